Source: an optimization exercise on an open RTL-to-GDS flow (aim: small area). Production flows keep margins and buffers that such runs may drop.
RTL that was checked went through simulation tests only; none was proved equivalent to the original.
Runs are listed by start time; runs that overlapped did not see each other's results, and the first one shown may already differ from the original design.
The series may have gaps, and a smaller design here may also do less where the tests do not look.
For runs 1 to 3, only the layout was checked, not whether the RTL still works.
Power and IR drop assume default switching activity. The clock port is modelled as an ideal driver; clocking choices that lean on that would not hold on a real chip.

==> flow/design.v <==
module Memory #(parameter Depth = 4,
			  parameter Data_width = 32)
			 ( input  wire clk,
			   input  wire rst,
			   input  wire EN,
			   input  wire wr_en,
			   input  wire rd_en,
			   input  wire [  Depth    - 1 : 0] add,
			   input  wire [Data_width - 1 : 0] Data_in,
			   output reg  valid_out,
			   output reg  [Data_width - 1 : 0] Data_out
			 );
reg [Data_width-1:0] mem [0:15];
reg [15:0] arr_add [0:15];
integer i;													
integer counter;
always @(posedge clk or negedge rst) begin
	if (~rst) begin
		for (i = 0; i < 16; i = i + 1)
	      begin
	        arr_add[i] <= 16'hFFFF;
	      end
	      counter <= 0; 
	end else if (EN)begin
		if (~wr_en && rd_en)begin
			mem[add]     <= Data_in;
			arr_add[add] <= add;
			if (counter == 15) begin 
				counter <= 1;
			end else begin
			counter <= counter + 1;
			end
		end else if (~rd_en && wr_en)begin
			if (counter == 0 || arr_add[add] != add) begin
			valid_out <= 0;
			Data_out <= 32'hXXXXXXXX;	
			end else begin
			Data_out  <= mem[add];
			valid_out <= 1;	
			end 
			end else begin 
			valid_out <= 0;
			Data_out <= 32'hXXXXXXXX;
			end
	end else begin 
		Data_out <= 32'hXXXXXXXX;
		valid_out <= 0;
	end
end
endmodule
==> flow/run.sh <==
#!/bin/bash
# synth_recipe.tcl (not shown) runs the flow's synth.tcl, then flattens the netlist and writes it again
# the make line also repeats each setting of config.mk as NAME=value (left out here)
make -C /OpenROAD-flow-scripts/flow DESIGN_CONFIG=/design/flow/config.mk WORK_HOME=/design/flow/orfs CLKGATE_MAP_FILE= SYNTH_SCRIPT=/design/flow/synth_recipe.tcl finish
==> flow/config.mk <==
export PLATFORM = sky130hd
export DESIGN_NAME = Memory
export DESIGN_NICKNAME = Memory
export VERILOG_FILES = /design/flow/design.v
export SDC_FILE = /design/flow/constraint.sdc
export NUM_CORES = 4
export LEC_CHECK = 0
export CAP_MARGIN = 20
export CORE_MARGIN = 2
export CORE_UTILIZATION = 40
export SLEW_MARGIN = 20
==> flow/constraint.sdc <==
create_clock -name core_clock -period 5.0 [get_ports {clk}]
set_input_delay 1.0000 -clock core_clock [delete_from_list [all_inputs] [get_ports {clk}]]
set_output_delay 1.0000 -clock core_clock [all_outputs]
set_load 0.01 [all_outputs]
==> summary.txt, run 1 <==
Status
The flow ran to the end and the layout has no timing, DRC or antenna violations.

Power
Power comes to 11.7 mW. For this design the ratio of total power to cell area is about 400 nW/µm². The analysis attributes to cell leakage a power of 9.74 nW. VDD sags by at most just over 0.2 mV.

Yosys
Synthesis instantiated 65 different standard cells from the library. The instance count of the mapped netlist is 1442. Sequential cells were found to cover 78.3% of the synthesized design area.

Of all flip-flops after synthesis, the portion carrying an async set or reset was between 10% and 20%. For this run, the number of Yosys warnings is 3. The mapped cell area is 24600 µm².

Counting every net in the synthesized netlist gives ~1500. The number of flops mapped to enable cells by yosys is 545. The synthesized design contains 657 register bits. Each instance of the synthesized netlist takes up on average roughly 17 µm². The most used flip-flop cell after synthesis is sky130_fd_sc_hd__edfxtp_1.

Timing
The final critical path takes up 72.0% of the cycle. The final count of pins violating max slew is 0. The worst-margin pin slew is approximately 1 ns. The worst path needs 3.60 ns of the cycle, external delays included. Hold is met by 0.447 ns. In this run the tightest slew margin relative to its limit is approximately a third. The number of endpoints with negative hold slack in the final report is 0. The clock arrives with 0.0191 ns of skew.

For this run, the top clock speed supported by timing is 278 MHz. Setup violations remaining at the end of the flow were counted as 0. Summed over all failing endpoints, the final setup total negative slack is 0 ns. Setup repair after global routing left no endpoint under its margin.

Critical path
Together, buffers and inverters on the worst path number 2. On the worst path, the slowest cell contributes a delay of 1.11 ns. Walking the worst path, the cells encountered are clkdlybuf4s50_1 -> or4_2 -> buf_4 -> nand3_1 -> nor3_2 -> mux2i_1 -> nor4_2. The worst setup path is launched from an input pin.

The capture instance of the worst register-to-register path is counter[28]. At the worst endpoint, the required time is 5.34 ns. The cell family contributing the most delay on the critical path is buffers and inverters. The startpoint identified for the worst register-to-register timing path is counter[0]. The setup check on the worst reg-to-reg path leaves a slack of between 2 and 3 ns. The maximum fanout along the worst path is 68.

The sort of element at the end of the critical path is a flop. Tracing the worst setup path back leads to its startpoint at add[2]. The setup path with the least slack is of type input pin to flop. The logic depth of the worst path, buffers included is 7. For the worst flop-to-flop path, the logic depth is 7. The arrival time of data at the critical path endpoint is between 3 and 4 ns. For this design, the slowest cell found on the critical path is sky130_fd_sc_hd__clkdlybuf4s50_1.

In this run the worst setup path terminates at valid_out.

Floorplan
The horizontal die dimension is about 250 µm. The core footprint is 60600 µm². The floorplan step set the die height to 252 µm. The starting density of the core is 40.6%. The floorplan step defined a die boundary enclosing 63500 µm².

During I/O placement, the number of pins put on the boundary was 74. Row generation in the floorplan step produced 90 rows.

Clock tree
The number of buffers created by CTS is 69. The clock passes through at most 3 buffers. The root cell of the clock tree is sky130_fd_sc_hd__clkbuf_16.

The post-CTS clock slew at the launch and capture registers of the worst setup and hold paths is 0.06 ns. The CTS tree is built. The clock net in this run drives a total of 657 sinks. The post-CTS setup buffer count is 0. The total number of H-tree levels is 3. In this run, post-CTS repair resized a total of 0 instances.

Clock latency on the worst-skew pair, taken at its later pin, is 0.61 ns. Hold repair after CTS inserted 0 buffers.

Route
In this run the remaining antenna-violating nets after routing total 0. The total number of vias is ~14000. The post-route DRC violation count is 0. The via count normalized by instance count is 5.94.

The final routed wirelength across all metal layers is 65700 µm. The first TritonRoute pass finished after 7 iterations. In the final routed layout, each cell accounts on average for 27.3 µm. The first routing iteration left 1688 violations.

GRT
The first global-routing pass estimated roughly 95000 µm of wire. Summed over all layers, the global routing overflow is 0. The global-route total usage across every layer is 20.7%. The via count of the first global-routing pass is around 14000. The initial antenna violation count came to 2. The pin count of the biggest net entering global routing is 69.

Layout
The area added between synthesis and finish is 17.7%. 0 antenna diodes ended up in the layout. The post-layout instance count excluding filler cells is 2408.

The number of nets at the end of the flow is around 1600. Of the cells placed in the final design, the portion with a size suffix greater than 1 is 19.6%.

Place
Once placement completed, the tool counted placed cells totaling 2282. The global placement routability congestion is around 0.86. Buffers placed on the I/O ports in this run total 73. The HPWL reported at the end of detailed placement is 35800 µm.

Run
The max-cap check violation count is 0.

Worst hold path
The type of the tightest min-delay check is input pin to async pin.
==> per-stage QoR <==
stage | utilization [%] | cell area (µm²) | worst slack (ns)
floorplan | - | 24600 | 1.51
global placement | 44.1 | 26700 | 0.879
detailed placement | 44.2 | 26700 | 0.846
CTS | 47.8 | 29000 | 1.47
global route | 47.8 | 29000 | 1.26
finish | 47.8 | 29000 | 1.40
==> worst min-delay path by stage <==
stage | slack (ns) | cells past startpoint | from | to
after floorplan | 0.45 | 1 | counter[31] | counter[31]
after global placement | 0.46 | 1 | counter[31] | counter[31]
after detailed placement | 0.47 | 1 | arr_add[12][1] | arr_add[12][1]
after CTS | 0.44 | 1 | rst | counter[7]
after global routing | 0.47 | 1 | rst | counter[7]
final | 0.45 | 1 | rst | counter[17]
==> registers in the layout, indices dropped and copies added (netlist names) <==
signal,cells
mem,512
arr_add,80
Data_out,32
counter,32
valid_out,1
==> worst register-to-register path, delay by kind of cell (launching register included) <==
| kind | cells | cell delay, ns |
|---|---|---|
| fa+ha+maj | 1 | 0.20 |
| simple gates | 5 | 1.29 |
| flops | 1 | 0.42 |
| xor+xnor | 1 | 0.14 |
==> Yosys cell counts, drive strengths merged (6+ instances only) <==
cell type / n / area, µm²
inv: 8 / 30.0
nor2: 19 / 71.3
o21ai: 8 / 40.0
or2: 30 / 188
nand3: 45 / 225
nor3: 11 / 81.3
buf: 50 / 267
nand2: 62 / 233
and3: 18 / 113
nor4: 19 / 140
dfstp: 80 / 2100
nor2b: 47 / 294
xnor2: 22 / 193
clkbuf: 33 / 124
a221oi: 64 / 561
edfxtp: 545 / 16400
a22oi: 106 / 796
o22a: 31 / 272
and2: 18 / 113
nand4: 45 / 282
nand3b: 6 / 45.0
mux2i: 7 / 70.1
a22o: 65 / 569
dfrtp: 32 / 801
==> area by class of cell <==
type                    instances  area, µm²
clock buffers                  91       1890
clock inverters                35        320
fillers                      5103      31600
inverters                       8       30.0
multi-input cells             694       5040
flip-flops and latches        657      19300
well taps                     782        978
repair buffers                141       1430
==> layout by cell type, fill, tap and decap left out, types with 8 or more instances in the layout <==
cell                              synthesis  layout
sky130_fd_sc_hd__clkdlybuf4s50_1          0      71
sky130_fd_sc_hd__nand3_1                 45      45
sky130_fd_sc_hd__inv_1                    8       8
sky130_fd_sc_hd__dfstp_2                 80      80
sky130_fd_sc_hd__nor4_1                  17      16
sky130_fd_sc_hd__nand2_1                 62      62
sky130_fd_sc_hd__nand4_1                 45      45
sky130_fd_sc_hd__clkbuf_16                0      71
sky130_fd_sc_hd__or2_2                   30      30
sky130_fd_sc_hd__clkinv_1                 0      15
sky130_fd_sc_hd__o21ai_0                  8       8
sky130_fd_sc_hd__nor2b_1                 47      47
sky130_fd_sc_hd__clkinv_2                 0       9
sky130_fd_sc_hd__a22o_1                  65      65
sky130_fd_sc_hd__xnor2_1                 22      22
sky130_fd_sc_hd__edfxtp_1               545     545
sky130_fd_sc_hd__buf_12                   0      16
sky130_fd_sc_hd__and3_2                   0      12
sky130_fd_sc_hd__and2_1                  18      12
sky130_fd_sc_hd__buf_4                    4      53
sky130_fd_sc_hd__a221oi_1                64      64
sky130_fd_sc_hd__dfrtp_1                 32      32
sky130_fd_sc_hd__a22oi_1                106     106
sky130_fd_sc_hd__nor2_1                  19      18
sky130_fd_sc_hd__clkbuf_1                33      16
sky130_fd_sc_hd__o22a_1                  31      31
==> routing by layer <==
metal	track usage, %	part of all wire, %	routed length [µm]
met1	29.3	42	27800
met4	5.17	2.0	1320
met2	32.9	47	31200
met3	4.18	8.2	5380
met5	0	0.050	33
==> power breakdown <==
group | leakage, nW | internal [mW] | switching, mW
clock | 1.07 | 2.85 | 2.12
sequential | 6.19 | 6.09 | 0.0665
combinational | 2.48 | 0.233 | 0.332
==> cell families after synthesis <==
group / after synthesis / share of synthesized area [%]
flip-flops: 657 / 78.3
AND/OR/NAND/NOR: 343 / 8.20
AO/OA/AOI/OAI: 312 / 10.3
buffers and inverters: 91 / 1.71
XOR/XNOR: 26 / 0.925
multiplexers: 11 / 0.468
adder cells (fa/ha/maj): 2 / 0.102
==> run 2: changes to the inputs <==
==> flow/design.v (replaced) <==
module Memory #(parameter Depth = 4,
                parameter Data_width = 32)
               ( input  wire clk,
                 input  wire rst,
                 input  wire EN,
                 input  wire wr_en,
                 input  wire rd_en,
                 input  wire [  Depth    - 1 : 0] add,
                 input  wire [Data_width - 1 : 0] Data_in,
                 output reg  valid_out,
                 output reg  [Data_width - 1 : 0] Data_out
               );
wire do_wr = EN & rd_en & ~wr_en;
wire do_rd = EN & wr_en & ~rd_en;
reg                   phase;
reg  [Data_width-1:0] st [0:15];
reg  [15:0]           written;
wire [Data_width-1:0] col = Data_in ^ {Data_width{phase}};
always @(posedge clk or negedge rst)
    if (~rst) phase <= 1'b0;
    else      phase <= ~phase;
wire [15:0] nsel;
wire [Data_width-1:0] pair [0:7];
genvar r;
generate
    for (r = 0; r < 16; r = r + 1) begin : row
        wire we  = do_wr & (add == r);
        wire nwe = ~(we & rst);
        assign nsel[r] = ~(add == r);
        always @(posedge clk)
            st[r] <= ~((st[r] | {Data_width{we}}) & (col | {Data_width{nwe}}));
        always @(posedge clk or negedge rst)
            if (~rst)    written[r] <= 1'b0;
            else if (we) written[r] <= 1'b1;
    end
    for (r = 0; r < 8; r = r + 1) begin : rp
        assign pair[r] = ~((st[2*r]   | {Data_width{nsel[2*r]}}) &
                           (st[2*r+1] | {Data_width{nsel[2*r+1]}}));
    end
endgenerate
wire [Data_width-1:0] nst = pair[0] | pair[1] | pair[2] | pair[3] |
                              pair[4] | pair[5] | pair[6] | pair[7];
always @(posedge clk) begin
    if (~do_wr) begin
        valid_out <= do_rd & written[add];
        Data_out  <= ~nst ^ {Data_width{phase}};
    end
end
endmodule
--- a/flow/config.mk
+++ b/flow/config.mk
@@ -7,5 +7,7 @@
 export LEC_CHECK = 0
 export CAP_MARGIN = 20
 export CORE_MARGIN = 2
-export CORE_UTILIZATION = 40
+export CORE_UTILIZATION = 70
+export CTS_BUF_LIST = sky130_fd_sc_hd__clkbuf_4 sky130_fd_sc_hd__clkbuf_8
+export CTS_CLUSTER_SIZE = 30
 export SLEW_MARGIN = 20
==> summary.txt, run 2 <==
Timing
The worst-margin pin slew is 1.18 ns (was 1.02 ns). The final count of pins violating max slew was 0 (unchanged). The setup violation total in the final timing report was 0 (unchanged). The setup slack after layout is 1.72 ns (was 1.40 ns). The worst clock skew on the final layout came to 0.0271 ns (was 0.0191 ns).

The accumulated negative setup slack is 0 ns (unchanged). The final critical delay including setup and external delays was 3.28 ns (was 3.60 ns). The highest clock rate is 305 MHz (was 278 MHz). The remaining max-slew budget at the tightest pin came to 21.3% (was 31.4%). The share of the clock period used by the worst path after layout was 65.5% (was 72.0%).

Unrepaired setup endpoints after global routing: no (unchanged). The number of endpoints with negative hold slack in the final report is 0 (unchanged).

Critical path
The critical path class is input pin to flop (unchanged). The depth of the most critical reg-to-reg path was 3 (was 7). The worst setup path startpoint was rd_en (was add[2]). The capture instance of the worst register-to-register path is st[11][17] (was counter[28]).

The origin of the critical flop-to-flop path is phase (was counter[0]). The category of the worst setup path launch point is an input pin (unchanged). The worst reg-to-reg setup slack is 2.31 ns (was 2.84 ns).

The required time of the critical path is 5.53 ns (was 5.34 ns). The sort of element at the end of the critical path is a flop (unchanged). The maximum fanout along the worst path is 21 (was 68). The endpoint of the most critical setup path is st[13][26] (was valid_out).

The arrival time of data at the critical path endpoint was 3.80 ns (was 3.94 ns).

GRT
The wire length of the first global-routing pass is 100000 µm (was 95500 µm). The aggregate global routing overflow came to 0 (unchanged). The via count of the first global-routing pass is 17058 (was 14023). The initial antenna violation count was 0 (was 2). The global-route total usage across every layer is 43.2% (was 20.7%).

The pin count of the biggest net entering global routing is 48 (was 69).

Place
The minimum setup slack after placement came to 1.25 ns (was 0.846 ns). The port buffer count is 73 (unchanged). The HPWL reported at the end of detailed placement was 37500 µm (was 35800 µm). The global placement routability congestion is 0.888 (was 0.865).

Run
The max-cap check violation count is 0 (unchanged).

Layout
The number of nets at the end of the flow is 1904 (was 1614). The area added between synthesis and finish is 14.8% (was 17.7%). The final antenna diode count is 0 (unchanged). The most common cell after layout, fill and taps aside is sky130_fd_sc_hd__o22ai_1 (was sky130_fd_sc_hd__edfxtp_1).

The register bank with the most flops is st (was mem). The flip-flop count of the largest register, all copies and words added is 512 (unchanged). Registers with the highest flip-flop counts: st (512), Data_out (32), written (16) (was mem (512), arr_add (80)). The count of filler cells inserted in the layout is 1785 (was 5103). The fraction of final layout cells sized beyond drive strength 1 is 18.7% (was 19.6%).

Top library cells by usage in the layout, fill and taps aside: sky130_fd_sc_hd__o22ai_1, sky130_fd_sc_hd__dfxtp_1, sky130_fd_sc_hd__clkbuf_8, sky130_fd_sc_hd__clkdlybuf4s50_1, sky130_fd_sc_hd__buf_4 (was sky130_fd_sc_hd__edfxtp_1, sky130_fd_sc_hd__a22oi_1, sky130_fd_sc_hd__dfstp_2, sky130_fd_sc_hd__clkbuf_16, sky130_fd_sc_hd__clkdlybuf4s50_1).

Route
The number of design-rule violations left by the first detailed-router iteration is 2783 (was 1688). The residual antenna-violating net count after detailed routing was 0 (unchanged). The post-route DRC violation count is 0 (unchanged). The total number of vias is 17519 (was 14314).

The final routed wirelength across all metal layers is 67300 µm (was 65700 µm). The number of detailed-routing iterations run before antenna repair is 7 (unchanged). The average wire per standard cell came to 29.1 µm (was 27.3 µm). The via count normalized by instance count is 7.57 (was 5.94).

Yosys
The flip-flop cell with the highest count after synthesis was sky130_fd_sc_hd__dfxtp_1 (was sky130_fd_sc_hd__edfxtp_1). The mean area per synthesized cell is 11.0 µm² (was 17.1 µm²). Leading cell types by total area after synthesis: sky130_fd_sc_hd__dfxtp_1, sky130_fd_sc_hd__o22ai_1, sky130_fd_sc_hd__edfxtp_1, sky130_fd_sc_hd__mux2_2, sky130_fd_sc_hd__buf_2 (was sky130_fd_sc_hd__edfxtp_1, sky130_fd_sc_hd__dfstp_2, sky130_fd_sc_hd__dfrtp_1, sky130_fd_sc_hd__a22oi_1, sky130_fd_sc_hd__a22o_1). The instance count of the mapped netlist is 1840 (was 1442).

The proportion of register bits with asynchronous set or reset after synthesis is 3.02% (was 17.0%). The number of flip-flops and latches in the synthesized netlist was 562 (was 657). The net count after synthesis is 1881 (was 1485). The sequential area share after synthesis is 57.9% (was 78.3%).

The most frequent cell after synthesis was sky130_fd_sc_hd__o22ai_1 (was sky130_fd_sc_hd__edfxtp_1). The cell type with the highest aggregate area in the netlist is sky130_fd_sc_hd__dfxtp_1 (was sky130_fd_sc_hd__edfxtp_1). The count of synthesis-stage warnings from yosys is 2 (was 3). The distinct cell type count after synthesis was 45 (was 65).

Synth cell count leaders: sky130_fd_sc_hd__o22ai_1, sky130_fd_sc_hd__dfxtp_1, sky130_fd_sc_hd__clkbuf_1 (was sky130_fd_sc_hd__edfxtp_1, sky130_fd_sc_hd__a22oi_1, sky130_fd_sc_hd__dfstp_2). The mapped cell area was 20200 µm² (was 24600 µm²). The top-area cell type share of the netlist area is 50.8% (was 66.5%).

The number of flops mapped to enable cells by yosys came to 33 (was 545).

Floorplan
The total die area came to 30200 µm² (was 63500 µm²). The horizontal die dimension is 174 µm (was 252 µm). The starting density of the core is 70.6% (was 40.6%). The count of standard-cell rows was 62 (was 90). The die outline height is 174 µm (was 252 µm). The core footprint was 28500 µm² (was 60600 µm²). The number of I/O pins is 74 (unchanged).

Clock tree
The number of buffers created by CTS is 86 (was 69). The post-CTS clock slew at the launch and capture registers of the worst setup and hold paths is 0.06 ns (about the same). The CTS tree is built (unchanged). The root cell of the clock tree is sky130_fd_sc_hd__clkbuf_8 (was sky130_fd_sc_hd__clkbuf_16). The number of clock sinks is 562 (was 657). The number of gates given a new drive strength after cts is 0 (unchanged). The maximum buffer depth of the clock tree was 3 (unchanged). The clock network latency to the later pin of the worst-skew pair is 0.62 ns (was 0.61 ns). The total number of H-tree levels is 3 (unchanged). The number of buffers added to fix hold violations after cts was 0 (unchanged).

The post-CTS setup buffer count is 0 (unchanged).

Status
Outcome: no timing/DRC/antenna violations (unchanged).

Power
The highest ir drop seen on vdd is 0.355 mV (was 0.202 mV). The power density over the cells is 474 nW/µm² (was 404 nW/µm²). The leakage power of the design was 8.63 nW (was 9.74 nW).

Worst hold path
The type of the tightest min-delay check is flop to flop (was input pin to async pin).
run 2: where the power goes:
group / total [mW] / internal, mW / switching (mW) / leakage (nW)
clock: 4.00 / 2.23 / 1.77 / 0.975
sequential: 5.63 / 5.25 / 0.378 / 5.04
combinational: 1.35 / 0.748 / 0.603 / 2.61
total: 11.0 / 8.23 / 2.75 / 8.63
run 2: critical path, stage by stage:
cell	delay, ns
sky130_fd_sc_hd__clkdlybuf4s50_1	0.46
sky130_fd_sc_hd__and3b_1	0.40
sky130_fd_sc_hd__nand2_1	0.19
sky130_fd_sc_hd__nor3_1	0.42
sky130_fd_sc_hd__nand2_1	0.63
sky130_fd_sc_hd__buf_4	0.49
sky130_fd_sc_hd__o22ai_1	0.19
run 2: cell families after synthesis:
family	synth area share (%)
DFF	57.9
and+or+nand+nor	2.38
buffers and inverters	4.79
AOI/OAI and AO/OA	26.7
xor gates and xnor gates	2.78
muxes	5.50
run 2: routing by layer:
layer | vias up | track usage [%] | wire length, µm
met5 | - | 0 | 0
met4 | 0 | 23.6 | 3720
met3 | 325 | 13.8 | 9080
met2 | 1443 | 65.3 | 29700
met1 | 8450 | 55.5 | 24800
li1 | 7301 | - | -
run 2: worst min-delay path by stage:
stage | end | start | depth (start not counted) | slack [ns]
2_1_floorplan | st[9][30] | st[9][30] | 1 | 0.43
3_3_place_gp | st[9][30] | st[9][30] | 1 | 0.43
3_5_place_dp | st[5][29] | st[5][29] | 1 | 0.44
4_1_cts | st[5][29] | st[5][29] | 1 | 0.45
5_1_grt | st[12][23] | st[12][23] | 1 | 0.46
6_report | st[5][29] | st[5][29] | 1 | 0.45
run 2: final cells by class:
type,instances,area (µm²),share of cell area [%]
Inverter,6,22.5,0.0973
Tap cell,384,480,2.08
Timing Repair Buffer,147,1380,5.94
Sequential cell,562,11700,50.4
Clock inverter,16,116,0.503
Clock buffer,139,1720,7.43
Multi-Input combinational cell,1060,7770,33.6
run 2: per-stage QoR:
| stage | cell area (µm²) | std cells | hold WS, ns | utilization (%) | power (mW) |
|---|---|---|---|---|---|
| global placement | 21100 | 2157 | 0.433 | 74.0 | 6.92 |
| detailed placement | 21200 | 2157 | 0.443 | 74.2 | 7.01 |
| floorplan | 20200 | 1840 | 0.425 | - | 6.56 |
| finish | 23200 | 2314 | 0.451 | 81.1 | 11.0 |
| CTS | 23000 | 2312 | 0.451 | 80.6 | 10.9 |
| global route | 23200 | 2314 | 0.465 | 81.1 | 11.3 |
==> run 3: changes to the inputs <==
--- a/flow/config.mk
+++ b/flow/config.mk
@@ -7,7 +7,5 @@
 export LEC_CHECK = 0
 export CAP_MARGIN = 20
 export CORE_MARGIN = 2
-export CORE_UTILIZATION = 70
-export CTS_BUF_LIST = sky130_fd_sc_hd__clkbuf_4 sky130_fd_sc_hd__clkbuf_8
-export CTS_CLUSTER_SIZE = 30
+export CORE_UTILIZATION = 40
 export SLEW_MARGIN = 20
==> summary.txt, run 3 <==
GRT
The met3 track demand over resource in global routing is 6.37% (was 13.8%). The pin count of the biggest net entering global routing is 44 (was 48). The layer carrying the most global-route usage is met2 (unchanged). The initial antenna violation count came to 1 (was 0). The global-route total usage across every layer is 26.1% (was 43.2%). The wire length of the first global-routing pass is 105000 µm (was 100000 µm). The aggregate global routing overflow is 0 (unchanged). The via count of the first global-routing pass is 16636 (was 17058).

The met2 track demand over resource was 40.7% (was 65.3%). The met1 track utilization from global routing is 34.6% (was 55.5%).

Floorplan
The horizontal die dimension is 229 µm (was 174 µm). The number of I/O pins came to 74 (unchanged). The die outline height is 229 µm (was 174 µm). The starting density of the core is 40.4% (was 70.6%). The total die area is 52200 µm² (was 30200 µm²).

The core footprint is 50000 µm² (was 28500 µm²). The count of standard-cell rows is 82 (was 62).

Clock tree
The post-CTS clock slew at the launch and capture registers of the worst setup and hold paths is 0.06 ns (about the same). The maximum buffer depth of the clock tree was 3 (unchanged). The number of clock sinks is 562 (unchanged). The clock network latency to the later pin of the worst-skew pair is 0.61 ns (was 0.62 ns). The total number of H-tree levels was 2 (was 3).

The post-CTS setup buffer count is 0 (unchanged). The root cell of the clock tree is sky130_fd_sc_hd__clkbuf_16 (was sky130_fd_sc_hd__clkbuf_8). The number of buffers added to fix hold violations after cts is 0 (unchanged). The CTS tree is built (unchanged). The number of buffers created by CTS is 54 (was 86). The number of gates given a new drive strength after cts came to 0 (unchanged).

Yosys
The top-area cell type share of the netlist area was 50.8% (unchanged). The share of synthesized area spent on multiplexers was 5.50% (unchanged). The cell type with the highest aggregate area in the netlist is sky130_fd_sc_hd__dfxtp_1 (unchanged). The count of synthesis-stage warnings from yosys came to 2 (unchanged). Leading cell types by total area after synthesis: sky130_fd_sc_hd__dfxtp_1, sky130_fd_sc_hd__o22ai_1, sky130_fd_sc_hd__edfxtp_1, sky130_fd_sc_hd__mux2_2, sky130_fd_sc_hd__buf_2 (unchanged). The flip-flop cell with the highest count after synthesis was sky130_fd_sc_hd__dfxtp_1 (unchanged).

The net count after synthesis is 1881 (unchanged). The largest family of logic cells by synthesized area was compound AO/OA/AOI/OAI gates (unchanged). The post-synthesis compound-gate area fraction is 26.7% (unchanged).

The sequential area share after synthesis is 57.9% (unchanged). The most frequent cell after synthesis is sky130_fd_sc_hd__o22ai_1 (unchanged). The instance count of the mapped netlist is 1840 (unchanged). The post-synthesis simple-gate area fraction came to 2.38% (unchanged).

The distinct cell type count after synthesis is 45 (unchanged). The number of flops mapped to enable cells by yosys is 33 (unchanged). The xor and xnor fraction of the mapped netlist area is 2.78% (unchanged). The number of flip-flops and latches in the synthesized netlist is 562 (unchanged).

The proportion of register bits with asynchronous set or reset after synthesis came to 3.02% (unchanged). The mean area per synthesized cell is 11.0 µm² (unchanged). The mapped cell area is 20200 µm² (unchanged). Synth cell count leaders: sky130_fd_sc_hd__o22ai_1, sky130_fd_sc_hd__dfxtp_1, sky130_fd_sc_hd__clkbuf_1 (unchanged). The area share of fa/ha/maj cells after synthesis came to 0% (unchanged).

Route
The via count normalized by instance count came to 6.59 (was 7.57). The number of detailed-routing iterations run before antenna repair is 6 (was 7). The total number of vias is 16796 (was 17519). The post-route DRC violation count is 0 (unchanged). The number of design-rule violations left by the first detailed-router iteration is 1939 (was 2783). The final routed wirelength across all metal layers is 70200 µm (was 67300 µm).

The residual antenna-violating net count after detailed routing is 0 (unchanged). The average wire per standard cell is 27.5 µm (was 29.1 µm).

Layout
The area added between synthesis and finish is 16.5% (was 14.8%). The combined area of the multi-input logic cells was 7790 µm² (was 7770 µm²). The final antenna diode count is 0 (unchanged).

The register area is 11700 µm² (about the same). The most common cell after layout, fill and taps aside is sky130_fd_sc_hd__o22ai_1 (unchanged). The fraction of final layout cells sized beyond drive strength 1 was 15.7% (was 18.7%). Top library cells by usage in the layout, fill and taps aside: sky130_fd_sc_hd__o22ai_1, sky130_fd_sc_hd__dfxtp_1, sky130_fd_sc_hd__buf_4, sky130_fd_sc_hd__clkdlybuf4s50_1, sky130_fd_sc_hd__mux2_2 (was sky130_fd_sc_hd__o22ai_1, sky130_fd_sc_hd__dfxtp_1, sky130_fd_sc_hd__clkbuf_8, sky130_fd_sc_hd__clkdlybuf4s50_1, sky130_fd_sc_hd__buf_4). The flip-flop count of the largest register, all copies and words added is 512 (unchanged). The number of nets at the end of the flow is 1875 (was 1904). The summed area of non-filler cells in the final layout is 23500 µm² (was 23200 µm²). The count of filler cells inserted in the layout is 4512 (was 1785). The register bank with the most flops is st (unchanged).

Registers with the highest flip-flop counts: st (512), Data_out (32), written (16) (unchanged).

Place
The port buffer count is 73 (unchanged). The HPWL reported at the end of detailed placement is 40000 µm (was 37500 µm). The area of placed instances is 21600 µm² (was 21200 µm²). The global placement routability congestion is 0.852 (was 0.888).

Run
The max-cap check violation count is 0 (unchanged).

Critical path
The maximum fanout along the worst path is 38 (was 21). The critical path class is input pin to flop (unchanged). The depth of the most critical reg-to-reg path is 3 (unchanged). The critical path's largest stage delay is 0.90 ns (was 0.63 ns). The arrival time of data at the critical path endpoint is 3.65 ns (was 3.80 ns). Cells traversed along the worst timing path: clkdlybuf4s50_1 -> or3b_2 -> buf_4 -> o22ai_1 -> o22ai_1 -> o2111a_1 -> xnor2_1 (was clkdlybuf4s50_1 -> and3b_1 -> nand2_1 -> nor3_1 -> nand2_1 -> buf_4 -> o22ai_1). The cell repeated most along the worst path is sky130_fd_sc_hd__o22ai_1 (was sky130_fd_sc_hd__nand2_1).

The required time of the critical path was 5.34 ns (was 5.53 ns). The sort of element at the end of the critical path is a flop (unchanged). The category of the worst setup path launch point is an input pin (unchanged). The slowest library cell on the worst path is sky130_fd_sc_hd__or3b_2 (was sky130_fd_sc_hd__nand2_1).

Timing
The highest clock rate is 303 MHz (was 305 MHz). The remaining max-slew budget at the tightest pin was 22.1% (was 21.3%). Unrepaired setup endpoints after global routing: no (unchanged). The number of endpoints with negative hold slack in the final report is 0 (unchanged). The setup violation total in the final timing report came to 0 (unchanged). The worst-margin pin slew is 1.17 ns (was 1.18 ns). The accumulated negative setup slack is 0 ns (unchanged). The worst clock skew on the final layout is 0.0118 ns (was 0.0271 ns). The share of the clock period used by the worst path after layout is 66.1% (was 65.5%).

The final critical delay including setup and external delays is 3.31 ns (was 3.28 ns). The final count of pins violating max slew is 0 (unchanged).

Status
Outcome: no timing/DRC/antenna violations (unchanged).

Worst hold path
The type of the tightest min-delay check is flop to flop (unchanged). The number of cells traversed by the worst hold path is 1 (unchanged).

Power
The power density over the cells is 472 nW/µm² (was 474 nW/µm²). The leakage power of the design was 8.53 nW (was 8.63 nW). The highest ir drop seen on vdd came to 0.258 mV (was 0.355 mV).
-- run 3: routing by layer --
| layer | part of all wire, % | routed length (µm) | up-vias |
|---|---|---|---|
| met5 | 0 | 0 | - |
| met4 | 4.0 | 2810 | 0 |
| met3 | 9.3 | 6510 | 191 |
| met2 | 45 | 31300 | 898 |
| met1 | 42 | 29500 | 8438 |
| li1 | - | - | 7269 |
-- run 3: power breakdown --
group | total (mW) | switching (mW) | internal (mW)
sequential | 5.62 | 0.365 | 5.25
clock | 4.12 | 1.77 | 2.35
combinational | 1.35 | 0.599 | 0.749
-- run 3: cell type report --
cell class	count	area share, %
well taps	672	3.58
repair buffers	150	5.84
flip-flops and latches	562	49.7
multi-input cells	1060	33.2
clock inverters	11	0.448
clock buffers	89	7.17
inverters	6	0.0959
-- run 3: logic make-up after synthesis --
group,count (synthesis)
muxes,97
buffers and inverters,218
AOI/OAI and AO/OA,804
xor gates and xnor gates,64
and+or+nand+nor,95
DFF,562
-- run 3: critical path: cells and delay by family --
kind | cells | cell delay (ns)
compound gates | 3 | 0.57
buf+inv | 2 | 1.07
simple gates | 1 | 0.90
xor+xnor | 1 | 0.06
-- run 3: worst paths after layout --
check                                from      endpoint  slack, ns
max in group asynchronous             rst         phase       4.04
worst min register to register  st[14][6]     st[14][6]       0.45
worst min-delay path            st[14][6]     st[14][6]       0.45
worst max register to register      phase    st[13][14]       2.55
min in group asynchronous             rst    written[8]       0.74
worst max-delay path               add[1]  Data_out[24]       1.69
-- run 3: through the flow --
| step | std cells | power (mW) | utilization (%) | setup WS (ns) | hold slack (ns) |
|---|---|---|---|---|---|
| 2_1_floorplan | 1840 | 6.56 | - | 2.40 | 0.425 |
| 3_3_place_gp | 2449 | 6.95 | 43.1 | 1.06 | 0.436 |
| 3_5_place_dp | 2449 | 7.02 | 43.2 | 1.18 | 0.443 |
| 4_1_cts | 2549 | 11.1 | 46.8 | 1.82 | 0.452 |
| 5_1_grt | 2550 | 11.5 | 47.0 | 1.66 | 0.465 |
| 6_report | 2550 | 11.1 | 47.0 | 1.69 | 0.450 |
==> run 4: changes to the inputs <==
==> flow/design.v (replaced) <==
module Memory #(parameter Depth = 4,
                parameter Data_width = 32)
               ( input  wire clk,
                 input  wire rst,
                 input  wire EN,
                 input  wire wr_en,
                 input  wire rd_en,
                 input  wire [  Depth    - 1 : 0] add,
                 input  wire [Data_width - 1 : 0] Data_in,
                 output reg  valid_out,
                 output wire [Data_width - 1 : 0] Data_out
               );
localparam W = Data_width;
wire do_wr = EN & rd_en & ~wr_en;
wire do_rd = EN & wr_en & ~rd_en;
reg          phase;
reg  [W-1:0] st [0:15];
reg  [15:0]  written;
reg  [W-1:0] dq;
always @(posedge clk or negedge rst)
    if (~rst) phase <= 1'b0;
    else      phase <= ~phase;
wire [W-1:0] col = Data_in ^ {W{phase}};
wire [15:0] nsel;
wire [W-1:0] pr [0:7];
genvar r;
generate
    for (r = 0; r < 16; r = r + 1) begin : row
        wire         we  = do_wr & (add == r);
        wire         nwe = ~we;
        wire [W-1:0] nx;
        assign nsel[r] = ~(~do_wr & (add == r));
        oai22 #(W) u_nx (.a1(st[r]), .a2({W{we}}), .b1(col), .b2({W{nwe}}), .y(nx));
        always @(posedge clk)
            st[r] <= nx;
        always @(posedge clk or negedge rst)
            if (~rst)    written[r] <= 1'b0;
            else if (we) written[r] <= 1'b1;
    end
    for (r = 0; r < 8; r = r + 1) begin : rp
        oai22 #(W) u_rd (.a1(st[2*r]),   .a2({W{nsel[2*r]}}),
                         .b1(st[2*r+1]), .b2({W{nsel[2*r+1]}}), .y(pr[r]));
    end
endgenerate
wire [W-1:0] q0, q1, nq, dnx;
or4v   #(W) u_q0 (.a(pr[0]), .b(pr[1]), .c(pr[2]), .d(pr[3]), .y(q0));
or4v   #(W) u_q1 (.a(pr[4]), .b(pr[5]), .c(pr[6]), .d(pr[7]), .y(q1));
nor2v  #(W) u_nq (.a(q0), .b(q1), .y(nq));
oai21v #(W) u_dq (.a1(dq), .a2({W{~do_wr}}), .b(nq), .y(dnx));
always @(posedge clk)
    dq <= dnx;
assign Data_out = dq ^ {W{phase}};
always @(posedge clk)
    if (~do_wr)
        valid_out <= do_rd & written[add];
endmodule
module oai22 #(parameter W = 1)
             (input wire [W-1:0] a1, a2, b1, b2, output wire [W-1:0] y);
assign y = ~((a1 | a2) & (b1 | b2));
endmodule
module or4v #(parameter W = 1)
            (input wire [W-1:0] a, b, c, d, output wire [W-1:0] y);
assign y = a | b | c | d;
endmodule
module nor2v #(parameter W = 1)
             (input wire [W-1:0] a, b, output wire [W-1:0] y);
assign y = ~(a | b);
endmodule
module oai21v #(parameter W = 1)
              (input wire [W-1:0] a1, a2, b, output wire [W-1:0] y);
assign y = ~((a1 | a2) & b);
endmodule
--- a/flow/config.mk
+++ b/flow/config.mk
@@ -9,3 +9,5 @@
 export CORE_MARGIN = 2
 export CORE_UTILIZATION = 40
 export SLEW_MARGIN = 20
+export SYNTH_HIERARCHICAL = 1
+export SYNTH_MINIMUM_KEEP_SIZE = 0
==> summary.txt, run 4 <==
Yosys
The distinct cell type count after synthesis came to 29 (was 45). The sequential area share after synthesis came to 62.7% (was 57.9%). The mean area per synthesized cell is 11.1 µm² (was 11.0 µm²). Leading cell types by total area after synthesis: sky130_fd_sc_hd__dfxtp_1, sky130_fd_sc_hd__o22ai_1, sky130_fd_sc_hd__xor2_1, sky130_fd_sc_hd__or4_1, sky130_fd_sc_hd__dfrtp_1 (was sky130_fd_sc_hd__dfxtp_1, sky130_fd_sc_hd__o22ai_1, sky130_fd_sc_hd__edfxtp_1, sky130_fd_sc_hd__mux2_2, sky130_fd_sc_hd__buf_2). The mapped cell area is 18100 µm² (was 20200 µm²). The flip-flop cell with the highest count after synthesis was sky130_fd_sc_hd__dfxtp_1 (unchanged). The cell type with the highest aggregate area in the netlist is sky130_fd_sc_hd__dfxtp_1 (unchanged). The count of synthesis-stage warnings from yosys is 9 (was 2). The instance count of the mapped netlist is 1636 (was 1840). The number of flip-flops and latches in the synthesized netlist came to 562 (unchanged). The most frequent cell after synthesis is sky130_fd_sc_hd__o22ai_1 (unchanged). Synth cell count leaders: sky130_fd_sc_hd__o22ai_1, sky130_fd_sc_hd__dfxtp_1, sky130_fd_sc_hd__or4_1, sky130_fd_sc_hd__xor2_1, sky130_fd_sc_hd__nor2_1 (was sky130_fd_sc_hd__o22ai_1, sky130_fd_sc_hd__dfxtp_1, sky130_fd_sc_hd__clkbuf_1).

The proportion of register bits with asynchronous set or reset after synthesis came to 3.02% (unchanged). The top-area cell type share of the netlist area was 60.2% (was 50.8%). The net count after synthesis is 1677 (was 1881).

The number of flops mapped to enable cells by yosys came to 1 (was 33).

Critical path
The family with the most delay on the worst path was simple AND/OR/NAND/NOR gates (was buffers and inverters). The arrival time of data at the critical path endpoint is 4.00 ns (was 3.65 ns). The sort of element at the end of the critical path was a flop (unchanged). The maximum fanout along the worst path came to 12 (was 38).

Cells traversed along the worst timing path: clkdlybuf4s50_1 -> inv_1 -> nand2_1 -> nor2_1 -> nand2_1 -> buf_4 -> o22ai_1 -> or4_1 -> nor2_1 -> o21ai_1 (was clkdlybuf4s50_1 -> or3b_2 -> buf_4 -> o22ai_1 -> o22ai_1 -> o2111a_1 -> xnor2_1). The critical path's largest stage delay is 0.69 ns (was 0.90 ns). The critical path class is input pin to flop (unchanged). The slowest library cell on the worst path is sky130_fd_sc_hd__clkdlybuf4s50_1 (was sky130_fd_sc_hd__or3b_2).

The number of buffers and inverters on the critical path is 3 (was 2). The worst reg-to-reg setup slack was 2.96 ns (was 2.55 ns). The required time of the critical path is 5.47 ns (was 5.34 ns). The category of the worst setup path launch point is an input pin (unchanged).

Power
The leakage power of the design was 8.65 nW (was 8.53 nW). The highest ir drop seen on vdd came to 0.271 mV (was 0.258 mV). The power density over the cells is 510 nW/µm² (was 472 nW/µm²).

Layout
The flip-flop count of the largest register, all copies and words added is 512 (unchanged). The number of nets at the end of the flow is 1876 (was 1875). The core occupancy in the finished layout was 50.6% (was 47.0%).

The most common cell after layout, fill and taps aside is sky130_fd_sc_hd__o22ai_1 (unchanged). The combined area of the multi-input logic cells was 6810 µm² (was 7790 µm²). The count of filler cells inserted in the layout is 4007 (was 4512). Top library cells by usage in the layout, fill and taps aside: sky130_fd_sc_hd__o22ai_1, sky130_fd_sc_hd__dfxtp_1, sky130_fd_sc_hd__clkdlybuf4s50_1, sky130_fd_sc_hd__buf_4, sky130_fd_sc_hd__or4_1 (was sky130_fd_sc_hd__o22ai_1, sky130_fd_sc_hd__dfxtp_1, sky130_fd_sc_hd__buf_4, sky130_fd_sc_hd__clkdlybuf4s50_1, sky130_fd_sc_hd__mux2_2). The register area is 11300 µm² (was 11700 µm²).

The area added between synthesis and finish is 24.1% (was 16.5%). The fraction of final layout cells sized beyond drive strength 1 was 11.7% (was 15.7%). The register bank with the most flops is st (unchanged). Registers with the highest flip-flop counts: st (512), dq (32), written (16) (was st (512), Data_out (32), written (16)).

Place
The HPWL reported at the end of detailed placement is 38300 µm (was 40000 µm). The port buffer count is 73 (unchanged). The global placement routability congestion is 0.848 (was 0.852).

GRT
The wire length of the first global-routing pass is 95400 µm (was 105000 µm). The via count of the first global-routing pass is 15611 (was 16636). The pin count of the biggest net entering global routing was 56 (was 44). The initial antenna violation count is 1 (unchanged). The aggregate global routing overflow is 0 (unchanged). The global-route total usage across every layer was 26.4% (was 26.1%).

Floorplan
The die outline height was 217 µm (was 229 µm). The core footprint is 44400 µm² (was 50000 µm²). The number of I/O pins is 74 (unchanged). The starting density of the core is 40.7% (was 40.4%). The horizontal die dimension came to 217 µm (was 229 µm). The count of standard-cell rows is 77 (was 82).

The total die area is 46900 µm² (was 52200 µm²).

Timing
The final critical delay including setup and external delays is 3.52 ns (was 3.31 ns). The worst clock skew on the final layout is 0.0191 ns (was 0.0118 ns). The accumulated negative setup slack is 0 ns (unchanged). The highest clock rate is 284 MHz (was 303 MHz). The worst-margin pin slew is 0.873 ns (was 1.17 ns). Unrepaired setup endpoints after global routing: no (unchanged). The setup violation total in the final timing report is 0 (unchanged).

The number of endpoints with negative hold slack in the final report is 0 (unchanged). The final count of pins violating max slew is 0 (unchanged). The share of the clock period used by the worst path after layout was 70.5% (was 66.1%). The remaining max-slew budget at the tightest pin is 41.8% (was 22.1%).

Route
The post-route DRC violation count came to 0 (unchanged). The via count normalized by instance count came to 6.57 (was 6.59). The total number of vias was 16262 (was 16796).

The number of detailed-routing iterations run before antenna repair was 7 (was 6). The final routed wirelength across all metal layers is 64200 µm (was 70200 µm). The total length of routed met3 wires came to 5050 µm (was 6510 µm).

The detailed route wirelength on metal2 is 29800 µm (was 31300 µm). The uppermost signal routing layer after detailed routing is met4 (unchanged). The total routed wire length on the met1 layer is 27100 µm (was 29500 µm). The average wire per standard cell was 26.0 µm (was 27.5 µm). The number of design-rule violations left by the first detailed-router iteration is 1782 (was 1939). The residual antenna-violating net count after detailed routing is 0 (unchanged).

Clock tree
The maximum buffer depth of the clock tree was 3 (unchanged). The number of clock sinks is 562 (unchanged). The CTS tree is built (unchanged).

The root cell of the clock tree is sky130_fd_sc_hd__clkbuf_16 (unchanged). The total number of H-tree levels came to 2 (unchanged). The clock network latency to the later pin of the worst-skew pair is 0.62 ns (was 0.61 ns). The number of buffers added to fix hold violations after cts was 0 (unchanged). The number of buffers created by CTS is 56 (was 54). The post-CTS clock slew at the launch and capture registers of the worst setup and hold paths is 0.06 ns (about the same). The post-CTS setup buffer count came to 0 (unchanged).

The number of gates given a new drive strength after cts is 0 (unchanged).

Status
Outcome: no timing/DRC/antenna violations (unchanged).

Run
The max-cap check violation count is 0 (unchanged).

Worst hold path
The type of the tightest min-delay check is flop to flop (unchanged).
-- run 4: logic make-up after synthesis --
group | count (synthesis) | synth area share [%]
AO/OA/AOI/OAI | 804 | 27.7
flip-flops | 562 | 62.7
AND/OR/NAND/NOR | 168 | 5.24
XOR/XNOR | 64 | 3.10
buffers and inverters | 32 | 0.796
multiplexers | 6 | 0.484
-- run 4: stage by stage --
stage	cell area [µm²]	std cells	total power, mW	hold WS [ns]	worst slack (ns)
after floorplan	18100	1636	6.49	0.422	1.32
after global placement	20300	2368	6.91	0.430	0.985
after detailed placement	20300	2368	6.99	0.438	0.948
after CTS	22300	2472	11.5	0.446	1.14
after global routing	22500	2473	11.8	0.451	1.40
final	22500	2474	11.4	0.442	1.48
-- run 4: routing by layer --
layer  GRT usage (%)  vias up
li1                -     7138
met1            35.0     8138
met2            42.5      831
met3            4.80      155
met4            10.7        0
met5               0        -
-- run 4: final timing paths --
kind                               endpoint  cells past startpoint  startpoint
min in group asynchronous       written[13]                      1         rst
worst min-delay path               st[7][9]                      1    st[7][9]
max in group asynchronous             phase                      1         rst
worst max-delay path                 dq[15]                     10      add[2]
worst max register to register   st[12][13]                      3       phase
worst min register to register     st[7][9]                      1    st[7][9]
-- run 4: layout make-up --
cell class / instances / share of cell area [%]
well taps: 592 / 3.30
diodes: 1 / 0.0111
flip-flops and latches: 562 / 50.5
clock buffers: 82 / 7.48
inverters: 19 / 0.318
clock inverters: 22 / 1.44
repair buffers: 154 / 6.55
multi-input cells: 1042 / 30.3
-- run 4: power breakdown --
group / switching (mW) / total [mW] / internal, mW
sequential: 0.466 / 5.77 / 5.31
combinational: 0.518 / 1.17 / 0.647
clock: 1.77 / 4.51 / 2.74
total: 2.76 / 11.4 / 8.69
==> run 5: changes to the inputs <==
==> flow/config.mk (replaced) <==
export PLATFORM = sky130hd
export DESIGN_NAME = Memory
export DESIGN_NICKNAME = Memory
export VERILOG_FILES = /design/flow/design.v
export SDC_FILE = /design/flow/constraint.sdc
export NUM_CORES = 4
export LEC_CHECK = 0
export CAP_MARGIN = 0
export CORE_MARGIN = 2
export CORE_UTILIZATION = 70
export CTS_CLUSTER_DIAMETER = 100
export CTS_CLUSTER_SIZE = 30
export SLEW_MARGIN = 0
export SYNTH_HIERARCHICAL = 1
export SYNTH_MINIMUM_KEEP_SIZE = 0
==> summary.txt, run 5 <==
Floorplan
The count of standard-cell rows is 58 (was 77). The number of I/O pins came to 74 (unchanged). The core footprint is 25300 µm² (was 44400 µm²).

The die outline height is 165 µm (was 217 µm). The total die area came to 27100 µm² (was 46900 µm²). The horizontal die dimension came to 165 µm (was 217 µm). The starting density of the core is 71.6% (was 40.7%).

Route
The number of design-rule violations left by the first detailed-router iteration is 2798 (was 1782). The number of detailed-routing iterations run before antenna repair is 7 (unchanged). The residual antenna-violating net count after detailed routing is 0 (unchanged). The average wire per standard cell is 28.8 µm (was 26.0 µm). The post-route DRC violation count is 0 (unchanged). The total number of vias is 16704 (was 16262).

The final routed wirelength across all metal layers is 61000 µm (was 64200 µm). The via count normalized by instance count is 7.88 (was 6.57).

Clock tree
The post-CTS clock slew at the launch and capture registers of the worst setup and hold paths is 0.11 ns (was 0.06 ns). The number of buffers added to fix hold violations after cts is 0 (unchanged). The clock network latency to the later pin of the worst-skew pair is 0.57 ns (was 0.62 ns).

The number of clock sinks was 562 (unchanged). The number of gates given a new drive strength after cts was 0 (unchanged). The maximum buffer depth of the clock tree is 3 (unchanged).

The post-CTS setup buffer count is 0 (unchanged). The CTS tree is built (unchanged). The number of buffers created by CTS is 22 (was 56). The total number of H-tree levels is 1 (was 2). The root cell of the clock tree is sky130_fd_sc_hd__clkbuf_16 (unchanged).

Worst hold path
The number of cells traversed by the worst hold path is 1 (unchanged). The startpoint of the lowest-slack hold path was st[6][25] (was st[7][9]). The type of the tightest min-delay check is flop to flop (unchanged). The worst hold path endpoint is st[6][25] (was st[7][9]).

Yosys
The mapped cell area was 18100 µm² (unchanged). The number of flip-flops and latches in the synthesized netlist came to 562 (unchanged). The most frequent cell after synthesis is sky130_fd_sc_hd__o22ai_1 (unchanged).

The number of flops mapped to enable cells by yosys is 1 (unchanged). The instance count of the mapped netlist came to 1636 (unchanged). The top-area cell type share of the netlist area was 60.2% (unchanged). The count of synthesis-stage warnings from yosys came to 9 (unchanged). The flip-flop cell with the highest count after synthesis was sky130_fd_sc_hd__dfxtp_1 (unchanged). Leading cell types by total area after synthesis: sky130_fd_sc_hd__dfxtp_1, sky130_fd_sc_hd__o22ai_1, sky130_fd_sc_hd__xor2_1, sky130_fd_sc_hd__or4_1, sky130_fd_sc_hd__dfrtp_1 (unchanged). The proportion of register bits with asynchronous set or reset after synthesis is 3.02% (unchanged).

The mean area per synthesized cell is 11.1 µm² (unchanged). Synth cell count leaders: sky130_fd_sc_hd__o22ai_1, sky130_fd_sc_hd__dfxtp_1, sky130_fd_sc_hd__or4_1, sky130_fd_sc_hd__xor2_1, sky130_fd_sc_hd__nor2_1 (unchanged). The net count after synthesis was 1677 (unchanged).

The distinct cell type count after synthesis is 29 (unchanged). The cell type with the highest aggregate area in the netlist is sky130_fd_sc_hd__dfxtp_1 (unchanged). The sequential area share after synthesis is 62.7% (unchanged).

Critical path
The depth of the most critical reg-to-reg path is 3 (unchanged). The maximum fanout along the worst path is 51 (was 12). The worst setup path startpoint was phase (was add[2]). The worst reg-to-reg setup slack was 2.25 ns (was 2.96 ns). The required time of the critical path is 4.00 ns (was 5.47 ns). The capture instance of the worst register-to-register path is st[15][3] (was st[12][13]).

The arrival time of data at the critical path endpoint is 2.73 ns (was 4.00 ns). The critical path class is flop to primary output (was input pin to flop). The sort of element at the end of the critical path is a primary output (was flop).

The origin of the critical flop-to-flop path is phase (unchanged). The category of the worst setup path launch point is a flop (was input pin).

GRT
The global-route total usage across every layer was 44.0% (was 26.4%). The initial antenna violation count is 1 (unchanged). The aggregate global routing overflow is 0 (unchanged). The wire length of the first global-routing pass is 90800 µm (was 95400 µm). The pin count of the biggest net entering global routing is 52 (was 56). The via count of the first global-routing pass came to 15987 (was 15611).

Timing
The worst-margin pin slew is 1.37 ns (was 0.873 ns). The share of the clock period used by the worst path after layout is 74.7% (was 70.5%). The accumulated negative setup slack came to 0 ns (unchanged). The final count of pins violating max slew is 0 (unchanged). The highest clock rate is 268 MHz (was 284 MHz).

The setup violation total in the final timing report is 0 (unchanged). The final critical delay including setup and external delays came to 3.73 ns (was 3.52 ns). The number of endpoints with negative hold slack in the final report came to 0 (unchanged). The remaining max-slew budget at the tightest pin is 8.29% (was 41.8%). The worst clock skew on the final layout is 0.0171 ns (was 0.0191 ns). Unrepaired setup endpoints after global routing: no (unchanged).

Layout
The most common cell after layout, fill and taps aside is sky130_fd_sc_hd__o22ai_1 (unchanged). The core occupancy in the finished layout came to 80.7% (was 50.6%). The fraction of final layout cells sized beyond drive strength 1 is 6.26% (was 11.7%).

Registers with the highest flip-flop counts: st (512), dq (32), written (16) (unchanged). The area added between synthesis and finish was 12.7% (was 24.1%). The flip-flop count of the largest register, all copies and words added is 512 (unchanged). The register bank with the most flops is st (unchanged). The number of nets at the end of the flow is 1827 (was 1876).

Top library cells by usage in the layout, fill and taps aside: sky130_fd_sc_hd__o22ai_1, sky130_fd_sc_hd__dfxtp_1, sky130_fd_sc_hd__clkdlybuf4s50_1, sky130_fd_sc_hd__xor2_1, sky130_fd_sc_hd__or4_1 (was sky130_fd_sc_hd__o22ai_1, sky130_fd_sc_hd__dfxtp_1, sky130_fd_sc_hd__clkdlybuf4s50_1, sky130_fd_sc_hd__buf_4, sky130_fd_sc_hd__or4_1).

Place
The global placement routability congestion is 0.860 (was 0.848). The port buffer count was 73 (unchanged). The HPWL reported at the end of detailed placement is 33100 µm (was 38300 µm).

Power
The power density over the cells came to 446 nW/µm² (was 510 nW/µm²). The leakage power of the design is 7.83 nW (was 8.65 nW). The highest ir drop seen on vdd is 0.432 mV (was 0.271 mV).

Status
Outcome: no timing/DRC/antenna violations (unchanged).

Run
The max-cap check violation count was 0 (unchanged).
-- run 5: cell counts after synthesis --
No cell type changed its count.
-- run 5: critical path, cell delays in order, from the launching register on --
cell and delay [ns]:
sky130_fd_sc_hd__dfrtp_4 1.03, sky130_fd_sc_hd__buf_4 0.33, sky130_fd_sc_hd__xor2_1 0.18, sky130_fd_sc_hd__clkdlybuf4s50_1 0.56
-- run 5: kinds of logic (layout without fill, tap and decap cells) --
kind of cell / count (synthesis) / in the layout / synth area share, %
AO/OA/AOI/OAI: 804 / 804 / 27.7
flip-flops: 562 / 562 / 62.7
AND/OR/NAND/NOR: 168 / 168 / 5.24
XOR/XNOR: 64 / 64 / 3.10
buffers and inverters: 32 / 184 / 0.796
multiplexers: 6 / 6 / 0.484
other: 0 / 1 / 0
-- run 5: worst max path at each step --
| stage | to | slack [ns] |
|---|---|---|
| 2_1_floorplan | st[13][0] | 1.32 |
| 3_3_place_gp | st[6][28] | 1.02 |
| 3_5_place_dp | st[6][13] | 1.0 |
| 4_1_cts | Data_out[24] | 1.29 |
| 5_1_grt | Data_out[24] | 1.18 |
| 6_report | Data_out[24] | 1.27 |
-- run 5: power breakdown --
group          internal, mW  total, mW  switching (mW)  leakage [nW]
Combinational         0.643       1.18           0.533          2.57
Clock                 0.814       2.13            1.31         0.285
Sequential             5.30       5.78           0.477          4.98
-- run 5: cell type report --
class	count	area [µm²]
Clock inverter	2	25.0
Timing Repair Buffer	139	1310
Clock buffer	24	558
Tap cell	330	413
Sequential cell	562	11300
Multi-Input combinational cell	1042	6650
Inverter	19	71.3
Fill cell	1589	4880
Antenna cell	1	2.50
-- run 5: stage by stage --
stage	cell area [µm²]	instances	hold slack, ns	power (mW)	setup WS [ns]
floorplan	18100	1636	0.422	6.49	1.32
global placement	19800	2092	0.430	6.87	1.02
detailed placement	19800	2092	0.438	6.97	0.998
CTS	20400	2118	0.451	9.00	1.29
global route	20400	2118	0.462	9.35	1.18
finish	20400	2119	0.449	9.08	1.27
-- run 5: per-layer routing --
metal  vias to the layer above  share of wire [%]  GRT usage, %  routed length, µm
met5                         -                  0             0                  0
met2                      1403                 45          70.1              27700
met4                         0                6.7          28.2               4060
met1                      7949                 35          54.1              21500
li1                       6991                  -             -                  -
met3                       361                 13          10.1               7700
==> run 6: changes to the inputs <==
--- a/flow/config.mk
+++ b/flow/config.mk
@@ -7,7 +7,7 @@
 export LEC_CHECK = 0
 export CAP_MARGIN = 0
 export CORE_MARGIN = 2
-export CORE_UTILIZATION = 70
+export CORE_UTILIZATION = 50
 export CTS_CLUSTER_DIAMETER = 100
 export CTS_CLUSTER_SIZE = 30
 export SLEW_MARGIN = 0
==> summary.txt, run 6 <==
Yosys
The mean area per synthesized cell came to 11.1 µm² (unchanged). The most frequent cell after synthesis is sky130_fd_sc_hd__o22ai_1 (unchanged). The top-area cell type share of the netlist area is 60.2% (unchanged). The number of flops mapped to enable cells by yosys is 1 (unchanged).

The instance count of the mapped netlist is 1636 (unchanged). The cell type with the highest aggregate area in the netlist is sky130_fd_sc_hd__dfxtp_1 (unchanged). Synth cell count leaders: sky130_fd_sc_hd__o22ai_1, sky130_fd_sc_hd__dfxtp_1, sky130_fd_sc_hd__or4_1, sky130_fd_sc_hd__xor2_1, sky130_fd_sc_hd__nor2_1 (unchanged). The sequential area share after synthesis came to 62.7% (unchanged). The distinct cell type count after synthesis was 29 (unchanged). The number of flip-flops and latches in the synthesized netlist is 562 (unchanged). The proportion of register bits with asynchronous set or reset after synthesis is 3.02% (unchanged). The flip-flop cell with the highest count after synthesis is sky130_fd_sc_hd__dfxtp_1 (unchanged).

Leading cell types by total area after synthesis: sky130_fd_sc_hd__dfxtp_1, sky130_fd_sc_hd__o22ai_1, sky130_fd_sc_hd__xor2_1, sky130_fd_sc_hd__or4_1, sky130_fd_sc_hd__dfrtp_1 (unchanged). The net count after synthesis was 1677 (unchanged). The mapped cell area is 18100 µm² (unchanged). The count of synthesis-stage warnings from yosys is 9 (unchanged).

Power
The power density over the cells was 440 nW/µm² (was 446 nW/µm²). The net switching power is 2.33 mW (was 2.32 mW). The combinational share of power was 12.7% (was 13.0%). The leakage power of the design is 7.87 nW (was 7.83 nW). The switching share of total power is 25.7% (was 25.6%). The internal power of the cells is 6.76 mW (about the same). The total power after layout is 9.09 mW (was 9.08 mW).

The share of power burned in registers is 63.3% (was 63.6%). The share of power burned in the clock network is 24.0% (was 23.4%). The highest ir drop seen on vdd came to 0.428 mV (was 0.432 mV).

Layout
Top library cells by usage in the layout, fill and taps aside: sky130_fd_sc_hd__o22ai_1, sky130_fd_sc_hd__dfxtp_1, sky130_fd_sc_hd__clkdlybuf4s50_1, sky130_fd_sc_hd__xor2_1, sky130_fd_sc_hd__or4_1 (unchanged). Registers with the highest flip-flop counts: st (512), dq (32), written (16) (unchanged). The number of nets at the end of the flow is 1832 (was 1827).

The flip-flop count of the largest register, all copies and words added is 512 (unchanged). The most common cell after layout, fill and taps aside is sky130_fd_sc_hd__o22ai_1 (unchanged). The final antenna diode count is 0 (was 1). The core occupancy in the finished layout was 58.2% (was 80.7%).

The register bank with the most flops was st (unchanged). The fraction of final layout cells sized beyond drive strength 1 was 6.74% (was 6.26%). The area added between synthesis and finish came to 14.4% (was 12.7%).

Worst hold path
The type of the tightest min-delay check is flop to flop (unchanged). The worst hold path endpoint is st[1][16] (was st[6][25]). The startpoint of the lowest-slack hold path is st[1][16] (was st[6][25]). The number of cells traversed by the worst hold path was 1 (unchanged).

Route
The residual antenna-violating net count after detailed routing came to 0 (unchanged). The number of design-rule violations left by the first detailed-router iteration is 1790 (was 2798). The average wire per standard cell came to 29.0 µm (was 28.8 µm). The via count normalized by instance count is 7.17 (was 7.88).

The final routed wirelength across all metal layers came to 65300 µm (was 61000 µm). The post-route DRC violation count is 0 (unchanged). The total number of vias came to 16171 (was 16704).

The number of detailed-routing iterations run before antenna repair is 5 (was 7).

Timing
The number of endpoints with negative hold slack in the final report is 0 (unchanged). The setup violation total in the final timing report is 0 (unchanged). The highest clock rate is 264 MHz (was 268 MHz). The remaining max-slew budget at the tightest pin is 10.2% (was 8.29%). Unrepaired setup endpoints after global routing: no (unchanged).

The final count of pins violating max slew is 0 (unchanged). The worst clock skew on the final layout is 0.0131 ns (was 0.0171 ns). The accumulated negative setup slack is 0 ns (unchanged).

The worst-margin pin slew was 1.34 ns (was 1.37 ns). The share of the clock period used by the worst path after layout is 75.8% (was 74.7%). The final critical delay including setup and external delays is 3.79 ns (was 3.73 ns).

Critical path
The capture instance of the worst register-to-register path is st[12][27] (was st[15][3]). The origin of the critical flop-to-flop path is phase (unchanged). The sort of element at the end of the critical path is a primary output (unchanged). The worst reg-to-reg setup slack came to 1.93 ns (was 2.25 ns). The category of the worst setup path launch point is a flop (unchanged). The critical path class is flop to primary output (unchanged).

The depth of the most critical reg-to-reg path is 4 (was 3). The arrival time of data at the critical path endpoint came to 2.79 ns (was 2.73 ns). The required time of the critical path is 4.00 ns (about the same).

The maximum fanout along the worst path is 44 (was 51). The worst setup path startpoint is phase (unchanged).

Floorplan
The starting density of the core is 50.9% (was 71.6%). The total die area came to 37700 µm² (was 27100 µm²). The die outline height is 194 µm (was 165 µm).

The horizontal die dimension is 194 µm (was 165 µm). The count of standard-cell rows is 69 (was 58). The core footprint was 35600 µm² (was 25300 µm²).

The number of I/O pins was 74 (unchanged).

Clock tree
The number of buffers created by CTS is 22 (unchanged). The post-CTS setup buffer count came to 0 (unchanged). The CTS tree is built (unchanged). The number of gates given a new drive strength after cts came to 0 (unchanged). The maximum buffer depth of the clock tree was 3 (unchanged). The clock network latency to the later pin of the worst-skew pair was 0.58 ns (was 0.57 ns).

The root cell of the clock tree is sky130_fd_sc_hd__clkbuf_16 (unchanged). The total number of H-tree levels is 1 (unchanged). The post-CTS clock slew at the launch and capture registers of the worst setup and hold paths came to 0.12 ns (was 0.11 ns). The number of buffers added to fix hold violations after cts is 0 (unchanged). The number of clock sinks is 562 (unchanged).

Place
The global placement routability congestion is 0.846 (was 0.860). The HPWL reported at the end of detailed placement is 36800 µm (was 33100 µm). The port buffer count is 73 (unchanged).

GRT
The wire length of the first global-routing pass is 97500 µm (was 90800 µm). The via count of the first global-routing pass was 15654 (was 15987). The pin count of the biggest net entering global routing is 45 (was 52). The initial antenna violation count is 0 (was 1). The global-route total usage across every layer is 33.2% (was 44.0%).

The aggregate global routing overflow is 0 (unchanged).

Run
The max-cap check violation count is 0 (unchanged).

Status
Outcome: no timing/DRC/antenna violations (unchanged).
-- run 6: cell counts after synthesis --
Identical to the previous run, type by type.
-- run 6: worst max-delay path by stage --
stage                         to  slack, ns  depth (start not counted)
floorplan              st[13][0]       1.32                          7
global placement          dq[21]       1.06                          9
detailed placement        dq[22]       0.97                          9
CTS                 Data_out[21]       1.18                          3
global route        Data_out[19]       1.07                          3
finish              Data_out[19]       1.21                          3
-- run 6: metrics by stage --
stage	worst slack (ns)	hold WS, ns	cell area [µm²]	std cells
finish	1.21	0.451	20700	2255
CTS	1.18	0.452	20700	2255
global placement	1.06	0.430	20100	2228
floorplan	1.32	0.422	18100	1636
global route	1.07	0.462	20700	2255
detailed placement	0.969	0.438	20100	2228
-- run 6: logic make-up after synthesis --
logic type             synth area share [%]
buffers and inverters                 0.796
flip-flops                             62.7
XOR/XNOR                               3.10
AND/OR/NAND/NOR                        5.24
multiplexers                          0.484
AO/OA/AOI/OAI                          27.7
-- run 6: worst max-delay path, stage by stage (launching register included) --
cell,delay [ns]
sky130_fd_sc_hd__dfrtp_4,0.97
sky130_fd_sc_hd__buf_4,0.44
sky130_fd_sc_hd__xor2_1,0.21
sky130_fd_sc_hd__clkdlybuf4s50_1,0.56
-- run 6: metal layers --
layer  share of wire, %  track usage, %  vias to the layer above
met1                 41            44.2                     8071
met4                3.9            13.1                        0
met3                8.7            5.84                      185
met5                  0               0                        -
li1                   -               -                     7003
met2                 46            53.7                      912
-- run 6: area by class of cell --
| cell class | count | area, µm² |
|---|---|---|
| Sequential cell | 562 | 11300 |
| Clock inverter | 2 | 25.0 |
| Clock buffer | 25 | 562 |
| Tap cell | 461 | 577 |
| Inverter | 19 | 71.3 |
| Multi-Input combinational cell | 1042 | 6680 |
| Timing Repair Buffer | 144 | 1430 |
| Fill cell | 3105 | 14900 |
-- run 6: power groups by stage --
| stage | registers [mW] | logic (mW) | clock network, mW |
|---|---|---|---|
| 2_1_floorplan | 5.71 | 0.783 | 0 |
| 3_3_place_gp | 5.81 | 1.10 | 0 |
| 3_5_place_dp | 5.83 | 1.14 | 0 |
| 4_1_cts | 5.73 | 1.14 | 2.20 |
| 5_1_grt | 5.83 | 1.26 | 2.34 |
| 6_report | 5.76 | 1.16 | 2.18 |
==> run 7: changes to the inputs <==
==> flow/flow/run.sh (new file) <==
#!/bin/bash
# The standard ORFS layout, with two changes passed to its make through the
# environment: ports are buffered with the smallest buffer, and clock tree
# synthesis adds no dummy loads. Each step's full log stays under orfs/logs/.
set -euo pipefail
cd "$(dirname "$0")/.."
export BUFFER_PORTS_ARGS="-buffer_cell sky130_fd_sc_hd__buf_1"
export CTS_ARGS="-sink_clustering_enable -repair_clock_nets -dont_use_dummy_load -sink_clustering_size 25 -sink_clustering_max_diameter 100"
bash standard.sh > standard.log 2>&1
==> flow/standard.sh (new file) <==
#!/bin/bash
# synth_recipe.tcl (not shown) runs the flow's synth.tcl, then flattens the netlist and writes it again
# the make line also repeats each setting of config.mk as NAME=value (left out here)
make -C /OpenROAD-flow-scripts/flow DESIGN_CONFIG=/design/flow/config.mk WORK_HOME=/design/flow/orfs CLKGATE_MAP_FILE= SYNTH_SCRIPT=/design/flow/synth_recipe.tcl "${@:-finish}"
--- a/flow/config.mk
+++ b/flow/config.mk
@@ -9,7 +9,7 @@
 export CORE_MARGIN = 2
 export CORE_UTILIZATION = 50
 export CTS_CLUSTER_DIAMETER = 100
-export CTS_CLUSTER_SIZE = 30
+export CTS_CLUSTER_SIZE = 25
 export SLEW_MARGIN = 0
 export SYNTH_HIERARCHICAL = 1
 export SYNTH_MINIMUM_KEEP_SIZE = 0
removed: flow/run.sh
==> summary.txt, run 7 <==
Clock tree
The number of buffers added to fix hold violations after cts is 0 (unchanged). The post-CTS setup buffer count is 0 (unchanged). The number of gates given a new drive strength after cts was 0 (unchanged). The clock network latency to the later pin of the worst-skew pair is 0.57 ns (was 0.58 ns). The total number of H-tree levels was 1 (unchanged). The number of clock sinks was 562 (unchanged). The CTS tree is built (unchanged).

The maximum buffer depth of the clock tree came to 3 (unchanged). The post-CTS clock slew at the launch and capture registers of the worst setup and hold paths came to 0.10 ns (was 0.12 ns). The root cell of the clock tree is sky130_fd_sc_hd__clkbuf_16 (unchanged). The number of buffers created by CTS is 26 (was 22).

Layout
The register bank with the most flops was st (unchanged). The flip-flop count of the largest register, all copies and words added is 512 (unchanged). The area added between synthesis and finish is 11.5% (was 14.4%). The post-layout instance count excluding filler cells was 2255 (unchanged). The fraction of final layout cells sized beyond drive strength 1 is 7.02% (was 6.74%). The register area is 11300 µm² (unchanged). The final antenna diode count was 0 (unchanged).

The number of nets at the end of the flow is 1837 (was 1832). Registers with the highest flip-flop counts: st (512), dq (32), written (16) (unchanged). The count of filler cells inserted in the layout is 3130 (was 3105).

The most common cell after layout, fill and taps aside is sky130_fd_sc_hd__o22ai_1 (unchanged). Top library cells by usage in the layout, fill and taps aside: sky130_fd_sc_hd__o22ai_1, sky130_fd_sc_hd__dfxtp_1, sky130_fd_sc_hd__buf_1, sky130_fd_sc_hd__buf_4 (was sky130_fd_sc_hd__o22ai_1, sky130_fd_sc_hd__dfxtp_1, sky130_fd_sc_hd__clkdlybuf4s50_1, sky130_fd_sc_hd__xor2_1, sky130_fd_sc_hd__or4_1). The combined area of the multi-input logic cells was 6690 µm² (was 6680 µm²).

Yosys
The instance count of the mapped netlist is 1636 (unchanged). The distinct cell type count after synthesis is 29 (unchanged). The cell type with the highest aggregate area in the netlist was sky130_fd_sc_hd__dfxtp_1 (unchanged). The most frequent cell after synthesis is sky130_fd_sc_hd__o22ai_1 (unchanged). The flip-flop cell with the highest count after synthesis is sky130_fd_sc_hd__dfxtp_1 (unchanged). The mapped cell area is 18100 µm² (unchanged). The number of flip-flops and latches in the synthesized netlist is 562 (unchanged). The proportion of register bits with asynchronous set or reset after synthesis is 3.02% (unchanged). The count of synthesis-stage warnings from yosys is 9 (unchanged). The number of flops mapped to enable cells by yosys was 1 (unchanged). Leading cell types by total area after synthesis: sky130_fd_sc_hd__dfxtp_1, sky130_fd_sc_hd__o22ai_1, sky130_fd_sc_hd__xor2_1, sky130_fd_sc_hd__or4_1, sky130_fd_sc_hd__dfrtp_1 (unchanged).

The net count after synthesis came to 1677 (unchanged). The top-area cell type share of the netlist area was 60.2% (unchanged). The sequential area share after synthesis came to 62.7% (unchanged).

The mean area per synthesized cell is 11.1 µm² (unchanged). Synth cell count leaders: sky130_fd_sc_hd__o22ai_1, sky130_fd_sc_hd__dfxtp_1, sky130_fd_sc_hd__or4_1, sky130_fd_sc_hd__xor2_1, sky130_fd_sc_hd__nor2_1 (unchanged).

GRT
The wire length of the first global-routing pass came to 96300 µm (was 97500 µm). The met3 track demand over resource in global routing is 4.30% (was 5.84%). The via count of the first global-routing pass was 15329 (was 15654). The initial antenna violation count came to 0 (unchanged). The layer carrying the most global-route usage is met2 (unchanged). The met2 track demand over resource is 54.0% (was 53.7%).

The pin count of the biggest net entering global routing was 48 (was 45). The aggregate global routing overflow is 0 (unchanged). The global-route total usage across every layer is 32.9% (was 33.2%). The met1 track utilization from global routing is 44.9% (was 44.2%).

Route
The final routed wirelength across all metal layers came to 64100 µm (was 65300 µm). The via count normalized by instance count came to 7.10 (was 7.17). The number of design-rule violations left by the first detailed-router iteration is 1812 (was 1790). The residual antenna-violating net count after detailed routing was 0 (unchanged). The post-route DRC violation count was 0 (unchanged). The total number of vias is 16004 (was 16171). The number of detailed-routing iterations run before antenna repair is 5 (unchanged). The average wire per standard cell is 28.4 µm (was 29.0 µm).

Timing
The highest clock rate is 294 MHz (was 264 MHz). The setup violation total in the final timing report is 0 (unchanged). The worst clock skew on the final layout is 0.0296 ns (was 0.0131 ns). The setup slack after layout is 1.60 ns (was 1.21 ns). The share of the clock period used by the worst path after layout was 68.1% (was 75.8%). The final critical delay including setup and external delays is 3.40 ns (was 3.79 ns). The final count of pins violating max slew was 0 (unchanged). The accumulated negative setup slack is 0 ns (unchanged). Unrepaired setup endpoints after global routing: no (unchanged). The worst-margin pin slew is 1.32 ns (was 1.34 ns). The remaining max-slew budget at the tightest pin is 12.0% (was 10.2%).

The number of endpoints with negative hold slack in the final report is 0 (unchanged).

Critical path
The category of the worst setup path launch point is a flop (unchanged). The critical path class is flop to primary output (unchanged). The sort of element at the end of the critical path was a primary output (unchanged). The required time of the critical path came to 4.00 ns (about the same). The maximum fanout along the worst path was 47 (was 44). The arrival time of data at the critical path endpoint is 2.40 ns (was 2.79 ns).

Power
The leakage power of the design is 7.67 nW (was 7.87 nW). The power density over the cells came to 451 nW/µm² (was 440 nW/µm²). The total power after layout is 9.09 mW (about the same).

The highest ir drop seen on vdd was 0.321 mV (was 0.428 mV).

Floorplan
The die outline height is 194 µm (unchanged). The horizontal die dimension is 194 µm (unchanged). The count of standard-cell rows is 69 (unchanged). The core footprint is 35600 µm² (unchanged). The number of I/O pins is 74 (unchanged). The total die area is 37700 µm² (unchanged). The starting density of the core came to 50.9% (unchanged).

Place
The count of placed standard cells including taps is 2229 (was 2228). The HPWL reported at the end of detailed placement is 36200 µm (was 36800 µm). The global placement routability congestion is 0.836 (was 0.846). The port buffer count came to 73 (unchanged). The minimum setup slack after placement was 1.08 ns (was 0.969 ns).

Worst hold path
The type of the tightest min-delay check is flop to flop (unchanged).

Run
The max-cap check violation count is 0 (unchanged).

Status
Outcome: no timing/DRC/antenna violations (unchanged).
-- run 7: path summary, 6_finish.rpt --
kind	startpoint	to	slack, ns	cells after the start
setup / recovery	phase	Data_out[21]	1.60	3
hold / removal	st[7][21]	st[7][21]	0.45	1
setup reg to reg	phase	st[0][26]	2.18	3
hold reg to reg	st[7][21]	st[7][21]	0.45	1
max in group asynchronous	rst	phase	3.73	1
min in group asynchronous	rst	written[6]	0.56	1
-- run 7: area by class of cell --
| class | instances | area share, % |
|---|---|---|
| flip-flops and latches | 562 | 56.3 |
| multi-input cells | 1042 | 33.1 |
| repair buffers | 145 | 4.16 |
| clock buffers | 26 | 3.23 |
| well taps | 461 | 2.86 |
| inverters | 19 | 0.354 |
-- run 7: cell families (layout without fill, tap and decap cells) --
group | after synthesis | in the layout | synth area share (%)
DFF | 562 | 562 | 62.7
and+or+nand+nor | 168 | 168 | 5.24
AOI/OAI and AO/OA | 804 | 804 | 27.7
buffers and inverters | 32 | 190 | 0.796
xor gates and xnor gates | 64 | 64 | 3.10
muxes | 6 | 6 | 0.484
-- run 7: power breakdown --
part	total (mW)	switching [mW]	internal [mW]	leakage [nW]
Combinational	1.07	0.516	0.551	2.37
Clock	2.27	1.34	0.931	0.320
Sequential	5.76	0.457	5.30	4.98
Total	9.09	2.31	6.78	7.67
-- run 7: through the flow --
| step | hold slack (ns) | util [%] | area (µm²) |
|---|---|---|---|
| 5_1_grt | 0.460 | 56.7 | 20200 |
| 3_5_place_dp | 0.438 | 54.9 | 19500 |
| 4_1_cts | 0.446 | 56.7 | 20200 |
| 6_report | 0.446 | 56.7 | 20200 |
| 2_1_floorplan | 0.422 | - | 18100 |
| 3_3_place_gp | 0.430 | 54.9 | 19500 |
-- run 7: metal layers --
| layer | up-vias | share of wire [%] |
|---|---|---|
| met1 | 8025 | 42 |
| met2 | 805 | 47 |
| li1 | 7022 | - |
| met3 | 152 | 7.5 |
| met4 | 0 | 3.2 |
| met5 | - | 0 |
-- run 7: worst max-delay path: stages, from the launching register on --
cell	delay [ns]
sky130_fd_sc_hd__dfrtp_4	0.99
sky130_fd_sc_hd__buf_4	0.46
sky130_fd_sc_hd__xor2_1	0.21
sky130_fd_sc_hd__buf_1	0.17
==> run 8: changes to the inputs <==
--- a/flow/flow/run.sh
+++ b/flow/flow/run.sh
@@ -5,5 +5,5 @@
 set -euo pipefail
 cd "$(dirname "$0")/.."
 export BUFFER_PORTS_ARGS="-buffer_cell sky130_fd_sc_hd__buf_1"
-export CTS_ARGS="-sink_clustering_enable -repair_clock_nets -dont_use_dummy_load -sink_clustering_size 25 -sink_clustering_max_diameter 100"
+export CTS_ARGS="-sink_clustering_enable -repair_clock_nets -dont_use_dummy_load -sink_clustering_size 30 -sink_clustering_max_diameter 100 -buf_list {sky130_fd_sc_hd__clkbuf_8 sky130_fd_sc_hd__clkbuf_16}"
 bash standard.sh > standard.log 2>&1
--- a/flow/config.mk
+++ b/flow/config.mk
@@ -7,9 +7,8 @@
 export LEC_CHECK = 0
 export CAP_MARGIN = 0
 export CORE_MARGIN = 2
-export CORE_UTILIZATION = 50
-export CTS_CLUSTER_DIAMETER = 100
-export CTS_CLUSTER_SIZE = 25
+export CORE_UTILIZATION = 65
+export GPL_TIMING_DRIVEN = 0
 export SLEW_MARGIN = 0
 export SYNTH_HIERARCHICAL = 1
 export SYNTH_MINIMUM_KEEP_SIZE = 0
==> summary.txt, run 8 <==
Yosys
The net count after synthesis was 1677 (unchanged). The top-area cell type share of the netlist area came to 60.2% (unchanged). Leading cell types by total area after synthesis: sky130_fd_sc_hd__dfxtp_1, sky130_fd_sc_hd__o22ai_1, sky130_fd_sc_hd__xor2_1, sky130_fd_sc_hd__or4_1, sky130_fd_sc_hd__dfrtp_1 (unchanged). The number of flip-flops and latches in the synthesized netlist came to 562 (unchanged). The cell type with the highest aggregate area in the netlist is sky130_fd_sc_hd__dfxtp_1 (unchanged). The instance count of the mapped netlist came to 1636 (unchanged). Synth cell count leaders: sky130_fd_sc_hd__o22ai_1, sky130_fd_sc_hd__dfxtp_1, sky130_fd_sc_hd__or4_1, sky130_fd_sc_hd__xor2_1, sky130_fd_sc_hd__nor2_1 (unchanged). The mean area per synthesized cell is 11.1 µm² (unchanged). The number of flops mapped to enable cells by yosys is 1 (unchanged). The count of synthesis-stage warnings from yosys came to 9 (unchanged).

The most frequent cell after synthesis is sky130_fd_sc_hd__o22ai_1 (unchanged). The distinct cell type count after synthesis came to 29 (unchanged). The sequential area share after synthesis is 62.7% (unchanged). The mapped cell area is 18100 µm² (unchanged). The proportion of register bits with asynchronous set or reset after synthesis was 3.02% (unchanged).

The flip-flop cell with the highest count after synthesis is sky130_fd_sc_hd__dfxtp_1 (unchanged).

Place
The port buffer count is 70 (was 73). The HPWL reported at the end of detailed placement was 33700 µm (was 36200 µm). The global placement routability congestion is 0.856 (was 0.836). The count of placed standard cells including taps is 2102 (was 2229).

Layout
The flip-flop count of the largest register, all copies and words added is 512 (unchanged). Registers with the highest flip-flop counts: st (512), dq (32), written (16) (unchanged). The area added between synthesis and finish is 11.4% (was 11.5%). The number of nets at the end of the flow is 1795 (was 1837). The fraction of final layout cells sized beyond drive strength 1 is 6.74% (was 7.02%).

The register bank with the most flops is st (unchanged). Top library cells by usage in the layout, fill and taps aside: sky130_fd_sc_hd__o22ai_1, sky130_fd_sc_hd__dfxtp_1, sky130_fd_sc_hd__buf_1, sky130_fd_sc_hd__or4_1, sky130_fd_sc_hd__xor2_1 (was sky130_fd_sc_hd__o22ai_1, sky130_fd_sc_hd__dfxtp_1, sky130_fd_sc_hd__buf_1, sky130_fd_sc_hd__buf_4). The count of filler cells inserted in the layout is 1975 (was 3130). The final antenna diode count is 0 (unchanged).

The post-layout instance count excluding filler cells is 2130 (was 2255). The most common cell after layout, fill and taps aside is sky130_fd_sc_hd__o22ai_1 (unchanged).

Clock tree
The CTS tree is built (unchanged). The maximum buffer depth of the clock tree is 3 (unchanged). The number of clock sinks is 562 (unchanged). The number of buffers added to fix hold violations after cts is 0 (unchanged). The post-CTS setup buffer count is 0 (unchanged). The root cell of the clock tree is sky130_fd_sc_hd__clkbuf_16 (unchanged).

The post-CTS clock slew at the launch and capture registers of the worst setup and hold paths is 0.10 ns (about the same). The total number of H-tree levels came to 1 (unchanged). The number of buffers created by CTS is 22 (was 26). The clock network latency to the later pin of the worst-skew pair is 0.56 ns (was 0.57 ns).

The number of gates given a new drive strength after cts is 0 (unchanged).

Critical path
The category of the worst setup path launch point is an input pin (was flop). The critical path class is input pin to flop (was flop to primary output). The sort of element at the end of the critical path is a flop (was primary output). The required time of the critical path is 5.45 ns (was 4.00 ns).

The maximum fanout along the worst path was 34 (was 47). The arrival time of data at the critical path endpoint is 4.98 ns (was 2.40 ns).

Power
The highest ir drop seen on vdd was 0.359 mV (was 0.321 mV). The power density over the cells is 443 nW/µm² (was 451 nW/µm²). The share of power burned in the clock network is 23.4% (was 25.0%). The share of power burned in registers is 64.4% (was 63.3%). The switching share of total power is 25.5% (was 25.4%). The net switching power was 2.28 mW (was 2.31 mW). The leakage power of the design is 7.58 nW (was 7.67 nW).

The internal power of the cells is 6.65 mW (was 6.78 mW). The combinational share of power is 12.2% (was 11.7%).

Floorplan
The count of standard-cell rows came to 61 (was 69). The core footprint is 27600 µm² (was 35600 µm²). The number of I/O pins is 74 (unchanged). The starting density of the core is 65.6% (was 50.9%).

The total die area is 29200 µm² (was 37700 µm²). The die outline height is 171 µm (was 194 µm). The horizontal die dimension came to 171 µm (was 194 µm).

Timing
The number of endpoints with negative hold slack in the final report came to 0 (unchanged). The worst clock skew on the final layout came to 0.0272 ns (was 0.0296 ns). The share of the clock period used by the worst path after layout is 90.6% (was 68.1%). The highest clock rate is 221 MHz (was 294 MHz). Unrepaired setup endpoints after global routing: no (unchanged). The final critical delay including setup and external delays is 4.53 ns (was 3.40 ns). The remaining max-slew budget at the tightest pin is -5.01% (was 12.0%). The accumulated negative setup slack came to 0 ns (unchanged). The final count of pins violating max slew is 66 (was 0). The setup violation total in the final timing report was 0 (unchanged).

The worst-margin pin slew came to 1.57 ns (was 1.32 ns).

GRT
The via count of the first global-routing pass is 15592 (was 15329). The met2 track demand over resource is 67.8% (was 54.0%). The global-route total usage across every layer is 40.5% (was 32.9%).

The met3 track demand over resource in global routing is 6.87% (was 4.30%). The wire length of the first global-routing pass is 89700 µm (was 96300 µm). The layer carrying the most global-route usage is met2 (unchanged).

The initial antenna violation count is 0 (unchanged). The aggregate global routing overflow was 0 (unchanged). The pin count of the biggest net entering global routing was 35 (was 48).

The met1 track utilization from global routing came to 49.7% (was 44.9%).

Route
The final routed wirelength across all metal layers is 60800 µm (was 64100 µm). The number of design-rule violations left by the first detailed-router iteration is 2059 (was 1812). The post-route DRC violation count is 0 (unchanged). The via count normalized by instance count was 7.63 (was 7.10). The total number of vias is 16248 (was 16004). The number of detailed-routing iterations run before antenna repair is 6 (was 5).

The residual antenna-violating net count after detailed routing is 0 (unchanged). The average wire per standard cell is 28.5 µm (was 28.4 µm).

Worst hold path
The type of the tightest min-delay check was flop to flop (unchanged).

Run
The max-cap check violation count is 2 (was 0).

Status
Outcome: finished with violations (was no timing/DRC/antenna violations). The violated checks flagged are capacitance limit, slew limit.
-- run 8: cell counts after synthesis --
No cell type changed its count.
-- run 8: critical path: stages --
cell and delay [ns]:
sky130_fd_sc_hd__buf_1 0.09, sky130_fd_sc_hd__and3b_1 0.21, sky130_fd_sc_hd__buf_2 0.20, sky130_fd_sc_hd__inv_1 0.48
sky130_fd_sc_hd__buf_16 0.25, sky130_fd_sc_hd__nor3_1 0.12, sky130_fd_sc_hd__nand2_2 0.81, sky130_fd_sc_hd__clkinv_1 1.11
sky130_fd_sc_hd__buf_16 0.47, sky130_fd_sc_hd__o22ai_1 0.20
-- run 8: logic make-up (layout without fill, tap and decap cells) --
logic type | count (synthesis) | count (layout) | synth area share (%)
muxes | 6 | 6 | 0.484
xor gates and xnor gates | 64 | 64 | 3.10
and+or+nand+nor | 168 | 168 | 5.24
buffers and inverters | 32 | 148 | 0.796
AOI/OAI and AO/OA | 804 | 804 | 27.7
DFF | 562 | 562 | 62.7
-- run 8: area by class of cell --
type	count	area [µm²]	area share [%]
Tap cell	378	473	2.35
Buffer	13	72.6	0.360
Inverter	19	71.3	0.354
Timing Repair Buffer	94	866	4.30
Clock buffer	22	551	2.73
Multi-Input combinational cell	1042	6780	33.6
Sequential cell	562	11300	56.3
-- run 8: per-stage QoR --
step	cell area, µm²	hold WS [ns]	setup slack, ns	total power [mW]	util (%)
2_1_floorplan	18100	0.422	1.32	6.49	-
3_3_place_gp	18800	0.430	-1.67	6.77	68.3
6_report	20200	0.448	0.472	8.93	73.1
5_1_grt	20200	0.459	0.548	9.24	73.1
3_5_place_dp	19400	0.438	-0.394	6.88	70.5
4_1_cts	20000	0.450	0.191	8.86	72.5
-- run 8: final timing paths --
| path | start | end | slack [ns] | cells after the start |
|---|---|---|---|---|
| max | wr_en | st[0][23] | 0.47 | 10 |
| min | st[6][20] | st[6][20] | 0.45 | 1 |
| max reg2reg | phase | st[13][12] | 2.34 | 4 |
| min reg2reg | st[6][20] | st[6][20] | 0.45 | 1 |
| max in group asynchronous | rst | written[6] | 3.89 | 1 |
| min in group asynchronous | rst | phase | 0.53 | 1 |
-- run 8: routing by layer --
layer  wire (µm)  up-vias
met5           0        -
met4        3160        0
met3        6310      271
met2       29000     1116
met1       22300     7934
li1            -     6927
-- run 8: power by group through the flow --
stage               Sequential, mW  Clock [mW]  Combinational (mW)
floorplan                     5.71           0               0.783
global placement              5.78           0               0.989
detailed placement            5.82           0                1.06
CTS                           5.72        2.08                1.06
global route                  5.82        2.24                1.18
finish                        5.75        2.09                1.09
==> run 9: changes to the inputs <==
--- a/flow/config.mk
+++ b/flow/config.mk
@@ -8,7 +8,7 @@
 export CAP_MARGIN = 0
 export CORE_MARGIN = 2
 export CORE_UTILIZATION = 65
-export GPL_TIMING_DRIVEN = 0
+export GPL_TIMING_DRIVEN = 1
 export SLEW_MARGIN = 0
 export SYNTH_HIERARCHICAL = 1
 export SYNTH_MINIMUM_KEEP_SIZE = 0
==> summary.txt, run 9 <==
Layout
Top library cells by usage in the layout, fill and taps aside: sky130_fd_sc_hd__o22ai_1, sky130_fd_sc_hd__dfxtp_1, sky130_fd_sc_hd__buf_1, sky130_fd_sc_hd__buf_4 (was sky130_fd_sc_hd__o22ai_1, sky130_fd_sc_hd__dfxtp_1, sky130_fd_sc_hd__buf_1, sky130_fd_sc_hd__or4_1, sky130_fd_sc_hd__xor2_1). The most common cell after layout, fill and taps aside was sky130_fd_sc_hd__o22ai_1 (unchanged). The fraction of final layout cells sized beyond drive strength 1 was 6.70% (was 6.74%).

The summed area of non-filler cells in the final layout is 20000 µm² (was 20200 µm²). The register bank with the most flops was st (unchanged). The number of nets at the end of the flow is 1835 (was 1795). The area added between synthesis and finish came to 10.5% (was 11.4%). The core occupancy in the finished layout is 72.5% (was 73.1%). The flip-flop count of the largest register, all copies and words added is 512 (unchanged). The post-layout instance count excluding filler cells is 2170 (was 2130). The count of filler cells inserted in the layout is 2085 (was 1975).

The final antenna diode count was 0 (unchanged). Registers with the highest flip-flop counts: st (512), dq (32), written (16) (unchanged).

Floorplan
The core footprint is 27600 µm² (unchanged). The count of standard-cell rows came to 61 (unchanged). The number of I/O pins was 74 (unchanged). The starting density of the core is 65.6% (unchanged).

The total die area is 29200 µm² (unchanged). The horizontal die dimension is 171 µm (unchanged). The die outline height came to 171 µm (unchanged).

Yosys
The sequential area share after synthesis is 62.7% (unchanged). The instance count of the mapped netlist is 1636 (unchanged). Leading cell types by total area after synthesis: sky130_fd_sc_hd__dfxtp_1, sky130_fd_sc_hd__o22ai_1, sky130_fd_sc_hd__xor2_1, sky130_fd_sc_hd__or4_1, sky130_fd_sc_hd__dfrtp_1 (unchanged). The most frequent cell after synthesis is sky130_fd_sc_hd__o22ai_1 (unchanged). The count of synthesis-stage warnings from yosys came to 9 (unchanged). Synth cell count leaders: sky130_fd_sc_hd__o22ai_1, sky130_fd_sc_hd__dfxtp_1, sky130_fd_sc_hd__or4_1, sky130_fd_sc_hd__xor2_1, sky130_fd_sc_hd__nor2_1 (unchanged). The cell type with the highest aggregate area in the netlist is sky130_fd_sc_hd__dfxtp_1 (unchanged). The distinct cell type count after synthesis is 29 (unchanged). The top-area cell type share of the netlist area is 60.2% (unchanged). The number of flops mapped to enable cells by yosys is 1 (unchanged).

The net count after synthesis is 1677 (unchanged). The mapped cell area came to 18100 µm² (unchanged). The flip-flop cell with the highest count after synthesis is sky130_fd_sc_hd__dfxtp_1 (unchanged). The proportion of register bits with asynchronous set or reset after synthesis is 3.02% (unchanged). The mean area per synthesized cell was 11.1 µm² (unchanged). The number of flip-flops and latches in the synthesized netlist is 562 (unchanged).

Power
The total power after layout came to 8.95 mW (was 8.93 mW). The power density over the cells is 448 nW/µm² (was 443 nW/µm²). The highest ir drop seen on vdd is 0.338 mV (was 0.359 mV). The leakage power of the design is 7.63 nW (was 7.58 nW).

Clock tree
The number of buffers added to fix hold violations after cts is 0 (unchanged). The post-CTS setup buffer count came to 0 (unchanged). The number of buffers created by CTS is 22 (unchanged). The CTS tree is built (unchanged). The clock network latency to the later pin of the worst-skew pair is 0.55 ns (was 0.56 ns). The maximum buffer depth of the clock tree is 3 (unchanged). The root cell of the clock tree is sky130_fd_sc_hd__clkbuf_16 (unchanged). The number of clock sinks is 562 (unchanged). The total number of H-tree levels is 1 (unchanged). The post-CTS clock slew at the launch and capture registers of the worst setup and hold paths is 0.11 ns (was 0.10 ns).

The number of gates given a new drive strength after cts is 0 (unchanged).

Timing
The highest clock rate is 302 MHz (was 221 MHz). The accumulated negative setup slack was 0 ns (unchanged). Unrepaired setup endpoints after global routing: no (unchanged). The remaining max-slew budget at the tightest pin is 7.13% (was -5.01%).

The worst clock skew on the final layout is 0.0272 ns (about the same). The setup violation total in the final timing report is 0 (unchanged). The share of the clock period used by the worst path after layout is 66.2% (was 90.6%). The number of endpoints with negative hold slack in the final report is 0 (unchanged). The worst-margin pin slew is 1.39 ns (was 1.57 ns). The final count of pins violating max slew is 0 (was 66). The final critical delay including setup and external delays came to 3.31 ns (was 4.53 ns).

Critical path
The worst setup path startpoint was add[2] (was wr_en). The sort of element at the end of the critical path was a flop (unchanged). The maximum fanout along the worst path is 20 (was 34). The critical path class is input pin to flop (unchanged).

The critical path's largest stage delay is 0.62 ns (was 1.11 ns). The slowest library cell on the worst path is sky130_fd_sc_hd__nand2_1 (was sky130_fd_sc_hd__clkinv_1). The capture instance of the worst register-to-register path was st[8][14] (was st[13][12]). The depth of the most critical reg-to-reg path is 3 (was 4). The origin of the critical flop-to-flop path was phase (unchanged).

The endpoint of the most critical setup path is dq[7] (was st[0][23]). The required time of the critical path was 5.44 ns (was 5.45 ns). Cells traversed along the worst timing path: buf_1 -> inv_1 -> nand2_1 -> nor2_1 -> nand2_1 -> buf_12 -> o22ai_1 -> or4_1 -> nor2_1 -> o21ai_1 (was buf_1 -> and3b_1 -> buf_2 -> inv_1 -> buf_16 -> nor3_1 -> nand2_2 -> clkinv_1 -> buf_16 -> o22ai_1). The worst reg-to-reg setup slack is 2.24 ns (was 2.34 ns). The category of the worst setup path launch point is an input pin (unchanged).

The arrival time of data at the critical path endpoint came to 3.75 ns (was 4.98 ns).

GRT
The global-route total usage across every layer is 41.7% (was 40.5%). The initial antenna violation count came to 0 (unchanged). The pin count of the biggest net entering global routing is 41 (was 35).

The via count of the first global-routing pass came to 15011 (was 15592). The aggregate global routing overflow was 0 (unchanged). The wire length of the first global-routing pass was 92000 µm (was 89700 µm).

Route
The residual antenna-violating net count after detailed routing is 0 (unchanged). The final routed wirelength across all metal layers was 62600 µm (was 60800 µm). The number of detailed-routing iterations run before antenna repair was 6 (unchanged).

The average wire per standard cell is 28.8 µm (was 28.5 µm). The number of design-rule violations left by the first detailed-router iteration was 2433 (was 2059). The total number of vias is 16623 (was 16248). The post-route DRC violation count is 0 (unchanged).

The via count normalized by instance count is 7.66 (was 7.63).

Place
The HPWL reported at the end of detailed placement came to 35700 µm (was 33700 µm). The count of placed standard cells including taps is 2148 (was 2102). The port buffer count is 73 (was 70). The global placement routability congestion is 0.928 (was 0.856). The area of placed instances is 19400 µm² (about the same).

Run
The max-cap check violation count came to 0 (was 2).

Worst hold path
The type of the tightest min-delay check was flop to flop (unchanged).

Status
Outcome: no timing/DRC/antenna violations (was finished with violations).
[run 9: changes by cell type in the layout (fill, tap and decap cells not counted), moves of 6 or more]
cell                      change
sky130_fd_sc_hd__xor2_2       -6
sky130_fd_sc_hd__buf_4       +69
sky130_fd_sc_hd__inv_1       +13
sky130_fd_sc_hd__buf_2       -10
sky130_fd_sc_hd__nand2_2     -18
sky130_fd_sc_hd__xor2_1       +6
sky130_fd_sc_hd__inv_2        -9
sky130_fd_sc_hd__buf_16      -18
sky130_fd_sc_hd__nand2_1     +18
[run 9: per-layer routing]
metal,GRT usage (%),vias up,share of wire (%),wire length (µm)
met5,0,-,0,0
met4,19.5,0,4.8,3010
met3,9.62,250,13,8350
met2,60.8,1312,43,27100
met1,59.1,8052,39,24200
li1,-,7009,-,-
[run 9: report_power, final]
| group | switching (mW) | internal, mW |
|---|---|---|
| clock | 1.31 | 0.798 |
| sequential | 0.465 | 5.30 |
| combinational | 0.534 | 0.551 |
| total | 2.30 | 6.65 |
[run 9: layout make-up]
cell class	instances	area (µm²)	area share, %
flip-flops and latches	562	11300	56.8
repair buffers	147	880	4.40
multi-input cells	1042	6670	33.3
clock buffers	22	551	2.75
well taps	378	473	2.37
inverters	19	71.3	0.357
[run 9: worst max-delay path: cells and delay by family]
family                 cells  cell delay (ns)
AND/OR/NAND/NOR            5             1.69
buffers and inverters      3             0.85
AO/OA/AOI/OAI              2             0.20
[run 9: kinds of logic after synthesis]
logic type             after synthesis  share of synthesized area (%)
XOR/XNOR                            64                           3.10
multiplexers                         6                          0.484
AO/OA/AOI/OAI                      804                           27.7
AND/OR/NAND/NOR                    168                           5.24
flip-flops                         562                           62.7
buffers and inverters               32                          0.796
[run 9: worst min path at each step]
stage | start | slack, ns | cells past startpoint | to
CTS | st[3][31] | 0.45 | 1 | st[3][31]
global route | st[10][20] | 0.46 | 1 | st[10][20]
global placement | st[5][20] | 0.43 | 1 | st[5][20]
floorplan | st[11][0] | 0.42 | 1 | st[11][0]
finish | st[14][31] | 0.45 | 1 | st[14][31]
detailed placement | st[3][28] | 0.44 | 1 | st[3][28]
[run 9: stage by stage]
step                      hold slack, ns  worst slack, ns
after detailed placement           0.438             1.24
after global routing               0.456             1.61
after floorplan                    0.422             1.32
final                              0.448             1.69
after CTS                          0.449             1.72
after global placement             0.430             1.32
==> run 10: changes to the inputs <==
--- a/flow/design.v
+++ b/flow/design.v
@@ -23,6 +23,7 @@
 wire [W-1:0] col = Data_in ^ {W{phase}};
 wire [15:0] nsel;
 wire [W-1:0] pr [0:7];
+wire [7:0]   pw;
 genvar r;
 generate
     for (r = 0; r < 16; r = r + 1) begin : row
@@ -40,33 +41,30 @@
     for (r = 0; r < 8; r = r + 1) begin : rp
         oai22 #(W) u_rd (.a1(st[2*r]),   .a2({W{nsel[2*r]}}),
                          .b1(st[2*r+1]), .b2({W{nsel[2*r+1]}}), .y(pr[r]));
+        oai22 #(1) u_wr (.a1(written[2*r]),   .a2(nsel[2*r]),
+                         .b1(written[2*r+1]), .b2(nsel[2*r+1]), .y(pw[r]));
     end
 endgenerate
-wire [W-1:0] q0, q1, nq, dnx;
-or4v   #(W) u_q0 (.a(pr[0]), .b(pr[1]), .c(pr[2]), .d(pr[3]), .y(q0));
-or4v   #(W) u_q1 (.a(pr[4]), .b(pr[5]), .c(pr[6]), .d(pr[7]), .y(q1));
-nor2v  #(W) u_nq (.a(q0), .b(q1), .y(nq));
-oai21v #(W) u_dq (.a1(dq), .a2({W{~do_wr}}), .b(nq), .y(dnx));
+wire [W-1:0] n0, n1, dnx;
+nor4v   #(W) u_n0 (.a(pr[0]), .b(pr[1]), .c(pr[2]), .d(pr[3]), .y(n0));
+nor4v   #(W) u_n1 (.a(pr[4]), .b(pr[5]), .c(pr[6]), .d(pr[7]), .y(n1));
+oai211v #(W) u_dq (.a1(dq), .a2({W{~do_wr}}), .b(n0), .c(n1), .y(dnx));
 always @(posedge clk)
     dq <= dnx;
 assign Data_out = dq ^ {W{phase}};
 always @(posedge clk)
     if (~do_wr)
-        valid_out <= do_rd & written[add];
+        valid_out <= do_rd & ~|pw;
 endmodule
 module oai22 #(parameter W = 1)
              (input wire [W-1:0] a1, a2, b1, b2, output wire [W-1:0] y);
 assign y = ~((a1 | a2) & (b1 | b2));
 endmodule
-module or4v #(parameter W = 1)
-            (input wire [W-1:0] a, b, c, d, output wire [W-1:0] y);
-assign y = a | b | c | d;
+module nor4v #(parameter W = 1)
+             (input wire [W-1:0] a, b, c, d, output wire [W-1:0] y);
+assign y = ~(a | b | c | d);
 endmodule
-module nor2v #(parameter W = 1)
-             (input wire [W-1:0] a, b, output wire [W-1:0] y);
-assign y = ~(a | b);
+module oai211v #(parameter W = 1)
+               (input wire [W-1:0] a1, a2, b, c, output wire [W-1:0] y);
+assign y = ~((a1 | a2) & b & c);
 endmodule
-module oai21v #(parameter W = 1)
-              (input wire [W-1:0] a1, a2, b, output wire [W-1:0] y);
-assign y = ~((a1 | a2) & b);
-endmodule
==> flow/flow/run.sh (replaced) <==
#!/bin/bash
# The standard ORFS layout with these changes:
#  - after the standard synthesis, the read-path NOR4 and OAI211 gates that
#    ABC mapped at drive strength 2 are set back to strength 1 (same
#    function; each drives a single gate input),
#  - ports are buffered with the smallest buffer,
#  - clock tree synthesis uses clkbuf_8 leaves and adds no dummy loads.
# The log of each standard.sh call is kept here; each ORFS step's full log
# stays under orfs/logs/.
set -euo pipefail
cd "$(dirname "$0")/.."
export BUFFER_PORTS_ARGS="-buffer_cell sky130_fd_sc_hd__buf_1"
export CTS_ARGS="-sink_clustering_enable -repair_clock_nets -dont_use_dummy_load -sink_clustering_size 18 -sink_clustering_max_diameter 100 -buf_list sky130_fd_sc_hd__clkbuf_8"
bash standard.sh synth > synth.log 2>&1
NET=orfs/results/sky130hd/Memory/base/1_2_yosys.v
cp "$NET" 1_2_yosys.standard.v
sed -i -e 's/sky130_fd_sc_hd__nor4_2 /sky130_fd_sc_hd__nor4_1 /' \
       -e 's/sky130_fd_sc_hd__o211ai_2 /sky130_fd_sc_hd__o211ai_1 /' "$NET"
rm -f orfs/results/sky130hd/Memory/base/1_synth.odb orfs/results/sky130hd/Memory/base/1_synth.sdc
bash standard.sh > layout.log 2>&1
--- a/flow/config.mk
+++ b/flow/config.mk
@@ -7,8 +7,7 @@
 export LEC_CHECK = 0
 export CAP_MARGIN = 0
 export CORE_MARGIN = 2
-export CORE_UTILIZATION = 65
-export GPL_TIMING_DRIVEN = 1
+export CORE_UTILIZATION = 50
 export SLEW_MARGIN = 0
 export SYNTH_HIERARCHICAL = 1
 export SYNTH_MINIMUM_KEEP_SIZE = 0
==> summary.txt, run 10 <==
Worst hold path
The type of the tightest min-delay check is flop to flop (unchanged).

Yosys
The instance count of the mapped netlist is 1605 (was 1636). The count of synthesis-stage warnings from yosys is 9 (unchanged). The mapped cell area is 18100 µm² (about the same).

The net count after synthesis was 1646 (was 1677). The mean area per synthesized cell is 11.3 µm² (was 11.1 µm²).

Layout
The fraction of final layout cells sized beyond drive strength 1 is 8.74% (was 6.70%). The combined area of the multi-input logic cells came to 6610 µm² (was 6670 µm²). Registers with the highest flip-flop counts: st (512), dq (32), written (16) (unchanged). The number of nets at the end of the flow is 1816 (was 1835). Top library cells by usage in the layout, fill and taps aside: sky130_fd_sc_hd__o22ai_1, sky130_fd_sc_hd__dfxtp_1, sky130_fd_sc_hd__buf_4, sky130_fd_sc_hd__buf_1, sky130_fd_sc_hd__nor4_1 (was sky130_fd_sc_hd__o22ai_1, sky130_fd_sc_hd__dfxtp_1, sky130_fd_sc_hd__buf_1, sky130_fd_sc_hd__buf_4). The register bank with the most flops is st (unchanged). The count of filler cells inserted in the layout is 3217 (was 2085). The summed area of non-filler cells in the final layout is 20000 µm² (about the same). The core occupancy in the finished layout is 56.2% (was 72.5%).

The area added between synthesis and finish is 10.4% (was 10.5%). The most common cell after layout, fill and taps aside is sky130_fd_sc_hd__o22ai_1 (unchanged). The register area is 11300 µm² (unchanged). The flip-flop count of the largest register, all copies and words added is 512 (unchanged). The final antenna diode count was 0 (unchanged).

Route
The total number of vias is 16049 (was 16623). The number of detailed-routing iterations run before antenna repair is 5 (was 6). The total routed wire length on the met1 layer is 26700 µm (was 24200 µm). The detailed route wirelength on metal2 is 30600 µm (was 27100 µm). The post-route DRC violation count is 0 (unchanged). The uppermost signal routing layer after detailed routing is met5 (was met4). The total length of routed met3 wires is 5320 µm (was 8350 µm).

The residual antenna-violating net count after detailed routing was 0 (unchanged). The final routed wirelength across all metal layers was 65100 µm (was 62600 µm). The average wire per standard cell came to 29.1 µm (was 28.8 µm).

The number of design-rule violations left by the first detailed-router iteration is 1643 (was 2433). The via count normalized by instance count is 7.18 (was 7.66).

Timing
The worst clock skew on the final layout is 0.0558 ns (was 0.0272 ns). The worst-margin pin slew is 1.37 ns (was 1.39 ns). The number of endpoints with negative hold slack in the final report was 0 (unchanged). The share of the clock period used by the worst path after layout is 69.6% (was 66.2%). The accumulated negative setup slack came to 0 ns (unchanged). The highest clock rate was 287 MHz (was 302 MHz). The final count of pins violating max slew is 0 (unchanged). The setup violation total in the final timing report is 0 (unchanged). The remaining max-slew budget at the tightest pin is 8.59% (was 7.13%).

The setup slack after layout is 1.52 ns (was 1.69 ns). The final critical delay including setup and external delays is 3.48 ns (was 3.31 ns). Unrepaired setup endpoints after global routing: no (unchanged).

Run
The max-cap check violation count is 0 (unchanged).

Power
The total power after layout came to 8.87 mW (was 8.95 mW). The combinational share of power was 12.1% (about the same). The highest ir drop seen on vdd came to 0.296 mV (was 0.338 mV). The net switching power is 2.36 mW (was 2.30 mW). The switching share of total power is 26.6% (was 25.7%). The leakage power of the design is 7.29 nW (was 7.63 nW). The share of power burned in the clock network was 22.9% (was 23.5%). The internal power of the cells was 6.51 mW (was 6.65 mW). The share of power burned in registers came to 65.1% (was 64.4%).

The power density over the cells is 444 nW/µm² (was 448 nW/µm²).

Clock tree
The post-CTS clock slew at the launch and capture registers of the worst setup and hold paths is 0.10 ns (was 0.11 ns). The post-CTS setup buffer count is 0 (unchanged). The number of gates given a new drive strength after cts is 0 (unchanged). The root cell of the clock tree is sky130_fd_sc_hd__clkbuf_8 (was sky130_fd_sc_hd__clkbuf_16).

The number of clock sinks is 562 (unchanged). The clock network latency to the later pin of the worst-skew pair is 0.56 ns (was 0.55 ns). The maximum buffer depth of the clock tree is 3 (unchanged). The CTS tree is built (unchanged). The total number of H-tree levels is 2 (was 1). The number of buffers created by CTS is 37 (was 22). The number of buffers added to fix hold violations after cts is 0 (unchanged).

Place
The global placement routability congestion is 0.792 (was 0.928). The area of placed instances was 19500 µm² (was 19400 µm²). The minimum setup slack after placement is 1.30 ns (was 1.24 ns). The port buffer count is 73 (unchanged). The HPWL reported at the end of detailed placement came to 37000 µm (was 35700 µm).

GRT
The aggregate global routing overflow is 0 (unchanged). The initial antenna violation count came to 0 (unchanged). The via count of the first global-routing pass is 15559 (was 15011). The pin count of the biggest net entering global routing is 53 (was 41). The global-route total usage across every layer is 33.1% (was 41.7%).

The wire length of the first global-routing pass was 96200 µm (was 92000 µm).

Critical path
The category of the worst setup path launch point was a flop (was input pin). The worst reg-to-reg setup slack is 2.19 ns (was 2.24 ns). The worst setup path startpoint is phase (was add[2]). The capture instance of the worst register-to-register path is st[4][0] (was st[8][14]).

The endpoint of the most critical setup path is Data_out[9] (was dq[7]). The critical path class is flop to primary output (was input pin to flop). The arrival time of data at the critical path endpoint was 2.48 ns (was 3.75 ns).

The required time of the critical path came to 4.00 ns (was 5.44 ns). The depth of the most critical reg-to-reg path is 3 (unchanged). The sort of element at the end of the critical path is a primary output (was flop).

The maximum fanout along the worst path is 52 (was 20). The origin of the critical flop-to-flop path is phase (unchanged).

Floorplan
The die outline height is 194 µm (was 171 µm). The count of standard-cell rows is 69 (was 61). The number of I/O pins is 74 (unchanged). The core footprint is 35600 µm² (was 27600 µm²). The starting density of the core is 50.9% (was 65.6%). The total die area was 37700 µm² (was 29200 µm²). The horizontal die dimension came to 194 µm (was 171 µm).

Status
Outcome: no timing/DRC/antenna violations (unchanged).
==> run 10: routing by layer <==
layer | up-vias | track usage [%]
met5 | - | 1.15
met4 | 2 | 13.2
met3 | 151 | 5.71
met2 | 837 | 54.8
met1 | 8016 | 43.1
li1 | 7043 | -
==> run 10: area by class of cell <==
type                            instances  share of cell area [%]
Clock buffer                           37                    2.55
Tap cell                              461                    2.89
Timing Repair Buffer                  159                    4.67
Multi-Input combinational cell       1013                    33.1
Inverter                                2                  0.0376
Sequential cell                       562                    56.8
==> run 10: stage by stage <==
| step | instances | hold slack, ns |
|---|---|---|
| floorplan | 1605 | 0.422 |
| global placement | 2197 | 0.430 |
| detailed placement | 2197 | 0.438 |
| CTS | 2234 | 0.450 |
| global route | 2234 | 0.463 |
| finish | 2234 | 0.448 |
==> run 10: critical path: stages, from the launching register on <==
cell and delay, ns:
sky130_fd_sc_hd__dfrtp_4 1.04, sky130_fd_sc_hd__buf_4 0.38, sky130_fd_sc_hd__xor2_1 0.23, sky130_fd_sc_hd__buf_1 0.20
==> run 10: power groups by stage <==
stage	logic, mW	clock network [mW]	registers [mW]
CTS	1.05	2.04	5.75
detailed placement	1.05	0	5.85
global placement	1.01	0	5.83
finish	1.07	2.03	5.77
global route	1.17	2.19	5.85
floorplan	0.775	0	5.71
==> run 10: worst min path at each step <==
stage / cells past startpoint / from / end / slack, ns
2_1_floorplan: 1 / st[11][0] / st[11][0] / 0.42
3_3_place_gp: 1 / st[7][26] / st[7][26] / 0.43
3_5_place_dp: 1 / st[13][8] / st[13][8] / 0.44
4_1_cts: 1 / st[6][26] / st[6][26] / 0.45
5_1_grt: 1 / st[0][14] / st[0][14] / 0.46
6_report: 1 / st[3][21] / st[3][21] / 0.45
==> run 11: changes to the inputs <==
--- a/flow/config.mk
+++ b/flow/config.mk
@@ -7,7 +7,7 @@
 export LEC_CHECK = 0
 export CAP_MARGIN = 0
 export CORE_MARGIN = 2
-export CORE_UTILIZATION = 50
+export CORE_UTILIZATION = 62
 export SLEW_MARGIN = 0
 export SYNTH_HIERARCHICAL = 1
 export SYNTH_MINIMUM_KEEP_SIZE = 0
==> summary.txt, run 11 <==
Yosys
The count of synthesis-stage warnings from yosys is 9 (unchanged). The mapped cell area is 18100 µm² (unchanged). The mean area per synthesized cell is 11.3 µm² (unchanged). The net count after synthesis is 1646 (unchanged). The instance count of the mapped netlist is 1605 (unchanged).

Clock tree
The post-CTS clock slew at the launch and capture registers of the worst setup and hold paths is 0.10 ns (about the same). The number of gates given a new drive strength after cts was 0 (unchanged). The clock network latency to the later pin of the worst-skew pair was 0.59 ns (was 0.56 ns).

The post-CTS setup buffer count is 0 (unchanged). The total number of H-tree levels is 2 (unchanged). The number of buffers added to fix hold violations after cts is 0 (unchanged). The number of clock sinks is 562 (unchanged). The CTS tree is built (unchanged). The maximum buffer depth of the clock tree came to 3 (unchanged).

The root cell of the clock tree is sky130_fd_sc_hd__clkbuf_8 (unchanged). The number of buffers created by CTS is 37 (unchanged).

Power
The leakage power of the design is 7.27 nW (was 7.29 nW). The share of power burned in registers is 65.2% (was 65.1%). The net switching power came to 2.33 mW (was 2.36 mW).

The total power after layout is 8.84 mW (was 8.87 mW). The combinational share of power is 12.1% (about the same). The power density over the cells is 444 nW/µm² (about the same). The share of power burned in the clock network came to 22.7% (was 22.9%). The switching share of total power came to 26.4% (was 26.6%). The highest ir drop seen on vdd is 0.308 mV (was 0.296 mV).

The internal power of the cells was 6.51 mW (about the same).

Layout
The count of filler cells inserted in the layout is 2278 (was 3217). The post-layout instance count excluding filler cells is 2144 (was 2234). The final antenna diode count is 0 (unchanged). The register bank with the most flops was st (unchanged). The most common cell after layout, fill and taps aside is sky130_fd_sc_hd__o22ai_1 (unchanged). The flip-flop count of the largest register, all copies and words added is 512 (unchanged). The number of nets at the end of the flow is 1803 (was 1816). Top library cells by usage in the layout, fill and taps aside: sky130_fd_sc_hd__o22ai_1, sky130_fd_sc_hd__dfxtp_1, sky130_fd_sc_hd__buf_1, sky130_fd_sc_hd__buf_4, sky130_fd_sc_hd__nor4_1 (was sky130_fd_sc_hd__o22ai_1, sky130_fd_sc_hd__dfxtp_1, sky130_fd_sc_hd__buf_4, sky130_fd_sc_hd__buf_1, sky130_fd_sc_hd__nor4_1). Registers with the highest flip-flop counts: st (512), dq (32), written (16) (unchanged). The area added between synthesis and finish was 10.0% (was 10.4%). The summed area of non-filler cells in the final layout is 19900 µm² (was 20000 µm²). The fraction of final layout cells sized beyond drive strength 1 is 8.64% (was 8.74%).

Place
The count of placed standard cells including taps came to 2107 (was 2197). The global placement routability congestion is 0.859 (was 0.792). The port buffer count is 73 (unchanged). The HPWL reported at the end of detailed placement is 35500 µm (was 37000 µm).

The area of placed instances was 19400 µm² (was 19500 µm²).

Route
The total number of vias came to 16394 (was 16049). The average wire per standard cell is 28.9 µm (was 29.1 µm). The number of design-rule violations left by the first detailed-router iteration came to 2199 (was 1643).

The post-route DRC violation count is 0 (unchanged). The number of detailed-routing iterations run before antenna repair is 5 (unchanged). The final routed wirelength across all metal layers is 62000 µm (was 65100 µm). The residual antenna-violating net count after detailed routing was 0 (unchanged).

The via count normalized by instance count is 7.65 (was 7.18).

Timing
The number of endpoints with negative hold slack in the final report came to 0 (unchanged). The final critical delay including setup and external delays is 3.44 ns (was 3.48 ns). The worst clock skew on the final layout is 0.0636 ns (was 0.0558 ns). The remaining max-slew budget at the tightest pin is 6.67% (was 8.59%). The highest clock rate is 291 MHz (was 287 MHz). The share of the clock period used by the worst path after layout is 68.8% (was 69.6%). The final count of pins violating max slew is 0 (unchanged). Unrepaired setup endpoints after global routing: no (unchanged). The accumulated negative setup slack was 0 ns (unchanged). The worst-margin pin slew is 1.40 ns (was 1.37 ns). The setup violation total in the final timing report is 0 (unchanged).

Run
The max-cap check violation count is 0 (unchanged).

Critical path
The arrival time of data at the critical path endpoint is 2.44 ns (was 2.48 ns). The category of the worst setup path launch point is a flop (unchanged). The sort of element at the end of the critical path is a primary output (unchanged). The critical path class is flop to primary output (unchanged).

The maximum fanout along the worst path is 45 (was 52). The required time of the critical path came to 4.00 ns (about the same).

Floorplan
The count of standard-cell rows is 62 (was 69). The die outline height is 175 µm (was 194 µm). The total die area is 30600 µm² (was 37700 µm²). The starting density of the core was 63.1% (was 50.9%). The number of I/O pins was 74 (unchanged). The core footprint came to 28700 µm² (was 35600 µm²). The horizontal die dimension is 175 µm (was 194 µm).

GRT
The global-route total usage across every layer is 39.4% (was 33.1%). The via count of the first global-routing pass is 15581 (was 15559). The pin count of the biggest net entering global routing was 49 (was 53).

The wire length of the first global-routing pass is 93000 µm (was 96200 µm). The aggregate global routing overflow is 0 (unchanged). The initial antenna violation count is 0 (unchanged).

Status
Outcome: no timing/DRC/antenna violations (unchanged).

Worst hold path
The type of the tightest min-delay check is flop to flop (unchanged).
-- run 11: path summary, 6_finish.rpt --
| kind | startpoint | end | slack [ns] | depth (start not counted) |
|---|---|---|---|---|
| max in group asynchronous | rst | phase | 3.60 | 1 |
| worst min register to register | st[1][16] | st[1][16] | 0.45 | 1 |
| worst max-delay path | phase | Data_out[0] | 1.56 | 3 |
| worst min-delay path | st[1][16] | st[1][16] | 0.45 | 1 |
| worst max register to register | phase | st[1][17] | 2.05 | 3 |
| min in group asynchronous | rst | written[0] | 0.55 | 1 |
-- run 11: routing by layer --
metal | track usage, % | routed length [µm]
met1 | 54.8 | 25400
met2 | 59.7 | 27200
met3 | 8.14 | 6520
met4 | 17.9 | 2840
met5 | 0 | 0
-- run 11: cell type report --
class / count / area, µm² / share of cell area, %
sequential: 562 / 11300 / 57.0
clock buffer: 37 / 509 / 2.56
multi-input combinational: 1013 / 6660 / 33.4
timing repair buffer: 146 / 910 / 4.57
tap: 384 / 480 / 2.41
inverter: 2 / 7.51 / 0.0377
-- run 11: stage by stage --
stage                     setup WS (ns)  util (%)  hold slack (ns)
after floorplan                    1.85         -            0.422
after global placement             1.36      67.6            0.430
after detailed placement           1.27      67.6            0.438
after CTS                          1.58      69.3            0.452
after global routing               1.47      69.4            0.458
final                              1.56      69.4            0.451
-- run 11: critical path, cell delays in order, from the launching register on --
cell	delay [ns]
sky130_fd_sc_hd__dfrtp_4	0.98
sky130_fd_sc_hd__buf_4	0.46
sky130_fd_sc_hd__xor2_1	0.21
sky130_fd_sc_hd__buf_1	0.19
-- run 11: power groups by stage --
| stage | clock, mW | sequential [mW] | combinational [mW] |
|---|---|---|---|
| 6_report | 2.00 | 5.76 | 1.07 |
| 4_1_cts | 2.01 | 5.74 | 1.05 |
| 3_3_place_gp | 0 | 5.80 | 1.00 |
| 5_1_grt | 2.16 | 5.83 | 1.16 |
| 3_5_place_dp | 0 | 5.84 | 1.05 |
| 2_1_floorplan | 0 | 5.71 | 0.775 |
==> run 12: changes to the inputs <==
--- a/flow/config.mk
+++ b/flow/config.mk
@@ -7,7 +7,8 @@
 export LEC_CHECK = 0
 export CAP_MARGIN = 0
 export CORE_MARGIN = 2
-export CORE_UTILIZATION = 62
+export CORE_UTILIZATION = 50
+export PLACE_DENSITY = 0.8
 export SLEW_MARGIN = 0
 export SYNTH_HIERARCHICAL = 1
 export SYNTH_MINIMUM_KEEP_SIZE = 0
==> summary.txt, run 12 <==
Clock tree
The root cell of the clock tree is sky130_fd_sc_hd__clkbuf_8 (unchanged). The number of buffers added to fix hold violations after cts is 0 (unchanged). The maximum buffer depth of the clock tree is 3 (unchanged). The number of gates given a new drive strength after cts came to 0 (unchanged).

The number of clock sinks came to 562 (unchanged). The CTS tree is built (unchanged). The clock network latency to the later pin of the worst-skew pair is 0.58 ns (was 0.59 ns).

The total number of H-tree levels is 2 (unchanged). The post-CTS clock slew at the launch and capture registers of the worst setup and hold paths was 0.11 ns (was 0.10 ns). The post-CTS setup buffer count came to 0 (unchanged). The number of buffers created by CTS was 37 (unchanged).

Critical path
The sort of element at the end of the critical path is a primary output (unchanged). The number of buffers and inverters on the critical path came to 2 (unchanged). The worst setup path startpoint is phase (unchanged). The worst reg-to-reg setup slack came to 2.08 ns (was 2.05 ns).

The critical path class was flop to primary output (unchanged). The origin of the critical flop-to-flop path was phase (unchanged). The capture instance of the worst register-to-register path is st[1][17] (unchanged). The depth of the most critical reg-to-reg path is 3 (unchanged).

The required time of the critical path is 4.00 ns (about the same). The category of the worst setup path launch point is a flop (unchanged). The slowest library cell on the worst path is sky130_fd_sc_hd__dfrtp_4 (unchanged).

The maximum fanout along the worst path was 44 (was 45). The family with the most delay on the worst path is flip-flops (unchanged). The arrival time of data at the critical path endpoint is 2.44 ns (about the same). Cells traversed along the worst timing path: buf_4 -> xor2_1 -> buf_1 (unchanged). The logic depth of the worst path, buffers included is 3 (unchanged). The critical path's largest stage delay came to 1.00 ns (was 0.98 ns).

Route
The average wire per standard cell is 27.4 µm (was 28.9 µm). The total number of vias is 16745 (was 16394). The post-route DRC violation count is 0 (unchanged). The number of design-rule violations left by the first detailed-router iteration is 2172 (was 2199). The residual antenna-violating net count after detailed routing was 0 (unchanged).

The via count normalized by instance count came to 7.51 (was 7.65). The final routed wirelength across all metal layers came to 61100 µm (was 62000 µm). The number of detailed-routing iterations run before antenna repair is 6 (was 5).

Floorplan
The number of I/O pins is 74 (unchanged). The core footprint came to 35600 µm² (was 28700 µm²). The total die area came to 37700 µm² (was 30600 µm²).

The starting density of the core is 50.9% (was 63.1%). The count of standard-cell rows is 69 (was 62). The die outline height is 194 µm (was 175 µm). The horizontal die dimension is 194 µm (was 175 µm).

Timing
The accumulated negative setup slack was 0 ns (unchanged). The final critical delay including setup and external delays is 3.44 ns (about the same). The remaining max-slew budget at the tightest pin was 7.17% (was 6.67%).

The final-layout worst hold slack is 0.447 ns (was 0.451 ns). The share of the clock period used by the worst path after layout is 68.8% (about the same). The worst clock skew on the final layout is 0.0707 ns (was 0.0636 ns). The highest clock rate is 291 MHz (about the same).

Unrepaired setup endpoints after global routing: no (unchanged). The number of endpoints with negative hold slack in the final report is 0 (unchanged). The worst-margin pin slew is 1.39 ns (was 1.40 ns). The setup violation total in the final timing report was 0 (unchanged). The final count of pins violating max slew was 0 (unchanged).

Worst hold path
The startpoint of the lowest-slack hold path is st[5][31] (was st[1][16]). The number of cells traversed by the worst hold path was 1 (unchanged). The worst hold path endpoint is st[5][31] (was st[1][16]). The type of the tightest min-delay check is flop to flop (unchanged).

Status
Outcome: no timing/DRC/antenna violations (unchanged).

Layout
The flip-flop count of the largest register, all copies and words added came to 512 (unchanged). Registers with the highest flip-flop counts: st (512), dq (32), written (16) (unchanged). The post-layout instance count excluding filler cells came to 2231 (was 2144). The register bank with the most flops is st (unchanged).

The number of nets at the end of the flow came to 1813 (was 1803). The area added between synthesis and finish is 10.0% (about the same). The final antenna diode count was 0 (unchanged).

The fraction of final layout cells sized beyond drive strength 1 is 8.02% (was 8.64%). Top library cells by usage in the layout, fill and taps aside: sky130_fd_sc_hd__o22ai_1, sky130_fd_sc_hd__dfxtp_1, sky130_fd_sc_hd__buf_4, sky130_fd_sc_hd__buf_1, sky130_fd_sc_hd__nor4_1 (was sky130_fd_sc_hd__o22ai_1, sky130_fd_sc_hd__dfxtp_1, sky130_fd_sc_hd__buf_1, sky130_fd_sc_hd__buf_4, sky130_fd_sc_hd__nor4_1). The most common cell after layout, fill and taps aside was sky130_fd_sc_hd__o22ai_1 (unchanged). The count of filler cells inserted in the layout was 2981 (was 2278). The register area is 11300 µm² (unchanged).

The combined area of the multi-input logic cells is 6560 µm² (was 6660 µm²). The summed area of non-filler cells in the final layout was 19900 µm² (about the same).

Place
The HPWL reported at the end of detailed placement is 36500 µm (was 35500 µm). The count of placed standard cells including taps is 2192 (was 2107). The port buffer count came to 73 (unchanged).

The global placement routability congestion came to 0.868 (was 0.859). The area of placed instances was 19400 µm² (about the same).

Yosys
The net count after synthesis is 1646 (unchanged). The mean area per synthesized cell is 11.3 µm² (unchanged). The mapped cell area is 18100 µm² (unchanged).

The instance count of the mapped netlist is 1605 (unchanged). The count of synthesis-stage warnings from yosys is 9 (unchanged).

GRT
The global-route total usage across every layer was 30.8% (was 39.4%). The initial antenna violation count is 0 (unchanged). The via count of the first global-routing pass is 16206 (was 15581).

The wire length of the first global-routing pass is 92800 µm (was 93000 µm). The pin count of the biggest net entering global routing is 49 (unchanged). The aggregate global routing overflow came to 0 (unchanged).

Power
The highest ir drop seen on vdd is 0.203 mV (was 0.308 mV). The total power after layout was 8.87 mW (was 8.84 mW). The power density over the cells was 446 nW/µm² (was 444 nW/µm²).

The leakage power of the design is 7.27 nW (about the same).

Run
The max-cap check violation count is 0 (unchanged).
run 12: cell types whose count changed in the layout (fill, tap and decap cells not counted):
cell	before	now
sky130_fd_sc_hd__buf_12	7	1
sky130_fd_sc_hd__buf_4	66	82
sky130_fd_sc_hd__nand3_1	11	32
sky130_fd_sc_hd__nand3_2	21	0
sky130_fd_sc_hd__xor2_1	63	62
sky130_fd_sc_hd__xor2_2	1	2
run 12: metal layers:
| layer | share of wire (%) | global-route usage, % | wire length (µm) |
|---|---|---|---|
| met4 | 6.6 | 19.3 | 4010 |
| met2 | 46 | 49.5 | 28100 |
| met1 | 37 | 38.7 | 22900 |
| met5 | 0 | 0 | 0 |
| met3 | 9.9 | 5.34 | 6040 |
run 12: layout make-up:
cell class                 instances  area share, %
sequential                       562           57.0
multi-input combinational       1013           32.9
timing repair buffer             156           4.57
tap                              461           2.90
clock buffer                      37           2.56
inverter                           2         0.0377
run 12: per-stage QoR:
stage,setup slack [ns],utilization (%)
finish,1.56,56.0
global route,1.44,56.0
CTS,1.61,55.9
detailed placement,1.44,54.5
global placement,1.43,54.5
floorplan,1.85,-
run 12: power by group:
group          internal, mW  switching [mW]  leakage [nW]  total [mW]
clock                 0.672            1.33         0.266        2.00
combinational         0.536           0.542          2.03        1.08
sequential             5.30           0.497          4.98        5.80
total                  6.51            2.37          7.27        8.87
run 12: worst max-delay path by stage:
stage | endpoint
finish | Data_out[15]
global route | Data_out[23]
CTS | Data_out[15]
detailed placement | dq[29]
global placement | dq[29]
floorplan | valid_out
run 12: worst register-to-register path: stages, from the launching register on:
cell and delay (ns):
sky130_fd_sc_hd__dfrtp_4 1.00, sky130_fd_sc_hd__buf_4 0.50, sky130_fd_sc_hd__xor2_1 1.08, sky130_fd_sc_hd__o22ai_1 0.18
==> run 13: changes to the inputs <==
--- a/flow/config.mk
+++ b/flow/config.mk
@@ -8,7 +8,8 @@
 export CAP_MARGIN = 0
 export CORE_MARGIN = 2
 export CORE_UTILIZATION = 50
-export PLACE_DENSITY = 0.8
+export GPL_ROUTABILITY_DRIVEN = 0
+export PLACE_DENSITY = 0.7
 export SLEW_MARGIN = 0
 export SYNTH_HIERARCHICAL = 1
 export SYNTH_MINIMUM_KEEP_SIZE = 0
==> summary.txt, run 13 <==
Status
Outcome: no timing/DRC/antenna violations (unchanged).

GRT
The met1 track utilization from global routing was 42.4% (was 38.7%). The global-route total usage across every layer is 31.1% (was 30.8%). The met2 track demand over resource is 48.5% (was 49.5%).

The aggregate global routing overflow is 0 (unchanged). The met3 track demand over resource in global routing is 5.04% (was 5.34%). The layer carrying the most global-route usage is met2 (unchanged). The pin count of the biggest net entering global routing is 49 (unchanged). The initial antenna violation count is 0 (unchanged). The wire length of the first global-routing pass is 92500 µm (was 92800 µm). The via count of the first global-routing pass is 15546 (was 16206).

Route
The post-route DRC violation count came to 0 (unchanged). The total number of vias is 16325 (was 16745). The residual antenna-violating net count after detailed routing is 0 (unchanged). The average wire per standard cell is 27.6 µm (was 27.4 µm). The number of design-rule violations left by the first detailed-router iteration is 2076 (was 2172). The final routed wirelength across all metal layers is 61500 µm (was 61100 µm).

The number of detailed-routing iterations run before antenna repair is 5 (was 6). The via count normalized by instance count came to 7.34 (was 7.51).

Layout
The flip-flop count of the largest register, all copies and words added is 512 (unchanged). The final antenna diode count is 0 (unchanged). The count of filler cells inserted in the layout is 3073 (was 2981). The fraction of final layout cells sized beyond drive strength 1 is 7.99% (was 8.02%). The area added between synthesis and finish came to 10.0% (unchanged). The most common cell after layout, fill and taps aside was sky130_fd_sc_hd__o22ai_1 (unchanged).

Registers with the highest flip-flop counts: st (512), dq (32), written (16) (unchanged). The register bank with the most flops is st (unchanged). The core occupancy in the finished layout came to 56.0% (unchanged).

The number of nets at the end of the flow was 1807 (was 1813). Top library cells by usage in the layout, fill and taps aside: sky130_fd_sc_hd__o22ai_1, sky130_fd_sc_hd__dfxtp_1, sky130_fd_sc_hd__buf_4, sky130_fd_sc_hd__buf_1, sky130_fd_sc_hd__nor4_1 (unchanged).

Clock tree
The number of gates given a new drive strength after cts is 0 (unchanged). The number of clock sinks came to 562 (unchanged). The maximum buffer depth of the clock tree came to 3 (unchanged). The total number of H-tree levels is 2 (unchanged). The post-CTS clock slew at the launch and capture registers of the worst setup and hold paths was 0.11 ns (about the same). The root cell of the clock tree is sky130_fd_sc_hd__clkbuf_8 (unchanged). The post-CTS setup buffer count came to 0 (unchanged). The CTS tree is built (unchanged).

The clock network latency to the later pin of the worst-skew pair is 0.60 ns (was 0.58 ns). The number of buffers created by CTS is 37 (unchanged). The number of buffers added to fix hold violations after cts is 0 (unchanged).

Floorplan
The core footprint is 35600 µm² (unchanged). The number of I/O pins is 74 (unchanged). The starting density of the core is 50.9% (unchanged). The total die area is 37700 µm² (unchanged). The horizontal die dimension is 194 µm (unchanged). The count of standard-cell rows is 69 (unchanged).

The die outline height is 194 µm (unchanged).

Timing
The worst clock skew on the final layout was 0.0908 ns (was 0.0707 ns). The final critical delay including setup and external delays is 3.33 ns (was 3.44 ns). The share of the clock period used by the worst path after layout is 66.6% (was 68.8%). The worst-margin pin slew is 1.37 ns (was 1.39 ns). The final count of pins violating max slew came to 0 (unchanged). The highest clock rate was 300 MHz (was 291 MHz). Unrepaired setup endpoints after global routing: no (unchanged).

The number of endpoints with negative hold slack in the final report came to 0 (unchanged). The setup slack after layout is 1.67 ns (was 1.56 ns). The accumulated negative setup slack is 0 ns (unchanged). The remaining max-slew budget at the tightest pin came to 8.58% (was 7.17%). The setup violation total in the final timing report was 0 (unchanged).

Place
The minimum setup slack after placement is 1.56 ns (was 1.44 ns). The HPWL reported at the end of detailed placement is 34900 µm (was 36500 µm). The port buffer count is 73 (unchanged).

Yosys
The mapped cell area came to 18100 µm² (unchanged). The net count after synthesis is 1646 (unchanged). The mean area per synthesized cell is 11.3 µm² (unchanged). The count of synthesis-stage warnings from yosys was 9 (unchanged). The instance count of the mapped netlist came to 1605 (unchanged).

Run
The max-cap check violation count is 0 (unchanged).

Critical path
The number of buffers and inverters on the critical path is 2 (unchanged). The category of the worst setup path launch point was a flop (unchanged). The critical path class is flop to primary output (unchanged). The required time of the critical path is 4.00 ns (about the same). Cells traversed along the worst timing path: buf_4 -> xor2_1 -> buf_1 (unchanged).

The sort of element at the end of the critical path is a primary output (unchanged). The family with the most delay on the worst path is flip-flops (unchanged). The maximum fanout along the worst path is 27 (was 44). The critical path's largest stage delay is 0.80 ns (was 1.00 ns). The arrival time of data at the critical path endpoint is 2.33 ns (was 2.44 ns). The slowest library cell on the worst path is sky130_fd_sc_hd__dfrtp_4 (unchanged).

Power
The power density over the cells is 444 nW/µm² (was 446 nW/µm²). The highest ir drop seen on vdd is 0.303 mV (was 0.203 mV). The leakage power of the design is 7.25 nW (was 7.27 nW).

Worst hold path
The type of the tightest min-delay check is flop to flop (unchanged).
run 13: stage by stage:
stage	area (µm²)	total power, mW	hold WS [ns]	cells
6_report	19900	8.85	0.443	2225
5_1_grt	19900	9.16	0.453	2225
4_1_cts	19900	8.81	0.444	2224
3_5_place_dp	19400	6.89	0.438	2187
3_3_place_gp	19400	6.81	0.430	2187
2_1_floorplan	18100	6.49	0.422	1605
run 13: layer usage:
layer | wire, µm | share of wire (%) | vias to the layer above
met2 | 27900 | 45 | 1044
met1 | 24700 | 40 | 8085
met5 | 0 | 0 | -
met4 | 2610 | 4.3 | 0
met3 | 6200 | 10 | 172
li1 | - | - | 7024
run 13: power breakdown:
part / switching [mW] / internal [mW] / total [mW]
Combinational: 0.534 / 0.535 / 1.07
Sequential: 0.474 / 5.30 / 5.77
Clock: 1.33 / 0.672 / 2.01
Total: 2.34 / 6.51 / 8.85
run 13: final cells by class:
| type | instances | area (µm²) | share of cell area [%] |
|---|---|---|---|
| tap | 461 | 577 | 2.90 |
| sequential | 562 | 11300 | 57.0 |
| clock buffer | 37 | 509 | 2.56 |
| timing repair buffer | 150 | 890 | 4.47 |
| multi-input combinational | 1013 | 6580 | 33.0 |
| inverter | 2 | 7.51 | 0.0377 |
run 13: worst paths after layout:
path | cells past startpoint | startpoint | slack (ns) | end
min in group asynchronous | 1 | rst | 0.55 | phase
min | 1 | st[6][28] | 0.44 | st[6][28]
max | 3 | phase | 1.67 | Data_out[19]
max reg2reg | 3 | phase | 2.35 | st[14][14]
min reg2reg | 1 | st[6][28] | 0.44 | st[6][28]
max in group asynchronous | 1 | rst | 3.76 | phase
==> run 14: changes to the inputs <==
--- a/flow/design.v
+++ b/flow/design.v
@@ -34,9 +34,11 @@
         oai22 #(W) u_nx (.a1(st[r]), .a2({W{we}}), .b1(col), .b2({W{nwe}}), .y(nx));
         always @(posedge clk)
             st[r] <= nx;
+        wire         wnx;
+        or2v #(1) u_wn (.a(written[r]), .b(we), .y(wnx));
         always @(posedge clk or negedge rst)
-            if (~rst)    written[r] <= 1'b0;
-            else if (we) written[r] <= 1'b1;
+            if (~rst) written[r] <= 1'b0;
+            else      written[r] <= wnx;
     end
     for (r = 0; r < 8; r = r + 1) begin : rp
         oai22 #(W) u_rd (.a1(st[2*r]),   .a2({W{nsel[2*r]}}),
@@ -60,6 +62,10 @@
              (input wire [W-1:0] a1, a2, b1, b2, output wire [W-1:0] y);
 assign y = ~((a1 | a2) & (b1 | b2));
 endmodule
+module or2v #(parameter W = 1)
+            (input wire [W-1:0] a, b, output wire [W-1:0] y);
+assign y = a | b;
+endmodule
 module nor4v #(parameter W = 1)
              (input wire [W-1:0] a, b, c, d, output wire [W-1:0] y);
 assign y = ~(a | b | c | d);
--- a/flow/config.mk
+++ b/flow/config.mk
@@ -8,8 +8,7 @@
 export CAP_MARGIN = 0
 export CORE_MARGIN = 2
 export CORE_UTILIZATION = 50
-export GPL_ROUTABILITY_DRIVEN = 0
-export PLACE_DENSITY = 0.7
+export PLACE_DENSITY = 0.8
 export SLEW_MARGIN = 0
 export SYNTH_HIERARCHICAL = 1
 export SYNTH_MINIMUM_KEEP_SIZE = 0
==> summary.txt, run 14 <==
Place
The minimum setup slack after placement is 1.03 ns (was 1.56 ns). The count of placed standard cells including taps is 2179 (was 2187). The port buffer count came to 73 (unchanged). At the end of routability-driven placement, the weighted congestion stood at 0.881. The HPWL reported at the end of detailed placement came to 35300 µm (was 34900 µm).

The area of placed instances is 19300 µm² (was 19400 µm²).

Timing
The setup slack after layout was 1.47 ns (was 1.67 ns). The final-layout worst hold slack was 0.449 ns (was 0.443 ns). The worst clock skew on the final layout is 0.0398 ns (was 0.0908 ns). The remaining max-slew budget at the tightest pin came to 9.79% (was 8.58%). The accumulated negative setup slack is 0 ns (unchanged). The highest clock rate was 283 MHz (was 300 MHz). The final critical delay including setup and external delays is 3.53 ns (was 3.33 ns).

The worst-margin pin slew is 1.35 ns (was 1.37 ns). The share of the clock period used by the worst path after layout was 70.6% (was 66.6%). Unrepaired setup endpoints after global routing: no (unchanged). The final count of pins violating max slew is 0 (unchanged). The number of endpoints with negative hold slack in the final report was 0 (unchanged).

The setup violation total in the final timing report is 0 (unchanged).

Route
The residual antenna-violating net count after detailed routing is 0 (unchanged). The average wire per standard cell was 26.3 µm (was 27.6 µm). The number of detailed-routing iterations run before antenna repair came to 6 (was 5). The number of design-rule violations left by the first detailed-router iteration is 2344 (was 2076). The final routed wirelength across all metal layers is 58400 µm (was 61500 µm). The via count normalized by instance count is 7.34 (about the same). The total number of vias is 16289 (was 16325). The post-route DRC violation count came to 0 (unchanged).

Power
The internal power of the cells came to 6.50 mW (was 6.51 mW). The share of power burned in the clock network is 22.7% (about the same). The highest ir drop seen on vdd is 0.360 mV (was 0.303 mV). The power density over the cells is 444 nW/µm² (about the same).

The net switching power is 2.31 mW (was 2.34 mW). The combinational share of power is 11.8% (was 12.1%). The share of power burned in registers is 65.5% (was 65.2%). The switching share of total power is 26.3% (was 26.5%).

The total power after layout is 8.81 mW (was 8.85 mW). The leakage power of the design is 7.23 nW (was 7.25 nW).

GRT
The aggregate global routing overflow is 0 (unchanged). The pin count of the biggest net entering global routing was 56 (was 49). The wire length of the first global-routing pass is 89100 µm (was 92500 µm).

The global-route total usage across every layer was 29.5% (was 31.1%). The initial antenna violation count is 0 (unchanged). The via count of the first global-routing pass is 15584 (was 15546).

Layout
The core occupancy in the finished layout is 55.7% (was 56.0%). Top library cells by usage in the layout, fill and taps aside: sky130_fd_sc_hd__o22ai_1, sky130_fd_sc_hd__dfxtp_1, sky130_fd_sc_hd__buf_1, sky130_fd_sc_hd__buf_4, sky130_fd_sc_hd__nor4_1 (was sky130_fd_sc_hd__o22ai_1, sky130_fd_sc_hd__dfxtp_1, sky130_fd_sc_hd__buf_4, sky130_fd_sc_hd__buf_1, sky130_fd_sc_hd__nor4_1). The final antenna diode count is 0 (unchanged). The register bank with the most flops is st (unchanged).

Registers with the highest flip-flop counts: st (512), dq (32), written (16) (unchanged). The summed area of non-filler cells in the final layout is 19800 µm² (was 19900 µm²). The flip-flop count of the largest register, all copies and words added is 512 (unchanged). The number of nets at the end of the flow was 1800 (was 1807). The post-layout instance count excluding filler cells was 2218 (was 2225). The area added between synthesis and finish is 10.0% (about the same).

The most common cell after layout, fill and taps aside is sky130_fd_sc_hd__o22ai_1 (unchanged). The fraction of final layout cells sized beyond drive strength 1 was 6.89% (was 7.99%).

Clock tree
The post-CTS setup buffer count is 0 (unchanged). The post-CTS clock slew at the launch and capture registers of the worst setup and hold paths is 0.10 ns (was 0.11 ns). The CTS tree is built (unchanged). The number of buffers added to fix hold violations after cts came to 0 (unchanged). The number of buffers created by CTS is 37 (unchanged). The clock network latency to the later pin of the worst-skew pair is 0.59 ns (was 0.60 ns). The root cell of the clock tree was sky130_fd_sc_hd__clkbuf_8 (unchanged). The number of gates given a new drive strength after cts came to 0 (unchanged). The maximum buffer depth of the clock tree is 3 (unchanged). The total number of H-tree levels is 2 (unchanged). The number of clock sinks is 562 (unchanged).

Critical path
The critical path class is input pin to flop (was flop to primary output). The maximum fanout along the worst path came to 49 (was 27). The arrival time of data at the critical path endpoint is 3.95 ns (was 2.33 ns). The required time of the critical path is 5.41 ns (was 4.00 ns).

The sort of element at the end of the critical path is a flop (was primary output). The category of the worst setup path launch point is an input pin (was flop).

Worst hold path
The type of the tightest min-delay check is flop to flop (unchanged).

Yosys
The mean area per synthesized cell came to 11.3 µm² (about the same). The instance count of the mapped netlist is 1597 (was 1605). The net count after synthesis is 1638 (was 1646).

The mapped cell area is 18000 µm² (was 18100 µm²). The count of synthesis-stage warnings from yosys is 9 (unchanged).

Floorplan
The horizontal die dimension is 194 µm (about the same). The count of standard-cell rows is 69 (unchanged). The number of I/O pins is 74 (unchanged). The total die area is 37600 µm² (was 37700 µm²).

The core footprint is 35600 µm² (unchanged). The starting density of the core was 50.7% (was 50.9%). The die outline height came to 194 µm (about the same).

Status
Outcome: no timing/DRC/antenna violations (unchanged).

Run
The max-cap check violation count came to 0 (unchanged).
## run 14: layer usage
metal	routed length (µm)	vias up	global-route usage [%]	part of all wire (%)
li1	-	6970	-	-
met1	23200	7929	40.2	40
met2	26400	1199	45.9	45
met3	6680	189	5.71	11
met4	2080	2	12.9	3.6
met5	54	-	0.894	0.092
## run 14: cell type report
cell class,count,area (µm²)
Inverter,2,10.0
Sequential cell,562,11300
Timing Repair Buffer,143,816
Fill cell,3033,15800
Tap cell,461,577
Clock buffer,37,509
Multi-Input combinational cell,1013,6560
## run 14: power groups by stage
stage	combinational (mW)	clock [mW]	sequential, mW
after global routing	1.13	2.15	5.84
after floorplan	0.758	0	5.71
after CTS	1.02	1.99	5.74
after global placement	0.962	0	5.80
final	1.04	2.00	5.77
after detailed placement	1.02	0	5.84
## run 14: path summary, 6_finish.rpt
path | from | to | slack [ns] | cells after the start
setup / recovery | wr_en | dq[20] | 1.47 | 9
hold / removal | st[0][27] | st[0][27] | 0.45 | 1
setup reg to reg | phase | st[11][14] | 2.14 | 3
hold reg to reg | st[0][27] | st[0][27] | 0.45 | 1
max in group asynchronous | rst | phase | 3.76 | 1
min in group asynchronous | rst | written[8] | 0.54 | 1
## run 14: critical path, stage by stage
cell and delay [ns]:
sky130_fd_sc_hd__buf_1 0.08, sky130_fd_sc_hd__and3b_1 0.27, sky130_fd_sc_hd__buf_4 0.30, sky130_fd_sc_hd__inv_4 0.33
sky130_fd_sc_hd__nand3_2 0.61, sky130_fd_sc_hd__buf_4 0.33, sky130_fd_sc_hd__o22ai_1 0.11, sky130_fd_sc_hd__nor4_1 0.72
sky130_fd_sc_hd__o211ai_1 0.18
==> run 15: changes to the inputs <==
--- a/flow/config.mk
+++ b/flow/config.mk
@@ -8,7 +8,7 @@
 export CAP_MARGIN = 0
 export CORE_MARGIN = 2
 export CORE_UTILIZATION = 50
-export PLACE_DENSITY = 0.8
+export PLACE_DENSITY = 0.9
 export SLEW_MARGIN = 0
 export SYNTH_HIERARCHICAL = 1
 export SYNTH_MINIMUM_KEEP_SIZE = 0
==> summary.txt, run 15 <==
GRT
The initial antenna violation count is 0 (unchanged). The aggregate global routing overflow is 0 (unchanged). The wire length of the first global-routing pass is 91000 µm (was 89100 µm). The global-route total usage across every layer is 30.2% (was 29.5%). The pin count of the biggest net entering global routing was 56 (unchanged). The via count of the first global-routing pass was 16405 (was 15584).

Yosys
The mean area per synthesized cell is 11.3 µm² (unchanged). The instance count of the mapped netlist is 1597 (unchanged). The mapped cell area is 18000 µm² (unchanged). The net count after synthesis is 1638 (unchanged). The count of synthesis-stage warnings from yosys came to 9 (unchanged).

Critical path
The worst reg-to-reg setup slack came to 2.02 ns (was 2.14 ns). The maximum fanout along the worst path came to 55 (was 49). The category of the worst setup path launch point is a flop (was input pin).

The arrival time of data at the critical path endpoint is 2.36 ns (was 3.95 ns). The depth of the most critical reg-to-reg path was 3 (unchanged). The required time of the critical path is 4.00 ns (was 5.41 ns). The sort of element at the end of the critical path is a primary output (was flop). The critical path class is flop to primary output (was input pin to flop).

Route
The via count normalized by instance count is 7.57 (was 7.34). The final routed wirelength across all metal layers was 59500 µm (was 58400 µm). The average wire per standard cell came to 26.9 µm (was 26.3 µm). The number of detailed-routing iterations run before antenna repair is 6 (unchanged). The total number of vias came to 16751 (was 16289). The post-route DRC violation count is 0 (unchanged). The residual antenna-violating net count after detailed routing is 0 (unchanged). The number of design-rule violations left by the first detailed-router iteration is 2825 (was 2344).

Timing
The setup violation total in the final timing report came to 0 (unchanged). The worst clock skew on the final layout is 0.0592 ns (was 0.0398 ns). The highest clock rate is 298 MHz (was 283 MHz). The worst-margin pin slew is 1.36 ns (was 1.35 ns). The share of the clock period used by the worst path after layout came to 67.2% (was 70.6%). The setup slack after layout was 1.64 ns (was 1.47 ns). The accumulated negative setup slack was 0 ns (unchanged). The remaining max-slew budget at the tightest pin is 9.32% (was 9.79%). The final critical delay including setup and external delays is 3.36 ns (was 3.53 ns). The final count of pins violating max slew is 0 (unchanged). Unrepaired setup endpoints after global routing: no (unchanged).

The number of endpoints with negative hold slack in the final report came to 0 (unchanged).

Power
The highest ir drop seen on vdd is 0.244 mV (was 0.360 mV). The power density over the cells is 448 nW/µm² (was 444 nW/µm²). The leakage power of the design is 7.19 nW (was 7.23 nW).

Floorplan
The total die area was 37600 µm² (unchanged). The horizontal die dimension came to 194 µm (unchanged). The core footprint came to 35600 µm² (unchanged).

The count of standard-cell rows is 69 (unchanged). The starting density of the core is 50.7% (unchanged). The number of I/O pins is 74 (unchanged).

The die outline height came to 194 µm (unchanged).

Clock tree
The number of buffers created by CTS was 37 (unchanged). The total number of H-tree levels is 2 (unchanged). The number of clock sinks was 562 (unchanged).

The number of gates given a new drive strength after cts is 0 (unchanged). The clock network latency to the later pin of the worst-skew pair came to 0.57 ns (was 0.59 ns). The root cell of the clock tree is sky130_fd_sc_hd__clkbuf_8 (unchanged). The post-CTS setup buffer count came to 0 (unchanged). The maximum buffer depth of the clock tree is 3 (unchanged). The number of buffers added to fix hold violations after cts was 0 (unchanged). The CTS tree was built (unchanged). The post-CTS clock slew at the launch and capture registers of the worst setup and hold paths is 0.10 ns (about the same).

Layout
The area added between synthesis and finish is 9.38% (was 10.0%). The flip-flop count of the largest register, all copies and words added was 512 (unchanged). The fraction of final layout cells sized beyond drive strength 1 was 6.00% (was 6.89%). The core occupancy in the finished layout is 55.4% (was 55.7%). The most common cell after layout, fill and taps aside was sky130_fd_sc_hd__o22ai_1 (unchanged).

The final antenna diode count is 0 (unchanged). The register bank with the most flops is st (unchanged). The number of nets at the end of the flow came to 1794 (was 1800). Top library cells by usage in the layout, fill and taps aside: sky130_fd_sc_hd__o22ai_1, sky130_fd_sc_hd__dfxtp_1, sky130_fd_sc_hd__buf_1, sky130_fd_sc_hd__nor4_1 (was sky130_fd_sc_hd__o22ai_1, sky130_fd_sc_hd__dfxtp_1, sky130_fd_sc_hd__buf_1, sky130_fd_sc_hd__buf_4, sky130_fd_sc_hd__nor4_1). The summed area of non-filler cells in the final layout is 19700 µm² (was 19800 µm²).

Registers with the highest flip-flop counts: st (512), dq (32), written (16) (unchanged).

Place
The global placement routability congestion is 0.894 (was 0.881). The port buffer count came to 73 (unchanged). The minimum setup slack after placement is 1.27 ns (was 1.03 ns). The HPWL reported at the end of detailed placement is 33900 µm (was 35300 µm). The area of placed instances is 19200 µm² (was 19300 µm²).

Run
The max-cap check violation count is 0 (unchanged).

Worst hold path
The number of cells traversed by the worst hold path is 1 (unchanged). The type of the tightest min-delay check is flop to flop (unchanged).

Status
Outcome: no timing/DRC/antenna violations (unchanged).
-- run 15: final cells by class --
type	count	area, µm²
clock buffers	37	509
fillers	2943	15900
inverters	2	10.0
multi-input cells	1013	6510
flip-flops and latches	562	11300
well taps	461	577
repair buffers	137	754
-- run 15: worst paths after layout --
path	endpoint	from
setup reg to reg	st[10][30]	phase
setup / recovery	Data_out[30]	phase
max in group asynchronous	phase	rst
hold / removal	st[6][26]	st[6][26]
hold reg to reg	st[6][26]	st[6][26]
min in group asynchronous	written[0]	rst
-- run 15: metal layers --
metal,part of all wire (%),track usage [%]
met2,44,46.8
met3,13,7.18
met5,0,0
met1,36,38.2
met4,6.2,18.5
-- run 15: metrics by stage --
step                      hold WS (ns)  power (mW)  cells
after floorplan                  0.422        6.47   1597
after detailed placement         0.438        6.87   2174
after global routing             0.460        9.13   2212
final                            0.444        8.83   2212
after global placement           0.429        6.75   2174
after CTS                        0.443        8.75   2211
-- run 15: worst max-delay path, stage by stage, from the launching register on --
cell	delay, ns
sky130_fd_sc_hd__dfrtp_4	1.09
sky130_fd_sc_hd__buf_4	0.35
sky130_fd_sc_hd__xor2_1	0.16
sky130_fd_sc_hd__buf_1	0.16
-- run 15: where the power goes --
part | internal [mW] | switching [mW] | leakage (nW)
sequential | 5.30 | 0.496 | 4.98
combinational | 0.521 | 0.528 | 1.95
clock | 0.671 | 1.31 | 0.266
total | 6.49 | 2.34 | 7.19
==> run 16: changes to the inputs <==
--- a/flow/flow/run.sh
+++ b/flow/flow/run.sh
@@ -10,7 +10,7 @@
 set -euo pipefail
 cd "$(dirname "$0")/.."
 export BUFFER_PORTS_ARGS="-buffer_cell sky130_fd_sc_hd__buf_1"
-export CTS_ARGS="-sink_clustering_enable -repair_clock_nets -dont_use_dummy_load -sink_clustering_size 18 -sink_clustering_max_diameter 100 -buf_list sky130_fd_sc_hd__clkbuf_8"
+export CTS_ARGS="-sink_clustering_enable -repair_clock_nets -dont_use_dummy_load -sink_clustering_size 20 -sink_clustering_max_diameter 60 -buf_list sky130_fd_sc_hd__clkbuf_8"
 bash standard.sh synth > synth.log 2>&1
 NET=orfs/results/sky130hd/Memory/base/1_2_yosys.v
 cp "$NET" 1_2_yosys.standard.v
--- a/flow/config.mk
+++ b/flow/config.mk
@@ -8,7 +8,7 @@
 export CAP_MARGIN = 0
 export CORE_MARGIN = 2
 export CORE_UTILIZATION = 50
-export PLACE_DENSITY = 0.9
+export PLACE_DENSITY = 0.95
 export SLEW_MARGIN = 0
 export SYNTH_HIERARCHICAL = 1
 export SYNTH_MINIMUM_KEEP_SIZE = 0
==> summary.txt, run 16 <==
Status
Outcome: finished with violations (was no timing/DRC/antenna violations). In this run the layout check failures are capacitance limit, slew limit.

Timing
The highest clock rate is 278 MHz (was 298 MHz). The final-layout worst hold slack was 0.448 ns (was 0.444 ns). The number of endpoints with negative hold slack in the final report is 0 (unchanged). The setup violation total in the final timing report is 0 (unchanged). The accumulated negative setup slack is 0 ns (unchanged).

The final count of pins violating max slew is 17 (was 0). The share of the clock period used by the worst path after layout came to 71.9% (was 67.2%). The remaining max-slew budget at the tightest pin came to -0.596% (was 9.32%). The worst-margin pin slew is 1.50 ns (was 1.36 ns). Unrepaired setup endpoints after global routing: no (unchanged).

The final critical delay including setup and external delays was 3.59 ns (was 3.36 ns). The worst clock skew on the final layout came to 0.0634 ns (was 0.0592 ns).

Place
The port buffer count is 73 (unchanged). The HPWL reported at the end of detailed placement came to 36400 µm (was 33900 µm). The global placement routability congestion is 0.894 (about the same).

GRT
The global-route total usage across every layer is 31.2% (was 30.2%). The met3 track demand over resource in global routing is 8.80% (was 7.18%). The wire length of the first global-routing pass is 93800 µm (was 91000 µm). The met1 track utilization from global routing is 38.2% (about the same). The met2 track demand over resource was 47.6% (was 46.8%). The via count of the first global-routing pass came to 16976 (was 16405). The pin count of the biggest net entering global routing is 57 (was 56). The initial antenna violation count came to 0 (unchanged).

The aggregate global routing overflow is 0 (unchanged). The layer carrying the most global-route usage is met2 (unchanged).

Yosys
The mapped cell area is 18000 µm² (unchanged). The mean area per synthesized cell is 11.3 µm² (unchanged). The net count after synthesis was 1638 (unchanged). The instance count of the mapped netlist was 1597 (unchanged).

The count of synthesis-stage warnings from yosys is 9 (unchanged).

Clock tree
The clock network latency to the later pin of the worst-skew pair is 0.61 ns (was 0.57 ns). The number of clock sinks came to 562 (unchanged). The number of buffers created by CTS is 35 (was 37).

The maximum buffer depth of the clock tree is 3 (unchanged). The root cell of the clock tree is sky130_fd_sc_hd__clkbuf_8 (unchanged). The post-CTS setup buffer count came to 0 (unchanged). The number of buffers added to fix hold violations after cts is 0 (unchanged). The total number of H-tree levels is 2 (unchanged).

The CTS tree is built (unchanged). The post-CTS clock slew at the launch and capture registers of the worst setup and hold paths is 0.12 ns (was 0.10 ns). The number of gates given a new drive strength after cts is 0 (unchanged).

Layout
The count of filler cells inserted in the layout is 2893 (was 2943). The area added between synthesis and finish is 9.92% (was 9.38%). The register bank with the most flops is st (unchanged).

Top library cells by usage in the layout, fill and taps aside: sky130_fd_sc_hd__o22ai_1, sky130_fd_sc_hd__dfxtp_1, sky130_fd_sc_hd__buf_4, sky130_fd_sc_hd__buf_1, sky130_fd_sc_hd__nor4_1 (was sky130_fd_sc_hd__o22ai_1, sky130_fd_sc_hd__dfxtp_1, sky130_fd_sc_hd__buf_1, sky130_fd_sc_hd__nor4_1). The flip-flop count of the largest register, all copies and words added is 512 (unchanged). The fraction of final layout cells sized beyond drive strength 1 is 6.74% (was 6.00%). The number of nets at the end of the flow is 1809 (was 1794). Registers with the highest flip-flop counts: st (512), dq (32), written (16) (unchanged). The final antenna diode count is 0 (unchanged). The most common cell after layout, fill and taps aside is sky130_fd_sc_hd__o22ai_1 (unchanged).

Floorplan
The number of I/O pins is 74 (unchanged). The horizontal die dimension was 194 µm (unchanged). The starting density of the core is 50.7% (unchanged). The count of standard-cell rows was 69 (unchanged). The die outline height is 194 µm (unchanged). The total die area came to 37600 µm² (unchanged). The core footprint is 35600 µm² (unchanged).

Worst hold path
The startpoint of the lowest-slack hold path is st[7][25] (was st[6][26]). The type of the tightest min-delay check is flop to flop (unchanged).

Power
The highest ir drop seen on vdd was 0.191 mV (was 0.244 mV). The leakage power of the design is 7.26 nW (was 7.19 nW). The power density over the cells is 447 nW/µm² (was 448 nW/µm²).

Critical path
The required time of the critical path came to 5.46 ns (was 4.00 ns). The origin of the critical flop-to-flop path is phase (unchanged). The critical path class is input pin to flop (was flop to primary output). The sort of element at the end of the critical path is a flop (was primary output).

The category of the worst setup path launch point is an input pin (was flop). The arrival time of data at the critical path endpoint came to 4.06 ns (was 2.36 ns). The maximum fanout along the worst path is 49 (was 55). The worst setup path startpoint is wr_en (was phase).

Route
The final routed wirelength across all metal layers is 61500 µm (was 59500 µm). The number of detailed-routing iterations run before antenna repair is 6 (unchanged). The average wire per standard cell is 27.6 µm (was 26.9 µm). The via count normalized by instance count was 7.74 (was 7.57). The residual antenna-violating net count after detailed routing is 0 (unchanged). The total number of vias came to 17231 (was 16751). The number of design-rule violations left by the first detailed-router iteration is 3251 (was 2825). The post-route DRC violation count came to 0 (unchanged).

Run
The max-cap check violation count is 1 (was 0).
[run 16: worst paths after layout]
kind / cells after the start / slack (ns) / end
hold / removal: 1 / 0.45 / st[7][25]
max in group asynchronous: 1 / 3.76 / phase
setup / recovery: 9 / 1.41 / dq[23]
hold reg to reg: 1 / 0.45 / st[7][25]
setup reg to reg: 3 / 2.10 / st[12][14]
min in group asynchronous: 1 / 0.54 / written[11]
[run 16: critical path, cell delays in order]
cell and delay [ns]:
sky130_fd_sc_hd__buf_1 0.08, sky130_fd_sc_hd__and3b_1 0.24, sky130_fd_sc_hd__buf_4 0.31, sky130_fd_sc_hd__inv_4 0.31, sky130_fd_sc_hd__nand3_1 0.52, sky130_fd_sc_hd__buf_4 0.44
sky130_fd_sc_hd__o22ai_1 0.15, sky130_fd_sc_hd__nor4_1 0.78, sky130_fd_sc_hd__o211ai_1 0.20
[run 16: report_power, final]
part           internal (mW)  switching, mW
sequential              5.30          0.523
clock                  0.637           1.32
combinational          0.526          0.546
total                   6.46           2.38
[run 16: final cells by class]
type	instances	area, µm²	share of cell area (%)
Sequential cell	562	11300	57.3
Multi-Input combinational cell	1013	6500	32.8
Timing Repair Buffer	154	882	4.45
Tap cell	461	577	2.91
Clock buffer	35	482	2.43
Inverter	2	10.0	0.0505
[run 16: through the flow]
stage	total power, mW	cells	instance area, µm²	util, %	setup WS (ns)
2_1_floorplan	6.47	1597	18000	-	1.95
5_1_grt	9.12	2227	19800	55.7	1.35
3_5_place_dp	6.90	2192	19300	54.3	1.09
4_1_cts	8.74	2227	19800	55.7	1.56
3_3_place_gp	6.77	2192	19300	54.3	1.17
6_report	8.85	2227	19800	55.7	1.41
[run 16: routing by layer]
| layer | vias to the layer above | wire length, µm |
|---|---|---|
| li1 | 6975 | - |
| met3 | 454 | 8960 |
| met5 | - | 0 |
| met2 | 1775 | 26700 |
| met4 | 0 | 4750 |
| met1 | 8027 | 21100 |
==> run 17: changes to the inputs <==
--- a/flow/flow/run.sh
+++ b/flow/flow/run.sh
@@ -10,7 +10,7 @@
 set -euo pipefail
 cd "$(dirname "$0")/.."
 export BUFFER_PORTS_ARGS="-buffer_cell sky130_fd_sc_hd__buf_1"
-export CTS_ARGS="-sink_clustering_enable -repair_clock_nets -dont_use_dummy_load -sink_clustering_size 20 -sink_clustering_max_diameter 60 -buf_list sky130_fd_sc_hd__clkbuf_8"
+export CTS_ARGS="-sink_clustering_enable -repair_clock_nets -dont_use_dummy_load -sink_clustering_size 18 -sink_clustering_max_diameter 100 -buf_list sky130_fd_sc_hd__clkbuf_8"
 bash standard.sh synth > synth.log 2>&1
 NET=orfs/results/sky130hd/Memory/base/1_2_yosys.v
 cp "$NET" 1_2_yosys.standard.v
--- a/flow/config.mk
+++ b/flow/config.mk
@@ -7,8 +7,8 @@
 export LEC_CHECK = 0
 export CAP_MARGIN = 0
 export CORE_MARGIN = 2
-export CORE_UTILIZATION = 50
-export PLACE_DENSITY = 0.95
+export CORE_UTILIZATION = 56
+export PLACE_DENSITY = 0.9
 export SLEW_MARGIN = 0
 export SYNTH_HIERARCHICAL = 1
 export SYNTH_MINIMUM_KEEP_SIZE = 0
==> summary.txt, run 17 <==
Critical path
The critical path class is flop to primary output (was input pin to flop). The family with the most delay on the worst path is flip-flops (was simple AND/OR/NAND/NOR gates). The worst setup path startpoint is phase (was wr_en).

The endpoint of the most critical setup path is Data_out[16] (was dq[23]). The logic depth of the worst path, buffers included is 3 (was 9). The critical path's largest stage delay is 1.11 ns (was 0.78 ns). Cells traversed along the worst timing path: buf_4 -> xor2_1 -> buf_1 (was buf_1 -> and3b_1 -> buf_4 -> inv_4 -> nand3_1 -> buf_4 -> o22ai_1 -> nor4_1 -> o211ai_1). The category of the worst setup path launch point is a flop (was input pin).

The slowest library cell on the worst path is sky130_fd_sc_hd__dfrtp_4 (was sky130_fd_sc_hd__nor4_1). The capture instance of the worst register-to-register path is st[13][13] (was st[12][14]). The required time of the critical path is 4.00 ns (was 5.46 ns). The worst reg-to-reg setup slack is 2.06 ns (was 2.10 ns). The sort of element at the end of the critical path is a primary output (was flop). The maximum fanout along the worst path came to 56 (was 49).

The depth of the most critical reg-to-reg path is 3 (unchanged). The arrival time of data at the critical path endpoint is 2.41 ns (was 4.06 ns). The number of buffers and inverters on the critical path is 2 (was 4). The origin of the critical flop-to-flop path is phase (unchanged).

Layout
Registers with the highest flip-flop counts: st (512), dq (32), written (16) (unchanged). The area added between synthesis and finish is 9.08% (was 9.92%). The core occupancy in the finished layout is 62.1% (was 55.7%).

The most common cell after layout, fill and taps aside is sky130_fd_sc_hd__o22ai_1 (unchanged). The flip-flop count of the largest register, all copies and words added was 512 (unchanged). The final antenna diode count is 0 (unchanged). The number of nets at the end of the flow was 1798 (was 1809).

Top library cells by usage in the layout, fill and taps aside: sky130_fd_sc_hd__o22ai_1, sky130_fd_sc_hd__dfxtp_1, sky130_fd_sc_hd__buf_1, sky130_fd_sc_hd__buf_4, sky130_fd_sc_hd__nor4_1 (was sky130_fd_sc_hd__o22ai_1, sky130_fd_sc_hd__dfxtp_1, sky130_fd_sc_hd__buf_4, sky130_fd_sc_hd__buf_1, sky130_fd_sc_hd__nor4_1). The register bank with the most flops is st (unchanged). The fraction of final layout cells sized beyond drive strength 1 is 6.10% (was 6.74%).

Timing
Unrepaired setup endpoints after global routing: no (unchanged). The setup violation total in the final timing report is 0 (unchanged). The number of endpoints with negative hold slack in the final report is 0 (unchanged). The highest clock rate is 293 MHz (was 278 MHz). The final critical delay including setup and external delays is 3.41 ns (was 3.59 ns). The share of the clock period used by the worst path after layout is 68.2% (was 71.9%). The worst-margin pin slew came to 1.54 ns (was 1.50 ns).

The worst clock skew on the final layout is 0.0594 ns (was 0.0634 ns). The setup slack after layout is 1.59 ns (was 1.41 ns). The remaining max-slew budget at the tightest pin is -2.80% (was -0.596%). The accumulated negative setup slack was 0 ns (unchanged).

The final count of pins violating max slew is 17 (unchanged).

Status
Outcome: finished with violations (unchanged). SO Faults: capacitance limit, slew limit (unchanged).

Route
The post-route DRC violation count came to 0 (unchanged). The residual antenna-violating net count after detailed routing came to 0 (unchanged). The total number of vias is 17034 (was 17231). The via count normalized by instance count is 7.90 (was 7.74). The average wire per standard cell is 28.8 µm (was 27.6 µm). The final routed wirelength across all metal layers came to 62100 µm (was 61500 µm). The number of detailed-routing iterations run before antenna repair is 6 (unchanged). The number of design-rule violations left by the first detailed-router iteration is 3021 (was 3251).

Place
The port buffer count is 73 (unchanged). The HPWL reported at the end of detailed placement was 34400 µm (was 36400 µm). The minimum setup slack after placement is 1.39 ns (was 1.09 ns). The global placement routability congestion came to 0.929 (was 0.894).

Yosys
The mapped cell area was 18000 µm² (unchanged). The count of synthesis-stage warnings from yosys is 9 (unchanged). The mean area per synthesized cell came to 11.3 µm² (unchanged). The net count after synthesis came to 1638 (unchanged). The instance count of the mapped netlist is 1597 (unchanged).

Clock tree
The root cell of the clock tree is sky130_fd_sc_hd__clkbuf_8 (unchanged). The number of buffers created by CTS is 37 (was 35). The total number of H-tree levels is 2 (unchanged). The post-CTS clock slew at the launch and capture registers of the worst setup and hold paths is 0.11 ns (was 0.12 ns).

The clock network latency to the later pin of the worst-skew pair came to 0.59 ns (was 0.61 ns). The number of clock sinks came to 562 (unchanged). The number of gates given a new drive strength after cts was 0 (unchanged).

The CTS tree is built (unchanged). The maximum buffer depth of the clock tree is 3 (unchanged). The post-CTS setup buffer count is 0 (unchanged). The number of buffers added to fix hold violations after cts was 0 (unchanged).

Worst hold path
The type of the tightest min-delay check is flop to flop (unchanged).

Floorplan
The count of standard-cell rows came to 65 (was 69). The horizontal die dimension is 183 µm (was 194 µm). The number of I/O pins is 74 (unchanged). The die outline height is 183 µm (was 194 µm). The starting density of the core is 57.0% (was 50.7%). The total die area is 33600 µm² (was 37600 µm²).

The core footprint came to 31600 µm² (was 35600 µm²).

GRT
The pin count of the biggest net entering global routing is 57 (unchanged). The wire length of the first global-routing pass was 92800 µm (was 93800 µm). The initial antenna violation count is 1 (was 0). The global-route total usage across every layer is 35.4% (was 31.2%). The via count of the first global-routing pass came to 16636 (was 16976). The aggregate global routing overflow is 0 (unchanged).

Power
The combinational share of power is 11.9% (was 12.1%). The highest ir drop seen on vdd is 0.228 mV (was 0.191 mV). The net switching power is 2.36 mW (was 2.38 mW).

The leakage power of the design came to 7.21 nW (was 7.26 nW). The share of power burned in registers is 65.6% (was 65.8%). The power density over the cells is 451 nW/µm² (was 447 nW/µm²). The switching share of total power was 26.7% (was 26.9%).

The share of power burned in the clock network was 22.5% (was 22.1%). The internal power of the cells is 6.49 mW (was 6.46 mW).

Run
The max-cap check violation count is 1 (unchanged).
==> run 17: how the worst min path moves through the flow <==
stage	start	endpoint	cells past startpoint
floorplan	st[11][0]	st[11][0]	1
global placement	st[4][23]	st[4][23]	1
detailed placement	st[13][6]	st[13][6]	1
CTS	st[7][7]	st[7][7]	1
global route	st[14][3]	st[14][3]	1
finish	st[0][19]	st[0][19]	1
==> run 17: worst register-to-register path, cell delays in order (launching register included) <==
cell	delay [ns]
sky130_fd_sc_hd__dfrtp_4	1.11
sky130_fd_sc_hd__buf_4	0.37
sky130_fd_sc_hd__xor2_1	1.10
sky130_fd_sc_hd__o22ai_1	0.17
==> run 17: layout make-up <==
cell class,instances,area (µm²)
Clock buffer,37,509
Multi-Input combinational cell,1013,6500
Sequential cell,562,11300
Fill cell,2440,12000
Inverter,2,10.0
Tap cell,402,503
Timing Repair Buffer,141,785
==> run 17: power by group through the flow <==
stage | Sequential (mW) | Combinational [mW] | Clock [mW]
2_1_floorplan | 5.71 | 0.758 | 0
3_3_place_gp | 5.81 | 0.949 | 0
3_5_place_dp | 5.86 | 1.02 | 0
4_1_cts | 5.77 | 1.02 | 1.97
5_1_grt | 5.86 | 1.13 | 2.13
6_report | 5.81 | 1.05 | 1.99
==> run 17: through the flow <==
stage / instance area [µm²] / total power [mW] / std cells / hold slack [ns]
final: 19700 / 8.86 / 2157 / 0.451
after CTS: 19700 / 8.76 / 2157 / 0.452
after detailed placement: 19100 / 6.88 / 2120 / 0.438
after global placement: 19100 / 6.76 / 2120 / 0.430
after floorplan: 18000 / 6.47 / 1597 / 0.422
after global routing: 19700 / 9.12 / 2157 / 0.462
==> run 17: routing by layer <==
layer  global-route usage (%)  wire length (µm)  vias up  part of all wire (%)
li1                         -                 -     6982                     -
met2                     54.9             27300     1686                    44
met4                     22.7              4010        2                   6.5
met5                        0                18        -                 0.029
met1                     43.2             21900     7958                    35
met3                     10.3              8880      406                    14
==> run 18: changes to the inputs <==
--- a/flow/flow/run.sh
+++ b/flow/flow/run.sh
@@ -10,7 +10,7 @@
 set -euo pipefail
 cd "$(dirname "$0")/.."
 export BUFFER_PORTS_ARGS="-buffer_cell sky130_fd_sc_hd__buf_1"
-export CTS_ARGS="-sink_clustering_enable -repair_clock_nets -dont_use_dummy_load -sink_clustering_size 18 -sink_clustering_max_diameter 100 -buf_list sky130_fd_sc_hd__clkbuf_8"
+export CTS_ARGS="-sink_clustering_enable -repair_clock_nets -dont_use_dummy_load -sink_clustering_size 11 -sink_clustering_max_diameter 50 -buf_list sky130_fd_sc_hd__clkbuf_4"
 bash standard.sh synth > synth.log 2>&1
 NET=orfs/results/sky130hd/Memory/base/1_2_yosys.v
 cp "$NET" 1_2_yosys.standard.v
--- a/flow/config.mk
+++ b/flow/config.mk
@@ -7,7 +7,7 @@
 export LEC_CHECK = 0
 export CAP_MARGIN = 0
 export CORE_MARGIN = 2
-export CORE_UTILIZATION = 56
+export CORE_UTILIZATION = 50
 export PLACE_DENSITY = 0.9
 export SLEW_MARGIN = 0
 export SYNTH_HIERARCHICAL = 1
==> summary.txt, run 18 <==
Status
Outcome: no timing/DRC/antenna violations (was finished with violations).

Timing
The worst clock skew on the final layout is 0.0848 ns (was 0.0594 ns). Unrepaired setup endpoints after global routing: no (unchanged). The final-layout worst hold slack is 0.402 ns (was 0.451 ns). The accumulated negative setup slack is 0 ns (unchanged). The worst-margin pin slew is 1.38 ns (was 1.54 ns). The final count of pins violating max slew is 0 (was 17). The remaining max-slew budget at the tightest pin was 7.69% (was -2.80%). The share of the clock period used by the worst path after layout was 70.7% (was 68.2%). The setup slack after layout was 1.47 ns (was 1.59 ns). The highest clock rate is 283 MHz (was 293 MHz). The number of endpoints with negative hold slack in the final report came to 0 (unchanged). The setup violation total in the final timing report is 0 (unchanged). The final critical delay including setup and external delays came to 3.53 ns (was 3.41 ns).

GRT
The initial antenna violation count is 1 (unchanged). The via count of the first global-routing pass is 16527 (was 16636). The global-route total usage across every layer is 30.1% (was 35.4%). The aggregate global routing overflow was 0 (unchanged). The pin count of the biggest net entering global routing is 56 (was 57). The wire length of the first global-routing pass is 90900 µm (was 92800 µm).

Clock tree
The number of buffers added to fix hold violations after cts is 0 (unchanged). The maximum buffer depth of the clock tree is 3 (unchanged). The total number of H-tree levels is 2 (unchanged).

The number of gates given a new drive strength after cts is 0 (unchanged). The number of clock sinks came to 562 (unchanged). The clock network latency to the later pin of the worst-skew pair was 0.77 ns (was 0.59 ns).

The post-CTS setup buffer count is 0 (unchanged). The CTS tree is built (unchanged). The root cell of the clock tree is sky130_fd_sc_hd__clkbuf_4 (was sky130_fd_sc_hd__clkbuf_8). The number of buffers created by CTS is 57 (was 37). The post-CTS clock slew at the launch and capture registers of the worst setup and hold paths came to 0.12 ns (was 0.11 ns).

Critical path
The maximum fanout along the worst path is 55 (was 56). The arrival time of data at the critical path endpoint came to 2.53 ns (was 2.41 ns). The required time of the critical path is 4.00 ns (about the same). The critical path class is flop to primary output (unchanged). The category of the worst setup path launch point was a flop (unchanged). The sort of element at the end of the critical path is a primary output (unchanged).

Layout
The number of nets at the end of the flow is 1814 (was 1798). The most common cell after layout, fill and taps aside is sky130_fd_sc_hd__o22ai_1 (unchanged). The register bank with the most flops is st (unchanged). The post-layout instance count excluding filler cells was 2233 (was 2157). The area added between synthesis and finish is 8.94% (was 9.08%). Registers with the highest flip-flop counts: st (512), dq (32), written (16) (unchanged). Top library cells by usage in the layout, fill and taps aside: sky130_fd_sc_hd__o22ai_1, sky130_fd_sc_hd__dfxtp_1, sky130_fd_sc_hd__buf_1, sky130_fd_sc_hd__nor4_1 (was sky130_fd_sc_hd__o22ai_1, sky130_fd_sc_hd__dfxtp_1, sky130_fd_sc_hd__buf_1, sky130_fd_sc_hd__buf_4, sky130_fd_sc_hd__nor4_1). The fraction of final layout cells sized beyond drive strength 1 came to 7.06% (was 6.10%). The flip-flop count of the largest register, all copies and words added is 512 (unchanged).

Floorplan
The die outline height is 194 µm (was 183 µm). The total die area is 37600 µm² (was 33600 µm²). The count of standard-cell rows is 69 (was 65). The core footprint is 35600 µm² (was 31600 µm²). The horizontal die dimension is 194 µm (was 183 µm). The number of I/O pins was 74 (unchanged). The starting density of the core is 50.7% (was 57.0%).

Route
The via count normalized by instance count is 7.53 (was 7.90). The average wire per standard cell is 26.7 µm (was 28.8 µm). The post-route DRC violation count is 0 (unchanged). The final routed wirelength across all metal layers is 59700 µm (was 62100 µm). The total number of vias came to 16806 (was 17034).

The number of design-rule violations left by the first detailed-router iteration is 2621 (was 3021). The number of detailed-routing iterations run before antenna repair is 6 (unchanged). The residual antenna-violating net count after detailed routing is 0 (unchanged).

Worst hold path
The type of the tightest min-delay check is input pin to async pin (was flop to flop).

Yosys
The net count after synthesis is 1638 (unchanged). The instance count of the mapped netlist is 1597 (unchanged). The mean area per synthesized cell was 11.3 µm² (unchanged). The count of synthesis-stage warnings from yosys was 9 (unchanged). The mapped cell area is 18000 µm² (unchanged).

Place
The minimum setup slack after placement is 1.27 ns (was 1.39 ns). The global placement routability congestion came to 0.894 (was 0.929). The HPWL reported at the end of detailed placement is 33900 µm (was 34400 µm).

The port buffer count came to 73 (unchanged). The count of placed standard cells including taps is 2174 (was 2120).

Power
The leakage power of the design is 7.19 nW (was 7.21 nW). The highest ir drop seen on vdd came to 0.195 mV (was 0.228 mV). The power density over the cells is 443 nW/µm² (was 451 nW/µm²). The total power after layout came to 8.69 mW (was 8.86 mW).

Run
The max-cap check violation count is 0 (was 1).
## run 18: worst max-delay path: stages (launching register included)
cell and delay (ns):
sky130_fd_sc_hd__dfrtp_4 1.08, sky130_fd_sc_hd__buf_4 0.35, sky130_fd_sc_hd__xor2_1 0.16, sky130_fd_sc_hd__buf_1 0.16
## run 18: per-layer routing
| layer | wire (µm) | up-vias | part of all wire, % | track usage (%) |
|---|---|---|---|---|
| li1 | - | 7030 | - | - |
| met1 | 21900 | 7890 | 37 | 37.7 |
| met2 | 26500 | 1560 | 44 | 47.1 |
| met3 | 7600 | 326 | 13 | 7.50 |
| met4 | 3780 | 0 | 6.3 | 18.3 |
| met5 | 0 | - | 0 | 0 |
## run 18: per-stage QoR
stage | area (µm²) | util, %
after floorplan | 18000 | -
after global routing | 19600 | 55.2
after CTS | 19600 | 55.2
final | 19600 | 55.2
after global placement | 19200 | 54.0
after detailed placement | 19200 | 54.0
## run 18: path summary, 6_finish.rpt
| kind | to | cells after the start | from | slack (ns) |
|---|---|---|---|---|
| max in group asynchronous | phase | 1 | rst | 3.83 |
| hold reg to reg | st[12][14] | 1 | st[12][14] | 0.45 |
| hold / removal | written[7] | 1 | rst | 0.40 |
| setup reg to reg | st[14][30] | 3 | phase | 2.06 |
| min in group core_clock | st[12][14] | 1 | st[12][14] | 0.45 |
| setup / recovery | Data_out[30] | 3 | phase | 1.47 |
## run 18: layout make-up
class                           instances  area, µm²
Fill cell                            2971      15900
Sequential cell                       562      11300
Multi-Input combinational cell       1013       6510
Timing Repair Buffer                  137        754
Tap cell                              461        577
Clock buffer                           57        428
Inverter                                2       10.0
Antenna cell                            1       2.50
## run 18: report_power, final
part / switching (mW) / internal, mW / total, mW
Clock: 1.33 / 0.522 / 1.85
Combinational: 0.528 / 0.521 / 1.05
Sequential: 0.494 / 5.30 / 5.79
==> run 19: changes to the inputs <==
--- a/flow/flow/run.sh
+++ b/flow/flow/run.sh
@@ -4,7 +4,8 @@
 #    ABC mapped at drive strength 2 are set back to strength 1 (same
 #    function; each drives a single gate input),
 #  - ports are buffered with the smallest buffer,
-#  - clock tree synthesis uses clkbuf_8 leaves and adds no dummy loads.
+#  - clock tree synthesis uses clkbuf_4 buffers in clusters of up to 11
+#    flip-flops and adds no dummy loads.
 # The log of each standard.sh call is kept here; each ORFS step's full log
 # stays under orfs/logs/.
 set -euo pipefail
==> summary.txt, run 19 <==
Layout
The count of filler cells inserted in the layout is 2971 (unchanged). Registers with the highest flip-flop counts: st (512), dq (32), written (16) (unchanged). The post-layout instance count excluding filler cells is 2233 (unchanged).

The register bank with the most flops is st (unchanged). The fraction of final layout cells sized beyond drive strength 1 is 7.06% (unchanged). The most common cell after layout, fill and taps aside is sky130_fd_sc_hd__o22ai_1 (unchanged).

Top library cells by usage in the layout, fill and taps aside: sky130_fd_sc_hd__o22ai_1, sky130_fd_sc_hd__dfxtp_1, sky130_fd_sc_hd__buf_1, sky130_fd_sc_hd__nor4_1 (unchanged). The area added between synthesis and finish is 8.94% (unchanged). The flip-flop count of the largest register, all copies and words added is 512 (unchanged).

The number of nets at the end of the flow is 1814 (unchanged).

Timing
The final count of pins violating max slew is 0 (unchanged). The setup violation total in the final timing report was 0 (unchanged). The final critical delay including setup and external delays is 3.53 ns (unchanged). The highest clock rate was 283 MHz (unchanged). The accumulated negative setup slack is 0 ns (unchanged). Unrepaired setup endpoints after global routing: no (unchanged). The number of endpoints with negative hold slack in the final report is 0 (unchanged). The worst-margin pin slew is 1.38 ns (unchanged). The remaining max-slew budget at the tightest pin is 7.69% (unchanged). The worst clock skew on the final layout was 0.0848 ns (unchanged). The share of the clock period used by the worst path after layout is 70.7% (unchanged).

Critical path
The worst reg-to-reg setup slack was 2.06 ns (about the same). The required time of the critical path was 4.00 ns (about the same). The sort of element at the end of the critical path was a primary output (unchanged).

The depth of the most critical reg-to-reg path is 3 (unchanged). The number of buffers and inverters on the critical path is 2 (unchanged). The origin of the critical flop-to-flop path was phase (unchanged).

The family with the most delay on the worst path is flip-flops (unchanged). Cells traversed along the worst timing path: buf_4 -> xor2_1 -> buf_1 (unchanged). The maximum fanout along the worst path is 55 (unchanged). The critical path's largest stage delay is 1.08 ns (about the same). The category of the worst setup path launch point is a flop (unchanged). The critical path class is flop to primary output (unchanged). The slowest library cell on the worst path was sky130_fd_sc_hd__dfrtp_4 (unchanged). The capture instance of the worst register-to-register path is st[14][30] (unchanged). The arrival time of data at the critical path endpoint is 2.53 ns (about the same).

Clock tree
The number of clock sinks was 562 (unchanged). The total number of H-tree levels was 2 (unchanged). The post-CTS clock slew at the launch and capture registers of the worst setup and hold paths is 0.12 ns (about the same).

The CTS tree was built (unchanged). The number of buffers created by CTS was 57 (unchanged). The maximum buffer depth of the clock tree is 3 (unchanged). The clock network latency to the later pin of the worst-skew pair is 0.77 ns (about the same). The number of gates given a new drive strength after cts was 0 (unchanged). The post-CTS setup buffer count is 0 (unchanged). The root cell of the clock tree is sky130_fd_sc_hd__clkbuf_4 (unchanged). The number of buffers added to fix hold violations after cts was 0 (unchanged).

Floorplan
The core footprint is 35600 µm² (unchanged). The die outline height is 194 µm (unchanged). The count of standard-cell rows was 69 (unchanged). The starting density of the core came to 50.7% (unchanged). The horizontal die dimension was 194 µm (unchanged). The number of I/O pins came to 74 (unchanged). The total die area is 37600 µm² (unchanged).

Route
The residual antenna-violating net count after detailed routing is 0 (unchanged). The total number of vias is 16806 (unchanged). The post-route DRC violation count was 0 (unchanged). The average wire per standard cell is 26.7 µm (unchanged). The final routed wirelength across all metal layers is 59700 µm (unchanged). The number of design-rule violations left by the first detailed-router iteration is 2621 (unchanged). The via count normalized by instance count is 7.53 (unchanged).

The number of detailed-routing iterations run before antenna repair is 6 (unchanged).

Place
The port buffer count was 73 (unchanged). The count of placed standard cells including taps was 2174 (unchanged). The HPWL reported at the end of detailed placement was 33900 µm (unchanged).

The global placement routability congestion is 0.894 (unchanged).

Run
The max-cap check violation count is 0 (unchanged).

GRT
The initial antenna violation count is 1 (unchanged). The met2 track demand over resource is 47.1% (unchanged). The global-route total usage across every layer was 30.1% (unchanged).

The pin count of the biggest net entering global routing is 56 (unchanged). The wire length of the first global-routing pass came to 90900 µm (unchanged). The met1 track utilization from global routing is 37.7% (unchanged).

The via count of the first global-routing pass is 16527 (unchanged). The met3 track demand over resource in global routing is 7.50% (unchanged). The aggregate global routing overflow is 0 (unchanged). The layer carrying the most global-route usage is met2 (unchanged).

Yosys
The count of synthesis-stage warnings from yosys came to 9 (unchanged). The net count after synthesis is 1638 (unchanged). The mean area per synthesized cell is 11.3 µm² (unchanged). The mapped cell area is 18000 µm² (unchanged). The instance count of the mapped netlist is 1597 (unchanged).

Power
The highest ir drop seen on vdd was 0.195 mV (unchanged). The power density over the cells is 443 nW/µm² (unchanged). The leakage power of the design is 7.19 nW (unchanged).

Worst hold path
The type of the tightest min-delay check is input pin to async pin (unchanged).

Status
Outcome: no timing/DRC/antenna violations (unchanged).
## run 19: cell counts in the layout (fill, tap and decap cells not counted)
Identical to the previous run, type by type.
## run 19: where the power goes
part	leakage, nW	switching, mW	internal, mW
Clock	0.262	1.33	0.522
Sequential	4.98	0.494	5.30
Combinational	1.95	0.528	0.521
Total	7.19	2.35	6.34
## run 19: worst register-to-register path, stage by stage (launching register included)
cell	delay, ns
sky130_fd_sc_hd__dfrtp_4	1.08
sky130_fd_sc_hd__buf_4	0.37
sky130_fd_sc_hd__xor2_1	1.07
sky130_fd_sc_hd__o22ai_1	0.18
## run 19: layout make-up
cell class | instances | area, µm² | area share, %
multi-input cells | 1013 | 6510 | 33.2
diodes | 1 | 2.50 | 0.0127
inverters | 2 | 10.0 | 0.0510
flip-flops and latches | 562 | 11300 | 57.8
well taps | 461 | 577 | 2.94
clock buffers | 57 | 428 | 2.18
repair buffers | 137 | 754 | 3.84
## run 19: metrics by stage
step	power [mW]	util [%]	setup WS, ns	hold WS (ns)	area (µm²)
floorplan	6.47	-	1.95	0.422	18000
global placement	6.75	54.0	1.33	0.429	19200
detailed placement	6.87	54.0	1.27	0.438	19200
CTS	8.62	55.2	1.36	0.416	19600
global route	9.00	55.2	1.29	0.461	19600
finish	8.69	55.2	1.47	0.402	19600
## run 19: metal layers
layer / up-vias / part of all wire (%)
li1: 7030 / -
met1: 7890 / 37
met2: 1560 / 44
met3: 326 / 13
met4: 0 / 6.3
met5: - / 0
## run 19: how the worst max path moves through the flow
stage / from / endpoint / slack, ns / depth (start not counted)
CTS: phase / Data_out[30] / 1.36 / 3
finish: phase / Data_out[30] / 1.47 / 3
global placement: rd_en / valid_out / 1.33 / 8
global route: phase / Data_out[30] / 1.29 / 3
floorplan: rd_en / valid_out / 1.95 / 8
detailed placement: rd_en / valid_out / 1.27 / 8
==> run 20: changes to the inputs <==
--- a/flow/config.mk
+++ b/flow/config.mk
@@ -8,6 +8,7 @@
 export CAP_MARGIN = 0
 export CORE_MARGIN = 2
 export CORE_UTILIZATION = 50
+export GPL_ROUTABILITY_DRIVEN = 0
 export PLACE_DENSITY = 0.9
 export SLEW_MARGIN = 0
 export SYNTH_HIERARCHICAL = 1
==> summary.txt, run 20 <==
Critical path
The category of the worst setup path launch point is a flop (unchanged). The critical path class is flop to primary output (unchanged). The family with the most delay on the worst path is flip-flops (unchanged). Cells traversed along the worst timing path: buf_4 -> xor2_1 -> buf_1 (unchanged). The logic depth of the worst path, buffers included was 3 (unchanged). The required time of the critical path is 4.00 ns (about the same).

The critical path's largest stage delay was 1.08 ns (about the same). The arrival time of data at the critical path endpoint is 2.53 ns (about the same). The sort of element at the end of the critical path is a primary output (unchanged). The origin of the critical flop-to-flop path is phase (unchanged). The slowest library cell on the worst path was sky130_fd_sc_hd__dfrtp_4 (unchanged).

The depth of the most critical reg-to-reg path is 3 (unchanged). The worst reg-to-reg setup slack is 2.06 ns (about the same). The number of buffers and inverters on the critical path is 2 (unchanged).

The maximum fanout along the worst path is 55 (unchanged). The capture instance of the worst register-to-register path is st[14][30] (unchanged).

Yosys
The instance count of the mapped netlist is 1597 (unchanged). The count of synthesis-stage warnings from yosys came to 9 (unchanged). The mapped cell area was 18000 µm² (unchanged). The net count after synthesis is 1638 (unchanged). The mean area per synthesized cell was 11.3 µm² (unchanged).

Power
The highest ir drop seen on vdd was 0.195 mV (unchanged). The power density over the cells came to 443 nW/µm² (unchanged). The leakage power of the design was 7.19 nW (unchanged).

Layout
The register bank with the most flops is st (unchanged). The fraction of final layout cells sized beyond drive strength 1 was 7.06% (unchanged). The number of nets at the end of the flow is 1814 (unchanged).

The post-layout instance count excluding filler cells is 2233 (unchanged). The count of filler cells inserted in the layout is 2971 (unchanged). Registers with the highest flip-flop counts: st (512), dq (32), written (16) (unchanged). The most common cell after layout, fill and taps aside is sky130_fd_sc_hd__o22ai_1 (unchanged). The flip-flop count of the largest register, all copies and words added is 512 (unchanged). Top library cells by usage in the layout, fill and taps aside: sky130_fd_sc_hd__o22ai_1, sky130_fd_sc_hd__dfxtp_1, sky130_fd_sc_hd__buf_1, sky130_fd_sc_hd__nor4_1 (unchanged). The area added between synthesis and finish came to 8.94% (unchanged). The summed area of non-filler cells in the final layout was 19600 µm² (unchanged).

Clock tree
The root cell of the clock tree is sky130_fd_sc_hd__clkbuf_4 (unchanged). The number of buffers created by CTS was 57 (unchanged). The post-CTS setup buffer count is 0 (unchanged). The post-CTS clock slew at the launch and capture registers of the worst setup and hold paths is 0.12 ns (about the same). The number of buffers added to fix hold violations after cts was 0 (unchanged). The CTS tree is built (unchanged). The number of clock sinks came to 562 (unchanged). The maximum buffer depth of the clock tree is 3 (unchanged).

The clock network latency to the later pin of the worst-skew pair was 0.77 ns (about the same). The total number of H-tree levels is 2 (unchanged). The number of gates given a new drive strength after cts is 0 (unchanged).

GRT
The met2 track demand over resource was 47.1% (unchanged). The met3 track demand over resource in global routing is 7.50% (unchanged). The aggregate global routing overflow is 0 (unchanged). The via count of the first global-routing pass was 16527 (unchanged). The met1 track utilization from global routing was 37.7% (unchanged). The layer carrying the most global-route usage is met2 (unchanged). The wire length of the first global-routing pass is 90900 µm (unchanged).

The global-route total usage across every layer came to 30.1% (unchanged). The pin count of the biggest net entering global routing is 56 (unchanged). The initial antenna violation count is 1 (unchanged).

Timing
The final critical delay including setup and external delays came to 3.53 ns (unchanged). The setup violation total in the final timing report is 0 (unchanged). The number of endpoints with negative hold slack in the final report was 0 (unchanged). The remaining max-slew budget at the tightest pin is 7.69% (unchanged). The highest clock rate is 283 MHz (unchanged). The setup slack after layout is 1.47 ns (unchanged). The share of the clock period used by the worst path after layout is 70.7% (unchanged). The worst clock skew on the final layout is 0.0848 ns (unchanged). The accumulated negative setup slack was 0 ns (unchanged). Unrepaired setup endpoints after global routing: no (unchanged). The worst-margin pin slew was 1.38 ns (unchanged).

The final count of pins violating max slew came to 0 (unchanged).

Route
The via count normalized by instance count is 7.53 (unchanged). The number of detailed-routing iterations run before antenna repair is 6 (unchanged). The number of design-rule violations left by the first detailed-router iteration was 2621 (unchanged). The final routed wirelength across all metal layers was 59700 µm (unchanged).

The average wire per standard cell is 26.7 µm (unchanged). The residual antenna-violating net count after detailed routing was 0 (unchanged). The total number of vias is 16806 (unchanged). The post-route DRC violation count is 0 (unchanged).

Place
The port buffer count is 73 (unchanged). The area of placed instances is 19200 µm² (unchanged). The HPWL reported at the end of detailed placement was 33900 µm (unchanged). The count of placed standard cells including taps is 2174 (unchanged).

The minimum setup slack after placement is 1.27 ns (unchanged).

Floorplan
The die outline height was 194 µm (unchanged). The number of I/O pins is 74 (unchanged). The starting density of the core is 50.7% (unchanged). The count of standard-cell rows came to 69 (unchanged). The total die area is 37600 µm² (unchanged). The horizontal die dimension came to 194 µm (unchanged). The core footprint is 35600 µm² (unchanged).

Worst hold path
The type of the tightest min-delay check is input pin to async pin (unchanged).

Run
The max-cap check violation count came to 0 (unchanged).

Status
Outcome: no timing/DRC/antenna violations (unchanged).
run 20: cell counts in the layout (fill, tap and decap cells not counted):
Identical to the previous run, type by type.
run 20: power breakdown:
group	switching (mW)	internal (mW)	total [mW]
clock	1.33	0.522	1.85
combinational	0.528	0.521	1.05
sequential	0.494	5.30	5.79
total	2.35	6.34	8.69
run 20: metrics by stage:
stage	util (%)	power, mW	hold WS, ns
detailed placement	54.0	6.87	0.438
global route	55.2	9.00	0.461
global placement	54.0	6.75	0.429
CTS	55.2	8.62	0.416
finish	55.2	8.69	0.402
floorplan	-	6.47	0.422
run 20: area by class of cell:
cell class | count | area, µm² | share of cell area, %
multi-input cells | 1013 | 6510 | 33.2
clock buffers | 57 | 428 | 2.18
flip-flops and latches | 562 | 11300 | 57.8
diodes | 1 | 2.50 | 0.0127
repair buffers | 137 | 754 | 3.84
well taps | 461 | 577 | 2.94
inverters | 2 | 10.0 | 0.0510
run 20: worst reg2reg max path: cells and delay by family, from the launching register on:
| family | cells | cell delay (ns) |
|---|---|---|
| flip-flops | 1 | 1.08 |
| XOR/XNOR | 1 | 1.07 |
| AO/OA/AOI/OAI | 1 | 0.18 |
| buffers and inverters | 1 | 0.37 |
run 20: routing by layer:
metal  routed length, µm  up-vias
met5                   0        -
met4                3780        0
met3                7600      326
met2               26500     1560
met1               21900     7890
li1                    -     7030
run 20: worst max path at each step:
| stage | from | end |
|---|---|---|
| finish | phase | Data_out[30] |
| floorplan | rd_en | valid_out |
| detailed placement | rd_en | valid_out |
| global placement | rd_en | valid_out |
| CTS | phase | Data_out[30] |
| global route | phase | Data_out[30] |

-- separate check: timing with driven ports --
How much do the figures lean on ideal ports? The routed layouts below were timed once more, with nothing changed but the port constraints. Step 1, drivers: a clkbuf_16 drives clk and a buf_2 each remaining input, both assumed. Step 2 times the ports against the registers' clock, not the clock port: input delays grow and output delays shrink by t, the midpoint of the rising clock arrivals with the driver on. Three values: ideal ports, drivers, drivers and shift; two values: the first two.
| run | t (ns) | setup WS [ns] | worst setup path after step 2 | clock arrival spread, ns | pins driven straight from the clock port |
|---|---|---|---|---|---|
| run 1 | 0.659 | 1.400 / 1.435 / 0.776 | input to register | 0.029 / 0.029 | 1 |
| run 2 | 0.661 | 1.723 / 1.750 / 1.088 | input to register | 0.031 / 0.031 | 1 |
| run 3 | 0.667 | 1.694 / 1.710 / 1.043 | input to register | 0.018 / 0.018 | 1 |
| run 4 | 0.661 | 1.475 / 1.478 / 0.849 | input to register | 0.023 / 0.022 | 1 |
| run 5 | 0.614 | 1.266 / 1.212 / 0.873 | input to register | 0.021 / 0.020 | 1 |
| run 6 | 0.627 | 1.211 / 1.156 / 0.899 | input to register | 0.023 / 0.023 | 1 |
| run 7 | 0.613 | 1.597 / 1.540 / 1.026 | input to register | 0.033 / 0.033 | 1 |
| run 8 | 0.595 | 0.472 / 0.498 / -0.097 | input to register | 0.030 / 0.031 | 1 |
| run 9 | 0.593 | 1.691 / 1.652 / 1.124 | input to register | 0.035 / 0.035 | 1 |
| run 10 | 0.600 | 1.520 / 1.470 / 1.186 | input to register | 0.089 / 0.088 | 1 |
| run 11 | 0.613 | 1.561 / 1.511 / 1.256 | input to register | 0.064 / 0.064 | 1 |
| run 12 | 0.600 | 1.562 / 1.513 / 1.304 | input to register | 0.085 / 0.084 | 1 |
| run 13 | 0.602 | 1.669 / 1.618 / 1.512 | input to register | 0.094 / 0.094 | 1 |
| run 14 | 0.621 | 1.468 / 1.493 / 0.872 | input to register | 0.047 / 0.046 | 1 |
| run 15 | 0.593 | 1.639 / 1.594 / 1.090 | input to register | 0.070 / 0.070 | 1 |
| run 16 | 0.617 | 1.405 / 1.430 / 0.813 | input to register | 0.091 / 0.090 | 1 |
| run 17 | 0.609 | 1.590 / 1.541 / 1.155 | input to register | 0.060 / 0.060 | 1 |
| run 18 | 0.776 | 1.465 / 1.419 / 1.154 | input to register | 0.102 / 0.102 | 1 |
| run 19 | 0.776 | 1.465 / 1.419 / 1.154 | input to register | 0.102 / 0.102 | 1 |
| run 20 | 0.776 | 1.465 / 1.419 / 1.154 | input to register | 0.102 / 0.102 | 1 |
For run 3, which loses most, drivers alone change the setup slack by +0.016 ns; drivers and shift together by -0.651 ns.
